Source: an optimization exercise on an open RTL-to-GDS flow (aim: small area). Production flows keep margins and buffers that such runs may drop.
In this exercise RTL edits were held to simulation tests only and were not proved equivalent to the original.
Order is by start time. A run may have started before the one above it ended, and the first run may already hold edits.
The series may have gaps, and a smaller design here may also do less where the tests do not look.
The clock cells of runs 10 to 14 and 17 come from the design's own scripts or RTL, not from TritonCTS.
The clock port is modelled as an ideal driver, which makes a skipped or thinned clock tree look cheaper than it is; a real chip needs a root buffer or a tree.

--- flow/design.v ---
module clk_div
  (
  input clk, reset,                     
  output reg clkOut                     
  );
  parameter NclkDIV= 50000000;           
  reg  [31:0] ckConta;                  
  always @(posedge clk or negedge reset)   
    begin
    if (!reset)                         
      begin
      ckConta <= 32'b0;                 
      clkOut <= 'b0;                    
      end
    else if (ckConta==NclkDIV)          
      begin
      ckConta <= 32'b0;                 
      clkOut <= ~clkOut;                
      end
    else                                
      ckConta <= ckConta + 'b1;         
    end
endmodule
module clk_div_10
  (
  input clk, reset,                     
  output reg clkOut                     
  );
  parameter NclkDIV= 5000000;           
  reg  [31:0] ckConta;                  
  always @(posedge clk or negedge reset)   
    begin
    if (!reset)                         
      begin
      ckConta <= 32'b0;                 
      clkOut <= 'b0;                    
      end
    else if (ckConta==NclkDIV)          
      begin
      ckConta <= 32'b0;                 
      clkOut <= ~clkOut;                
      end
    else                                
      ckConta <= ckConta + 'b1;         
    end
endmodule
module clk_div_5
  (
  input clk, reset,                     
  output reg clkOut                     
  );
  parameter NclkDIV= 10000000;           
  reg  [31:0] ckConta;                  
  always @(posedge clk or negedge reset)   
    begin
    if (!reset)                         
      begin
      ckConta <= 32'b0;                 
      clkOut <= 'b0;                    
      end
    else if (ckConta==NclkDIV)          
      begin
      ckConta <= 32'b0;                 
      clkOut <= ~clkOut;                
      end
    else                                
      ckConta <= ckConta + 'b1;         
    end
endmodule
module intercepte 
(
input clk50, reset,								 
input start, pause, fire,						 
input [NCHV-1:0] ChvCode,						 
output LEDGameOver,								 
output LEDPause1, LEDPause2,					 
output reg [SZGR-1:0] SR_GR,					 
output reg [SZRD-1:0] SR_RD,					 
output reg[6:0] DscM,							 
output reg[6:0] DscC,							 
output reg[6:0] DscD,							 
output reg[6:0] DscU,							 
output reg [6:0] DcrD,							 
output reg [6:0] DcrU							 
 ); 
parameter SZRD = 18;                 		 
parameter SZGR = 8;                  		 
parameter TIME_DEB = 32'd100; 		 
parameter TIME_FIRE = 32'd50; 		 
parameter TIPO_DISPLAY = 0;          		 
parameter NCHV = 8;                  		 
parameter NBITS_CHV = (NCHV<2)? 1: (NCHV<4)? 2: (NCHV<8)? 3:(NCHV<16)? 4: (NCHV<32)? 5: 6;
reg [2:0]Zout;
wire clk1Hz, clk5Hz, clk10Hz;
reg  clk1Hz_d, clk5Hz_d, clk10Hz_d;   		 
wire rise1  = clk1Hz  & ~clk1Hz_d;
wire rise5  = clk5Hz  & ~clk5Hz_d;
wire rise10 = clk10Hz & ~clk10Hz_d;
wire fall10 = ~clk10Hz & clk10Hz_d;
wire en_RD  = rise5  & Zout[0];      		 
wire en_GR  = rise10 & Zout[0];      		 
wire en_SC  = fall10 & Zout[0];      		 
wire en_CRN = rise1  & Zout[0];      		 
always @(posedge clk50 or negedge reset)
begin
	if (!reset)
	begin
		clk1Hz_d <= 1'b0;
		clk5Hz_d <= 1'b0;
		clk10Hz_d <= 1'b0;
	end
	else
	begin
		clk1Hz_d <= clk1Hz;
		clk5Hz_d <= clk5Hz;
		clk10Hz_d <= clk10Hz;
	end
end
assign LEDGameOver = Zout[2];        		 
assign LEDPause1 = Zout[1];          		 
assign LEDPause2 = Zout[1];          		 
reg [31:0] Cnt_start, Cnt_pause, Cnt_fire;
reg stb_start, stb_pause, stb_fire;
reg [2:0] Estado;                    		 
parameter INICIAL=0, JOGANDO=1, PAUSE=2, PAUSE1=3, PAUSE2=4, GAMEOVER=5;
always @ (posedge clk50 or negedge reset) 
begin
	if (!reset)                  				 
	begin
		Estado <= INICIAL;        				 
		Zout <= 3'b000;							 
	end
	else
	begin
	case (Estado)									 
		INICIAL:										 
		begin
			Zout <= 3'b000;						 
			if (stb_start == 'b1)				 
				Estado <= JOGANDO;
			else 
				Estado <= INICIAL;				 
		end
		JOGANDO:										 
		begin
			Zout <= 3'b011;						 
			if (stb_pause == 'b1)				 
				Estado <= PAUSE;
			else if ((crU == 4'b0) && (crD == 4'b0))  
				Estado <= GAMEOVER;
				else
					Estado <= JOGANDO;				 
		end
		PAUSE:										 
		begin
			Zout <= 3'b000;						 
			if (stb_pause == 'b1)				 
				Estado <= PAUSE;
			else
				Estado <= PAUSE1;					 
		end
		PAUSE1:										 
		begin
			if (stb_pause == 'b0)				 
				Estado <= PAUSE1;
			else
				Estado <= PAUSE2;					 
		end
		PAUSE2:										 
		begin
			if (stb_pause == 'b1)				 
				Estado <= PAUSE2;
			else
				Estado <= JOGANDO;				 
		end
		GAMEOVER:									 
		begin
			Estado <= GAMEOVER;					 
			Zout <= 3'b100;							 
		end          
		default:
			Estado <= INICIAL;					 
	endcase
	end
end
reg [3:0] counter1;            
reg invert_flag;              
reg [7:0] ChvCode_inv;        
always @(*) begin
	ChvCode_inv = ~ChvCode;  
end
always @(posedge clk50 or negedge reset)
begin
	if (!reset)
	begin
		SR_RD <= 18'b0;
		counter1 <= 4'b0;
		invert_flag <= 1'b0;
	end
	else if (en_RD)
	begin
		if (invert_flag == 1'b0)
		begin
			if (counter1 < NCHV)
			begin
				SR_RD <= SR_RD >> 1;
				SR_RD [17]<= ChvCode[counter1];
				counter1 <= counter1 + 1;
			end
			else
			begin
				invert_flag <= 1'b1;
				counter1 <= 4'b0;
			end
		end
		else if (invert_flag == 1'b1)
		begin
			if (counter1 < NCHV)
			begin
				SR_RD <= SR_RD >> 1;
				SR_RD [17]<= ChvCode_inv[counter1];
				counter1 <= counter1 + 1;
			end
			else
			begin
				invert_flag <= 1'b0;
				counter1 <= 4'b0;
			end
		end
	end
end
always @(posedge clk50 or negedge reset)
begin
	if (!reset)
		SR_GR <= 8'b0;
	else if (en_GR)
	begin
		SR_GR <= SR_GR << 1;
		SR_GR[0] <= stb_fire;
	end
end                        
clk_div #( .NclkDIV (249)) ckDv1		 
  (                                    		 
  .clk    ( clk50 ),                   		 
  .reset  ( reset),                    		 
  .clkOut ( clk1Hz )                   		 
  );
 clk_div_10 #( .NclkDIV (24)) ckDv10	 
  (                                    		 
  .clk    ( clk50 ),                   		 
  .reset  ( reset),                    		 
  .clkOut ( clk10Hz )                  		 
  );
  clk_div_5 #( .NclkDIV (49)) ckDv5	 
  (                                    		 
  .clk    ( clk50 ),                   		 
  .reset  ( reset),                    		 
  .clkOut ( clk5Hz )                   		 
  );
reg [3:0] crU;
reg [3:0] crD;
always@(posedge clk50 or negedge reset)
begin
	if(reset == 0) 
	begin
		crU <= 4'd9;
		crD <= 4'd5;
	end
	else if(en_CRN && crU > 4'd0)
	begin
		crU <= crU-4'd1;
	end
		else if(en_CRN && crD == 0)
		begin
			crD <=4'd0;
			crU <=4'd0;
		end
			else if(en_CRN)
			begin
				crD <= crD - 4'd1;
				crU <= 4'd9;
	end
end
always @(posedge clk50 or negedge reset)
begin
	if (!reset)
		DcrU <= 7'b0010000;
	else if (rise1)
	case(crU)                    
      4'b0000: DcrU <= 7'b1000000;
      4'b0001: DcrU <= 7'b1111001;
      4'b0010: DcrU <= 7'b0100100;
      4'b0011: DcrU <= 7'b0110000;
      4'b0100: DcrU <= 7'b0011001;
      4'b0101: DcrU <= 7'b0010010;
      4'b0110: DcrU <= 7'b0000010;
      4'b0111: DcrU <= 7'b1111000;
      4'b1000: DcrU <= 7'b0000000;
      4'b1001: DcrU <= 7'b0010000;
		default: DcrU <= 7'b0111111;
	endcase
end
always @(posedge clk50 or negedge reset)
begin
	if (!reset)
		DcrD <= 7'b0010010;
	else if (rise1)
	case(crD)                    
		4'b0000: DcrD <= 7'b1000000;
		4'b0001: DcrD <= 7'b1111001;
		4'b0010: DcrD <= 7'b0100100;
		4'b0011: DcrD <= 7'b0110000;
		4'b0100: DcrD <= 7'b0011001;
      4'b0101: DcrD <= 7'b0010010;
      4'b0110: DcrD <= 7'b0000010;
      4'b0111: DcrD <= 7'b1111000;
      4'b1000: DcrD <= 7'b0000000;
      4'b1001: DcrD <= 7'b0010000;
      default: DcrD <= 7'b0111111;
   endcase
end 
reg [3:0] scrM;
reg [3:0] scrC;
reg [3:0] scrD;
reg [3:0] scrU;
reg signed [15:0] score, temp_score;       
always @(posedge clk50 or negedge reset)
begin
	if (!reset)
		begin
			score <= 0;     
		end
	else if (en_SC && (SR_GR[7] == 'b1) && (SR_RD[0] == 'b1))  
		begin
			score <= score + 50;   
		end
	else if (en_SC && (SR_GR[7] == 'b1) && (SR_RD[0] == 'b0))  
		begin
			score <= score - 5;   
		end
	else if (en_SC && (SR_GR[7] == 'b0) && (SR_RD[0] == 'b1))
		begin
				score <= score - 5;   
		end
end
parameter MAXSCORE_MIL = 9999;
reg [1:0] estados_score;
always @(posedge clk50 or negedge reset)
begin
	if (!reset)
		begin
			temp_score <= 0;
			estados_score <= 2'b00;     
			scrM <= 4'd0;
			scrC <= 4'd0;
			scrD <= 4'd0;
			scrU <= 4'd0;
		end	
    else if (score >= MAXSCORE_MIL && estados_score == 2'b00)
		begin
			temp_score <= 9999;
			estados_score <= 2'b01;
		end
	else if (score < 0 && estados_score == 2'b00)
			begin
				temp_score <= 0;
				estados_score <= 2'b01;
			end
	else if (estados_score == 2'b00)
		begin
			temp_score <= score;
			estados_score <= 2'b01;
		end
	else if (estados_score == 2'b01)
		begin
        scrM <= (temp_score / 16'sd1000);     
		  scrC <= (temp_score % 16'sd1000) / 16'sd100;
		  scrD <= (temp_score % 16'sd100) / 16'sd10;
		  scrU <= (temp_score % 16'sd10);
		  estados_score <= 2'b10;
		end
	else if (estados_score == 2'b10)
		estados_score <= 2'b00;
end
always @(posedge clk50 or negedge reset)
begin
	if (!reset)
		DscM <= 7'b1000000;
	else
	case(scrM)                    
      4'b0000: DscM <= 7'b1000000;
      4'b0001: DscM <= 7'b1111001;
      4'b0010: DscM <= 7'b0100100;
      4'b0011: DscM <= 7'b0110000;
      4'b0100: DscM <= 7'b0011001;
      4'b0101: DscM <= 7'b0010010;
      4'b0110: DscM <= 7'b0000010;
      4'b0111: DscM <= 7'b1111000;
      4'b1000: DscM <= 7'b0000000;
      4'b1001: DscM <= 7'b0010000;
      default: DscM <= 7'b0111111;
	endcase
end
always @(posedge clk50 or negedge reset)
begin
	if (!reset)
		DscC <= 7'b1000000;
	else
	case(scrC)                    
      4'b0000: DscC <= 7'b1000000;
      4'b0001: DscC <= 7'b1111001;
      4'b0010: DscC <= 7'b0100100;
      4'b0011: DscC <= 7'b0110000;
      4'b0100: DscC <= 7'b0011001;
      4'b0101: DscC <= 7'b0010010;
      4'b0110: DscC <= 7'b0000010;
      4'b0111: DscC <= 7'b1111000;
      4'b1000: DscC <= 7'b0000000;
      4'b1001: DscC <= 7'b0010000;
      default: DscC <= 7'b0111111;
	endcase
	end
always @(posedge clk50 or negedge reset)
begin
	if (!reset)
		DscD <= 7'b1000000;
	else
	case(scrD)                    
      4'b0000: DscD <= 7'b1000000;
      4'b0001: DscD <= 7'b1111001;
      4'b0010: DscD <= 7'b0100100;
      4'b0011: DscD <= 7'b0110000;
      4'b0100: DscD <= 7'b0011001;
      4'b0101: DscD <= 7'b0010010;
      4'b0110: DscD <= 7'b0000010;
      4'b0111: DscD <= 7'b1111000;
      4'b1000: DscD <= 7'b0000000;
      4'b1001: DscD <= 7'b0010000;
      default: DscD <= 7'b0111111;
	endcase
end
always @(posedge clk50 or negedge reset)
begin
	if (!reset)
		DscU <= 7'b1000000;
	else
	case(scrU)                    
      4'b0000: DscU <= 7'b1000000;
      4'b0001: DscU <= 7'b1111001;
      4'b0010: DscU <= 7'b0100100;
      4'b0011: DscU <= 7'b0110000;
      4'b0100: DscU <= 7'b0011001;
      4'b0101: DscU <= 7'b0010010;
      4'b0110: DscU <= 7'b0000010;
      4'b0111: DscU <= 7'b1111000;
      4'b1000: DscU <= 7'b0000000;
      4'b1001: DscU <= 7'b0010000;
      default: DscU <= 7'b0111111;
	endcase
end
reg [1:0] stt_fired;									 
always @(posedge clk50 or negedge reset)		 
begin
	if (reset=='b0)									 
	begin
		Cnt_fire <= 32'b0;							 
		stb_fire <= 'b0;								 
		stt_fired <= 2'b00;							 
	end
	else													 
	begin													 
		if ((fire=='b0) && (stt_fired==2'b00))	 
		begin
			stt_fired <= 2'b01;						 
			stb_fire <= 'b1;							 
			Cnt_fire <= TIME_FIRE;					 
		end
		else if ((Cnt_fire > 0) && (stt_fired==2'b01))
		begin
			Cnt_fire <= Cnt_fire - 1;				 
		end
			else if ((Cnt_fire == 0) && (stt_fired==2'b01))
			begin
				stt_fired <= 2'b10;					 
				stb_fire <= 'b0;						 
			end
				else if ((fire=='b1) && (stt_fired==2'b10))  
				begin
					stt_fired <= 2'b11;				 
					Cnt_fire <= TIME_FIRE;			 
				end
					else if ((Cnt_fire > 0) && (stt_fired==2'b11))
					begin
						Cnt_fire <= Cnt_fire - 1;		 
					end
						else if ((Cnt_fire == 0) && (stt_fired==2'b11))
						begin
							stt_fired <= 2'b00;			 
						end
		end
end
always @(posedge clk50 or negedge reset) 
begin
	if (reset=='b0)										 
	begin
		Cnt_start <= TIME_DEB;							 
		stb_start <= 'b0;									 
	end
	else														 
	begin
		if ((start=='b0) && (stb_start=='b0))		 
			stb_start <= 'b1;              			 
		else if ((stb_start=='b1) && (Cnt_start>32'b0))  
			Cnt_start <= Cnt_start-1;     			 
			else if ((start=='b1) && (Cnt_start==32'b0))  
			begin
				Cnt_start <= TIME_DEB;					 
				stb_start <= 'b0;							 
			end
	end
end
always @(posedge clk50 or negedge reset) 
begin
	if (reset=='b0)										 
	begin
		Cnt_pause <= TIME_DEB;							 
		stb_pause <= 'b0;									 
	end
	else														 
	begin
		if ((pause=='b0) && (stb_pause=='b0))		 
			stb_pause <= 'b1;								 
			else if ((stb_pause=='b1) && (Cnt_pause>32'b0))  
				Cnt_pause <= Cnt_pause-1;				 
				else if ((pause=='b1) && (Cnt_pause==32'b0))  
				begin
					Cnt_pause <= TIME_DEB;				 
					stb_pause <= 'b0;						 
				end
	end
end
endmodule
--- flow/run.sh ---
#!/bin/bash
# synth_recipe.tcl (not shown) runs the flow's synth.tcl, then flattens the netlist and writes it again
# the make line also repeats each setting of config.mk as NAME=value (left out here)
make -C /OpenROAD-flow-scripts/flow DESIGN_CONFIG=/design/flow/config.mk WORK_HOME=/design/flow/orfs CLKGATE_MAP_FILE= SYNTH_SCRIPT=/design/flow/synth_recipe.tcl finish
--- flow/config.mk ---
export PLATFORM = sky130hd
export DESIGN_NAME = intercepte
export DESIGN_NICKNAME = intercepte
export VERILOG_FILES = /design/flow/design.v
export SDC_FILE = /design/flow/constraint.sdc
export NUM_CORES = 4
export LEC_CHECK = 0
export CAP_MARGIN = 20
export CORE_MARGIN = 2
export CORE_UTILIZATION = 40
export SLEW_MARGIN = 20
--- flow/constraint.sdc ---
create_clock -name core_clock -period 20.0 [get_ports {clk50}]
set_input_delay 4.0000 -clock core_clock [delete_from_list [all_inputs] [get_ports {clk50}]]
set_output_delay 4.0000 -clock core_clock [all_outputs]
set_load 0.01 [all_outputs]
==> results.toml, run 1 <==
[run_status]
status = "timing/DRC/antenna clean"

[yosys]
synth.largest_area_cell = "dfrtp_1"
yosysMostFrequentCell = "dfrtp_1"
synth_cell_types = 135
synth_top_area_share_pct = 35.4
synthTopCellsByArea = "dfrtp_1, xnor2_1, nor2_1, nand2_1, xor2_1"
synth_seq_cells = 339
synth_flop_cell = "dfrtp_1"
syn-instance-count = 2538
syn_nets = 2609
synth_edf_count = 0
syn-cell-area_sq_um = 22800
avgSynthCellArea_sq_um = 8.98
synthArstFlopShare_pct = 100
synth.yosys.seq_area_share_pct = 37.3
ys_top_cells_by_count = "dfrtp_1, nor2_1, nand2_1"
yosysWarnings = 4

[routing]
drc = 0
avgViaCountPerCell = 5.68
drtAntennaViolNets = 0
vias = 19100
drt_iter0_markers = 1243
drt_pass1_iterations = 5
routedWlPerCell_microns = 15.6
wl_microns = 52500

[global_route]
grt_pass1_vias = 18600
antenna_found_initial = 0
grt_overflow = 0
grt_pass1_wl_microns = 89800
grtUsageTotal_pct = 17.6
grt_max_degree = 110

[placed_design]
dp.cells = 3292
dpl.hpwl_microns = 36900
place_ws_ns = 8.49
place.gp.congestion = 0.877
port_buffers = 83

[floorplan]
die_w_microns = 243
die_area_sq_um = 58900
core_sq_um = 56400
rows = 87
start_util_pct = 40.4
fp.dieH_microns = 243
num_io_pins = 84

[worst_setup_path]
crit_slowest_cell = "xor2_1"
cp-end-kind = "flip-flop"
crit_type = "reg2reg"
crit_path_start_kind = "flip-flop"
cpMostUsedCell = "nor2_1"
cp_max_fo = 14
critical_path_required_ns = 20.39
max_stage_delay_ns = 0.81
rr_worst_depth = 36
crit_arrival_ns = 12.09
r2r_slack_ns = 8.30
rr_endpoint = "scrD[2]$_DFFE_PN0P_"
reg2reg_from = "temp_score[0]$_DFFE_PN0P_"

[sta]
drv_slew = 0
worst_slew_pin_slew_ns = 1.09
worst_slack_ns = 8.30
fin_crit_sh_pct = 58.5
max_slew_margin_pct = 27.3
finalSetupViolations = 0
finClkSkew_ns = 0.0340
rsz0062_at_grt = "false"
whs_ns = 0.426
timing.final.hold_violations = 0
min_period_ns = 11.70
setup_tns_ns = 0
fmax_mhz = 85.5

[clock_tree]
cts_resized = 0
worstSkewPairLatency_ns = 0.57
hold_buffers = 0
path_clk_slew_ns = 0.06
clock_path_buffers = 3
cts_sinks = 339
cts_tree = "built"
numCtsBuffers = 40
cts_root_buf = "clkbuf_16"
cts-htree-levels = 2
cts_setup_buffers = 0

[worst_hold_path]
hold_path_depth = 0
min_from = "ckDv5.clkOut$_DFFE_PN0N_"
holdPathEnd = "clk5Hz_d$_DFF_PN0_"
hold_class = "reg2reg"

[final_layout]
drive_above_1_share_pct = 9.66
n_antenna_cell = 0
instances_no_fill = 3364
fin_nets = 2649
layout-area-overhead-vs-synth_pct = 12.6

[run]
max-cap-violations = 0
## cell families (layout without fill, tap and decap cells)
kind of cell | count (synthesis) | count (layout) | synth area share, %
buffers and inverters | 179 | 249 | 3.34
XOR/XNOR | 252 | 252 | 9.83
adder cells (fa/ha/maj) | 65 | 65 | 3.50
flip-flops | 339 | 339 | 37.3
multiplexers | 76 | 76 | 3.71
AO/OA/AOI/OAI | 628 | 628 | 20.4
AND/OR/NAND/NOR | 999 | 999 | 21.9
## worst max path at each step
| stage | start | end | slack (ns) | depth (start not counted) |
|---|---|---|---|---|
| finish | temp_score[0]$_DFFE_PN0P_ | scrD[2]$_DFFE_PN0P_ | 8.30 | 36 |
| global route | temp_score[0]$_DFFE_PN0P_ | scrD[3]$_DFFE_PN0P_ | 7.19 | 36 |
| CTS | temp_score[0]$_DFFE_PN0P_ | scrD[2]$_DFFE_PN0P_ | 8.42 | 36 |
| detailed placement | temp_score[0]$_DFFE_PN0P_ | scrD[2]$_DFFE_PN0P_ | 8.49 | 36 |
| global placement | temp_score[0]$_DFFE_PN0P_ | scrD[2]$_DFFE_PN0P_ | 8.82 | 36 |
| floorplan | temp_score[0]$_DFFE_PN0P_ | scrC[1]$_DFFE_PN0P_ | 10.58 | 42 |
## layer usage
layer	global-route usage (%)	vias up	wire, microns
met4	5.72	0	1320
met1	24.3	9171	24900
li1	-	9391	-
met2	28.2	434	23800
met5	0	-	0
met3	2.79	97	2410
## sequential cells by signal (all words and copies together), names as in the netlist, 16 cells and up
register        count
ckDv10.ckConta     32
Cnt_fire           32
score              16
Cnt_start          32
ckDv1.ckConta      32
ckDv5.ckConta      32
SR_RD              18
Cnt_pause          32
temp_score         16
## cells in the final DEF, fill, tap and decap left out, drive strengths merged, types with 38 or more instances in the layout
cell and instances:
dfrtp 322, nor2 251, nand2 247, xnor2 163, o21ai 161, a21oi 120
nand3 96, xor2 89, clkdlybuf4s50 82, nor3 82, inv 68, nor4 61
ha 58, clkbuf 58, nand4 48, mux2 38
## critical path: cells and delay by family, from the launching register on
kind,cells,cell delay (ns)
DFF,1,0.45
adders and majority gates,2,0.52
buffers and inverters,2,0.30
xor gates and xnor gates,3,1.37
AOI/OAI and AO/OA,18,5.81
and+or+nand+nor,10,2.74
muxes,1,0.35
## final cells by class
| type | instances | area, sq um |
|---|---|---|
| repair buffers | 108 | 1030 |
| multi-input cells | 2020 | 13600 |
| well taps | 756 | 946 |
| fillers | 5458 | 30700 |
| clock buffers | 58 | 1130 |
| flip-flops and latches | 339 | 8500 |
| clock inverters | 14 | 214 |
| inverters | 69 | 259 |
## metrics by stage
stage          cell area [sq um]  utilization (%)
6_report                   25700             45.5
5_1_grt                    25700             45.5
4_1_cts                    25600             45.5
3_5_place_dp               24300             43.1
3_3_place_gp               24300             43.1
2_1_floorplan              22800                -
Power of run 1 is not shown: the default activity estimate is doubtful for this run.
==> run 2, diff against run 1 <==
==> flow/design.v (replaced) <==
module intercepte
(
input clk50, reset,
input start, pause, fire,
input [NCHV-1:0] ChvCode,
output LEDGameOver,
output LEDPause1, LEDPause2,
output reg [SZGR-1:0] SR_GR,
output reg [SZRD-1:0] SR_RD,
output [6:0] DscM,
output [6:0] DscC,
output [6:0] DscD,
output [6:0] DscU,
output [6:0] DcrD,
output [6:0] DcrU
);
parameter SZRD = 18;
parameter SZGR = 8;
parameter NCHV = 8;
function [6:0] seg7;
	input [3:0] v;
	reg a, b, c, d, e, f, g;
	begin
		a = v[3] | v[1] | (v[2] & v[0]) | (~v[2] & ~v[0]);
		b = ~v[2] | (~v[1] & ~v[0]) | (v[1] & v[0]);
		c = v[2] | ~v[1] | v[0];
		d = v[3] | (~v[2] & ~v[0]) | (~v[2] & v[1]) | (v[1] & ~v[0]) | (v[2] & ~v[1] & v[0]);
		e = (~v[2] & ~v[0]) | (v[1] & ~v[0]);
		f = v[3] | (~v[1] & ~v[0]) | (v[2] & ~v[1]) | (v[2] & ~v[0]);
		g = v[3] | (~v[2] & v[1]) | (v[2] & ~v[1]) | (v[1] & ~v[0]);
		seg7 = ~{g, f, e, d, c, b, a};
	end
endfunction
reg [4:0] tx, ty;
wire tick = tx[4] & tx[3];
always @(posedge clk50 or negedge reset)
begin
	if (!reset)
	begin
		tx <= 5'd24;
		ty <= 5'd0;
	end
	else
	begin
		tx <= tick ? 5'd0 : tx + 5'd1;
		if (tick)
			ty <= (ty[4] & ty[1] & ty[0]) ? 5'd0 : ty + 5'd1;
	end
end
wire ev_gr = tick & ty[0];
wire ev_sc = tick & ~ty[0];
wire ev_rd = tick & ty[1] & ~ty[0];
wire ev_1  = tick & (ty[3:0] == 4'b1010);
reg [1:0] es;
always @(posedge clk50 or negedge reset)
	if (!reset)
		es <= 2'b00;
	else
		es <= {es[0], ~(es[0] | es[1])};
reg [6:0] pc;
wire p_idle = pc[6] & pc[5] & pc[4];
wire p_end  = pc[6] & pc[5] & pc[2] & ~pc[0];
wire stb_pause = ~p_idle;
always @(posedge clk50 or negedge reset)
	if (!reset)
		pc <= 7'h7f;
	else if (p_end)
	begin
		if (pause)
			pc <= 7'h7f;
	end
	else if (~p_idle | ~pause)
		pc <= pc + 7'd1;
reg fh;
reg [5:0] fc;
wire f_idle = fc[5] & fc[4] & fc[3];
wire f_end  = fc[5] & fc[4] & fc[1] & ~fc[0];
wire stb_fire = ~fh & ~f_idle;
always @(posedge clk50 or negedge reset)
	if (!reset)
	begin
		fh <= 1'b0;
		fc <= 6'h3f;
	end
	else if (f_end)
	begin
		fc <= 6'h3f;
		fh <= ~fh;
	end
	else if (~f_idle | (fire == fh))
		fc <= fc + 6'd1;
reg [2:0] sD;
reg [3:0] sU;
reg cf;
wire       u_bor = cf & (sU == 4'd0);
wire [3:0] cU = u_bor ? 4'd9 : sU - {3'b0, cf};
wire [2:0] cD = sD - {2'b0, u_bor};
wire cz = (sD == 3'd0) & (sU[3:1] == 3'd0) & (sU[0] == cf);
localparam S_I0 = 3'b000, S_I1 = 3'b001, S_JOG = 3'b011, S_PA = 3'b010,
           S_P1 = 3'b110, S_P2 = 3'b111, S_GO = 3'b101;
reg [2:0] st;
reg run;
always @(posedge clk50 or negedge reset)
	if (!reset)
	begin
		st <= S_I0;
		run <= 1'b0;
	end
	else
	begin
		run <= (st == S_JOG);
		case (st)
			S_I0: st <= start ? S_I0 : S_I1;
			S_I1: st <= S_JOG;
			S_JOG: st <= stb_pause ? S_PA : (cz ? S_GO : S_JOG);
			S_PA: st <= stb_pause ? S_PA : S_P1;
			S_P1: st <= stb_pause ? S_P2 : S_P1;
			S_P2: st <= stb_pause ? S_P2 : S_JOG;
			default: st <= S_GO;
		endcase
	end
assign LEDPause1 = run;
assign LEDPause2 = run;
assign LEDGameOver = st[2] & ~st[1] & ~run;
always @(posedge clk50 or negedge reset)
	if (!reset)
	begin
		sD <= 3'd5;
		sU <= 4'd9;
		cf <= 1'b0;
	end
	else if (ev_1)
	begin
		sD <= cD;
		sU <= cU;
		cf <= run & ~cz;
	end
assign DcrU = seg7(sU);
assign DcrD = seg7({1'b0, sD});
reg [3:0] rc;        
reg inv;
always @(posedge clk50 or negedge reset)
	if (!reset)
	begin
		SR_RD <= 18'b0;
		rc <= 4'd0;
		inv <= 1'b0;
	end
	else if (ev_rd & run)
	begin
		if (rc[3])
		begin
			rc <= 4'd0;
			inv <= ~inv;
		end
		else
		begin
			SR_RD <= {ChvCode[rc[2:0]] ^ inv, SR_RD[17:1]};
			rc <= rc + 4'd1;
		end
	end
always @(posedge clk50 or negedge reset)
	if (!reset)
		SR_GR <= 8'b0;
	else if (ev_gr & run)
		SR_GR <= {SR_GR[6:0], stb_fire};
reg pa, ps;          
wire hit  = SR_GR[7] & SR_RD[0];
wire miss = SR_GR[7] ^ SR_RD[0];
wire apply = es[1] & (tx[2] | tx[1]);
always @(posedge clk50 or negedge reset)
	if (!reset)
	begin
		pa <= 1'b0;
		ps <= 1'b0;
	end
	else
	begin
		pa <= (ev_sc & run & hit) | (pa & ~apply);
		ps <= (ev_sc & run & miss) | (ps & ~apply);
	end
reg [2:0] sq;
reg [3:0] s3, s2, s1, s0;
wire       a_c1 = s1[3] | (s1[2] & (s1[1] | s1[0]));
wire [3:0] a_1  = a_c1 ? s1 - 4'd5 : s1 + 4'd5;
wire       a_c2 = a_c1 & s2[3] & s2[0];
wire [3:0] a_2  = a_c1 ? (a_c2 ? 4'd0 : s2 + 4'd1) : s2;
wire       a_c3 = a_c2 & s3[3] & s3[0];
wire [3:0] a_3  = a_c2 ? (a_c3 ? 4'd0 : s3 + 4'd1) : s3;
wire [2:0] a_q  = sq + {2'b0, a_c3};
wire       a_w  = (sq == 3'd3) & s3[1] & s2[2] & s2[1] & s2[0] & (s1[2] | s1[1] | (s1[0] & s0[3]));
wire       w_c0 = s0[3] | (s0[2] & s0[1]);
wire [3:0] w_0  = w_c0 ? s0 - 4'd6 : s0 + 4'd4;
wire [3:0] w_1  = s1 + 4'd1 + {3'b0, w_c0};
wire       m_b0 = ~(s0[3] | (s0[2] & (s0[1] | s0[0])));
wire [3:0] m_0  = m_b0 ? s0 + 4'd5 : s0 - 4'd5;
wire       m_b1 = m_b0 & (s1 == 4'd0);
wire [3:0] m_1  = m_b0 ? (s1 == 4'd0 ? 4'd9 : s1 - 4'd1) : s1;
wire       m_b2 = m_b1 & (s2 == 4'd0);
wire [3:0] m_2  = m_b1 ? (s2 == 4'd0 ? 4'd9 : s2 - 4'd1) : s2;
wire       m_b3 = m_b2 & (s3 == 4'd0);
wire [3:0] m_3  = m_b2 ? (s3 == 4'd0 ? 4'd9 : s3 - 4'd1) : s3;
wire [2:0] m_q  = sq - {2'b0, m_b3};
wire       m_w  = (sq == 3'd4) & ~s3[3] & ~s2[3] & ~s2[2] & ~s2[0] & ~s1[3] & ~s1[2]
                  & ~s0[3] & ~(s0[2] & s0[1] & s0[0]);
always @(posedge clk50 or negedge reset)
	if (!reset)
	begin
		sq <= 3'd0;
		s3 <= 4'd0;
		s2 <= 4'd0;
		s1 <= 4'd0;
		s0 <= 4'd0;
	end
	else if (apply & pa)
	begin
		if (a_w)
		begin
			sq <= 3'd4;
			s3 <= 4'd7;
			s2 <= 4'd2;
			s1 <= w_1;
			s0 <= w_0;
		end
		else
		begin
			sq <= a_q;
			s3 <= a_3;
			s2 <= a_2;
			s1 <= a_1;
		end
	end
	else if (apply & ps)
	begin
		if (m_w)
		begin
			sq <= 3'd3;
			s3 <= 4'd2;
			s2 <= 4'd7;
			s1 <= 4'd6;
			s0 <= s0 + 4'd1;
		end
		else
		begin
			sq <= m_q;
			s3 <= m_3;
			s2 <= m_2;
			s1 <= m_1;
			s0 <= m_0;
		end
	end
wire inr = (sq == 3'd0);
wire big = ~sq[2] & ~inr;
assign DscM = seg7(inr ? s3 : {big, 2'b0, big});
assign DscC = seg7(inr ? s2 : {big, 2'b0, big});
assign DscD = seg7(inr ? s1 : {big, 2'b0, big});
assign DscU = seg7(inr ? s0 : {big, 2'b0, big});
endmodule
==> results.toml, run 2 <==
[routing]
wl_microns = 13200
drtAntennaViolNets = 0
vias = 4799
routedWlPerCell_microns = 15.4
avgViaCountPerCell = 5.62
drt_pass1_iterations = 5
drc = 0
drt_iter0_markers = 375

[yosys]
synthTopCellsByArea = "dfrtp_1, dfstp_2, ha_1, mux2_2, nand2_1"
yosysMostFrequentCell = "dfrtp_1"
synth_edf_count = 0
ys_top_cells_by_count = "dfrtp_1, nand2_1, a21oi_1"
synth.yosys.seq_area_share_pct = 39.9
avgSynthCellArea_sq_um = 9.35
synth_top_area_share_pct = 31.2
synth.largest_area_cell = "dfrtp_1"
synth_flop_cell = "dfrtp_1"
syn_nets = 653
syn-cell-area_sq_um = 5700
synthArstFlopShare_pct = 100
yosysWarnings = 1
syn-instance-count = 610
synth_seq_cells = 90
synth_cell_types = 75

[clock_tree]
path_clk_slew_ns = 0.07
cts_setup_buffers = 0
worstSkewPairLatency_ns = 0.34
cts_tree = "built"
hold_buffers = 0
cts_root_buf = "clkbuf_16"
cts_resized = 0
numCtsBuffers = 9
cts-htree-levels = 3
cts_sinks = 90
clock_path_buffers = 2

[global_route]
grt_max_degree = 66
grtUsageTotal_pct = 17.7
grt_pass1_wl_microns = 21700
grt_pass1_vias = 4545
grt_overflow = 0
antenna_found_initial = 0

[sta]
setup_tns_ns = 0
fmax_mhz = 153
timing.final.hold_violations = 0
max_slew_margin_pct = 47.6
drv_slew = 0
finalSetupViolations = 0
fin_crit_sh_pct = 32.6
worst_slew_pin_slew_ns = 0.786
rsz0062_at_grt = "false"
min_period_ns = 6.52
finClkSkew_ns = 0.00704

[final_layout]
final_common_cell = "clkdlybuf4s50_1"
layout-area-overhead-vs-synth_pct = 20.5
fin_nets = 712
top_register = "SR_RD"
n_antenna_cell = 0
largest_reg_flops = 18
final_area_sq_um = 6870
drive_above_1_share_pct = 12.2
layout_common_cells = "clkdlybuf4s50_1, dfrtp_1, nand2_1"
reg_top3 = "SR_RD (18), SR_GR (8), pc (7)"

[placed_design]
port_buffers = 83
place.gp.congestion = 0.873
dpl.hpwl_microns = 9200
place_area_sq_um = 6600

[worst_setup_path]
crit_path_start_kind = "flip-flop"
cp_max_fo = 20
critical_path_required_ns = 16.00
cp-end-kind = "output pin"
crit_type = "reg2out"
crit_arrival_ns = 2.52

[floorplan]
core_sq_um = 13900
rows = 43
die_area_sq_um = 15200
die_w_microns = 123
fp.dieH_microns = 123
num_io_pins = 84
start_util_pct = 41.1

[run_status]
status = "timing/DRC/antenna clean"

[run]
max-cap-violations = 0

[worst_hold_path]
hold_class = "reg2reg"
## run 2: cell type report
type	instances	area (sq um)
well taps	180	225
repair buffers	86	851
fillers	1302	7010
inverters	24	90.1
clock inverters	4	28.8
multi-input cells	458	3150
flip-flops and latches	90	2280
clock buffers	12	246
## run 2: path summary, 6_finish.rpt
kind,from,to,slack (ns),cells past startpoint
min in group asynchronous,reset,SR_RD[12]$_DFFE_PN0P_,3.57,1
worst max-delay path,sq[2]$_DFFE_PN0P_,DscM[0],13.48,3
max in group asynchronous,reset,s1[1]$_DFFE_PN0P_,15.32,2
worst min register to register,es[0]$_DFF_PN0_,es[1]$_DFF_PN0_,0.38,0
worst min-delay path,es[0]$_DFF_PN0_,es[1]$_DFF_PN0_,0.38,0
worst max register to register,s0[1]$_DFFE_PN0P_,s0[3]$_DFFE_PN0P_,17.24,9
## run 2: critical path, stage by stage, from the launching register on
cell and delay (ns):
dfrtp_1 0.51, or3_1 0.72, nor4_1 0.35, clkdlybuf4s50_1 0.60
## run 2: cells by family after synthesis
family / synth area share [%]
flops: 39.9
buf+inv: 4.76
mux: 7.59
compound gates: 17.9
xor+xnor: 4.61
fa+ha+maj: 6.91
simple gates: 18.3
## run 2: metrics by stage
stage | cells | utilization (%) | hold slack (ns) | worst slack (ns)
after detailed placement | 838 | 47.5 | 0.359 | 13.87
final | 854 | 49.5 | 0.382 | 13.48
after CTS | 854 | 49.5 | 0.380 | 13.50
after global routing | 854 | 49.5 | 0.407 | 13.31
after floorplan | 610 | - | 0.355 | 14.60
after global placement | 838 | 47.5 | 0.361 | 13.90
## run 2: routing by layer
| layer | GRT usage [%] | share of wire (%) | vias up |
|---|---|---|---|
| li1 | - | - | 2329 |
| met5 | 0 | 0 | - |
| met2 | 28.3 | 47 | 132 |
| met1 | 23.5 | 47 | 2313 |
| met4 | 7.03 | 2.3 | 0 |
| met3 | 3.74 | 4.1 | 25 |
Power of run 2 is not shown: the default activity estimate is doubtful for this run.
==> run 3, diff against run 2 <==
--- a/flow/design.v
+++ b/flow/design.v
@@ -20,15 +20,22 @@
 function [6:0] seg7;
 	input [3:0] v;
-	reg a, b, c, d, e, f, g;
-	begin
-		a = v[3] | v[1] | (v[2] & v[0]) | (~v[2] & ~v[0]);
-		b = ~v[2] | (~v[1] & ~v[0]) | (v[1] & v[0]);
-		c = v[2] | ~v[1] | v[0];
-		d = v[3] | (~v[2] & ~v[0]) | (~v[2] & v[1]) | (v[1] & ~v[0]) | (v[2] & ~v[1] & v[0]);
-		e = (~v[2] & ~v[0]) | (v[1] & ~v[0]);
-		f = v[3] | (~v[1] & ~v[0]) | (v[2] & ~v[1]) | (v[2] & ~v[0]);
-		g = v[3] | (~v[2] & v[1]) | (v[2] & ~v[1]) | (v[1] & ~v[0]);
-		seg7 = ~{g, f, e, d, c, b, a};
-	end
+	seg7 = {(~v[3] & ~v[2] & ~v[1]) | (v[2] & v[1] & v[0]),
+	        (~v[2] & v[1]) | (~v[3] & ~v[2] & v[0]) | (v[1] & v[0]),
+	        (v[2] & ~v[1]) | v[0],
+	        (v[2] & ~v[1] & ~v[0]) | (~v[3] & ~v[2] & ~v[1] & v[0]) | (v[2] & v[1] & v[0]),
+	        ~v[2] & v[1] & ~v[0],
+	        (v[2] & v[1] & ~v[0]) | (v[2] & ~v[1] & v[0]),
+	        (~v[3] & ~v[2] & ~v[1] & v[0]) | (v[2] & ~v[1] & ~v[0])};
+endfunction
+function [6:0] seg7q;
+	input h;
+	input [2:0] m;
+	seg7q = {(~h & ~m[2] & ~m[1]) | (h & m[1] & ~m[0]),
+	         (m[1] & ~m[0]) | (~h & m[0]),
+	         ~((~h & ~m[2] & ~m[0]) | (h & m[0])),
+	         ~((~h & ~m[2] & ~m[0]) | (m[1] & m[0]) | (h & ~m[1])),
+	         ~h & m[1] & ~m[0],
+	         h & ~m[2] & ~m[1],
+	         (~h & ~m[1] & m[0]) | (~h & m[2])};
 endfunction
 reg [4:0] tx, ty;
@@ -181,35 +188,42 @@
 	end
 reg [2:0] sq;
-reg [3:0] s3, s2, s1, s0;
-wire       a_c1 = s1[3] | (s1[2] & (s1[1] | s1[0]));
-wire [3:0] a_1  = a_c1 ? s1 - 4'd5 : s1 + 4'd5;
-wire       a_c2 = a_c1 & s2[3] & s2[0];
-wire [3:0] a_2  = a_c1 ? (a_c2 ? 4'd0 : s2 + 4'd1) : s2;
-wire       a_c3 = a_c2 & s3[3] & s3[0];
-wire [3:0] a_3  = a_c2 ? (a_c3 ? 4'd0 : s3 + 4'd1) : s3;
-wire [2:0] a_q  = sq + {2'b0, a_c3};
-wire       a_w  = (sq == 3'd3) & s3[1] & s2[2] & s2[1] & s2[0] & (s1[2] | s1[1] | (s1[0] & s0[3]));
-wire       w_c0 = s0[3] | (s0[2] & s0[1]);
-wire [3:0] w_0  = w_c0 ? s0 - 4'd6 : s0 + 4'd4;
-wire [3:0] w_1  = s1 + 4'd1 + {3'b0, w_c0};
-wire       m_b0 = ~(s0[3] | (s0[2] & (s0[1] | s0[0])));
-wire [3:0] m_0  = m_b0 ? s0 + 4'd5 : s0 - 4'd5;
-wire       m_b1 = m_b0 & (s1 == 4'd0);
-wire [3:0] m_1  = m_b0 ? (s1 == 4'd0 ? 4'd9 : s1 - 4'd1) : s1;
-wire       m_b2 = m_b1 & (s2 == 4'd0);
-wire [3:0] m_2  = m_b1 ? (s2 == 4'd0 ? 4'd9 : s2 - 4'd1) : s2;
-wire       m_b3 = m_b2 & (s3 == 4'd0);
-wire [3:0] m_3  = m_b2 ? (s3 == 4'd0 ? 4'd9 : s3 - 4'd1) : s3;
-wire [2:0] m_q  = sq - {2'b0, m_b3};
-wire       m_w  = (sq == 3'd4) & ~s3[3] & ~s2[3] & ~s2[2] & ~s2[0] & ~s1[3] & ~s1[2]
-                  & ~s0[3] & ~(s0[2] & s0[1] & s0[0]);
+reg h3, h2, h1, h0;
+reg [2:0] m3, m2, m1, m0;
+wire a_c2 = h1;
+wire a_c3 = a_c2 & h2 & m2[2];
+wire a_cq = a_c3 & h3 & m3[2];
+wire b_1 = ~h0;
+wire b_2 = b_1 & ~h1 & (m1 == 3'd0);
+wire b_3 = b_2 & ~h2 & (m2 == 3'd0);
+wire b_q = b_3 & ~h3 & (m3 == 3'd0);
+wire a_w = (sq == 3'd3) & m3[1] & h2 & m2[1] &
+           (h1 | m1[2] | m1[1] | (m1[0] & h0 & (m0[2] | (m0[1] & m0[0]))));
+wire       w_nz = (m0 != 3'd0);
+wire       w_c = h0 & w_nz;
+reg        w_h1;
+reg  [2:0] w_m1;
+always @(*)
+	case ({w_c, h1, m1})
+		5'b0_0_001: {w_h1, w_m1} = {1'b0, 3'd2};
+		5'b0_0_010: {w_h1, w_m1} = {1'b0, 3'd3};
+		5'b0_0_011: {w_h1, w_m1} = {1'b0, 3'd4};
+		5'b0_0_100: {w_h1, w_m1} = {1'b1, 3'd0};
+		5'b0_1_000: {w_h1, w_m1} = {1'b1, 3'd1};
+		5'b0_1_001: {w_h1, w_m1} = {1'b1, 3'd2};
+		5'b1_0_001: {w_h1, w_m1} = {1'b0, 3'd3};
+		5'b1_0_010: {w_h1, w_m1} = {1'b0, 3'd4};
+		5'b1_0_011: {w_h1, w_m1} = {1'b1, 3'd0};
+		5'b1_0_100: {w_h1, w_m1} = {1'b1, 3'd1};
+		5'b1_1_000: {w_h1, w_m1} = {1'b1, 3'd2};
+		default:    {w_h1, w_m1} = {1'b1, 3'd3};
+	endcase
+wire m_w = (sq == 3'd4) & ~m3[2] & ~m3[0] & ~h2 & ~m2[2] & ~m2[0] & ~h1 & ~m1[2] &
+           (~h0 | (~m0[2] & ~m0[1]));
 always @(posedge clk50 or negedge reset)
 	if (!reset)
 	begin
 		sq <= 3'd0;
-		s3 <= 4'd0;
-		s2 <= 4'd0;
-		s1 <= 4'd0;
-		s0 <= 4'd0;
+		{h3, h2, h1, h0} <= 4'b0;
+		{m3, m2, m1, m0} <= 12'b0;
 	end
 	else if (apply & pa)
@@ -218,15 +232,24 @@
 		begin
 			sq <= 3'd4;
-			s3 <= 4'd7;
-			s2 <= 4'd2;
-			s1 <= w_1;
-			s0 <= w_0;
+			h3 <= 1'b1; m3 <= 3'd2;
+			h2 <= 1'b0; m2 <= 3'd2;
+			h1 <= w_h1; m1 <= w_m1;
+			h0 <= h0 ^ w_nz;
+			m0 <= w_nz ? m0 - 3'd1 : 3'd4;
 		end
 		else
 		begin
-			sq <= a_q;
-			s3 <= a_3;
-			s2 <= a_2;
-			s1 <= a_1;
+			h1 <= ~h1;
+			if (a_c2)
+			begin
+				m2 <= m2[2] ? 3'd0 : m2 + 3'd1;
+				if (m2[2]) h2 <= ~h2;
+			end
+			if (a_c3)
+			begin
+				m3 <= m3[2] ? 3'd0 : m3 + 3'd1;
+				if (m3[2]) h3 <= ~h3;
+			end
+			if (a_cq) sq <= sq + 3'd1;
 		end
 	end
@@ -236,23 +259,36 @@
 		begin
 			sq <= 3'd3;
-			s3 <= 4'd2;
-			s2 <= 4'd7;
-			s1 <= 4'd6;
-			s0 <= s0 + 4'd1;
+			h3 <= 1'b0; m3 <= 3'd2;
+			h2 <= 1'b1; m2 <= 3'd2;
+			h1 <= 1'b1; m1 <= 3'd1;
+			m0 <= m0[2] ? 3'd0 : m0 + 3'd1;
+			if (m0[2]) h0 <= 1'b1;
 		end
 		else
 		begin
-			sq <= m_q;
-			s3 <= m_3;
-			s2 <= m_2;
-			s1 <= m_1;
-			s0 <= m_0;
+			h0 <= ~h0;
+			if (b_1)
+			begin
+				m1 <= (m1 == 3'd0) ? 3'd4 : m1 - 3'd1;
+				if (m1 == 3'd0) h1 <= ~h1;
+			end
+			if (b_2)
+			begin
+				m2 <= (m2 == 3'd0) ? 3'd4 : m2 - 3'd1;
+				if (m2 == 3'd0) h2 <= ~h2;
+			end
+			if (b_3)
+			begin
+				m3 <= (m3 == 3'd0) ? 3'd4 : m3 - 3'd1;
+				if (m3 == 3'd0) h3 <= ~h3;
+			end
+			if (b_q) sq <= sq - 3'd1;
 		end
 	end
 wire inr = (sq == 3'd0);
 wire big = ~sq[2] & ~inr;
-assign DscM = seg7(inr ? s3 : {big, 2'b0, big});
-assign DscC = seg7(inr ? s2 : {big, 2'b0, big});
-assign DscD = seg7(inr ? s1 : {big, 2'b0, big});
-assign DscU = seg7(inr ? s0 : {big, 2'b0, big});
+assign DscM = seg7q(inr ? h3 : big, inr ? m3 : {big, 2'b0});
+assign DscC = seg7q(inr ? h2 : big, inr ? m2 : {big, 2'b0});
+assign DscD = seg7q(inr ? h1 : big, inr ? m1 : {big, 2'b0});
+assign DscU = seg7q(inr ? h0 : big, inr ? m0 : {big, 2'b0});
 endmodule
==> flow/flow/run.sh (new file) <==
#!/bin/bash
# Standard ORFS layout, with the smallest buffer on the ports.
set -e
export BUFFER_PORTS_ARGS="-buffer_cell sky130_fd_sc_hd__buf_1"
bash standard.sh > standard.log 2>&1
==> flow/standard.sh (new file) <==
#!/bin/bash
# synth_recipe.tcl (not shown) runs the flow's synth.tcl, then flattens the netlist and writes it again
# the make line also repeats each setting of config.mk as NAME=value (left out here)
make -C /OpenROAD-flow-scripts/flow DESIGN_CONFIG=/design/flow/config.mk WORK_HOME=/design/flow/orfs CLKGATE_MAP_FILE= SYNTH_SCRIPT=/design/flow/synth_recipe.tcl "${@:-finish}"
removed: flow/run.sh
==> results.toml, run 3 <==
[floorplan]
start_util_pct = 41.2
num_io_pins = 84
fp.dieH_microns = 121
rows = 42
core_sq_um = 13300
die_area_sq_um = 14700
die_w_microns = 121

[global_route]
grt_max_degree = 82
grt_pass1_vias = 4194
grtUsageTotal_pct = 16.6
antenna_found_initial = 0
grt_overflow = 0
grt_pass1_wl_microns = 20000

[yosys]
ys_top_cells_by_count = "dfrtp_1, nand2_1, a21oi_1"
synth_seq_cells = 90
avgSynthCellArea_sq_um = 9.85
syn_nets = 604
synth_flop_cell = "dfrtp_1"
syn-instance-count = 559
syn-cell-area_sq_um = 5510
yosysMostFrequentCell = "dfrtp_1"
synthTopCellsByArea = "dfrtp_1, dfstp_2, ha_1, mux2_2, a21oi_1"
synthArstFlopShare_pct = 100
yosysWarnings = 1
synth.largest_area_cell = "dfrtp_1"
synth_edf_count = 0
synth_top_area_share_pct = 32.3
synth.yosys.seq_area_share_pct = 41.3
synth_cell_types = 73

[routing]
wl_met1_microns = 5560
drt_iter0_markers = 320
wl_microns = 11600
routedWlPerCell_microns = 14.4
maxUsedRoutingLayer = "met4"
drtAntennaViolNets = 0
avgViaCountPerCell = 5.50
drc = 0
wl_met3_microns = 633
drt_pass1_iterations = 4
vias = 4421
wl_met2_microns = 5260

[clock_tree]
numCtsBuffers = 9
cts_tree = "built"
cts_resized = 0
worstSkewPairLatency_ns = 0.35
path_clk_slew_ns = 0.06
cts_sinks = 90
cts-htree-levels = 3
hold_buffers = 0
cts_root_buf = "clkbuf_16"
cts_setup_buffers = 0
clock_path_buffers = 2

[final_layout]
drive_above_1_share_pct = 13.9
n_antenna_cell = 0
final_common_cell = "buf_1"
reg_top3 = "SR_RD (18), SR_GR (8), pc (7)"
fin_nets = 668
top_register = "SR_RD"
layout_common_cells = "buf_1, dfrtp_1, nand2_1"
largest_reg_flops = 18
layout-area-overhead-vs-synth_pct = 11.8

[sta]
worst_slew_pin_slew_ns = 0.843
min_period_ns = 6.36
setup_tns_ns = 0
fin_crit_sh_pct = 31.8
drv_slew = 0
finClkSkew_ns = 0.0103
finalSetupViolations = 0
timing.final.hold_violations = 0
max_slew_margin_pct = 43.0
fmax_mhz = 157
rsz0062_at_grt = "false"

[placed_design]
dpl.hpwl_microns = 8210
place.gp.congestion = 0.848
port_buffers = 83

[worst_setup_path]
crit_slowest_cell = "a2111oi_0"
path_buf_inv = 2
crit_type = "reg2out"
cp_cell_sequence = "inv_1, ha_1, nand2_1, a2111oi_0, buf_1"
crit_arrival_ns = 2.36
cp_max_fo = 20
critical_path_required_ns = 16.00
max_stage_delay_ns = 0.53
crit_path_start_kind = "flip-flop"
cp-end-kind = "output pin"
cp_top_family = "compound AO/OA/AOI/OAI gates"

[run_status]
status = "timing/DRC/antenna clean"

[worst_hold_path]
hold_class = "reg2reg"

[run]
max-cap-violations = 0
[run 3: cell type report]
class | instances | area [sq um]
Tap cell | 176 | 220
Sequential cell | 90 | 2280
Fill cell | 1296 | 7190
Multi-Input combinational cell | 409 | 2950
Inverter | 29 | 109
Timing Repair Buffer | 84 | 327
Clock buffer | 10 | 229
Clock inverter | 6 | 51.3
[run 3: worst paths after layout]
| kind | startpoint | end | slack (ns) | depth (start not counted) |
|---|---|---|---|---|
| worst min register to register | es[0]$_DFF_PN0_ | es[1]$_DFF_PN0_ | 0.38 | 0 |
| worst max register to register | m1[1]$_DFFE_PN0P_ | h3$_DFFE_PN0P_ | 17.30 | 8 |
| worst min-delay path | es[0]$_DFF_PN0_ | es[1]$_DFF_PN0_ | 0.38 | 0 |
| max in group asynchronous | reset | m3[0]$_DFFE_PN0P_ | 15.51 | 2 |
| min in group asynchronous | reset | m0[2]$_DFFE_PN0P_ | 3.51 | 1 |
| worst max-delay path | sq[0]$_DFFE_PN0P_ | DscM[3] | 13.64 | 5 |
[run 3: cells by family (layout without fill, tap and decap cells)]
group | after synthesis | count (layout) | synth area share, %
simple gates | 167 | 167 | 16.0
fa+ha+maj | 32 | 32 | 7.27
flops | 90 | 90 | 41.3
xor+xnor | 17 | 17 | 2.70
compound gates | 149 | 149 | 18.2
mux | 44 | 44 | 9.25
buf+inv | 60 | 129 | 5.16
[run 3: routing by layer]
metal	vias to the layer above	GRT usage, %
li1	2167	-
met1	2121	22.7
met2	119	26.2
met3	14	4.23
met4	0	4.89
met5	-	0
[run 3: per-stage QoR]
stage	std cells	util (%)	cell area [sq um]	setup WS [ns]	hold WS, ns
after floorplan	559	-	5510	14.31	0.355
after global placement	788	44.0	5870	14.12	0.363
after detailed placement	788	44.0	5870	13.98	0.372
after CTS	804	46.1	6150	13.61	0.381
after global routing	804	46.1	6160	13.43	0.384
final	804	46.1	6160	13.64	0.380
Power of run 3 is not shown: the default activity estimate is doubtful for this run.
==> run 4, diff against run 3 <==
==> flow/flow/run.sh (replaced) <==
#!/bin/bash
# ORFS layout through standard.sh, with:
#  - synthesis: ORFS's script without the full-adder extraction and with an area-oriented
#    ABC script (registers are untouched: same passes, flattening and names);
#  - the smallest buffer (buf_1) on the ports.
set -euo pipefail
here=$(pwd)
export ADDER_MAP_FILE=
export AREA_ABC_SCRIPT=$here/flow/area.abc
export BUFFER_PORTS_ARGS="-buffer_cell sky130_fd_sc_hd__buf_1"
bash standard.sh SYNTH_SCRIPT=$here/flow/synth.tcl synth > synth.log 2>&1
bash standard.sh SYNTH_SCRIPT=$here/flow/synth.tcl finish > layout.log 2>&1
==> flow/flow/area.abc (new file) <==
strash
ifraig
dc2
strash
dch -f
map -a
topo
==> flow/flow/synth.tcl (new file) <==
# ORFS synthesis as synth_recipe.tcl runs it (no fsm/share passes, flattened, function nets
# renamed), with an area-oriented ABC script in place of ORFS's.
proc synth {args} { yosys synth -nofsm -noshare {*}$args }
proc abc {args} {
  set i [lsearch $args -script]
  if {$i >= 0} { lset args [expr {$i + 1}] $::env(AREA_ABC_SCRIPT) }
  yosys abc {*}$args
}
source $::env(SCRIPTS_DIR)/synth.tcl
# left out here: clear keep_hierarchy, flatten, clean up, hide names made inside functions, write 1_2_yosys.v
==> results.toml, run 4 <==
[run_status]
status = "timing/DRC/antenna clean"

[clock_tree]
cts_sinks = 90
cts_resized = 0
path_clk_slew_ns = 0.06
clock_path_buffers = 2
worstSkewPairLatency_ns = 0.33
hold_buffers = 0
numCtsBuffers = 9
cts-htree-levels = 3
cts_setup_buffers = 0
cts_tree = "built"
cts_root_buf = "clkbuf_16"

[final_layout]
final_common_cell = "nand2_1"
n_antenna_cell = 0
drive_above_1_share_pct = 5.59
layout-area-overhead-vs-synth_pct = 17.5
reg_top3 = "SR_RD (18), SR_GR (8), pc (7)"
largest_reg_flops = 18
layout_common_cells = "nand2_1, nor2_1, clkinv_1"
top_register = "SR_RD"
instances_no_fill = 877
fin_nets = 742

[yosys]
syn_nets = 647
synth.largest_area_cell = "dfrtp_1"
avgSynthCellArea_sq_um = 7.44
synth_edf_count = 0
synth_seq_cells = 90
syn-cell-area_sq_um = 4710
yosysWarnings = 1
synthArstFlopShare_pct = 100
synthTopCellsByArea = "dfrtp_1, nand2_1, dfstp_2, nor2_1, clkinv_1"
yosysMostFrequentCell = "nand2_1"
synth_cell_types = 30
synth_top_area_share_pct = 37.7
ys_top_cells_by_count = "nand2_1, nor2_1, clkinv_1"
syn-instance-count = 634
synth.yosys.seq_area_share_pct = 48.3
synth_flop_cell = "dfrtp_1"

[floorplan]
die_area_sq_um = 12700
fp.dieH_microns = 113
start_util_pct = 41.1
core_sq_um = 11500
die_w_microns = 113
rows = 39
num_io_pins = 84

[run]
max-cap-violations = 0

[worst_hold_path]
hold_class = "reg2reg"
hold_path_depth = 0
holdPathEnd = "es[1]$_DFF_PN0_"
min_from = "es[0]$_DFF_PN0_"

[placed_design]
dp.cells = 861
dpl.hpwl_microns = 7880
port_buffers = 83
place.gp.congestion = 0.892

[routing]
drtAntennaViolNets = 0
avgViaCountPerCell = 5.06
routedWlPerCell_microns = 12.2
drt_pass1_iterations = 4
drc = 0
drt_iter0_markers = 270
vias = 4441
wl_microns = 10700

[worst_setup_path]
critical_path_required_ns = 16.00
crit_arrival_ns = 2.89
cp-end-kind = "output pin"
rr_endpoint = "sq[2]$_DFFE_PN0P_"
crit_type = "reg2out"
rr_worst_depth = 9
crit_path_start_kind = "flip-flop"
r2r_slack_ns = 16.73
reg2reg_from = "h1$_DFFE_PN0P_"
cp_max_fo = 11

[sta]
timing.final.hold_violations = 0
finClkSkew_ns = 0.00513
max_slew_margin_pct = 35.8
min_period_ns = 6.89
finalSetupViolations = 0
fmax_mhz = 145
setup_tns_ns = 0
fin_crit_sh_pct = 34.5
worst_slew_pin_slew_ns = 0.963
drv_slew = 0
rsz0062_at_grt = "false"

[global_route]
antenna_found_initial = 0
grt_overflow = 0
grtUsageTotal_pct = 17.7
grt_pass1_vias = 4129
grt_pass1_wl_microns = 18700
grt_max_degree = 78
-- run 4: cell types whose count changed after synthesis, sizes merged, moves of 7 or more --
cell and change:
ha -32, clkinv +87, mux2 -32, nor2 +77, o21ai +23, nand3 +11
buf -17, inv -29, clkbuf -13, a21o -7, xnor2 -10, mux2i -10
nand2 +91
-- run 4: area by class of cell --
class                      count  area (sq um)
timing repair buffer          85           330
sequential                    90          2280
inverter                      87           327
clock inverter                 5          77.6
clock buffer                  11           243
multi-input combinational    456          2110
tap                          143           179
fill                        1128          5930
-- run 4: routing by layer --
metal	global-route usage [%]	up-vias	share of wire, %
met4	6.91	0	1.7
met2	28.5	103	46
met1	24.2	2039	48
met5	0	-	0
met3	2.48	14	4.1
li1	-	2285	-
-- run 4: cells by family after synthesis --
group	count (synthesis)	synth area share, %
simple gates	313	27.1
compound gates	132	15.5
flops	90	48.3
buf+inv	88	7.09
xor+xnor	11	2.04
-- run 4: worst max-delay path by stage --
stage                          to  cells after the start              start  slack (ns)
final                     DscD[6]                      8  sq[0]$_DFFE_PN0P_       13.11
after global routing      DscD[6]                      8  sq[1]$_DFFE_PN0P_       12.76
after CTS                 DscD[6]                      8  sq[0]$_DFFE_PN0P_       13.13
after detailed placement  DscD[6]                      8  sq[0]$_DFFE_PN0P_       13.50
after global placement    DscD[6]                      8  sq[1]$_DFFE_PN0P_       13.64
after floorplan           DscD[6]                      7  sq[1]$_DFFE_PN0P_       14.00
-- run 4: metrics by stage --
| step | setup WS (ns) | hold slack (ns) | util, % | instance area [sq um] |
|---|---|---|---|---|
| 6_report | 13.11 | 0.377 | 48.3 | 5540 |
| 2_1_floorplan | 14.00 | 0.355 | - | 4710 |
| 3_5_place_dp | 13.50 | 0.372 | 45.5 | 5220 |
| 5_1_grt | 12.76 | 0.400 | 48.3 | 5540 |
| 4_1_cts | 13.13 | 0.379 | 48.3 | 5540 |
| 3_3_place_gp | 13.64 | 0.363 | 45.5 | 5220 |
-- run 4: worst max-delay path, stage by stage, from the launching register on --
cell and delay [ns]:
dfrtp_1 0.40, nor2_1 0.27, clkinv_1 0.28, nor2_1 0.56, clkinv_1 0.34, nor2_1 0.28, nand2_1 0.13, o22ai_1 0.12
buf_1 0.17
Power of run 4 is not shown: the default activity estimate is doubtful for this run.
==> run 5, diff against run 4 <==
--- a/flow/flow/run.sh
+++ b/flow/flow/run.sh
@@ -9,4 +9,5 @@
 export AREA_ABC_SCRIPT=$here/flow/area.abc
 export BUFFER_PORTS_ARGS="-buffer_cell sky130_fd_sc_hd__buf_1"
+export CTS_ARGS="-sink_clustering_enable -repair_clock_nets -buf_list sky130_fd_sc_hd__clkbuf_8 -dont_use_dummy_load"
 bash standard.sh SYNTH_SCRIPT=$here/flow/synth.tcl synth > synth.log 2>&1
 bash standard.sh SYNTH_SCRIPT=$here/flow/synth.tcl finish > layout.log 2>&1
==> results.toml, run 5 <==
[yosys]
synth_cell_types = 30
syn_nets = 647
synth_edf_count = 0
syn-instance-count = 634
synth.yosys.seq_area_share_pct = 48.3
synth_flop_cell = "dfrtp_1"
synth.largest_area_cell = "dfrtp_1"
ys_top_cells_by_count = "nand2_1, nor2_1, clkinv_1"
synthArstFlopShare_pct = 100
yosysMostFrequentCell = "nand2_1"
avgSynthCellArea_sq_um = 7.44
synth_top_area_share_pct = 37.7
synth_seq_cells = 90
syn-cell-area_sq_um = 4710
synthTopCellsByArea = "dfrtp_1, nand2_1, dfstp_2, nor2_1, clkinv_1"
yosysWarnings = 1

[placed_design]
dpl.hpwl_microns = 7880
place.gp.congestion = 0.892
place_area_sq_um = 5220
port_buffers = 83

[global_route]
grt_max_degree = 78
grt_overflow = 0
antenna_found_initial = 0
grtUsageTotal_pct = 17.5
grt_pass1_vias = 4103
grt_pass1_wl_microns = 18600

[routing]
routedWlPerCell_microns = 12.2
wl_met2_microns = 4890
maxUsedRoutingLayer = "met4"
drtAntennaViolNets = 0
wl_met1_microns = 5100
avgViaCountPerCell = 5.07
drt_iter0_markers = 250
wl_met3_microns = 438
drc = 0
wl_microns = 10600
vias = 4412
drt_pass1_iterations = 5

[worst_hold_path]
hold_class = "reg2reg"
hold_path_depth = 0
min_from = "es[0]$_DFF_PN0_"
holdPathEnd = "es[1]$_DFF_PN0_"

[sta]
rsz0062_at_grt = "false"
timing.final.hold_violations = 0
min_period_ns = 6.89
setup_tns_ns = 0
drv_slew = 0
finClkSkew_ns = 0.0152
fmax_mhz = 145
max_slew_margin_pct = 35.2
fin_crit_sh_pct = 34.5
finalSetupViolations = 0
worst_slew_pin_slew_ns = 0.972

[clock_tree]
cts-htree-levels = 3
clock_path_buffers = 2
worstSkewPairLatency_ns = 0.34
hold_buffers = 0
cts_tree = "built"
path_clk_slew_ns = 0.07
cts_root_buf = "clkbuf_8"
cts_setup_buffers = 0
cts_sinks = 90
cts_resized = 0
numCtsBuffers = 9

[worst_setup_path]
crit_type = "reg2out"
crit_path_start_kind = "flip-flop"
crit_slowest_cell = "nor2_1"
crit_arrival_ns = 2.89
rr_worst_depth = 9
critical_path_required_ns = 16.00
cpMostUsedCell = "nor2_1"
cp_cell_sequence = "nor2_1, clkinv_1, nor2_1, clkinv_1, nor2_1, nand2_1, o22ai_1, buf_1"
max_stage_delay_ns = 0.56
reg2reg_from = "h1$_DFFE_PN0P_"
cp-end-kind = "output pin"
cp_max_fo = 11
r2r_slack_ns = 16.73
cp_top_family = "simple AND/OR/NAND/NOR gates"
rr_endpoint = "sq[2]$_DFFE_PN0P_"
path_buf_inv = 3

[final_layout]
layout-area-overhead-vs-synth_pct = 13.3
reg_top3 = "SR_RD (18), SR_GR (8), pc (7)"
fin_nets = 742
multi_input_area_sq_um = 2110
layout_common_cells = "nand2_1, nor2_1, clkinv_1"
drive_above_1_share_pct = 4.81
final_common_cell = "nand2_1"
top_register = "SR_RD"
n_antenna_cell = 0
regArea_sq_um = 2280
nFillCells = 1158
final_area_sq_um = 5340
largest_reg_flops = 18

[floorplan]
rows = 39
core_sq_um = 11500
die_area_sq_um = 12700
num_io_pins = 84
fp.dieH_microns = 113
start_util_pct = 41.1
die_w_microns = 113

[run_status]
status = "timing/DRC/antenna clean"

[run]
max-cap-violations = 0
[run 5: cell counts after synthesis]
No cell type changed its count.
[run 5: how the worst max path moves through the flow]
stage / cells past startpoint / slack, ns / end / from
6_report: 8 / 13.11 / DscD[6] / sq[0]$_DFFE_PN0P_
5_1_grt: 8 / 12.74 / DscD[6] / sq[1]$_DFFE_PN0P_
4_1_cts: 8 / 13.11 / DscD[6] / sq[0]$_DFFE_PN0P_
3_5_place_dp: 8 / 13.50 / DscD[6] / sq[0]$_DFFE_PN0P_
3_3_place_gp: 8 / 13.64 / DscD[6] / sq[1]$_DFFE_PN0P_
2_1_floorplan: 7 / 14.00 / DscD[6] / sq[1]$_DFFE_PN0P_
[run 5: cells by family (layout without fill, tap and decap cells)]
group / Yosys count / in the layout / synth area share (%)
compound gates: 132 / 132 / 15.5
flops: 90 / 90 / 48.3
xor+xnor: 11 / 11 / 2.04
buf+inv: 88 / 181 / 7.09
simple gates: 313 / 313 / 27.1
[run 5: metrics by stage]
stage                     util, %  setup WS [ns]  hold WS [ns]  instances
after floorplan                 -          14.00         0.355        634
after global placement       45.5          13.64         0.363        861
after detailed placement     45.5          13.50         0.372        861
after CTS                    46.6          13.11         0.383        870
after global routing         46.6          12.74         0.406        870
final                        46.6          13.11         0.380        870
[run 5: cell type report]
type | count | share of cell area, %
well taps | 143 | 3.35
inverters | 87 | 6.11
repair buffers | 85 | 6.18
multi-input cells | 456 | 39.4
flip-flops and latches | 90 | 42.6
clock buffers | 9 | 2.32
[run 5: per-layer routing]
layer	GRT usage (%)	up-vias
li1	-	2267
met3	2.65	13
met2	28.3	103
met4	5.93	0
met5	0	-
met1	24.2	2029
[run 5: worst register-to-register path: stages (launching register included)]
cell and delay [ns]:
dfrtp_1 0.48, nor2_1 0.33, nand3_1 0.12, nor4_1 0.53, nor2_1 0.37, clkinv_1 0.23
a31oi_1 0.08, a2111oi_1 0.71, nand2_1 0.14, xor2_1 0.18
Power of run 5 is not shown: the default activity estimate is doubtful for this run.
==> run 6, diff against run 5 <==
--- a/flow/flow/run.sh
+++ b/flow/flow/run.sh
@@ -9,5 +9,5 @@
 export AREA_ABC_SCRIPT=$here/flow/area.abc
 export BUFFER_PORTS_ARGS="-buffer_cell sky130_fd_sc_hd__buf_1"
-export CTS_ARGS="-sink_clustering_enable -repair_clock_nets -buf_list sky130_fd_sc_hd__clkbuf_8 -dont_use_dummy_load"
+export CTS_ARGS="-sink_clustering_enable -repair_clock_nets -buf_list {sky130_fd_sc_hd__clkbuf_2 sky130_fd_sc_hd__clkbuf_4 sky130_fd_sc_hd__clkbuf_8} -dont_use_dummy_load"
 bash standard.sh SYNTH_SCRIPT=$here/flow/synth.tcl synth > synth.log 2>&1
 bash standard.sh SYNTH_SCRIPT=$here/flow/synth.tcl finish > layout.log 2>&1
==> results.toml, run 6 <==
[floorplan]
die_w_microns = 113
die_area_sq_um = 12700
start_util_pct = 41.1
fp.dieH_microns = 113
rows = 39
num_io_pins = 84
core_sq_um = 11500

[clock_tree]
cts_tree = "built"
worstSkewPairLatency_ns = 0.34
path_clk_slew_ns = 0.07
numCtsBuffers = 9
cts_setup_buffers = 0
cts-htree-levels = 3
clock_path_buffers = 2
cts_sinks = 90
hold_buffers = 0
cts_resized = 0
cts_root_buf = "clkbuf_8"

[worst_setup_path]
crit_type = "reg2out"
critical_path_required_ns = 16.00
crit_arrival_ns = 2.89
cp_max_fo = 11
cp-end-kind = "output pin"
crit_path_start_kind = "flip-flop"

[yosys]
synth_cell_types = 30
yosysWarnings = 1
synthTopCellsByArea = "dfrtp_1, nand2_1, dfstp_2, nor2_1, clkinv_1"
syn-cell-area_sq_um = 4710
avgSynthCellArea_sq_um = 7.44
yosysMostFrequentCell = "nand2_1"
synthArstFlopShare_pct = 100
ys_top_cells_by_count = "nand2_1, nor2_1, clkinv_1"
syn-instance-count = 634
synth_flop_cell = "dfrtp_1"
synth_edf_count = 0
synth.yosys.seq_area_share_pct = 48.3
synth.largest_area_cell = "dfrtp_1"
synth_seq_cells = 90
syn_nets = 647
synth_top_area_share_pct = 37.7

[sta]
setup_tns_ns = 0
worst_slew_pin_slew_ns = 0.972
fmax_mhz = 145
finClkSkew_ns = 0.0152
max_slew_margin_pct = 35.2
timing.final.hold_violations = 0
min_period_ns = 6.89
drv_slew = 0
rsz0062_at_grt = "false"
fin_crit_sh_pct = 34.5
whs_ns = 0.380
finalSetupViolations = 0

[routing]
avgViaCountPerCell = 5.07
drtAntennaViolNets = 0
drc = 0
wl_microns = 10600
drt_pass1_iterations = 5
drt_iter0_markers = 250
routedWlPerCell_microns = 12.2
vias = 4412

[global_route]
grt_pass1_vias = 4103
grt_overflow = 0
grt_pass1_wl_microns = 18600
grt_max_degree = 78
grtUsageTotal_pct = 17.5
antenna_found_initial = 0

[final_layout]
fin_nets = 742
drive_above_1_share_pct = 4.81
nFillCells = 1158
layout_common_cells = "nand2_1, nor2_1, clkinv_1"
n_antenna_cell = 0
reg_top3 = "SR_RD (18), SR_GR (8), pc (7)"
top_register = "SR_RD"
largest_reg_flops = 18
layout-area-overhead-vs-synth_pct = 13.3
final_common_cell = "nand2_1"

[placed_design]
dpl.hpwl_microns = 7880
place.gp.congestion = 0.892
port_buffers = 83

[run]
max-cap-violations = 0

[worst_hold_path]
hold_class = "reg2reg"

[run_status]
status = "timing/DRC/antenna clean"
==> run 6: critical path, stage by stage (launching register included) <==
cell      delay (ns)
dfrtp_1         0.40
nor2_1          0.27
clkinv_1        0.28
nor2_1          0.56
clkinv_1        0.34
nor2_1          0.28
nand2_1         0.13
o22ai_1         0.12
buf_1           0.17
==> run 6: cell families (layout without fill, tap and decap cells) <==
group | after synthesis | count (layout) | synth area share, %
XOR/XNOR | 11 | 11 | 2.04
flip-flops | 90 | 90 | 48.3
AND/OR/NAND/NOR | 313 | 313 | 27.1
AO/OA/AOI/OAI | 132 | 132 | 15.5
buffers and inverters | 88 | 181 | 7.09
==> run 6: final timing paths <==
check | slack, ns | start | end | cells past startpoint
setup reg to reg | 16.73 | h1$_DFFE_PN0P_ | sq[2]$_DFFE_PN0P_ | 9
max in group asynchronous | 15.25 | reset | rc[0]$_DFFE_PN0P_ | 2
min in group asynchronous | 3.52 | reset | m0[1]$_DFFE_PN0P_ | 1
hold reg to reg | 0.38 | es[0]$_DFF_PN0_ | es[1]$_DFF_PN0_ | 0
hold / removal | 0.38 | es[0]$_DFF_PN0_ | es[1]$_DFF_PN0_ | 0
setup / recovery | 13.11 | sq[0]$_DFFE_PN0P_ | DscD[6] | 8
==> run 6: layout make-up <==
cell class	instances	area, sq um	area share (%)
inverter	87	327	6.11
multi-input combinational	456	2110	39.4
clock buffer	9	124	2.32
timing repair buffer	85	330	6.18
tap	143	179	3.35
sequential	90	2280	42.6
==> run 6: per-stage QoR <==
| stage | worst slack, ns | cell area [sq um] | utilization, % | instances |
|---|---|---|---|---|
| global route | 12.74 | 5340 | 46.6 | 870 |
| finish | 13.11 | 5340 | 46.6 | 870 |
| CTS | 13.11 | 5340 | 46.6 | 870 |
| global placement | 13.64 | 5220 | 45.5 | 861 |
| detailed placement | 13.50 | 5220 | 45.5 | 861 |
| floorplan | 14.00 | 4710 | - | 634 |
==> run 6: metal layers <==
metal | wire, microns | global-route usage (%)
met4 | 150 | 5.93
met5 | 0 | 0
met3 | 438 | 2.65
met1 | 5100 | 24.2
met2 | 4890 | 28.3
Power of run 6 is not shown: the default activity estimate is doubtful for this run.
==> run 7, diff against run 6 <==
==> flow/flow/run.sh (replaced) <==
#!/bin/bash
# ORFS layout through standard.sh, with:
#  - synthesis: ORFS's script without the full-adder extraction and with an area-oriented
#    ABC script (registers are untouched: same passes, flattening and names);
#  - the smallest buffer (buf_1) on the ports;
#  - a clock tree of clkbuf_8 without dummy loads.
set -euo pipefail
here=$(pwd)
export ADDER_MAP_FILE=
export AREA_ABC_SCRIPT=$here/flow/area.abc
export BUFFER_PORTS_ARGS="-buffer_cell sky130_fd_sc_hd__buf_1"
export CTS_ARGS="-sink_clustering_enable -repair_clock_nets -buf_list sky130_fd_sc_hd__clkbuf_8 -dont_use_dummy_load"
bash standard.sh SYNTH_SCRIPT=$here/flow/synth.tcl synth > synth.log 2>&1
bash standard.sh SYNTH_SCRIPT=$here/flow/synth.tcl finish > layout.log 2>&1
==> flow/flow/area.abc (replaced) <==
&get -n
&st
&deepsyn -T 60
&put
strash
dch -f
if -K 4 -a
mfs2 -a
strash
dch -f
amap
topo
==> results.toml, run 7 <==
[yosys]
yosysMostFrequentCell = "nor2_1"
synth.yosys.seq_area_share_pct = 51.7
synth_edf_count = 0
ys_top_cells_by_count = "nor2_1, clkinv_1, dfrtp_1"
syn-instance-count = 506
synth.largest_area_cell = "dfrtp_1"
synth_flop_cell = "dfrtp_1"
synthTopCellsByArea = "dfrtp_1, dfstp_2, nor2_1, clkinv_1, o22a_1"
avgSynthCellArea_sq_um = 8.70
syn_nets = 519
synth_seq_cells = 90
syn-cell-area_sq_um = 4400
synth_cell_types = 38
yosysWarnings = 1
synth_top_area_share_pct = 40.4
synthArstFlopShare_pct = 100

[worst_setup_path]
crit_slowest_cell = "dfrtp_1"
cp-startpoint = "sq[0]$_DFFE_PN0P_"
rr_worst_depth = 20
crit_type = "reg2out"
r2r_slack_ns = 15.13
crit_path_start_kind = "flip-flop"
rr_endpoint = "sq[2]$_DFFE_PN0P_"
cp_cell_sequence = "nor2_1, clkinv_1, nor2_1, clkinv_1, o32ai_1, buf_1"
cp_max_fo = 14
reg2reg_from = "m0[0]$_DFFE_PN0P_"
crit_arrival_ns = 2.64
cp-end-kind = "output pin"
critical_path_required_ns = 16.00
endpoint = "DscC[0]"
max_stage_delay_ns = 0.42

[global_route]
grt_overflow = 0
antenna_found_initial = 0
grt_pass1_wl_microns = 17100
grtUsageTotal_pct = 18.1
grt_max_degree = 61
grt_pass1_vias = 3710

[sta]
worst_slack_ns = 13.36
setup_tns_ns = 0
max_slew_margin_pct = 34.5
rsz0062_at_grt = "false"
worst_slew_pin_slew_ns = 0.957
min_period_ns = 6.64
fin_crit_sh_pct = 33.2
finClkSkew_ns = 0.0274
drv_slew = 0
fmax_mhz = 151
whs_ns = 0.382
finalSetupViolations = 0
timing.final.hold_violations = 0

[placed_design]
port_buffers = 83
place_ws_ns = 13.76
place.gp.congestion = 0.892
dpl.hpwl_microns = 7550
dp.cells = 729

[clock_tree]
worstSkewPairLatency_ns = 0.35
hold_buffers = 0
cts_tree = "built"
path_clk_slew_ns = 0.08
cts_resized = 0
clock_path_buffers = 2
cts_sinks = 90
cts_setup_buffers = 0
cts_root_buf = "clkbuf_8"
numCtsBuffers = 9
cts-htree-levels = 3

[floorplan]
fp.dieH_microns = 109
start_util_pct = 40.8
core_sq_um = 10800
die_w_microns = 109
die_area_sq_um = 11900
num_io_pins = 84
rows = 38

[final_layout]
top_register = "SR_RD"
layout_common_cells = "nor2_1, buf_1, clkinv_1"
nFillCells = 1082
layout-area-overhead-vs-synth_pct = 14.0
drive_above_1_share_pct = 5.18
n_antenna_cell = 0
fin_nets = 613
instances_no_fill = 738
regArea_sq_um = 2280
largest_reg_flops = 18
multi_input_area_sq_um = 1830
reg_top3 = "SR_RD (18), SR_GR (8), pc (7)"
final_common_cell = "nor2_1"

[routing]
routedWlPerCell_microns = 13.7
avgViaCountPerCell = 5.36
vias = 3957
drc = 0
drtAntennaViolNets = 0
wl_microns = 10100
drt_iter0_markers = 267
drt_pass1_iterations = 4

[run]
max-cap-violations = 0

[worst_hold_path]
hold_class = "reg2reg"

[run_status]
status = "timing/DRC/antenna clean"
run 7: cell count changes after synthesis, sizes merged, moves of 9 or more:
cell	previous run	this run
nand2	139	35
o22a	0	26
o21ai	56	36
a21oi	45	26
nand3	26	8
nor2	115	98
clkinv	87	76
xor2	10	0
o22ai	4	13
run 7: metrics by stage:
| stage | util [%] | area (sq um) |
|---|---|---|
| floorplan | - | 4400 |
| global placement | 45.3 | 4890 |
| detailed placement | 45.3 | 4890 |
| CTS | 46.5 | 5020 |
| global route | 46.5 | 5020 |
| finish | 46.5 | 5020 |
run 7: final cells by class:
cell class                      count  share of cell area [%]
Clock buffer                        9                    2.47
Inverter                           76                    5.69
Multi-Input combinational cell    339                    36.6
Sequential cell                    90                    45.4
Tap cell                          140                    3.49
Timing Repair Buffer               84                    6.43
run 7: how the worst min path moves through the flow:
| stage | endpoint | startpoint | slack, ns | depth (start not counted) |
|---|---|---|---|---|
| global route | es[1]$_DFF_PN0_ | es[0]$_DFF_PN0_ | 0.40 | 0 |
| finish | es[1]$_DFF_PN0_ | es[0]$_DFF_PN0_ | 0.38 | 0 |
| global placement | es[1]$_DFF_PN0_ | es[0]$_DFF_PN0_ | 0.36 | 0 |
| detailed placement | es[1]$_DFF_PN0_ | es[0]$_DFF_PN0_ | 0.37 | 0 |
| CTS | es[1]$_DFF_PN0_ | es[0]$_DFF_PN0_ | 0.39 | 0 |
| floorplan | es[1]$_DFF_PN0_ | es[0]$_DFF_PN0_ | 0.35 | 0 |
run 7: cells by family (layout without fill, tap and decap cells):
logic type / after synthesis / count (layout) / share of synthesized area, %
AOI/OAI and AO/OA: 161 / 161 / 24.6
DFF: 90 / 90 / 51.7
and+or+nand+nor: 177 / 177 / 16.9
xor gates and xnor gates: 1 / 1 / 0.199
buffers and inverters: 77 / 169 / 6.65
run 7: per-layer routing:
metal | routed length (microns) | track usage (%)
met1 | 4640 | 24.1
met4 | 144 | 6.59
met5 | 0 | 0
met2 | 4690 | 29.0
met3 | 642 | 4.06
run 7: critical path: cells and delay by family, from the launching register on:
| family | cells | cell delay (ns) |
|---|---|---|
| flip-flops | 1 | 0.42 |
| AO/OA/AOI/OAI | 1 | 0.41 |
| AND/OR/NAND/NOR | 2 | 0.62 |
| buffers and inverters | 3 | 0.87 |
Power of run 7 is not shown: the default activity estimate is doubtful for this run.
==> run 8, diff against run 7 <==
==> flow/design.v (replaced) <==
module intercepte
(
input clk50, reset,
input start, pause, fire,
input [NCHV-1:0] ChvCode,
output LEDGameOver,
output LEDPause1, LEDPause2,
output reg [SZGR-1:0] SR_GR,
output reg [SZRD-1:0] SR_RD,
output [6:0] DscM,
output [6:0] DscC,
output [6:0] DscD,
output [6:0] DscU,
output [6:0] DcrD,
output [6:0] DcrU
);
parameter SZRD = 18;
parameter SZGR = 8;
parameter NCHV = 8;
function [6:0] seg7;
	input [3:0] v;
	seg7 = {(~v[3] & ~v[2] & ~v[1]) | (v[2] & v[1] & v[0]),
	        (~v[2] & v[1]) | (~v[3] & ~v[2] & v[0]) | (v[1] & v[0]),
	        (v[2] & ~v[1]) | v[0],
	        (v[2] & ~v[1] & ~v[0]) | (~v[3] & ~v[2] & ~v[1] & v[0]) | (v[2] & v[1] & v[0]),
	        ~v[2] & v[1] & ~v[0],
	        (v[2] & v[1] & ~v[0]) | (v[2] & ~v[1] & v[0]),
	        (~v[3] & ~v[2] & ~v[1] & v[0]) | (v[2] & ~v[1] & ~v[0])};
endfunction
reg [4:0] tx_s, ty;
wire [4:0] tx = tx_s ^ 5'd24;
wire tick = tx[4] & tx[3];
always @(posedge clk50 or negedge reset)
begin
	if (!reset)
	begin
		tx_s <= 5'd0;
		ty <= 5'd0;
	end
	else
	begin
		tx_s <= (tick ? 5'd0 : tx + 5'd1) ^ 5'd24;
		if (tick)
			ty <= (ty[4] & ty[1] & ty[0]) ? 5'd0 : ty + 5'd1;
	end
end
wire ev_gr = tick & ty[0];
wire ev_sc = tick & ~ty[0];
wire ev_rd = tick & ty[1] & ~ty[0];
wire ev_1  = tick & (ty[3:0] == 4'b1010);
reg [1:0] es;
always @(posedge clk50 or negedge reset)
	if (!reset)
		es <= 2'b00;
	else
		es <= {es[0], ~(es[0] | es[1])};
reg [6:0] pc_s;
wire [6:0] pc = ~pc_s;
wire p_idle = pc[6] & pc[5] & pc[4];
wire p_end  = pc[6] & pc[5] & pc[2] & ~pc[0];
wire stb_pause = ~p_idle;
always @(posedge clk50 or negedge reset)
	if (!reset)
		pc_s <= 7'h00;
	else if (p_end)
	begin
		if (pause)
			pc_s <= 7'h00;
	end
	else if (~p_idle | ~pause)
		pc_s <= ~(pc + 7'd1);
reg fh;
reg [5:0] fc_s;
wire [5:0] fc = ~fc_s;
wire f_idle = fc[5] & fc[4] & fc[3];
wire f_end  = fc[5] & fc[4] & fc[1] & ~fc[0];
wire stb_fire = ~fh & ~f_idle;
always @(posedge clk50 or negedge reset)
	if (!reset)
	begin
		fh <= 1'b0;
		fc_s <= 6'h00;
	end
	else if (f_end)
	begin
		fc_s <= 6'h00;
		fh <= ~fh;
	end
	else if (~f_idle | (fire == fh))
		fc_s <= ~(fc + 6'd1);
reg [2:0] sD_s;
reg [3:0] sU_s;
wire [2:0] sD = sD_s ^ 3'd5;
wire [3:0] sU = sU_s ^ 4'd9;
reg cf;
wire       u_bor = cf & (sU == 4'd0);
wire [3:0] cU = u_bor ? 4'd9 : sU - {3'b0, cf};
wire [2:0] cD = sD - {2'b0, u_bor};
wire cz = (sD == 3'd0) & (sU[3:1] == 3'd0) & (sU[0] == cf);
localparam S_I0 = 3'b000, S_I1 = 3'b001, S_JOG = 3'b011, S_PA = 3'b010,
           S_P1 = 3'b110, S_P2 = 3'b111, S_GO = 3'b101;
reg [2:0] st;
reg run;
always @(posedge clk50 or negedge reset)
	if (!reset)
	begin
		st <= S_I0;
		run <= 1'b0;
	end
	else
	begin
		run <= (st == S_JOG);
		case (st)
			S_I0: st <= start ? S_I0 : S_I1;
			S_I1: st <= S_JOG;
			S_JOG: st <= stb_pause ? S_PA : (cz ? S_GO : S_JOG);
			S_PA: st <= stb_pause ? S_PA : S_P1;
			S_P1: st <= stb_pause ? S_P2 : S_P1;
			S_P2: st <= stb_pause ? S_P2 : S_JOG;
			default: st <= S_GO;
		endcase
	end
assign LEDPause1 = run;
assign LEDPause2 = run;
assign LEDGameOver = st[2] & ~st[1] & ~run;
always @(posedge clk50 or negedge reset)
	if (!reset)
	begin
		sD_s <= 3'd0;
		sU_s <= 4'd0;
		cf <= 1'b0;
	end
	else if (ev_1)
	begin
		sD_s <= cD ^ 3'd5;
		sU_s <= cU ^ 4'd9;
		cf <= run & ~cz;
	end
assign DcrU = seg7(sU);
assign DcrD = seg7({1'b0, sD});
reg [3:0] rc;        
reg inv;
always @(posedge clk50 or negedge reset)
	if (!reset)
	begin
		SR_RD <= 18'b0;
		rc <= 4'd0;
		inv <= 1'b0;
	end
	else if (ev_rd & run)
	begin
		if (rc[3])
		begin
			rc <= 4'd0;
			inv <= ~inv;
		end
		else
		begin
			SR_RD <= {ChvCode[rc[2:0]] ^ inv, SR_RD[17:1]};
			rc <= rc + 4'd1;
		end
	end
always @(posedge clk50 or negedge reset)
	if (!reset)
		SR_GR <= 8'b0;
	else if (ev_gr & run)
		SR_GR <= {SR_GR[6:0], stb_fire};
reg pa, ps;          
wire hit  = SR_GR[7] & SR_RD[0];
wire miss = SR_GR[7] ^ SR_RD[0];
wire apply = es[1] & (tx[2] | tx[1]);
always @(posedge clk50 or negedge reset)
	if (!reset)
	begin
		pa <= 1'b0;
		ps <= 1'b0;
	end
	else
	begin
		pa <= (ev_sc & run & hit) | (pa & ~apply);
		ps <= (ev_sc & run & miss) | (ps & ~apply);
	end
function [2:0] inc5;
	input [2:0] m;
	inc5 = {~((~m[2] & m[1]) | (~m[0])), (~m[1]) | (m[2] & m[0]), (~m[2])};
endfunction
function [2:0] dec5;
	input [2:0] m;
	dec5 = {(~m[0]), ~((m[1] & m[0])), (~m[1] & m[0]) | (m[2])};
endfunction
function is0;
	input [2:0] m;
	is0 = (~m[2] & ~m[0]);
endfunction
function is4;
	input [2:0] m;
	is4 = (m[1] & ~m[0]);
endfunction
function [6:0] seg7q;
	input h;
	input [2:0] m;
	seg7q = {(~h & ~m[2] & ~m[0]) | (~h & ~m[2] & m[1]) | (h & ~m[1] & m[0]),
	         ~((h & m[1]) | (~m[0])),
	         ~((~h & ~m[1]) | (h & m[1] & m[0])),
	         (~h & m[1] & ~m[0]) | (~h & ~m[2] & m[1]) | (h & ~m[1] & m[0]),
	         (~h & ~m[1] & m[0]),
	         ~((~h) | (~m[1] & m[0]) | (m[2])),
	         ~((h) | (~m[1]) | (m[2] & m[0]))};
endfunction
function w_m3p;
	input [2:0] m;
	w_m3p = (~m[1] & m[0]);
endfunction
function w_m2p;
	input [2:0] m;
	w_m2p = (~m[1] & m[0]);
endfunction
function w_m1ge2;
	input [2:0] m;
	w_m1ge2 = (~m[1] & m[0]) | (m[2]);
endfunction
function w_m1e1;
	input [2:0] m;
	w_m1e1 = (m[0]);
endfunction
function w_m0ge3;
	input [2:0] m;
	w_m0ge3 = (m[2]);
endfunction
function w_m3n;
	input [2:0] m;
	w_m3n = (~m[2]);
endfunction
function w_m2n;
	input [2:0] m;
	w_m2n = (~m[2]);
endfunction
function w_m1n;
	input [2:0] m;
	w_m1n = (m[0]);
endfunction
function w_m0le1;
	input [2:0] m;
	w_m0le1 = ~((~m[1] & m[0]) | (m[2]));
endfunction
reg [2:0] sq;
reg h3, h2, h1, h0;
reg [2:0] m3, m2, m1, m0;
wire a_c2 = h1;
wire a_c3 = a_c2 & h2 & is4(m2);
wire a_cq = a_c3 & h3 & is4(m3);
wire b_1 = ~h0;
wire b_2 = b_1 & ~h1 & is0(m1);
wire b_3 = b_2 & ~h2 & is0(m2);
wire b_q = b_3 & ~h3 & is0(m3);
wire a_w = (sq == 3'd3) & w_m3p(m3) & h2 & w_m2p(m2) &
           (h1 | w_m1ge2(m1) | (w_m1e1(m1) & h0 & w_m0ge3(m0)));
wire m_w = (sq == 3'd4) & w_m3n(m3) & ~h2 & w_m2n(m2) & ~h1 & w_m1n(m1) &
           (~h0 | w_m0le1(m0));
wire       w_nz = ~is0(m0);
wire       w_c = h0 & w_nz;
reg        w_h1;
reg  [2:0] w_m1;
always @(*)
	case ({w_c, h1, m1})
		5'b0_0_011: {w_h1, w_m1} = {1'b0, 3'b001};
		5'b0_0_001: {w_h1, w_m1} = {1'b0, 3'b111};
		5'b0_0_111: {w_h1, w_m1} = {1'b0, 3'b110};
		5'b0_0_110: {w_h1, w_m1} = {1'b1, 3'b000};
		5'b0_1_000: {w_h1, w_m1} = {1'b1, 3'b011};
		5'b0_1_011: {w_h1, w_m1} = {1'b1, 3'b001};
		5'b1_0_011: {w_h1, w_m1} = {1'b0, 3'b111};
		5'b1_0_001: {w_h1, w_m1} = {1'b0, 3'b110};
		5'b1_0_111: {w_h1, w_m1} = {1'b1, 3'b000};
		5'b1_0_110: {w_h1, w_m1} = {1'b1, 3'b011};
		5'b1_1_000: {w_h1, w_m1} = {1'b1, 3'b001};
		5'b1_1_011: {w_h1, w_m1} = {1'b1, 3'b111};
		default: {w_h1, w_m1} = {1'b0, 3'b000};
	endcase
always @(posedge clk50 or negedge reset)
	if (!reset)
	begin
		sq <= 3'd0;
		{h3, h2, h1, h0} <= 4'b0;
		{m3, m2, m1, m0} <= {4{3'b000}};
	end
	else if (apply & pa)
	begin
		if (a_w)
		begin
			sq <= 3'd4;
			h3 <= 1'b1;
			h2 <= 1'b0;
			h1 <= w_h1; m1 <= w_m1;
			h0 <= h0 ^ w_nz;
			m0 <= dec5(m0);
		end
		else
		begin
			h1 <= ~h1;
			if (a_c2)
			begin
				m2 <= inc5(m2);
				if (is4(m2)) h2 <= ~h2;
			end
			if (a_c3)
			begin
				m3 <= inc5(m3);
				if (is4(m3)) h3 <= ~h3;
			end
			if (a_cq) sq <= sq + 3'd1;
		end
	end
	else if (apply & ps)
	begin
		if (m_w)
		begin
			sq <= 3'd3;
			h3 <= 1'b0;
			h2 <= 1'b1;
			h1 <= 1'b1; m1 <= 3'b011;
			m0 <= inc5(m0);
			if (is4(m0)) h0 <= 1'b1;
		end
		else
		begin
			h0 <= ~h0;
			if (b_1)
			begin
				m1 <= dec5(m1);
				if (is0(m1)) h1 <= ~h1;
			end
			if (b_2)
			begin
				m2 <= dec5(m2);
				if (is0(m2)) h2 <= ~h2;
			end
			if (b_3)
			begin
				m3 <= dec5(m3);
				if (is0(m3)) h3 <= ~h3;
			end
			if (b_q) sq <= sq - 3'd1;
		end
	end
wire inr = (sq == 3'd0);
wire big = ~sq[2] & ~inr;
wire [2:0] m_clamp = big ? 3'b110 : 3'b000;
assign DscM = seg7q(inr ? h3 : big, inr ? m3 : m_clamp);
assign DscC = seg7q(inr ? h2 : big, inr ? m2 : m_clamp);
assign DscD = seg7q(inr ? h1 : big, inr ? m1 : m_clamp);
assign DscU = seg7q(inr ? h0 : big, inr ? m0 : m_clamp);
endmodule
==> results.toml, run 8 <==
[run_status]
status = "timing/DRC/antenna clean"

[worst_setup_path]
cp_max_fo = 13
crit_path_start_kind = "flip-flop"
critical_path_required_ns = 16.00
crit_type = "reg2out"
cp-end-kind = "output pin"
cp_cell_sequence = "nor2_1, clkinv_1, nor2_1, clkinv_1, a2111oi_0, a21o_1, buf_1"
crit_slowest_cell = "a2111oi_0"
max_stage_delay_ns = 0.61
crit_arrival_ns = 3.05

[floorplan]
rows = 38
start_util_pct = 40.5
fp.dieH_microns = 108
num_io_pins = 84
core_sq_um = 10700
die_w_microns = 108
die_area_sq_um = 11700

[yosys]
synth_cell_types = 43
synth.largest_area_cell = "dfrtp_1"
avgSynthCellArea_sq_um = 8.81
synth.yosys.seq_area_share_pct = 51.8
synth_top_family_by_area = "compound AO/OA/AOI/OAI gates"
synthTopCellsByArea = "dfrtp_1, nor2_1, o22a_1, clkinv_1, o21ai_0"
syn-cell-area_sq_um = 4350
ys_top_cells_by_count = "dfrtp_1, nor2_1, clkinv_1"
yosysWarnings = 1
syn_nets = 507
synthAdderAreaFrac_pct = 0
syn-instance-count = 494
synthArstFlopShare_pct = 100
synth_edf_count = 0
synth-simple-area-share_pct = 18.6
synth_flop_cell = "dfrtp_1"
synth_seq_cells = 90
synth_compound_area_share_pct = 23.8
synth_mux_area_share_pct = 0
synth-xor-area-share_pct = 0
synth_top_area_share_pct = 51.8
yosysMostFrequentCell = "dfrtp_1"

[clock_tree]
cts_tree = "built"
hold_buffers = 0
path_clk_slew_ns = 0.08
cts_sinks = 90
worstSkewPairLatency_ns = 0.35
cts_resized = 0
numCtsBuffers = 9
clock_path_buffers = 2
cts_setup_buffers = 0
cts-htree-levels = 3
cts_root_buf = "clkbuf_8"

[global_route]
grt_pass1_wl_microns = 16300
grtUsageTotal_pct = 17.4
antenna_found_initial = 0
grt_pass1_vias = 3587
grt_overflow = 0
grt_max_degree = 52

[placed_design]
place.gp.congestion = 0.895
port_buffers = 83
dpl.hpwl_microns = 7350

[sta]
fin_crit_sh_pct = 35.2
drv_slew = 0
fmax_mhz = 142
min_period_ns = 7.05
finClkSkew_ns = 0.0172
worst_slew_pin_slew_ns = 0.647
rsz0062_at_grt = "false"
timing.final.hold_violations = 0
setup_tns_ns = 0
finalSetupViolations = 0
max_slew_margin_pct = 55.8

[final_layout]
largest_reg_flops = 18
nFillCells = 1083
drive_above_1_share_pct = 2.04
top_register = "SR_RD"
layout_common_cells = "dfrtp_1, nor2_1, buf_1"
fin_util_pct = 46.3
fin_nets = 602
reg_top3 = "SR_RD (18), SR_GR (8), pc_s (7)"
layout-area-overhead-vs-synth_pct = 14.3
n_antenna_cell = 0
final_common_cell = "dfrtp_1"

[run]
max-cap-violations = 0

[worst_hold_path]
hold_class = "reg2reg"

[routing]
drt_iter0_markers = 249
routedWlPerCell_microns = 13.5
drtAntennaViolNets = 0
drt_pass1_iterations = 5
wl_microns = 9840
avgViaCountPerCell = 5.40
vias = 3923
drc = 0
==> run 8: cell types whose count changed in the layout (fill, tap and decap cells not counted), moves of 5 or more <==
cell | previous run | this run
or2_0 | 1 | 6
clkinv_1 | 76 | 66
dfrtp_1 | 71 | 90
a21oi_1 | 26 | 21
nand2_1 | 35 | 46
dfstp_2 | 19 | 0
a31oi_1 | 12 | 4
nor2_1 | 97 | 87
a211oi_1 | 6 | 1
==> run 8: cell type report <==
class | instances | area, sq um | area share (%)
timing repair buffer | 85 | 330 | 6.64
sequential | 90 | 2250 | 45.3
clock buffer | 9 | 124 | 2.49
multi-input combinational | 337 | 1840 | 37.1
inverter | 66 | 248 | 4.98
tap | 140 | 175 | 3.52
==> run 8: worst paths after layout <==
kind / from / to / slack [ns] / cells after the start
worst max-delay path: sq[1]$_DFFE_PN0P_ / DscU[3] / 12.95 / 7
worst max register to register: tx_s[2]$_DFF_PN0_ / sq[2]$_DFFE_PN0P_ / 16.33 / 15
max in group asynchronous: reset / run$_DFF_PN0_ / 15.29 / 2
min in group asynchronous: reset / m2[0]$_DFFE_PN0P_ / 3.66 / 1
worst min-delay path: es[0]$_DFF_PN0_ / es[1]$_DFF_PN0_ / 0.38 / 0
worst min register to register: es[0]$_DFF_PN0_ / es[1]$_DFF_PN0_ / 0.38 / 0
==> run 8: per-layer routing <==
layer / wire [microns] / track usage [%]
met5: 0 / 0
met4: 166 / 7.51
met3: 505 / 2.53
met2: 4610 / 28.5
met1: 4560 / 23.1
==> run 8: stage by stage <==
stage / instances / worst slack, ns / instance area, sq um / hold WS (ns)
2_1_floorplan: 494 / 13.70 / 4350 / 0.355
3_3_place_gp: 718 / 13.46 / 4850 / 0.364
3_5_place_dp: 718 / 13.35 / 4850 / 0.370
4_1_cts: 727 / 12.93 / 4970 / 0.388
5_1_grt: 727 / 12.68 / 4970 / 0.402
6_report: 727 / 12.95 / 4970 / 0.384
==> run 8: worst max-delay path: cells and delay by family, from the launching register on <==
kind / cells / cell delay, ns
AOI/OAI and AO/OA: 2 / 0.75
DFF: 1 / 0.41
buffers and inverters: 3 / 0.87
and+or+nand+nor: 2 / 0.66
==> run 8: kinds of logic (layout without fill, tap and decap cells) <==
kind of cell | Yosys count | after routing
AND/OR/NAND/NOR | 188 | 188
buffers and inverters | 67 | 160
flip-flops | 90 | 90
AO/OA/AOI/OAI | 149 | 149
Power of run 8 is not shown: the default activity estimate is doubtful for this run.
==> run 9, diff against run 8 <==
--- a/flow/design.v
+++ b/flow/design.v
@@ -28,4 +28,68 @@
 	        (~v[3] & ~v[2] & ~v[1] & v[0]) | (v[2] & ~v[1] & ~v[0])};
 endfunction
+function [2:0] inc5;
+	input [2:0] m;
+	inc5 = {~((~m[2] & m[1]) | (~m[0])), (~m[1]) | (m[2] & m[0]), (~m[2])};
+endfunction
+function [2:0] dec5;
+	input [2:0] m;
+	dec5 = {(~m[0]), ~((m[1] & m[0])), (~m[1] & m[0]) | (m[2])};
+endfunction
+function is0;
+	input [2:0] m;
+	is0 = (~m[2] & ~m[0]);
+endfunction
+function is4;
+	input [2:0] m;
+	is4 = (m[1] & ~m[0]);
+endfunction
+function [6:0] seg7q;
+	input h;
+	input [2:0] m;
+	seg7q = {(~h & ~m[2] & ~m[0]) | (~h & ~m[2] & m[1]) | (h & ~m[1] & m[0]),
+	         ~((h & m[1]) | (~m[0])),
+	         ~((~h & ~m[1]) | (h & m[1] & m[0])),
+	         (~h & m[1] & ~m[0]) | (~h & ~m[2] & m[1]) | (h & ~m[1] & m[0]),
+	         (~h & ~m[1] & m[0]),
+	         ~((~h) | (~m[1] & m[0]) | (m[2])),
+	         ~((h) | (~m[1]) | (m[2] & m[0]))};
+endfunction
+function w_m3p;
+	input [2:0] m;
+	w_m3p = (~m[1] & m[0]);
+endfunction
+function w_m2p;
+	input [2:0] m;
+	w_m2p = (~m[1] & m[0]);
+endfunction
+function w_m1ge2;
+	input [2:0] m;
+	w_m1ge2 = (~m[1] & m[0]) | (m[2]);
+endfunction
+function w_m1e1;
+	input [2:0] m;
+	w_m1e1 = (m[0]);
+endfunction
+function w_m0ge3;
+	input [2:0] m;
+	w_m0ge3 = (m[2]);
+endfunction
+function w_m3n;
+	input [2:0] m;
+	w_m3n = (~m[2]);
+endfunction
+function w_m2n;
+	input [2:0] m;
+	w_m2n = (~m[2]);
+endfunction
+function w_m1n;
+	input [2:0] m;
+	w_m1n = (m[0]);
+endfunction
+function w_m0le1;
+	input [2:0] m;
+	w_m0le1 = ~((~m[1] & m[0]) | (m[2]));
+endfunction
+localparam [2:0] M1 = 3'b011, M4 = 3'b110;
 reg [4:0] tx_s, ty;
 wire [4:0] tx = tx_s ^ 5'd24;
@@ -90,14 +154,17 @@
 		fc_s <= ~(fc + 6'd1);
 reg [2:0] sD_s;
-reg [3:0] sU_s;
+reg uh_s;
+reg [2:0] um_s;
 wire [2:0] sD = sD_s ^ 3'd5;
-wire [3:0] sU = sU_s ^ 4'd9;
+wire uh = ~uh_s;
+wire [2:0] um = um_s ^ M4;
 reg cf;
-wire       u_bor = cf & (sU == 4'd0);
-wire [3:0] cU = u_bor ? 4'd9 : sU - {3'b0, cf};
+wire       u_bor = cf & ~uh & is0(um);
+wire [2:0] cum = cf ? dec5(um) : um;
+wire       cuh = uh ^ (cf & is0(um));
 wire [2:0] cD = sD - {2'b0, u_bor};
-wire cz = (sD == 3'd0) & (sU[3:1] == 3'd0) & (sU[0] == cf);
-localparam S_I0 = 3'b000, S_I1 = 3'b001, S_JOG = 3'b011, S_PA = 3'b010,
-           S_P1 = 3'b110, S_P2 = 3'b111, S_GO = 3'b101;
+wire cz = (sD == 3'd0) & ~uh & (cf ? (um == M1) : is0(um));
+localparam S_I0 = 3'b000, S_I1 = 3'b001, S_JOG = 3'b110, S_PA = 3'b111,
+           S_P1 = 3'b010, S_P2 = 3'b011, S_GO = 3'b100;
 reg [2:0] st;
 reg run;
@@ -128,5 +195,6 @@
 	begin
 		sD_s <= 3'd0;
-		sU_s <= 4'd0;
+		uh_s <= 1'b0;
+		um_s <= 3'd0;
 		cf <= 1'b0;
 	end
@@ -134,8 +202,9 @@
 	begin
 		sD_s <= cD ^ 3'd5;
-		sU_s <= cU ^ 4'd9;
+		uh_s <= ~cuh;
+		um_s <= cum ^ M4;
 		cf <= run & ~cz;
 	end
-assign DcrU = seg7(sU);
+assign DcrU = seg7q(uh, um);
 assign DcrD = seg7({1'b0, sD});
 reg [3:0] rc;        
@@ -181,67 +250,4 @@
 		ps <= (ev_sc & run & miss) | (ps & ~apply);
 	end
-function [2:0] inc5;
-	input [2:0] m;
-	inc5 = {~((~m[2] & m[1]) | (~m[0])), (~m[1]) | (m[2] & m[0]), (~m[2])};
-endfunction
-function [2:0] dec5;
-	input [2:0] m;
-	dec5 = {(~m[0]), ~((m[1] & m[0])), (~m[1] & m[0]) | (m[2])};
-endfunction
-function is0;
-	input [2:0] m;
-	is0 = (~m[2] & ~m[0]);
-endfunction
-function is4;
-	input [2:0] m;
-	is4 = (m[1] & ~m[0]);
-endfunction
-function [6:0] seg7q;
-	input h;
-	input [2:0] m;
-	seg7q = {(~h & ~m[2] & ~m[0]) | (~h & ~m[2] & m[1]) | (h & ~m[1] & m[0]),
-	         ~((h & m[1]) | (~m[0])),
-	         ~((~h & ~m[1]) | (h & m[1] & m[0])),
-	         (~h & m[1] & ~m[0]) | (~h & ~m[2] & m[1]) | (h & ~m[1] & m[0]),
-	         (~h & ~m[1] & m[0]),
-	         ~((~h) | (~m[1] & m[0]) | (m[2])),
-	         ~((h) | (~m[1]) | (m[2] & m[0]))};
-endfunction
-function w_m3p;
-	input [2:0] m;
-	w_m3p = (~m[1] & m[0]);
-endfunction
-function w_m2p;
-	input [2:0] m;
-	w_m2p = (~m[1] & m[0]);
-endfunction
-function w_m1ge2;
-	input [2:0] m;
-	w_m1ge2 = (~m[1] & m[0]) | (m[2]);
-endfunction
-function w_m1e1;
-	input [2:0] m;
-	w_m1e1 = (m[0]);
-endfunction
-function w_m0ge3;
-	input [2:0] m;
-	w_m0ge3 = (m[2]);
-endfunction
-function w_m3n;
-	input [2:0] m;
-	w_m3n = (~m[2]);
-endfunction
-function w_m2n;
-	input [2:0] m;
-	w_m2n = (~m[2]);
-endfunction
-function w_m1n;
-	input [2:0] m;
-	w_m1n = (m[0]);
-endfunction
-function w_m0le1;
-	input [2:0] m;
-	w_m0le1 = ~((~m[1] & m[0]) | (m[2]));
-endfunction
 reg [2:0] sq;
 reg h3, h2, h1, h0;
==> flow/flow/run.sh (replaced) <==
#!/bin/bash
# ORFS layout through standard.sh, with:
#  - synthesis: ORFS's script without the full-adder extraction and with an area-oriented
#    ABC script (registers are untouched: same passes, flattening and names);
#  - the smallest buffer (buf_1) on the ports;
#  - a small two-level clock tree (clock_tree.tcl, in place of TritonCTS's tree).
set -euo pipefail
here=$(pwd)
export ADDER_MAP_FILE=
export AREA_ABC_SCRIPT=$here/flow/area.abc
export BUFFER_PORTS_ARGS="-buffer_cell sky130_fd_sc_hd__buf_1"
export PRE_CTS_TCL=$here/flow/clock_tree.tcl
bash standard.sh SYNTH_SCRIPT=$here/flow/synth.tcl synth > synth.log 2>&1
bash standard.sh SYNTH_SCRIPT=$here/flow/synth.tcl finish > layout.log 2>&1
==> flow/flow/clock_tree.tcl (new file) <==
# Clock tree in place of TritonCTS (sourced by ORFS's cts.tcl as PRE_CTS_TCL): the clock
# port drives one root buffer, which drives a few leaf buffers, each feeding a cluster of
# nearby flip-flops (balanced k-means on the flip-flop positions). Every flip-flop is two
# buffers from the port. Leaves whose flip-flops would see a slow clock edge are upsized.
proc build_clock_tree {root_master leaf_master nleaf} {
  set block [ord::get_db_block]
  set db [ord::get_db]
  set pnet [$block findNet clk50]
  $pnet setSigType CLOCK
  set sinks {}
  foreach it [$pnet getITerms] {
    set bb [[$it getInst] getBBox]
    lappend sinks [list $it [expr {([$bb xMin] + [$bb xMax]) / 2.0}] [expr {([$bb yMin] + [$bb yMax]) / 2.0}]]
  }
  set n [llength $sinks]
  # k-means, seeded with sinks spread along the x-sorted order
  set sorted [lsort -real -index 1 $sinks]
  set cent {}
  for {set k 0} {$k < $nleaf} {incr k} {
    set s [lindex $sorted [expr {int(($k + 0.5) * $n / $nleaf)}]]
    lappend cent [list [lindex $s 1] [lindex $s 2]]
  }
  set cap [expr {int(ceil(double($n) / $nleaf)) + 1}]
  for {set iter 0} {$iter < 30} {incr iter} {
    # balanced assignment: each sink to its nearest centre with room left
    set pairs {}
    foreach s $sinks {
      set k 0
      foreach c $cent {
        set d [expr {abs([lindex $s 1] - [lindex $c 0]) + abs([lindex $s 2] - [lindex $c 1])}]
        lappend pairs [list $d [lindex $s 0] $k [lindex $s 1] [lindex $s 2]]
        incr k
      }
    }
    set pairs [lsort -real -index 0 $pairs]
    array unset taken; array unset cnt; array unset grp
    for {set k 0} {$k < $nleaf} {incr k} { set cnt($k) 0; set grp($k) {} }
    foreach p $pairs {
      set it [lindex $p 1]; set k [lindex $p 2]
      if {[info exists taken($it)] || $cnt($k) >= $cap} { continue }
      set taken($it) 1; incr cnt($k)
      lappend grp($k) [list $it [lindex $p 3] [lindex $p 4]]
    }
    set newcent {}
    for {set k 0} {$k < $nleaf} {incr k} {
      set sx 0; set sy 0
      foreach s $grp($k) { set sx [expr {$sx + [lindex $s 1]}]; set sy [expr {$sy + [lindex $s 2]}] }
      set m [llength $grp($k)]
      if {$m == 0} { lappend newcent [lindex $cent $k] } else { lappend newcent [list [expr {$sx / $m}] [expr {$sy / $m}]] }
    }
    set cent $newcent
  }
  set root [odb::dbInst_create $block [$db findMaster $root_master] clkbuf_root]
  set rnet [odb::dbNet_create $block clknet_root]
  $rnet setSigType CLOCK
  [$root findITerm A] connect $pnet
  [$root findITerm X] connect $rnet
  set rx 0; set ry 0
  for {set k 0} {$k < $nleaf} {incr k} {
    set leaf [odb::dbInst_create $block [$db findMaster $leaf_master] clkbuf_leaf_$k]
    set lnet [odb::dbNet_create $block clknet_leaf_$k]
    $lnet setSigType CLOCK
    foreach s $grp($k) { set it [lindex $s 0]; $it disconnect; $it connect $lnet }
    [$leaf findITerm A] connect $rnet
    [$leaf findITerm X] connect $lnet
    set c [lindex $cent $k]
    $leaf setLocation [expr {int([lindex $c 0])}] [expr {int([lindex $c 1])}]
    $leaf setPlacementStatus PLACED
    set rx [expr {$rx + [lindex $c 0]}]; set ry [expr {$ry + [lindex $c 1]}]
    puts "clock leaf $k: [llength $grp($k)] flip-flops"
  }
  $root setLocation [expr {int($rx / $nleaf)}] [expr {int($ry / $nleaf)}]
  $root setPlacementStatus PLACED
}

proc clock_slew_at_sinks {net} {
  set worst 0
  foreach it [$net getITerms] {
    if {[$it isOutputSignal]} { continue }
    set pin [get_pins [[$it getInst] getName]/[[$it getMTerm] getName]]
    foreach e {rise fall} {
      set s [get_property $pin slew_max_$e]
      if {$s > $worst} { set worst $s }
    }
  }
  return $worst
}

# root buffer, leaf buffer, number of leaves; slew limits (ns, placement estimate) above
# which a leaf (at its flip-flops) or the root (at the leaves) is upsized
set clock_tree_root sky130_fd_sc_hd__clkbuf_4
set clock_tree_leaf sky130_fd_sc_hd__clkbuf_8
set clock_tree_leaves 5
set clock_tree_leaf_slew 0.120
set clock_tree_root_slew 0.300

proc clock_tree_synthesis {args} {
  puts "clock_tree_synthesis $args: replaced by the flow's own clock tree"
  build_clock_tree $::clock_tree_root $::clock_tree_leaf $::clock_tree_leaves
  set block [ord::get_db_block]
  set_propagated_clock [all_clocks]
  set sizes {sky130_fd_sc_hd__clkbuf_2 sky130_fd_sc_hd__clkbuf_4 sky130_fd_sc_hd__clkbuf_8 sky130_fd_sc_hd__clkbuf_16}
  for {set pass 0} {$pass < 4} {incr pass} {
    estimate_parasitics -placement
    set changed 0
    foreach name [concat [list clkbuf_root] [lmap k [lsort -integer [lmap i [get_cells clkbuf_leaf_*] {lindex [split [get_name $i] _] end}]] {set x clkbuf_leaf_$k}]] {
      set inst [$block findInst $name]
      set net [[$inst findITerm X] getNet]
      set s [clock_slew_at_sinks $net]
      set m [[$inst getMaster] getName]
      set i [lsearch $sizes $m]
      set limit [expr {$name eq "clkbuf_root" ? $::clock_tree_root_slew : $::clock_tree_leaf_slew}]
      if {$s > $limit && $i >= 0 && $i < [llength $sizes] - 1} {
        puts "clock tree: $name ($m) sinks see [format %.3f $s] ns, upsizing"
        replace_cell [get_cells $name] [lindex $sizes [expr {$i + 1}]]
        set changed 1
      }
    }
    if {!$changed} { break }
  }
  estimate_parasitics -placement
  foreach name [concat clkbuf_root [lmap i [get_cells clkbuf_leaf_*] {get_name $i}]] {
    set inst [$block findInst $name]
    puts "clock tree: $name [[$inst getMaster] getName] slew [format %.3f [clock_slew_at_sinks [[$inst findITerm X] getNet]]] ns"
  }
}
==> results.toml, run 9 <==
[run_status]
status = "stopped before the end"
stop_stage = "clock tree synthesis"
stop_error = "Error: cts.tcl, 36 can't read \"::clock_tree_root\": no such variable"

[placed_design]
place.gp.congestion = 0.874
dpl.hpwl_microns = 7430
port_buffers = 83

[yosys]
synth_edf_count = 0
synth_flop_cell = "dfrtp_1"
synth.yosys.seq_area_share_pct = 51.6
synthTopCellsByArea = "dfrtp_1, nor2_1, clkinv_1, o22a_1, o21ai_0"
synth_cell_types = 39
syn_nets = 518
synth_top_area_share_pct = 51.6
synth.largest_area_cell = "dfrtp_1"
syn-instance-count = 505
synth_seq_cells = 90
syn-cell-area_sq_um = 4360
ys_top_cells_by_count = "nor2_1, dfrtp_1, clkinv_1"
avgSynthCellArea_sq_um = 8.64
synthArstFlopShare_pct = 100
yosysMostFrequentCell = "nor2_1"
yosysWarnings = 1

[floorplan]
rows = 38
fp.dieH_microns = 108
num_io_pins = 84
start_util_pct = 40.6
die_w_microns = 108
run 9: cells by family after synthesis:
family,synth area share (%)
AOI/OAI and AO/OA,23.1
buffers and inverters,6.97
DFF,51.6
and+or+nand+nor,18.3
run 9: worst min-delay path by stage:
| stage | to | slack, ns | cells past startpoint |
|---|---|---|---|
| 2_1_floorplan | es[1]$_DFF_PN0_ | 0.35 | 0 |
| 3_3_place_gp | es[1]$_DFF_PN0_ | 0.36 | 0 |
| 3_5_place_dp | es[1]$_DFF_PN0_ | 0.37 | 0 |
run 9: stage by stage:
stage / utilization [%] / worst slack (ns) / cells / cell area, sq um
floorplan: - / 13.82 / 505 / 4360
global placement: 45.3 / 13.78 / 730 / 4870
detailed placement: 45.3 / 13.68 / 730 / 4870
==> run 10, diff against run 9 <==
--- a/flow/design.v
+++ b/flow/design.v
@@ -119,24 +119,39 @@
 	else
 		es <= {es[0], ~(es[0] | es[1])};
-reg [6:0] pc_s;
-wire [6:0] pc = ~pc_s;
-wire p_idle = pc[6] & pc[5] & pc[4];
-wire p_end  = pc[6] & pc[5] & pc[2] & ~pc[0];
+function [6:0] p_step;
+	input [6:0] x;
+	p_step = {x[5:0], x[6] ^ x[5]};
+endfunction
+localparam [6:0] P_START = 7'h01;
+localparam [6:0] P_END = 7'h3b;        
+reg [6:0] pc;
+wire p_idle = ~|pc;
+wire p_end  = (pc == P_END);
 wire stb_pause = ~p_idle;
 always @(posedge clk50 or negedge reset)
 	if (!reset)
-		pc_s <= 7'h00;
+		pc <= 7'h00;
+	else if (p_idle)
+	begin
+		if (~pause)
+			pc <= P_START;
+	end
 	else if (p_end)
 	begin
 		if (pause)
-			pc_s <= 7'h00;
+			pc <= 7'h00;
 	end
-	else if (~p_idle | ~pause)
-		pc_s <= ~(pc + 7'd1);
+	else
+		pc <= p_step(pc);
+function [5:0] f_step;
+	input [5:0] x;
+	f_step = {x[4:0], x[5] ^ x[4]};
+endfunction
+localparam [5:0] F_START = 6'h01;
+localparam [5:0] F_END = 6'h35;        
 reg fh;
-reg [5:0] fc_s;
-wire [5:0] fc = ~fc_s;
-wire f_idle = fc[5] & fc[4] & fc[3];
-wire f_end  = fc[5] & fc[4] & fc[1] & ~fc[0];
+reg [5:0] fc;
+wire f_idle = ~|fc;
+wire f_end  = (fc == F_END);
 wire stb_fire = ~fh & ~f_idle;
 always @(posedge clk50 or negedge reset)
@@ -144,13 +159,18 @@
 	begin
 		fh <= 1'b0;
-		fc_s <= 6'h00;
+		fc <= 6'h00;
 	end
 	else if (f_end)
 	begin
-		fc_s <= 6'h00;
+		fc <= 6'h00;
 		fh <= ~fh;
 	end
-	else if (~f_idle | (fire == fh))
-		fc_s <= ~(fc + 6'd1);
+	else if (f_idle)
+	begin
+		if (fire == fh)
+			fc <= F_START;
+	end
+	else
+		fc <= f_step(fc);
 reg [2:0] sD_s;
 reg uh_s;
@@ -158,5 +178,5 @@
 wire [2:0] sD = sD_s ^ 3'd5;
 wire uh = ~uh_s;
-wire [2:0] um = um_s ^ M4;
+wire [2:0] um = um_s;
 reg cf;
 wire       u_bor = cf & ~uh & is0(um);
@@ -196,5 +216,5 @@
 		sD_s <= 3'd0;
 		uh_s <= 1'b0;
-		um_s <= 3'd0;
+		um_s <= M4;
 		cf <= 1'b0;
 	end
@@ -203,5 +223,5 @@
 		sD_s <= cD ^ 3'd5;
 		uh_s <= ~cuh;
-		um_s <= cum ^ M4;
+		um_s <= cum;
 		cf <= run & ~cz;
 	end
--- a/flow/flow/clock_tree.tcl
+++ b/flow/flow/clock_tree.tcl
@@ -89,9 +89,9 @@
 # root buffer, leaf buffer, number of leaves; slew limits (ns, placement estimate) above
 # which a leaf (at its flip-flops) or the root (at the leaves) is upsized
-set clock_tree_root sky130_fd_sc_hd__clkbuf_4
-set clock_tree_leaf sky130_fd_sc_hd__clkbuf_8
-set clock_tree_leaves 5
-set clock_tree_leaf_slew 0.120
-set clock_tree_root_slew 0.300
+set ::clock_tree_root sky130_fd_sc_hd__clkbuf_4
+set ::clock_tree_leaf sky130_fd_sc_hd__clkbuf_8
+set ::clock_tree_leaves 5
+set ::clock_tree_leaf_slew 0.120
+set ::clock_tree_root_slew 0.300
 
 proc clock_tree_synthesis {args} {
==> results.toml, run 10 <==
[sta]
finClkSkew_ns = 0.0283
max_slew_margin_pct = 36.2
rsz0062_at_grt = "false"
finalSetupViolations = 0
drv_slew = 0
fmax_mhz = 160
timing.final.hold_violations = 0
worst_slew_pin_slew_ns = 0.956
min_period_ns = 6.24
setup_tns_ns = 0
fin_crit_sh_pct = 31.2

[floorplan]
start_util_pct = 41.3
core_sq_um = 10300
num_io_pins = 84
fp.dieH_microns = 107
die_area_sq_um = 11500
die_w_microns = 107
rows = 37

[global_route]
grt_pass1_wl_microns = 16200
antenna_found_initial = 0
grtUsageTotal_pct = 16.7
grt_pass1_vias = 3358
grt_overflow = 0
grt_max_degree = 78

[final_layout]
nFillCells = 997
layout-area-overhead-vs-synth_pct = 13.7
reg_top3 = "SR_RD (18), SR_GR (8), pc (7)"
largest_reg_flops = 18
drive_above_1_share_pct = 1.96
top_register = "SR_RD"
layout_common_cells = "dfrtp_1, buf_1, nor2_1"
n_antenna_cell = 0
final_common_cell = "dfrtp_1"
multi_input_area_sq_um = 1740
regArea_sq_um = 2250
fin_nets = 577

[worst_setup_path]
rr_worst_depth = 19
cp_cell_sequence = "clkinv_1, nand3_1, o31ai_1, a2111oi_0, or2_0, buf_1"
rr_endpoint = "sq[2]$_DFFE_PN0P_"
r2r_slack_ns = 16.44
endpoint = "DscM[3]"
cp-end-kind = "output pin"
cp_max_fo = 12
crit_path_start_kind = "flip-flop"
crit_type = "reg2out"
crit_arrival_ns = 2.24
cp-startpoint = "sq[0]$_DFFE_PN0P_"
max_stage_delay_ns = 0.46
critical_path_required_ns = 16.00
reg2reg_from = "sq[2]$_DFFE_PN0P_"
crit_slowest_cell = "a2111oi_0"

[yosys]
syn-cell-area_sq_um = 4260
yosysWarnings = 1
synth_edf_count = 0
avgSynthCellArea_sq_um = 8.99
synthArstFlopShare_pct = 100
synth_cell_types = 39
ys_top_cells_by_count = "dfrtp_1, nor2_1, clkinv_1"
syn_nets = 487
synth_top_area_share_pct = 51.7
synth_seq_cells = 90
yosysMostFrequentCell = "dfrtp_1"
synth.largest_area_cell = "dfrtp_1"
synth.yosys.seq_area_share_pct = 52.9
syn-instance-count = 474
synthTopCellsByArea = "dfrtp_1, nor2_1, clkinv_1, o22a_1, o21ai_0"
synth_flop_cell = "dfrtp_1"

[run]
max-cap-violations = 0

[clock_tree]
hold_buffers = 0
worstSkewPairLatency_ns = 0.43
cts_resized = 0
path_clk_slew_ns = 0.11
cts_setup_buffers = 0

[routing]
drtAntennaViolNets = 0
drt_iter0_markers = 219
avgViaCountPerCell = 5.42
drt_pass1_iterations = 4
vias = 3784
routedWlPerCell_microns = 13.9
drc = 0
wl_microns = 9700

[placed_design]
dpl.hpwl_microns = 7160
port_buffers = 83
place.gp.congestion = 0.912

[worst_hold_path]
hold_class = "reg2reg"

[run_status]
status = "timing/DRC/antenna clean"
[run 10: worst min-delay path by stage]
| stage | start | to | slack (ns) | depth (start not counted) |
|---|---|---|---|---|
| 6_report | fc[3]$_DFFE_PN0P_ | fc[4]$_DFFE_PN0P_ | 0.38 | 0 |
| 5_1_grt | fc[3]$_DFFE_PN0P_ | fc[4]$_DFFE_PN0P_ | 0.40 | 0 |
| 4_1_cts | fc[3]$_DFFE_PN0P_ | fc[4]$_DFFE_PN0P_ | 0.38 | 0 |
| 3_5_place_dp | fc[3]$_DFFE_PN0P_ | fc[4]$_DFFE_PN0P_ | 0.36 | 0 |
| 3_3_place_gp | fc[3]$_DFFE_PN0P_ | fc[4]$_DFFE_PN0P_ | 0.35 | 0 |
| 2_1_floorplan | es[0]$_DFF_PN0_ | es[1]$_DFF_PN0_ | 0.35 | 0 |
[run 10: final cells by class]
class                      instances  share of cell area (%)
multi-input combinational        315                    36.0
buffer                             6                    2.04
inverter                          66                    5.11
tap                              136                    3.51
timing repair buffer              85                    6.82
sequential                        90                    46.6
[run 10: kinds of logic (layout without fill, tap and decap cells)]
logic type / Yosys count / in the layout / share of synthesized area, %
simple gates: 176 / 176 / 18.6
compound gates: 139 / 139 / 22.3
flops: 90 / 90 / 52.9
buf+inv: 69 / 157 / 6.17
[run 10: layer usage]
metal	vias up	routed length (microns)	track usage (%)
li1	1903	-	-
met1	1770	4660	25.2
met2	99	4400	26.8
met3	12	466	1.34
met4	0	177	2.50
met5	-	0	0
[run 10: stage by stage]
stage                     instances  utilization (%)  area [sq um]  setup WS, ns  hold WS, ns
after floorplan                 474                -          4260         14.13        0.355
after global placement          692             46.0          4740         14.31        0.349
after detailed placement        692             46.0          4740         14.24        0.355
after CTS                       698             46.9          4840         13.77        0.382
after global routing            698             46.9          4840         13.55        0.402
final                           698             46.9          4840         13.76        0.381
[run 10: critical path, delay by kind of cell (launching register included)]
kind / cells / cell delay (ns)
AOI/OAI and AO/OA: 2 / 0.59
buffers and inverters: 2 / 0.43
and+or+nand+nor: 2 / 0.41
DFF: 1 / 0.40
Power of run 10 is not shown: the default activity estimate is doubtful for this run.
==> run 11, diff against run 10 <==
--- a/flow/flow/clock_tree.tcl
+++ b/flow/flow/clock_tree.tcl
@@ -90,7 +90,7 @@
 # which a leaf (at its flip-flops) or the root (at the leaves) is upsized
 set ::clock_tree_root sky130_fd_sc_hd__clkbuf_4
-set ::clock_tree_leaf sky130_fd_sc_hd__clkbuf_8
-set ::clock_tree_leaves 5
-set ::clock_tree_leaf_slew 0.120
+set ::clock_tree_leaf sky130_fd_sc_hd__clkbuf_4
+set ::clock_tree_leaves 8
+set ::clock_tree_leaf_slew 0.110
 set ::clock_tree_root_slew 0.300
 
==> results.toml, run 11 <==
[sta]
worst_slack_ns = 13.20
fin_crit_sh_pct = 34.0
rsz0062_at_grt = "false"
max_slew_margin_pct = 47.3
finClkSkew_ns = 0.0335
finalSetupViolations = 0
drv_slew = 0
fmax_mhz = 147
setup_tns_ns = 0
worst_slew_pin_slew_ns = 0.783
timing.final.hold_violations = 0
min_period_ns = 6.80

[routing]
routedWlPerCell_microns = 13.9
vias = 3864
drc = 0
drt_pass1_iterations = 4
drt_iter0_markers = 261
avgViaCountPerCell = 5.50
wl_microns = 9780
drtAntennaViolNets = 0

[worst_setup_path]
cp_top_family = "simple AND/OR/NAND/NOR gates"
cp_cell_sequence = "nor2_1, clkinv_1, nor2_1, clkinv_1, a21oi_1, nor2b_1, buf_1"
crit_arrival_ns = 2.80
max_stage_delay_ns = 0.43
path_buf_inv = 3
cp-end-kind = "output pin"
crit_slowest_cell = "dfrtp_1"
cp_max_fo = 10
crit_path_start_kind = "flip-flop"
critical_path_required_ns = 16.00
crit_type = "reg2out"

[clock_tree]
cts_resized = 0
worstSkewPairLatency_ns = 0.45
hold_buffers = 0
cts_setup_buffers = 0
path_clk_slew_ns = 0.10

[global_route]
grt_overflow = 0
grtUsageTotal_pct = 16.8
grt_max_degree = 58
antenna_found_initial = 0
grt_pass1_wl_microns = 16500
grt_pass1_vias = 3625

[yosys]
synthArstFlopShare_pct = 100
syn-instance-count = 474
synthTopCellsByArea = "dfrtp_1, nor2_1, clkinv_1, o22a_1, o21ai_0"
synth_seq_cells = 90
avgSynthCellArea_sq_um = 8.97
synth.yosys.seq_area_share_pct = 53.0
yosysWarnings = 1
syn-cell-area_sq_um = 4250
ys_top_cells_by_count = "dfrtp_1, nor2_1, clkinv_1"
synth-simple-area-share_pct = 17.0
synthAdderAreaFrac_pct = 0
yosysMostFrequentCell = "dfrtp_1"
synth-xor-area-share_pct = 0
synth_top_area_share_pct = 51.8
synth.largest_area_cell = "dfrtp_1"
synth_compound_area_share_pct = 23.4
synth_flop_cell = "dfrtp_1"
syn_nets = 487
synth_mux_area_share_pct = 0
synth_cell_types = 36
synth_edf_count = 0
synth_top_family_by_area = "compound AO/OA/AOI/OAI gates"

[run_status]
status = "timing/DRC/antenna clean"

[floorplan]
rows = 37
start_util_pct = 41.2
core_sq_um = 10300
die_w_microns = 107
num_io_pins = 84
fp.dieH_microns = 107
die_area_sq_um = 11500

[run]
max-cap-violations = 0

[final_layout]
layout-area-overhead-vs-synth_pct = 13.9
top_register = "SR_RD"
fin_nets = 580
largest_reg_flops = 18
drive_above_1_share_pct = 2.48
nFillCells = 1020
final_common_cell = "dfrtp_1"
layout_common_cells = "dfrtp_1, buf_1, nor2_1"
reg_top3 = "SR_RD (18), SR_GR (8), pc (7)"

[placed_design]
place.gp.congestion = 0.891
port_buffers = 83
place_ws_ns = 13.70
dpl.hpwl_microns = 7240

[worst_hold_path]
hold_class = "reg2reg"
==> run 11: cell count changes after synthesis, sizes merged, moves of 3 or more <==
cell	delta
a21oi	+7
a221oi	+3
a22oi	-5
and3	+6
clkinv	+4
nand2	-3
nand3	-3
nor2b	+4
nor3	-7
or2	-6
==> run 11: worst register-to-register path: stages (launching register included) <==
cell and delay, ns:
dfrtp_1 0.49, clkinv_1 0.20, nor3_1 0.38, nand4_1 0.21
a31oi_1 0.26, nand3_1 0.19, clkinv_1 0.13, nor2_1 0.09
clkinv_1 0.13, a31oi_1 0.06, a21oi_1 0.18, clkinv_1 0.11
nor2_1 0.19, o221ai_1 0.18, clkinv_1 0.09, o21ai_0 0.09
nand2_1 0.08, o21ai_0 0.07
==> run 11: layout make-up <==
cell class,count,area [sq um],share of cell area [%]
well taps,136,170,3.51
multi-input cells,311,1720,35.5
plain buffers,9,105,2.17
repair buffers,85,330,6.82
inverters,70,263,5.42
flip-flops and latches,90,2250,46.5
diodes,1,2.50,0.0516
==> run 11: kinds of logic (layout without fill, tap and decap cells) <==
kind of cell / after synthesis / after routing
other cells: 0 / 1
buf+inv: 73 / 164
simple gates: 162 / 162
flops: 90 / 90
compound gates: 149 / 149
==> run 11: stage by stage <==
step                      cells  hold slack [ns]  util [%]  area [sq um]
final                       702            0.381      46.9          4850
after global routing        701            0.402      46.9          4840
after CTS                   701            0.385      46.9          4840
after detailed placement    692            0.371      45.9          4740
after global placement      692            0.367      45.9          4740
after floorplan             474            0.355         -          4250
==> run 11: final timing paths <==
kind                                   start                 to  slack [ns]  cells after the start
setup / recovery           sq[0]$_DFFE_PN0P_            DscD[2]       13.20                      7
hold / removal               es[0]$_DFF_PN0_    es[1]$_DFF_PN0_        0.38                      0
setup reg to reg           m2[0]$_DFFE_PN0P_  sq[2]$_DFFE_PN0P_       16.77                     17
hold reg to reg              es[0]$_DFF_PN0_    es[1]$_DFF_PN0_        0.38                      0
max in group asynchronous              reset      run$_DFF_PN0_       15.39                      2
min in group asynchronous              reset  m3[2]$_DFFE_PN0P_        3.51                      1
==> run 11: metal layers <==
| metal | up-vias | wire length, microns | GRT usage [%] |
|---|---|---|---|
| met4 | 0 | 154 | 3.15 |
| met3 | 16 | 504 | 2.37 |
| li1 | 1890 | - | - |
| met1 | 1861 | 4350 | 22.2 |
| met5 | - | 0 | 0 |
| met2 | 97 | 4770 | 29.5 |
Power of run 11 is not shown: the default activity estimate is doubtful for this run.
==> run 12, diff against run 11 <==
--- a/flow/flow/clock_tree.tcl
+++ b/flow/flow/clock_tree.tcl
@@ -91,5 +91,5 @@
 set ::clock_tree_root sky130_fd_sc_hd__clkbuf_4
 set ::clock_tree_leaf sky130_fd_sc_hd__clkbuf_4
-set ::clock_tree_leaves 8
+set ::clock_tree_leaves 6
 set ::clock_tree_leaf_slew 0.110
 set ::clock_tree_root_slew 0.300
--- a/flow/config.mk
+++ b/flow/config.mk
@@ -8,4 +8,5 @@
 export CAP_MARGIN = 20
 export CORE_MARGIN = 2
-export CORE_UTILIZATION = 40
+export CORE_UTILIZATION = 70
+export PLACE_DENSITY = 0.8
 export SLEW_MARGIN = 20
==> results.toml, run 12 <==
[clock_tree]
cts_setup_buffers = 0
path_clk_slew_ns = 0.10
hold_buffers = 0
cts_resized = 0
worstSkewPairLatency_ns = 0.41

[final_layout]
fin_nets = 577
largest_reg_flops = 18
final_common_cell = "dfrtp_1"
nFillCells = 400
reg_top3 = "SR_RD (18), SR_GR (8), pc (7)"
layout_common_cells = "dfrtp_1, buf_1, nor2_1"
n_antenna_cell = 0
drive_above_1_share_pct = 2.14
top_register = "SR_RD"
layout-area-overhead-vs-synth_pct = 11.6

[yosys]
avgSynthCellArea_sq_um = 8.97
yosysMostFrequentCell = "dfrtp_1"
synth_edf_count = 0
ys_top_cells_by_count = "dfrtp_1, nor2_1, clkinv_1"
yosysWarnings = 1
synth_flop_cell = "dfrtp_1"
synth_seq_cells = 90
syn-cell-area_sq_um = 4250
synthTopCellsByArea = "dfrtp_1, nor2_1, clkinv_1, o22a_1, o21ai_0"
synthArstFlopShare_pct = 100
synth_cell_types = 36
synth.yosys.seq_area_share_pct = 53.0
syn-instance-count = 474
synth_top_area_share_pct = 51.8
synth.largest_area_cell = "dfrtp_1"
syn_nets = 487

[placed_design]
port_buffers = 83
dpl.hpwl_microns = 7130
place.gp.congestion = 0.964

[global_route]
antenna_found_initial = 0
grt_pass1_wl_microns = 15300
grtUsageTotal_pct = 28.4
grt_overflow = 0
grt_max_degree = 48
grt_pass1_vias = 3454

[worst_setup_path]
critical_path_required_ns = 16.00
crit_arrival_ns = 2.89
rr_worst_depth = 17
cp_max_fo = 10
r2r_slack_ns = 16.66
cp-end-kind = "output pin"
reg2reg_from = "m2[0]$_DFFE_PN0P_"
rr_endpoint = "sq[2]$_DFFE_PN0P_"
crit_type = "reg2out"
crit_path_start_kind = "flip-flop"

[sta]
worst_slew_pin_slew_ns = 0.767
fmax_mhz = 145
finalSetupViolations = 0
drv_slew = 0
fin_crit_sh_pct = 34.5
timing.final.hold_violations = 0
rsz0062_at_grt = "false"
min_period_ns = 6.89
setup_tns_ns = 0
finClkSkew_ns = 0.00972
max_slew_margin_pct = 48.8

[routing]
wl_microns = 9800
routedWlPerCell_microns = 15.4
avgViaCountPerCell = 6.21
drtAntennaViolNets = 0
drt_pass1_iterations = 5
drt_iter0_markers = 358
drc = 0
vias = 3956

[worst_hold_path]
holdPathEnd = "es[1]$_DFF_PN0_"
hold_path_depth = 0
min_from = "es[0]$_DFF_PN0_"
hold_class = "reg2reg"

[run]
max-cap-violations = 0

[floorplan]
start_util_pct = 72.3
rows = 28
num_io_pins = 84
die_area_sq_um = 6710
core_sq_um = 5890
fp.dieH_microns = 81.9
die_w_microns = 81.9

[run_status]
status = "timing/DRC/antenna clean"
-- run 12: cell count changes in the layout (fill, tap and decap cells not counted), sizes merged --
| cell | delta |
|---|---|
| clkbuf | -2 |
| buf | -1 |
| diode | -1 |
-- run 12: layer usage --
metal / track usage, % / vias up / wire length, microns
li1: - / 1875 / -
met1: 38.7 / 1859 / 3990
met2: 48.6 / 190 / 4900
met3: 2.86 / 32 / 694
met4: 8.00 / 0 / 220
met5: 0 / - / 0
-- run 12: worst max path at each step --
stage	from	end	slack, ns
final	sq[0]$_DFFE_PN0P_	DscD[2]	13.11
after global placement	sq[0]$_DFFE_PN0P_	DscD[2]	13.94
after floorplan	sq[0]$_DFFE_PN0P_	DscD[2]	14.12
after global routing	sq[0]$_DFFE_PN0P_	DscD[2]	12.86
after detailed placement	sq[0]$_DFFE_PN0P_	DscD[2]	13.63
after CTS	sq[0]$_DFFE_PN0P_	DscD[2]	13.18
-- run 12: final cells by class --
cell class	count	area (sq um)	share of cell area [%]
Timing Repair Buffer	84	323	6.80
Sequential cell	90	2250	47.5
Tap cell	75	93.8	1.98
Multi-Input combinational cell	311	1720	36.3
Buffer	7	90.1	1.90
Inverter	70	263	5.54
-- run 12: metrics by stage --
stage               worst slack [ns]  hold slack, ns  instances  instance area (sq um)  util (%)
finish                         13.11           0.398        637                   4750      80.7
global route                   12.86           0.417        637                   4750      80.7
CTS                            13.18           0.398        637                   4740      80.6
detailed placement             13.63           0.375        630                   4650      79.1
global placement               13.94           0.362        630                   4650      79.1
floorplan                      14.12           0.355        474                   4250         -
-- run 12: logic make-up after synthesis --
family | share of synthesized area [%]
flip-flops | 53.0
AO/OA/AOI/OAI | 23.4
AND/OR/NAND/NOR | 17.0
buffers and inverters | 6.53
-- run 12: critical path: stages (launching register included) --
cell and delay [ns]:
dfrtp_1 0.43, nor2_1 0.32, clkinv_1 0.28, nor2_1 0.44, clkinv_1 0.41, a21oi_1 0.27, nor2b_1 0.16, buf_1 0.16
Power of run 12 is not shown: the default activity estimate is doubtful for this run.
==> run 13, diff against run 12 <==
--- a/flow/flow/clock_tree.tcl
+++ b/flow/flow/clock_tree.tcl
@@ -90,7 +90,7 @@
 # which a leaf (at its flip-flops) or the root (at the leaves) is upsized
 set ::clock_tree_root sky130_fd_sc_hd__clkbuf_4
-set ::clock_tree_leaf sky130_fd_sc_hd__clkbuf_4
-set ::clock_tree_leaves 6
-set ::clock_tree_leaf_slew 0.110
+set ::clock_tree_leaf sky130_fd_sc_hd__clkbuf_8
+set ::clock_tree_leaves 5
+set ::clock_tree_leaf_slew 0.120
 set ::clock_tree_root_slew 0.300
 
==> results.toml, run 13 <==
[routing]
drt_iter0_markers = 318
wl_met3_microns = 671
drtAntennaViolNets = 0
avgViaCountPerCell = 6.20
wl_microns = 9780
maxUsedRoutingLayer = "met4"
drc = 0
wl_met2_microns = 4680
vias = 3950
wl_met1_microns = 4130
routedWlPerCell_microns = 15.4
drt_pass1_iterations = 5

[final_layout]
largest_reg_flops = 18
top_register = "SR_RD"
final_common_cell = "dfrtp_1"
layout-area-overhead-vs-synth_pct = 11.5
reg_top3 = "SR_RD (18), SR_GR (8), pc (7)"
drive_above_1_share_pct = 1.96
layout_common_cells = "dfrtp_1, buf_1, nor2_1"
fin_util_pct = 80.7
nFillCells = 379
fin_nets = 577
n_antenna_cell = 0

[sta]
setup_tns_ns = 0
finalSetupViolations = 0
rsz0062_at_grt = "false"
max_slew_margin_pct = 47.6
finClkSkew_ns = 0.0137
fmax_mhz = 158
worst_slew_pin_slew_ns = 0.786
drv_slew = 0
min_period_ns = 6.32
timing.final.hold_violations = 0
fin_crit_sh_pct = 31.6

[yosys]
synthTopCellsByArea = "dfrtp_1, nor2_1, clkinv_1, o22a_1, o21ai_0"
synth_seq_cells = 90
syn-cell-area_sq_um = 4260
syn-instance-count = 474
synth_cell_types = 39
synth_top_area_share_pct = 51.7
syn_nets = 487
synth.largest_area_cell = "dfrtp_1"
synth_edf_count = 0
synthArstFlopShare_pct = 100
yosysMostFrequentCell = "dfrtp_1"
avgSynthCellArea_sq_um = 8.99
yosysWarnings = 1
ys_top_cells_by_count = "dfrtp_1, nor2_1, clkinv_1"
synth.yosys.seq_area_share_pct = 52.9
synth_flop_cell = "dfrtp_1"

[floorplan]
core_sq_um = 5890
rows = 28
die_w_microns = 82
die_area_sq_um = 6720
fp.dieH_microns = 82
start_util_pct = 72.4
num_io_pins = 84

[worst_setup_path]
cp_top_family = "compound AO/OA/AOI/OAI gates"
max_stage_delay_ns = 0.53
crit_slowest_cell = "a2111oi_0"
cp-end-kind = "output pin"
r2r_slack_ns = 16.27
crit_arrival_ns = 2.32
crit_type = "reg2out"
crit_path_start_kind = "flip-flop"
path_buf_inv = 2
cp_cell_sequence = "clkinv_1, nand3_1, o31ai_1, a2111oi_0, or2_0, buf_1"
critical_path_required_ns = 16.00
cp_max_fo = 12

[global_route]
grt_pass1_vias = 3538
grtUsageTotal_pct = 29.3
grt_overflow = 0
grt_pass1_wl_microns = 15800
grt_max_degree = 91
antenna_found_initial = 0

[run]
max-cap-violations = 0

[clock_tree]
cts_setup_buffers = 0
hold_buffers = 0
cts_resized = 0
path_clk_slew_ns = 0.12
worstSkewPairLatency_ns = 0.41

[run_status]
status = "timing/DRC/antenna clean"

[worst_hold_path]
hold_class = "reg2reg"

[placed_design]
place.gp.congestion = 0.960
dpl.hpwl_microns = 7170
port_buffers = 83
[run 13: layout make-up]
cell class	instances	area [sq um]	share of cell area, %
tap	75	93.8	1.98
timing repair buffer	85	334	7.04
multi-input combinational	315	1740	36.7
inverter	66	248	5.22
sequential	90	2250	47.5
buffer	6	76.3	1.61
[run 13: path summary, 6_finish.rpt]
| path | from | to | depth (start not counted) |
|---|---|---|---|
| setup reg to reg | sq[2]$_DFFE_PN0P_ | sq[2]$_DFFE_PN0P_ | 19 |
| max in group asynchronous | reset | SR_RD[3]$_DFFE_PN0P_ | 2 |
| setup / recovery | sq[0]$_DFFE_PN0P_ | DscM[3] | 6 |
| hold / removal | fc[1]$_DFFE_PN0P_ | fc[2]$_DFFE_PN0P_ | 0 |
| min in group asynchronous | reset | m2[1]$_DFFE_PN0P_ | 2 |
| hold reg to reg | fc[1]$_DFFE_PN0P_ | fc[2]$_DFFE_PN0P_ | 0 |
[run 13: cell families (layout without fill, tap and decap cells)]
kind of cell           Yosys count  count (layout)  synth area share [%]
AOI/OAI and AO/OA              139             139                  22.3
buffers and inverters           69             157                  6.17
DFF                             90              90                  52.9
and+or+nand+nor                176             176                  18.6
[run 13: metrics by stage]
step / hold slack (ns) / instance area [sq um] / std cells / setup WS [ns]
global placement: 0.349 / 4670 / 631 / 14.34
detailed placement: 0.355 / 4670 / 631 / 14.12
global route: 0.393 / 4750 / 637 / 13.29
finish: 0.376 / 4750 / 637 / 13.68
CTS: 0.380 / 4740 / 637 / 13.65
floorplan: 0.355 / 4260 / 474 / 14.13
[run 13: metal layers]
metal,vias up,track usage [%]
li1,1887,-
met1,1839,41.0
met2,192,48.1
met3,32,3.30
met4,0,10.0
met5,-,0
Power of run 13 is not shown: the default activity estimate is doubtful for this run.
==> run 14, diff against run 13 <==
--- a/flow/design.v
+++ b/flow/design.v
@@ -286,22 +286,8 @@
 wire       w_nz = ~is0(m0);
 wire       w_c = h0 & w_nz;
-reg        w_h1;
-reg  [2:0] w_m1;
-always @(*)
-	case ({w_c, h1, m1})
-		5'b0_0_011: {w_h1, w_m1} = {1'b0, 3'b001};
-		5'b0_0_001: {w_h1, w_m1} = {1'b0, 3'b111};
-		5'b0_0_111: {w_h1, w_m1} = {1'b0, 3'b110};
-		5'b0_0_110: {w_h1, w_m1} = {1'b1, 3'b000};
-		5'b0_1_000: {w_h1, w_m1} = {1'b1, 3'b011};
-		5'b0_1_011: {w_h1, w_m1} = {1'b1, 3'b001};
-		5'b1_0_011: {w_h1, w_m1} = {1'b0, 3'b111};
-		5'b1_0_001: {w_h1, w_m1} = {1'b0, 3'b110};
-		5'b1_0_111: {w_h1, w_m1} = {1'b1, 3'b000};
-		5'b1_0_110: {w_h1, w_m1} = {1'b1, 3'b011};
-		5'b1_1_000: {w_h1, w_m1} = {1'b1, 3'b001};
-		5'b1_1_011: {w_h1, w_m1} = {1'b1, 3'b111};
-		default: {w_h1, w_m1} = {1'b0, 3'b000};
-	endcase
+wire [2:0] w_u = w_c ? inc5(m1) : m1;
+wire       w_uh = h1 ^ (w_c & is4(m1));
+wire [2:0] w_m1 = inc5(w_u);
+wire       w_h1 = w_uh ^ is4(w_u);
 always @(posedge clk50 or negedge reset)
 	if (!reset)
==> results.toml, run 14 <==
[run_status]
status = "timing/DRC/antenna clean"

[global_route]
grt_pass1_vias = 3481
grtUsageTotal_pct = 28.8
grt_max_degree = 67
grt_overflow = 0
grt_pass1_wl_microns = 15500
antenna_found_initial = 0

[yosys]
synthArstFlopShare_pct = 100
synth.yosys.seq_area_share_pct = 52.9
yosysMostFrequentCell = "dfrtp_1"
synth-xor-area-share_pct = 0
synth_top_area_share_pct = 51.6
syn_nets = 494
avgSynthCellArea_sq_um = 8.87
synth-simple-area-share_pct = 18.5
synthTopCellsByArea = "dfrtp_1, nor2_1, clkinv_1, o22a_1, o21ai_0"
synth.largest_area_cell = "dfrtp_1"
syn-instance-count = 481
synthAdderAreaFrac_pct = 0
synth_mux_area_share_pct = 0
synth_top_family_by_area = "compound AO/OA/AOI/OAI gates"
ys_top_cells_by_count = "dfrtp_1, nor2_1, clkinv_1"
synth_flop_cell = "dfrtp_1"
synth_cell_types = 38
synth_seq_cells = 90
synth_edf_count = 0
synth_compound_area_share_pct = 21.7
syn-cell-area_sq_um = 4260
yosysWarnings = 1

[worst_setup_path]
crit_arrival_ns = 3.03
cp_cell_sequence = "nor2_1, clkinv_1, nor2_1, clkinv_1, nor3_1, a21o_1, buf_1"
critical_path_required_ns = 16.00
crit_slowest_cell = "nor2_1"
path_buf_inv = 3
crit_path_start_kind = "flip-flop"
cp-end-kind = "output pin"
cp_max_fo = 10
cp_top_family = "simple AND/OR/NAND/NOR gates"
crit_type = "reg2out"
max_stage_delay_ns = 0.46

[routing]
vias = 3927
drt_iter0_markers = 337
routedWlPerCell_microns = 15.1
drtAntennaViolNets = 0
drt_pass1_iterations = 4
drc = 0
wl_microns = 9690
avgViaCountPerCell = 6.11

[sta]
setup_tns_ns = 0
min_period_ns = 7.03
finClkSkew_ns = 0.0110
worst_slew_pin_slew_ns = 0.787
fmax_mhz = 142
fin_crit_sh_pct = 35.1
finalSetupViolations = 0
rsz0062_at_grt = "false"
timing.final.hold_violations = 0
drv_slew = 0
max_slew_margin_pct = 47.5

[final_layout]
regArea_sq_um = 2250
largest_reg_flops = 18
nFillCells = 404
top_register = "SR_RD"
multi_input_area_sq_um = 1720
n_antenna_cell = 0
drive_above_1_share_pct = 1.94
fin_nets = 583
layout-area-overhead-vs-synth_pct = 11.3
reg_top3 = "SR_RD (18), SR_GR (8), pc (7)"
layout_common_cells = "dfrtp_1, nor2_1, buf_1"
final_common_cell = "dfrtp_1"

[floorplan]
start_util_pct = 72.0
rows = 28
core_sq_um = 5920
die_w_microns = 82.1
num_io_pins = 84
fp.dieH_microns = 82.1
die_area_sq_um = 6730

[clock_tree]
cts_resized = 0
hold_buffers = 0
cts_setup_buffers = 0
worstSkewPairLatency_ns = 0.41
path_clk_slew_ns = 0.11

[placed_design]
dpl.hpwl_microns = 7190
place.gp.congestion = 1.02
port_buffers = 83

[run]
max-cap-violations = 0

[worst_hold_path]
hold_class = "reg2reg"
==> run 14: changes by cell type after synthesis, moves of 3 or more <==
| cell | before | now |
|---|---|---|
| o21ai_0 | 35 | 29 |
| a22oi_1 | 8 | 3 |
| and3_1 | 0 | 4 |
| nor4_1 | 10 | 7 |
| nor2_1 | 76 | 84 |
| clkinv_1 | 66 | 75 |
| or2_0 | 8 | 5 |
| o22a_1 | 26 | 30 |
| nand3_1 | 12 | 7 |
| a21oi_1 | 19 | 23 |
==> run 14: worst reg2reg max path, stage by stage, from the launching register on <==
cell	delay, ns
dfrtp_1	0.42
o21ai_0	0.50
clkinv_1	0.28
nand3_1	0.19
or4_1	0.14
nor2_1	0.08
nand4_1	0.17
o21ai_0	0.10
o31ai_1	0.10
o21ai_0	0.18
o21ai_0	0.21
o21ai_0	0.21
nor2_1	0.25
o221ai_1	0.20
clkinv_1	0.09
o21ai_0	0.09
nand2_1	0.09
o21ai_0	0.08
==> run 14: per-stage QoR <==
step	worst slack, ns	util, %	area, sq um	hold slack [ns]	instances
floorplan	14.03	-	4260	0.355	481
global route	12.79	80.1	4740	0.388	643
CTS	13.11	80.1	4740	0.379	643
detailed placement	13.59	78.8	4670	0.355	637
finish	12.97	80.1	4740	0.377	643
global placement	13.78	78.8	4670	0.352	637
==> run 14: cell type report <==
class | count | area share, %
buffer | 6 | 1.61
inverter | 75 | 5.93
multi-input combinational | 313 | 36.2
sequential | 90 | 47.5
tap | 75 | 1.98
timing repair buffer | 84 | 6.80
==> run 14: cell families after synthesis <==
| group | after synthesis |
|---|---|
| AND/OR/NAND/NOR | 177 |
| AO/OA/AOI/OAI | 136 |
| flip-flops | 90 |
| buffers and inverters | 78 |
==> run 14: metal layers <==
metal | wire length (microns) | global-route usage [%] | up-vias
li1 | - | - | 1883
met4 | 208 | 7.33 | 0
met3 | 681 | 2.97 | 24
met5 | 0 | 0 | -
met1 | 4080 | 39.6 | 1837
met2 | 4720 | 49.6 | 183
==> run 14: final timing paths <==
| kind | start | endpoint | slack [ns] | depth (start not counted) |
|---|---|---|---|---|
| worst max-delay path | sq[0]$_DFFE_PN0P_ | DscD[3] | 12.97 | 7 |
| worst min-delay path | fc[3]$_DFFE_PN0P_ | fc[4]$_DFFE_PN0P_ | 0.38 | 0 |
| worst max register to register | tx_s[2]$_DFF_PN0_ | sq[2]$_DFFE_PN0P_ | 16.49 | 17 |
| worst min register to register | fc[3]$_DFFE_PN0P_ | fc[4]$_DFFE_PN0P_ | 0.38 | 0 |
| max in group asynchronous | reset | sq[0]$_DFFE_PN0P_ | 15.37 | 2 |
| min in group asynchronous | reset | m2[2]$_DFFE_PN0P_ | 3.52 | 1 |
Power of run 14 is not shown: the default activity estimate is doubtful for this run.
==> run 15, diff against run 14 <==
--- a/flow/flow/clock_tree.tcl
+++ b/flow/flow/clock_tree.tcl
@@ -91,5 +91,5 @@
 set ::clock_tree_root sky130_fd_sc_hd__clkbuf_4
 set ::clock_tree_leaf sky130_fd_sc_hd__clkbuf_8
-set ::clock_tree_leaves 5
+set ::clock_tree_leaves 4
 set ::clock_tree_leaf_slew 0.120
 set ::clock_tree_root_slew 0.300
--- a/flow/config.mk
+++ b/flow/config.mk
@@ -8,5 +8,5 @@
 export CAP_MARGIN = 20
 export CORE_MARGIN = 2
-export CORE_UTILIZATION = 70
-export PLACE_DENSITY = 0.8
+export CORE_UTILIZATION = 85
+export PLACE_DENSITY = 0.9
 export SLEW_MARGIN = 20
==> results.toml, run 15 <==
[yosys]
synth-simple-area-share_pct = 18.5
syn-instance-count = 481
syn-cell-area_sq_um = 4260
synth_top_family_by_area = "compound AO/OA/AOI/OAI gates"
avgSynthCellArea_sq_um = 8.87
synth_flop_cell = "dfrtp_1"
yosysMostFrequentCell = "dfrtp_1"
synthArstFlopShare_pct = 100
synth.yosys.seq_area_share_pct = 52.9
ys_top_cells_by_count = "dfrtp_1, nor2_1, clkinv_1"
synth_cell_types = 38
synth-xor-area-share_pct = 0
synth_compound_area_share_pct = 21.7
synth.largest_area_cell = "dfrtp_1"
syn_nets = 494
yosysWarnings = 1
synth_edf_count = 0
synth_seq_cells = 90
synthAdderAreaFrac_pct = 0
synthTopCellsByArea = "dfrtp_1, nor2_1, clkinv_1, o22a_1, o21ai_0"
synth_mux_area_share_pct = 0
synth_top_area_share_pct = 51.6

[floorplan]
fp.dieH_microns = 74.8
start_util_pct = 89.1
rows = 25
die_w_microns = 74.8

[run_status]
stop_stage = "global placement without I/O"
status = "stopped before the end"
stop_error = "[ERROR GPL-0301] Utilization 101.123 % exceeds 100%."
run 15: cell counts after synthesis:
Identical to the previous run, type by type.
run 15: kinds of logic after synthesis:
family | Yosys count
compound gates | 136
buf+inv | 78
flops | 90
simple gates | 177
==> run 16, diff against run 15 <==
--- a/flow/flow/clock_tree.tcl
+++ b/flow/flow/clock_tree.tcl
@@ -91,5 +91,5 @@
 set ::clock_tree_root sky130_fd_sc_hd__clkbuf_4
 set ::clock_tree_leaf sky130_fd_sc_hd__clkbuf_8
-set ::clock_tree_leaves 4
+set ::clock_tree_leaves 5
 set ::clock_tree_leaf_slew 0.120
 set ::clock_tree_root_slew 0.300
==> results.toml, run 16 <==
[floorplan]
start_util_pct = 89.1
rows = 25
die_w_microns = 74.8
fp.dieH_microns = 74.8

[yosys]
synthAdderAreaFrac_pct = 0
syn-instance-count = 481
synth_top_area_share_pct = 51.6
synth-simple-area-share_pct = 18.5
synth_seq_cells = 90
avgSynthCellArea_sq_um = 8.87
synth_edf_count = 0
synth.yosys.seq_area_share_pct = 52.9
synthTopCellsByArea = "dfrtp_1, nor2_1, clkinv_1, o22a_1, o21ai_0"
ys_top_cells_by_count = "dfrtp_1, nor2_1, clkinv_1"
synth.largest_area_cell = "dfrtp_1"
synth_top_family_by_area = "compound AO/OA/AOI/OAI gates"
synth_compound_area_share_pct = 21.7
yosysWarnings = 1
synth_flop_cell = "dfrtp_1"
synth-xor-area-share_pct = 0
syn_nets = 494
synth_mux_area_share_pct = 0
synthArstFlopShare_pct = 100
yosysMostFrequentCell = "dfrtp_1"
syn-cell-area_sq_um = 4260
synth_cell_types = 38

[run_status]
stop_error = "[ERROR GPL-0301] Utilization 101.123 % exceeds 100%."
status = "stopped before the end"
stop_stage = "global placement without I/O"
==> run 16: cell counts after synthesis <==
Identical to the previous run, type by type.
==> run 16: cells by family after synthesis <==
kind of cell,count (synthesis)
flip-flops,90
AND/OR/NAND/NOR,177
AO/OA/AOI/OAI,136
buffers and inverters,78
==> run 17, diff against run 16 <==
--- a/flow/design.v
+++ b/flow/design.v
@@ -92,6 +92,7 @@
 endfunction
 localparam [2:0] M1 = 3'b011, M4 = 3'b110;
-reg [4:0] tx_s, ty;
+reg [4:0] tx_s, ty_s;
 wire [4:0] tx = tx_s ^ 5'd24;
+wire [4:0] ty = ty_s ^ 5'd9;
 wire tick = tx[4] & tx[3];
 always @(posedge clk50 or negedge reset)
@@ -100,5 +101,5 @@
 	begin
 		tx_s <= 5'd0;
-		ty <= 5'd0;
+		ty_s <= 5'd0;
 	end
 	else
@@ -106,11 +107,11 @@
 		tx_s <= (tick ? 5'd0 : tx + 5'd1) ^ 5'd24;
 		if (tick)
-			ty <= (ty[4] & ty[1] & ty[0]) ? 5'd0 : ty + 5'd1;
+			ty_s <= ((ty[4] & ty[1] & ty[0]) ? 5'd0 : ty + 5'd1) ^ 5'd9;
 	end
 end
-wire ev_gr = tick & ty[0];
-wire ev_sc = tick & ~ty[0];
-wire ev_rd = tick & ty[1] & ~ty[0];
-wire ev_1  = tick & (ty[3:0] == 4'b1010);
+wire ev_gr = tick & ~ty[0];
+wire ev_sc = tick & ty[0];
+wire ev_rd = tick & ty[1] & ty[0];
+wire ev_1  = tick & ty[4] & ty[1] & ty[0];
 reg [1:0] es;
 always @(posedge clk50 or negedge reset)
@@ -358,5 +359,5 @@
 wire inr = (sq == 3'd0);
 wire big = ~sq[2] & ~inr;
-wire [2:0] m_clamp = big ? 3'b110 : 3'b000;
+wire [2:0] m_clamp = big ? 3'b100 : 3'b000;
 assign DscM = seg7q(inr ? h3 : big, inr ? m3 : m_clamp);
 assign DscC = seg7q(inr ? h2 : big, inr ? m2 : m_clamp);
--- a/flow/config.mk
+++ b/flow/config.mk
@@ -8,5 +8,5 @@
 export CAP_MARGIN = 20
 export CORE_MARGIN = 2
-export CORE_UTILIZATION = 85
-export PLACE_DENSITY = 0.9
+export CORE_UTILIZATION = 70
+export PLACE_DENSITY = 0.8
 export SLEW_MARGIN = 20
==> results.toml, run 17 <==
[run_status]
status = "timing/DRC/antenna clean"

[yosys]
synth.yosys.seq_area_share_pct = 52.8
syn-instance-count = 497
yosysMostFrequentCell = "nor2_1"
avgSynthCellArea_sq_um = 8.60
syn-cell-area_sq_um = 4270
synth.largest_area_cell = "dfrtp_1"
synthArstFlopShare_pct = 100
synthTopCellsByArea = "dfrtp_1, nor2_1, clkinv_1, o21ai_0, o22a_1"
synth_top_area_share_pct = 51.5
ys_top_cells_by_count = "nor2_1, dfrtp_1, clkinv_1"
synth_seq_cells = 90
yosysWarnings = 1
synth_edf_count = 0
synth_flop_cell = "dfrtp_1"
synth_cell_types = 38
syn_nets = 510

[sta]
finalSetupViolations = 0
finClkSkew_ns = 0.00404
worst_slew_pin_slew_ns = 0.894
whs_ns = 0.384
drv_slew = 0
setup_tns_ns = 0
min_period_ns = 6.70
timing.final.hold_violations = 0
max_slew_margin_pct = 40.0
fin_crit_sh_pct = 33.5
rsz0062_at_grt = "false"
fmax_mhz = 149

[worst_setup_path]
cp_max_fo = 11
endpoint = "DscM[6]"
crit_path_start_kind = "flip-flop"
crit_arrival_ns = 2.70
cp-startpoint = "sq[1]$_DFFE_PN0P_"
crit_type = "reg2out"
reg2reg_from = "m2[0]$_DFFE_PN0P_"
rr_endpoint = "m1[2]$_DFFE_PN0P_"
cp-end-kind = "output pin"
critical_path_required_ns = 16.00
r2r_slack_ns = 16.59
rr_worst_depth = 12

[routing]
drc = 0
vias = 3939
drtAntennaViolNets = 0
routedWlPerCell_microns = 14.5
drt_pass1_iterations = 4
drt_iter0_markers = 246
wl_microns = 9540
avgViaCountPerCell = 5.97

[floorplan]
num_io_pins = 84
core_sq_um = 5920
start_util_pct = 72.2
fp.dieH_microns = 82.1
rows = 28
die_area_sq_um = 6750
die_w_microns = 82.1

[final_layout]
layout_common_cells = "nor2_1, dfrtp_1, buf_1"
reg_top3 = "SR_RD (18), SR_GR (8), pc (7)"
largest_reg_flops = 18
final_area_sq_um = 4760
n_antenna_cell = 0
instances_no_fill = 660
fin_nets = 600
drive_above_1_share_pct = 1.88
final_common_cell = "nor2_1"
top_register = "SR_RD"
layout-area-overhead-vs-synth_pct = 11.4

[placed_design]
dpl.hpwl_microns = 7010
place_area_sq_um = 4680
place.gp.congestion = 0.917
port_buffers = 83
dp.cells = 654

[global_route]
grt_pass1_vias = 3658
grt_max_degree = 89
antenna_found_initial = 0
grt_overflow = 0
grtUsageTotal_pct = 29.0
grt_pass1_wl_microns = 15800

[clock_tree]
hold_buffers = 0
cts_resized = 0
cts_setup_buffers = 0
path_clk_slew_ns = 0.11
worstSkewPairLatency_ns = 0.40

[run]
max-cap-violations = 0

[worst_hold_path]
hold_class = "reg2reg"
==> run 17: cell count changes after synthesis, sizes merged, moves of 4 or more <==
cell,before,now
o21ai,29,44
nor2,84,92
nand2,30,37
nor3,23,29
nand4,7,2
o22a,30,25
a21oi,23,27
clkinv,75,79
==> run 17: critical path: stages (launching register included) <==
cell,delay (ns)
dfrtp_1,0.44
nor2_1,0.15
clkinv_1,0.24
nor2_1,0.45
clkinv_1,0.42
nor3_1,0.31
nor2_1,0.06
o21ai_0,0.08
buf_1,0.16
==> run 17: metrics by stage <==
step | utilization [%] | setup WS, ns
CTS | 80.4 | 13.32
floorplan | - | 14.24
finish | 80.5 | 13.30
global route | 80.5 | 13.05
detailed placement | 79.1 | 13.77
global placement | 79.1 | 13.95
==> run 17: kinds of logic after synthesis <==
family	count (synthesis)	synth area share, %
compound gates	145	22.1
buf+inv	82	7.29
flops	90	52.8
simple gates	180	17.8
==> run 17: area by class of cell <==
type | instances | area [sq um]
Sequential cell | 90 | 2250
Multi-Input combinational cell | 325 | 1710
Fill cell | 418 | 1160
Timing Repair Buffer | 85 | 334
Inverter | 79 | 297
Tap cell | 75 | 93.8
Buffer | 6 | 76.3
==> run 17: how the worst min path moves through the flow <==
| stage | start | depth (start not counted) | end |
|---|---|---|---|
| after floorplan | es[0]$_DFF_PN0_ | 0 | es[1]$_DFF_PN0_ |
| after global placement | fc[3]$_DFFE_PN0P_ | 0 | fc[4]$_DFFE_PN0P_ |
| after detailed placement | fc[3]$_DFFE_PN0P_ | 0 | fc[4]$_DFFE_PN0P_ |
| after CTS | fc[3]$_DFFE_PN0P_ | 0 | fc[4]$_DFFE_PN0P_ |
| after global routing | fc[3]$_DFFE_PN0P_ | 0 | fc[4]$_DFFE_PN0P_ |
| final | fc[3]$_DFFE_PN0P_ | 0 | fc[4]$_DFFE_PN0P_ |
==> run 17: per-layer routing <==
metal / share of wire (%) / up-vias / track usage (%)
met4: 2.1 / 0 / 8.17
met2: 50 / 141 / 51.1
met1: 42 / 1864 / 37.9
li1: - / 1916 / -
met5: 0 / - / 0
met3: 5.7 / 18 / 4.02
Power of run 17 is not shown: the default activity estimate is doubtful for this run.

[static timing again, ports no longer ideal]
Ports are ideal in the flow. The routed layouts listed here were re-timed in OpenROAD. Step 1 assumes that a clkbuf_16 drives the clock port and a buf_2 every other input. Step 2 times the ports against the registers' clock, not the clock port: input delays grow and output delays shrink by t, the midpoint of the rising clock arrivals with the driver on. Slacks: ideal / step 1 / step 2; pairs: ideal / step 1.
| run | t (ns) | setup WS [ns] | hold slack, ns | latest minus earliest clock arrival (ns) | worst slew at a driven data input, ns |
|---|---|---|---|---|---|
| run 1 | 0.605 | 8.300 / 8.300 / 8.300 | 0.426 / 0.426 / 0.426 | 0.038 / 0.037 | 0.05 |
| run 2 | 0.372 | 13.485 / 13.446 / 13.818 | 0.382 / 0.382 / 0.382 | 0.007 / 0.008 | 0.04 |
| run 3 | 0.376 | 13.636 / 13.601 / 13.977 | 0.380 / 0.380 / 0.380 | 0.011 / 0.012 | 0.04 |
| run 4 | 0.366 | 13.107 / 13.071 / 13.437 | 0.377 / 0.377 / 0.377 | 0.005 / 0.005 | 0.03 |
| run 5 | 0.368 | 13.107 / 13.076 / 13.444 | 0.380 / 0.380 / 0.380 | 0.016 / 0.016 | 0.03 |
| run 6 | 0.368 | 13.107 / 13.076 / 13.444 | 0.380 / 0.380 / 0.380 | 0.016 / 0.016 | 0.03 |
| run 7 | 0.368 | 13.359 / 13.330 / 13.699 | 0.382 / 0.382 / 0.382 | 0.028 / 0.027 | 0.03 |
| run 8 | 0.370 | 12.953 / 12.920 / 13.290 | 0.384 / 0.384 / 0.384 | 0.018 / 0.018 | 0.03 |
| run 10 | 0.450 | 13.761 / 13.732 / 14.182 | 0.381 / 0.381 / 0.381 | 0.028 / 0.028 | 0.04 |
| run 11 | 0.463 | 13.202 / 13.173 / 13.636 | 0.381 / 0.381 / 0.381 | 0.034 / 0.033 | 0.04 |
| run 12 | 0.432 | 13.109 / 13.083 / 13.515 | 0.398 / 0.398 / 0.398 | 0.010 / 0.010 | 0.03 |
| run 13 | 0.436 | 13.678 / 13.649 / 14.085 | 0.376 / 0.376 / 0.376 | 0.014 / 0.014 | 0.03 |
| run 14 | 0.425 | 12.971 / 12.946 / 13.371 | 0.377 / 0.377 / 0.377 | 0.011 / 0.012 | 0.04 |
| run 17 | 0.430 | 13.301 / 13.273 / 13.703 | 0.384 / 0.384 / 0.384 | 0.005 / 0.005 | 0.03 |
After both steps every run listed still meets setup and hold.
